From an optimization exercise on the open Yosys and OpenROAD flow, aimed at small area; shortcuts taken in it are not production practice. Function was checked by simulation only, so behaviour that the tests miss may differ from the original. Order is by start time. A run may have started before the one above it ended, and the first run may already hold edits. Not every run is shown, and edits may drop behaviour that the tests do not exercise. No driver is modelled on the clock port, so clocking that relies on it looks cheaper here than on a real chip.

## design.v

```verilog
module INTEL_8254(
    input clk,
    input rst,
    input CS,
    output wire [7:0] data,
    output reg OUT0,
    input wire GATE0
    );
    reg GATE0S, flag, FLAG;  
    reg [3:0] counter;  
    reg [3:0] capture;  
    reg [3:0] Toggles;  
    wire toggle = GATE0 ^ GATE0S;  
    wire flag_now = flag | toggle;  
    wire [3:0] Toggles_now = (Toggles < 10) ? Toggles + 4'd1 : (FLAG ? 4'd1 : Toggles);
    always @(posedge clk, negedge rst)  
        if(~rst) begin
            flag <= 0;
            capture <= 0;
            Toggles <= 4'hF;
        end
        else if(CS && toggle) begin
            capture <= counter;  
            flag <= 1;  
            Toggles <= Toggles_now;  
        end
    always @(posedge clk, negedge rst)  
        if(~rst) begin
            GATE0S <= 1;
            FLAG <= 0;
        end
        else if(CS) begin
            GATE0S <= GATE0;  
            FLAG <= flag_now;
        end
    always @(posedge clk, negedge rst)
        if(~rst) begin
            OUT0 <= 0;
            counter <= 1;
        end
        else if(CS)
            begin
                if(flag_now)
                    if(toggle)  
                            begin
                                if(FLAG & ~(Toggles_now%10 == 0))  
                                    OUT0 <= 1;  
                                else
                                    OUT0 <= 0;
                                counter <= 1;  
                            end
                        else
                            begin
                                OUT0 <= 0;  
                                counter <= counter + 1;  
                            end
            end
        else
            OUT0 <= 0;  
assign data = {4'b0000, capture};  
endmodule
module INTEL_8237(
input clk,
input rst,
output [8:0] Address,
output reg EOP,
output MEMW,
input  DREQ,
input  CS,
output BHE
);
reg [8:0] address;
assign MEMW = DREQ && CS;   
assign BHE  = MEMW && address[0];   
always @ (posedge clk or negedge rst)  
    begin
      if(!rst)
        begin
          address <= 0;
          EOP <= 0;
        end
      else if (DREQ == 1 && CS)
        begin
          address <= address + 1;  
          EOP <= (address == 98) ? 1:0;  
        end
    end
assign Address = address;  
endmodule
module RAM(
input clk,
input rst,
input wire MEMW,
input wire MEMR,
input [7:0] Address,
input [7:0] data_in,
output [7:0] data_out,
input CS
);
parameter size = 256,
          word = 16;
integer i;
reg [word/2-1:0]Mem[0:size-1];
always @ ( posedge clk or negedge rst )
begin
 if ( !rst )
   for ( i =0 ; i<size ; i = i + 1)
   begin
     Mem[i] <= 0;
   end
 else
 begin
  if ( MEMW == 1 && CS)
    Mem[Address] <= data_in;
 end
end
assign data_out = (MEMR && CS) ? Mem[Address]: 8'b0;
endmodule
module barcode39(
input clk,
input rst_n,
input scan_en,
input scan_bit,
input mem_rd,
input [8:0] rd_addr,
output [7:0] rd_data,
output eop
);
wire wDREQ, wMEMW, wBHE;
wire [7:0] data_timer_wire;
wire [8:0] dma_address;
wire [7:0] even_data, odd_data;
wire [8:0] wAddressBus = wMEMW ? dma_address : rd_addr;
wire wBHE_bus = wMEMW ? wBHE : rd_addr[0];
INTEL_8254 Timer(
.clk(clk),
.rst(rst_n),
.CS(scan_en),
.data(data_timer_wire),
.OUT0(wDREQ),
.GATE0(scan_bit));
INTEL_8237 DMA_Unit(
.clk(clk),
.rst(rst_n),
.Address(dma_address),
.MEMW(wMEMW),
.DREQ(wDREQ),
.CS(!mem_rd),
.EOP(eop),
.BHE(wBHE));
RAM EVEN(
.clk(clk),
.rst(rst_n),
.MEMW(wMEMW),
.MEMR(mem_rd),
.Address(wAddressBus[8:1]),
.data_in(data_timer_wire),
.data_out(even_data),
.CS(!wBHE_bus && wAddressBus[0] == 1'b0)
);
RAM ODD(
.clk(clk),
.rst(rst_n),
.MEMW(wMEMW),
.MEMR(mem_rd),
.Address(wAddressBus[8:1]),
.data_in(data_timer_wire),
.data_out(odd_data),
.CS(wBHE_bus && wAddressBus[0] == 1'b1)
);
assign rd_data = even_data | odd_data;
endmodule
```

## constraint.sdc

```tcl
create_clock -name core_clock -period 20.0 [get_ports {clk}]
set_input_delay 4.0000 -clock core_clock [delete_from_list [all_inputs] [get_ports {clk}]]
set_output_delay 4.0000 -clock core_clock [all_outputs]
set_load 0.01 [all_outputs]
```

## run.sh

```bash
#!/bin/bash
# synth_recipe.tcl (not shown) runs the flow's synth.tcl, then flattens the netlist and writes it again
# the make line also repeats each setting of config.mk as NAME=value (left out here)
make -C /OpenROAD-flow-scripts/flow DESIGN_CONFIG=/design/flow/config.mk WORK_HOME=/design/flow/orfs CLKGATE_MAP_FILE= SYNTH_SCRIPT=/design/flow/synth_recipe.tcl finish
```

## config.mk

```make
export PLATFORM = sky130hd
export DESIGN_NAME = barcode39
export DESIGN_NICKNAME = barcode39
export VERILOG_FILES = /design/flow/design.v
export SDC_FILE = /design/flow/constraint.sdc
export NUM_CORES = 8
export LEC_CHECK = 0
export CAP_MARGIN = 50
export CORE_MARGIN = 2
export CORE_UTILIZATION = 30
export PLACE_DENSITY = 0.45
export SLEW_MARGIN = 50
```

==> results of run 1 <==
worst paths after layout:
| path | to | start | slack [ns] | depth (start not counted) |
|---|---|---|---|---|
| max reg2reg | ODD.Mem[0][2] | Timer.OUT0 | 14.34 | 14 |
| min reg2reg | ODD.Mem[243][2] | ODD.Mem[243][2] | 0.50 | 1 |
| min | ODD.Mem[243][2] | ODD.Mem[243][2] | 0.50 | 1 |
| max in group asynchronous | EVEN.Mem[169][2] | rst_n | 13.48 | 8 |
| min in group asynchronous | Timer.FLAG | rst_n | 2.93 | 1 |
| max | rd_data[2] | mem_rd | 4.43 | 16 |
cell type report:
| type | instances | area share [%] |
|---|---|---|
| inverters | 19 | 0.0607 |
| clock buffers | 394 | 6.63 |
| repair buffers | 789 | 6.27 |
| well taps | 4140 | 4.41 |
| diodes | 114 | 0.243 |
| clock inverters | 69 | 0.917 |
| multi-input cells | 4582 | 37.3 |
| flip-flops and latches | 2074 | 44.2 |
routing by layer:
layer	share of wire (%)	vias up	global-route usage [%]	routed length (um)
met4	10	34	40.6	79000
met2	39	6836	65.0	307000
met1	39	44820	61.1	306000
li1	-	28678	-	-
met5	0.030	-	0	234
met3	12	2003	19.0	92900
cells in the final DEF, fill, tap and decap left out, types with 64 or more instances in the layout:
master | Yosys | final
clkbuf_1 | 297 | 65
mux2_2 | 2051 | 2050
diode_2 | 0 | 114
nor4_4 | 2 | 124
a22o_1 | 307 | 302
nand2_1 | 411 | 377
buf_4 | 39 | 584
a221oi_1 | 302 | 236
nor4_2 | 72 | 147
dfrtp_1 | 2068 | 2060
a22oi_1 | 348 | 323
clkbuf_16 | 0 | 268
nand3_1 | 73 | 70
nor2_2 | 0 | 98
nand4_1 | 140 | 140
clkbuf_8 | 0 | 64
nor2_1 | 347 | 204
flip-flops by register name, indices dropped and copies added, names as in the netlist:
register / count
Timer.capture: 4
Timer.Toggles: 4
EVEN.Mem: 1024
Timer.flag: 1
Timer.counter: 4
ODD.Mem: 1024
Timer.GATE0S: 1
Timer.OUT0: 1
Timer.FLAG: 1
DMA_Unit.address: 9
DMA_Unit.EOP: 1
kinds of logic (layout without fill, tap and decap cells):
family          Yosys count  count (layout)
xor+xnor                  9               9
buf+inv                 476            1271
other cells               1             118
compound gates         1115            1115
flops                  2074            2074
mux                    2069            2069
fa+ha+maj                 7               7
simple gates           1378            1378
per-stage QoR:
stage                     util, %  std cells
after floorplan                 -       7132
after global placement       33.4      11411
after detailed placement     34.6      11585
after CTS                    37.5      12048
after global routing         37.6      12078
final                        37.7      12181
==> flow_metrics.env, run 1 <==
export IMPL_setup_viol=0
export IMPL_synth_most_common_cell="dfrtp_1"
export IMPL_yosysUniqueCellTypes=64
export IMPL_nFillCells=30008
export IMPL_portBuffers=18
export IMPL_cp_end_kind="output port"
export IMPL_slew_violations=0
export IMPL_nets=7750
export IMPL_setup_slack_ns=4.43
export IMPL_hold_violations=0
export IMPL_routed_wl_mm=785
export IMPL_cts_max_level=5
export IMPL_rsz0062_at_grt="no"
export IMPL_yosys_most_used_dff="dfrtp_1"
export IMPL_grt_pass1_vias=75659
export IMPL_ios=23
export IMPL_root_buffer="clkbuf_16"
export IMPL_hold_slack_ns=0.504
export IMPL_hp_class="flip-flop to flip-flop"
export IMPL_drc=0
export IMPL_cts_tree="done"
export IMPL_synth_compound_area_share_pct=9.78
export IMPL_chipHeight_um=563
export IMPL_avgViaCountPerCell=6.76
export IMPL_grt_max_degree=82
export IMPL_synth_seq_area_share_pct=55.3
export IMPL_yosys_top_cells_area="dfrtp_1 (55%), mux2_2 (25%), a22o_1 (2.9%)"
export IMPL_maxCapViolations=0
export IMPL_period_minus_slack_ns=15.57
export IMPL_synth_xor_area_share_pct=0.0840
export IMPL_antenna_found_initial=154
export IMPL_wl_per_cell_um=64.5
export IMPL_max_freq_mhz=64.2
export IMPL_drtAntennaViolNets=0
export IMPL_synth_mux_area_share_pct=24.8
export IMPL_dp_hpwl_mm=605
export IMPL_initial_utilization_pct=30.1
export IMPL_synthSimpleGateAreaFrac_pct=7.61
export IMPL_regArea_sq_um=51900
export IMPL_drtIter0Drc=13071
export IMPL_clock_sinks=2074
export IMPL_cp_buffers_inverters=6
export IMPL_yosysTopAreaCell="dfrtp_1"
export IMPL_async_reset_ff_share_pct=100
export IMPL_ys_warn_count=4
export IMPL_grt_overflow_total=0
export IMPL_drive_gt1_share_pct=48.3
export IMPL_period_share_pct=77.9
export IMPL_track_usage_pct=48.6
export IMPL_synth_top_family_by_area="multiplexers"
export IMPL_die_w_um=563
export IMPL_dpl_cell_area_sq_um=108000
export IMPL_synth_edf_count=0
export IMPL_cp_required_ns=16.00
export IMPL_multiInputGateArea_sq_um=43800
export IMPL_slowest_delay_ns=0.78
export IMPL_status="no timing/DRC/antenna violations"
export IMPL_critPathKind="input pin to output port"
export IMPL_post_place_ws_ns=4.76
export IMPL_crit_arrival_ns=11.57
export IMPL_cts_resized=0
export IMPL_grt_pass1_wl_mm=965
export IMPL_place_congestion=1.09
export IMPL_stdcell_area_sq_um=117000
export IMPL_clock_latency_ns=0.95
export IMPL_tns_ns=0
export IMPL_worst_pin_slew_ns=0.907
export IMPL_fp_row_count=205
export IMPL_clkTransAtPathRegs_ns=0.06
export IMPL_critPathLaunchType="input pin"
export IMPL_slew_headroom_pct=39.5
export IMPL_clockBufferDepth=4
export IMPL_syn_inst=7129
export IMPL_syn_area_sq_um=93900
export IMPL_finClkSkew_ns=0.0616
export IMPL_dr_total_vias=82371
export IMPL_yosysTopAreaCellShare_pct=55.1
export IMPL_synth_area_per_cell_sq_um=13.2
export IMPL_design_core_area_sq_um=312000
export IMPL_cts_hold_buf=0
export IMPL_syn2layout_area_growth_pct=25.1
export IMPL_cts_buffers=263
export IMPL_critical_path_top_delay_family="buffers and inverters"
export IMPL_cp_slowest_cell="clkdlybuf4s50_1"
export IMPL_drt_first_pass_iters=6
export IMPL_path_max_fanout=38
export IMPL_die_area_sq_um=317000
export IMPL_crit_path_cell_trace="clkdlybuf4s50_1 -> nand2b_4 -> buf_12 -> buf_16 -> mux2_8 -> buf_4 -> nor4_2 -> buf_4 -> a22o_1 -> a221oi_2 -> nand4_1 -> nor4_2 -> nand4_1 -> o32ai_1 -> o22ai_1 -> clkdlybuf4s50_1"
export IMPL_synth_common_cells="dfrtp_1 (2,068), mux2_2 (2,051), nand2_1 (411)"
export IMPL_synth_fa_ha_area_share_pct=0.0933
export IMPL_post_cts_buffers=0
export IMPL_synth_seq_cells=2074
Power of run 1 is not shown: the default activity estimate is doubtful for this run.
==> run 2, diff against run 1 <==
--- a/design.v
+++ b/design.v
@@ -66,6 +66,6 @@
 output reg EOP,
+output reg Wrapped,
 output MEMW,
 input  DREQ,
-input  CS,
-output BHE
+input  CS
 );
@@ -73,3 +73,2 @@
 assign MEMW = DREQ && CS;   
-assign BHE  = MEMW && address[0];   
 always @ (posedge clk or negedge rst)  
@@ -80,4 +79,5 @@
           EOP <= 0;
+          Wrapped <= 0;
         end
-      else if (DREQ == 1 && CS)
+      else if (MEMW)
         begin
@@ -85,2 +85,3 @@
           EOP <= (address == 98) ? 1:0;  
+          if (&address) Wrapped <= 1;
         end
@@ -92,27 +93,44 @@
 input rst,
-input wire MEMW,
-input wire MEMR,
-input [7:0] Address,
-input [7:0] data_in,
-output [7:0] data_out,
-input CS
+input MEMW,             
+input [8:0] waddr,
+input [3:0] wdata,
+input [8:0] raddr,
+output [3:0] rdata      
 );
-parameter size = 256,
-          word = 16;
-integer i;
-reg [word/2-1:0]Mem[0:size-1];
-always @ ( posedge clk or negedge rst )
-begin
- if ( !rst )
-   for ( i =0 ; i<size ; i = i + 1)
-   begin
-     Mem[i] <= 0;
-   end
- else
- begin
-  if ( MEMW == 1 && CS)
-    Mem[Address] <= data_in;
- end
-end
-assign data_out = (MEMR && CS) ? Mem[Address]: 8'b0;
+reg [8:0] phase;        
+reg [8:0] head;         
+reg [2047:0] ring;
+reg [63:0] pb;          
+wire [8:0] d = head - phase - 9'd1;            
+wire [4:0] m = waddr[4:0] - head[4:0];         
+wire drain = (m != 5'd0) && (d[3:0] == 4'd0);  
+wire [3:0] hdata = pb[4*head[3:0] +: 4];
+always @(posedge clk or negedge rst)
+  if (!rst) begin
+    phase <= 0;
+    head <= 0;
+  end else begin
+    phase <= phase + 9'd1;
+    if (drain) head <= head + 9'd1;
+  end
+genvar g;
+generate
+  for (g = 0; g < 16; g = g + 1) begin : pbw
+    always @(posedge clk)
+      if (MEMW && waddr[3:0] == g) pb[4*g +: 4] <= wdata;
+  end
+  for (g = 0; g < 512; g = g + 1) begin : rw
+    if (g % 16 == 0) begin : ins
+      always @(posedge clk)
+        ring[4*g +: 4] <= (drain && d[8:4] == g/16) ? hdata : ring[4*((g+1)%512) +: 4];
+    end else begin : sh
+      always @(posedge clk)
+        ring[4*g +: 4] <= ring[4*((g+1)%512) +: 4];
+    end
+  end
+endgenerate
+wire [8:0] rpos = raddr - phase;
+wire [8:0] roff = raddr - head;
+wire pend = roff < {4'd0, m};
+assign rdata = pend ? pb[4*raddr[3:0] +: 4] : ring[4*rpos +: 4];
 endmodule
@@ -128,8 +146,6 @@
 );
-wire wDREQ, wMEMW, wBHE;
+wire wDREQ, wMEMW, wWrapped;
 wire [7:0] data_timer_wire;
 wire [8:0] dma_address;
-wire [7:0] even_data, odd_data;
-wire [8:0] wAddressBus = wMEMW ? dma_address : rd_addr;
-wire wBHE_bus = wMEMW ? wBHE : rd_addr[0];
+wire [3:0] mem_data;
 INTEL_8254 Timer(
@@ -145,8 +161,8 @@
 .Address(dma_address),
+.EOP(eop),
+.Wrapped(wWrapped),
 .MEMW(wMEMW),
 .DREQ(wDREQ),
-.CS(!mem_rd),
-.EOP(eop),
-.BHE(wBHE));
-RAM EVEN(
+.CS(!mem_rd));
+RAM Buffer(
 .clk(clk),
@@ -154,19 +170,8 @@
 .MEMW(wMEMW),
-.MEMR(mem_rd),
-.Address(wAddressBus[8:1]),
-.data_in(data_timer_wire),
-.data_out(even_data),
-.CS(!wBHE_bus && wAddressBus[0] == 1'b0)
-);
-RAM ODD(
-.clk(clk),
-.rst(rst_n),
-.MEMW(wMEMW),
-.MEMR(mem_rd),
-.Address(wAddressBus[8:1]),
-.data_in(data_timer_wire),
-.data_out(odd_data),
-.CS(wBHE_bus && wAddressBus[0] == 1'b1)
-);
-assign rd_data = even_data | odd_data;
+.waddr(dma_address),
+.wdata(data_timer_wire[3:0]),
+.raddr(rd_addr),
+.rdata(mem_data));
+wire written = wWrapped || (rd_addr < dma_address);
+assign rd_data = {4'b0000, written ? mem_data : 4'b0000};
 endmodule
==> run 2 against run 1 <==
Against the previous run: still clean on timing, DRC and antenna; clock skew decreased by 0.025 ns; synthesized cell count decreased by 43%; maximum frequency increased by 13%; core utilization decreased by 2.6 points; critical path depth unchanged; highest routed layer unchanged.
==> flow_metrics.env, run 2 <==
export IMPL_drtAntennaViolNets=0
export IMPL_reg_top3="Buffer.ring (2048), Buffer.pb (64)"
export IMPL_most_common_layout_cells="dfxtp_1 (2,048), mux4_2 (608), nand2_1 (237), clkbuf_16 (222), mux2_2 (146)"
export IMPL_cts_hold_buf=0
export IMPL_post_cts_buffers=0
export IMPL_cts_resized=0
export IMPL_status="no timing/DRC/antenna violations"
export IMPL_path_max_fanout=44
export IMPL_rr_endpoint="Buffer.ring[960]"
export IMPL_syn_area_sq_um=66700
export IMPL_avgViaCountPerCell=4.55
export IMPL_yosysTopAreaCell="dfxtp_1"
export IMPL_yosys_top_cells_area="dfxtp_1 (61%), mux4_2 (21%), edfxtp_1 (2.9%)"
export IMPL_maxCapViolations=0
export IMPL_grt_pass1_wl_mm=236
export IMPL_yosys_most_used_dff="dfxtp_1"
export IMPL_synth_seq_cells=2157
export IMPL_ios=23
export IMPL_setup_viol=0
export IMPL_dr_total_vias=33150
export IMPL_wl_per_cell_um=21.4
export IMPL_hp_class="flip-flop to flip-flop"
export IMPL_period_minus_slack_ns=13.83
export IMPL_crit_arrival_ns=9.83
export IMPL_nets=4194
export IMPL_synth_common_cells="dfxtp_1 (2,048), mux4_2 (611), nand2_1 (240)"
export IMPL_portBuffers=18
export IMPL_hold_violations=0
export IMPL_largest_register_ff_count=2048
export IMPL_cts_tree="done"
export IMPL_worst_pin_slew_ns=0.742
export IMPL_routed_wl_mm=156
export IMPL_yosysTopAreaCellShare_pct=61.5
export IMPL_clkTransAtPathRegs_ns=0.06
export IMPL_async_reset_ff_share_pct=2.09
export IMPL_synth_edf_count=64
export IMPL_period_share_pct=69.1
export IMPL_grt_pass1_vias=35354
export IMPL_die_area_sq_um=226000
export IMPL_yosysUniqueCellTypes=89
export IMPL_fp_row_count=173
export IMPL_mostFrequentLayoutCell="dfxtp_1"
export IMPL_root_buffer="clkbuf_16"
export IMPL_crit_path_start="rd_addr[0]"
export IMPL_ff2ff_path_depth=11
export IMPL_ys_warn_count=3
export IMPL_track_usage_pct=14.0
export IMPL_critPathLaunchType="input pin"
export IMPL_synth_seq_area_share_pct=66.1
export IMPL_synth_most_common_cell="dfxtp_1"
export IMPL_dp_hpwl_mm=99.1
export IMPL_drt_first_pass_iters=7
export IMPL_grt_max_degree=107
export IMPL_grt_overflow_total=0
export IMPL_drtIter0Drc=2200
export IMPL_design_core_area_sq_um=222000
export IMPL_syn2layout_area_growth_pct=16.8
export IMPL_stdcell_count=7284
export IMPL_placedCellCount=6874
export IMPL_regToRegSetupSlack_ns=16.01
export IMPL_clock_latency_ns=0.85
export IMPL_slew_violations=0
export IMPL_die_w_um=475
export IMPL_chipHeight_um=475
export IMPL_endpoint="rd_data[0]"
export IMPL_largest_register="Buffer.ring"
export IMPL_antenna_found_initial=16
export IMPL_tns_ns=0
export IMPL_syn_inst=4030
export IMPL_drive_gt1_share_pct=28.8
export IMPL_cts_max_level=4
export IMPL_r2r_start="Buffer.head[0]"
export IMPL_slew_headroom_pct=50.6
export IMPL_place_congestion=0.742
export IMPL_initial_utilization_pct=30.1
export IMPL_cp_required_ns=16.00
export IMPL_clockBufferDepth=3
export IMPL_cp_end_kind="output port"
export IMPL_min_from="Buffer.ring[1298]"
export IMPL_clock_sinks=2157
export IMPL_cts_buffers=219
export IMPL_synth_area_per_cell_sq_um=16.5
export IMPL_finClkSkew_ns=0.0365
export IMPL_drc=0
export IMPL_rsz0062_at_grt="no"
export IMPL_max_freq_mhz=72.3
export IMPL_critPathKind="input pin to output port"
-- run 2: area by class of cell --
class | count | area, sq um
fill | 21109 | 144000
sequential | 2157 | 44100
multi-input combinational | 1622 | 21400
clock buffer | 330 | 6520
tap | 2975 | 3720
timing repair buffer | 79 | 1050
clock inverter | 71 | 962
inverter | 46 | 173
antenna | 4 | 10.0
-- run 2: critical path, cell delays in order --
cell	delay, ns
clkdlybuf4s50_1	0.45
buf_4	0.35
inv_1	0.16
ha_4	0.20
fa_4	0.90
buf_12	0.23
buf_16	0.18
buf_4	0.56
mux4_2	0.41
mux4_2	0.53
nand2_1	0.09
nand3_1	0.08
a21oi_1	0.64
o31ai_1	0.12
a41o_1	0.33
clkdlybuf4s50_1	0.51
-- run 2: kinds of logic after synthesis --
logic type	Yosys count	synth area share [%]
xor+xnor	50	0.696
compound gates	175	2.05
flops	2157	66.1
buf+inv	254	2.14
other cells	1	0.00562
simple gates	515	3.66
fa+ha+maj	55	1.08
mux	823	24.3
-- run 2: stage by stage --
stage / area [sq um] / hold slack, ns / worst slack, ns / utilization, %
2_1_floorplan: 66700 / 0.326 / 8.55 / -
3_5_place_dp: 70300 / 0.331 / 5.96 / 31.7
5_1_grt: 77900 / 0.320 / 5.84 / 35.1
4_1_cts: 77800 / 0.307 / 5.97 / 35.1
3_3_place_gp: 69900 / 0.327 / 5.43 / 31.5
6_report: 77900 / 0.316 / 6.17 / 35.1
-- run 2: worst min path at each step --
stage	slack (ns)	endpoint	cells past startpoint
2_1_floorplan	0.33	Buffer.ring[1008]	0
3_3_place_gp	0.33	Buffer.ring[116]	0
3_5_place_dp	0.33	Buffer.ring[722]	0
4_1_cts	0.31	Buffer.ring[1339]	0
5_1_grt	0.32	Buffer.ring[1035]	0
6_report	0.32	Buffer.ring[1294]	0
-- run 2: metal layers --
metal	part of all wire, %	track usage (%)
met5	0.026	0
met4	2.4	4.25
met3	4.5	2.76
met2	45	21.2
met1	48	20.0
Power of run 2 is not shown: the default activity estimate is doubtful for this run.
==> run 3, diff against run 2 <==
--- a/config.mk
+++ b/config.mk
@@ -7,6 +7,7 @@
 export LEC_CHECK = 0
-export CAP_MARGIN = 50
+export ABC_AREA = 1
+export CAP_MARGIN = 10
 export CORE_MARGIN = 2
-export CORE_UTILIZATION = 30
-export PLACE_DENSITY = 0.45
-export SLEW_MARGIN = 50
+export CORE_UTILIZATION = 60
+export PLACE_DENSITY = 0.7
+export SLEW_MARGIN = 10
==> run 3 against run 2 <==
Against the previous run: global-route usage increased by 15 points; die area decreased by 46%; flip-flop and latch count unchanged; non-clock buffer count decreased by 6; first-iteration DRC count increased by 130%; worst setup slack got worse by 1.2 ns; count of clock-buffer cells in the layout decreased by 45.
==> flow_metrics.env, run 3 <==
export IMPL_yosys_top_cells_area="dfxtp_1 (58%), nand2_1 (16%), nand3_1 (9.2%)"
export IMPL_slowest_delay_ns=1.58
export IMPL_drive_gt1_share_pct=5.28
export IMPL_yosys_most_used_dff="dfxtp_1"
export IMPL_grt_max_degree=205
export IMPL_crit_path_start="rd_addr[1]"
export IMPL_chipHeight_um=348
export IMPL_finClkSkew_ns=0.0318
export IMPL_cp_slowest_cell="fa_4"
export IMPL_multiInputGateArea_sq_um=24000
export IMPL_reg_top3="Buffer.ring (2048), Buffer.pb (64)"
export IMPL_largest_register_ff_count=2048
export IMPL_cp_required_ns=16.00
export IMPL_grt_overflow_total=0
export IMPL_avgViaCountPerCell=5.40
export IMPL_cp_buffers_inverters=6
export IMPL_design_core_area_sq_um=118000
export IMPL_cts_hold_buf=0
export IMPL_clock_sinks=2157
export IMPL_rsz0062_at_grt="no"
export IMPL_synth_edf_count=64
export IMPL_yosysTopAreaCell="dfxtp_1"
export IMPL_antenna_cells=0
export IMPL_syn_inst=8332
export IMPL_critical_path_top_delay_family="buffers and inverters"
export IMPL_drt_first_pass_iters=6
export IMPL_maxCapViolations=0
export IMPL_ys_warn_count=3
export IMPL_largest_register="Buffer.ring"
export IMPL_die_w_um=348
export IMPL_clkTransAtPathRegs_ns=0.07
export IMPL_status="no timing/DRC/antenna violations"
export IMPL_yosysTopAreaCellShare_pct=57.8
export IMPL_fin_util_pct=66.7
export IMPL_dp_hpwl_mm=94.8
export IMPL_antenna_found_initial=2
export IMPL_r2r_start="Buffer.head[1]"
export IMPL_synth_most_common_cell="nand2_1"
export IMPL_worst_pin_slew_ns=1.10
export IMPL_synth_common_cells="nand2_1 (3,085), dfxtp_1 (2,048), nand3_1 (1,311)"
export IMPL_critPathKind="input pin to output port"
export IMPL_hp_class="flip-flop to flip-flop"
export IMPL_initial_utilization_pct=60.3
export IMPL_routed_wl_mm=173
export IMPL_fp_row_count=126
export IMPL_nets=8196
export IMPL_synth_seq_area_share_pct=62.1
export IMPL_syn_area_sq_um=71000
export IMPL_rr_endpoint="Buffer.ring[1027]"
export IMPL_period_share_pct=75.4
export IMPL_critPathLaunchType="input pin"
export IMPL_wl_per_cell_um=17.6
export IMPL_dr_total_vias=53077
export IMPL_cts_resized=0
export IMPL_cts_max_level=4
export IMPL_slew_headroom_pct=26.4
export IMPL_post_cts_buffers=0
export IMPL_grt_pass1_vias=51143
export IMPL_root_buffer="clkbuf_16"
export IMPL_crit_path_frequent_cell="nand3_1"
export IMPL_die_area_sq_um=121000
export IMPL_place_congestion=0.860
export IMPL_synth_area_per_cell_sq_um=8.52
export IMPL_slew_violations=0
export IMPL_tns_ns=0
export IMPL_portBuffers=18
export IMPL_crit_path_cell_trace="clkdlybuf4s50_1 -> inv_1 -> fa_4 -> buf_12 -> buf_4 -> o21ai_0 -> o21ai_0 -> nand2_1 -> nand3_1 -> nand3_1 -> nand3_1 -> nand3_1 -> nand3_1 -> nand3_1 -> nand3_1 -> nand2_1 -> inv_1 -> clkdlybuf4s50_1"
export IMPL_grt_pass1_wl_mm=279
export IMPL_cp_num_cells=18
export IMPL_path_max_fanout=160
export IMPL_track_usage_pct=28.5
export IMPL_max_freq_mhz=66.4
export IMPL_hold_depth=0
export IMPL_period_minus_slack_ns=15.07
export IMPL_drc=0
export IMPL_drtIter0Drc=5091
export IMPL_mostFrequentLayoutCell="nand2_1"
export IMPL_regToRegSetupSlack_ns=14.88
export IMPL_syn2layout_area_growth_pct=10.6
export IMPL_clock_latency_ns=0.82
export IMPL_async_reset_ff_share_pct=2.09
export IMPL_drtAntennaViolNets=0
export IMPL_synth_seq_cells=2157
export IMPL_ff2ff_path_depth=10
export IMPL_setup_viol=0
export IMPL_endpoint="rd_data[2]"
export IMPL_ios=23
export IMPL_yosysUniqueCellTypes=47
export IMPL_most_common_layout_cells="nand2_1 (3,083), dfxtp_1 (2,048), nand3_1 (1,311), o21ai_0 (401), nor2_1 (395)"
export IMPL_crit_arrival_ns=11.07
export IMPL_cts_tree="done"
export IMPL_cts_buffers=202
export IMPL_nFillCells=9558
export IMPL_regArea_sq_um=44100
export IMPL_clockBufferDepth=3
export IMPL_hold_violations=0
export IMPL_cp_end_kind="output port"
==> run 3: cell types whose count changed after synthesis, sizes merged, moves of 50 or more <==
cell | previous run | this run
a21oi | 38 | 88
buf | 153 | 311
clkbuf | 55 | 174
inv | 45 | 214
mux2 | 146 | 0
mux2i | 57 | 0
mux4 | 620 | 0
nand2 | 242 | 3096
nand3 | 62 | 1312
nor2 | 72 | 397
o21ai | 35 | 412
==> run 3: metal layers <==
| layer | up-vias | wire [um] | global-route usage, % |
|---|---|---|---|
| met5 | - | 0 | 0 |
| met4 | 0 | 4870 | 9.81 |
| met3 | 322 | 10400 | 4.16 |
| met2 | 1539 | 78900 | 45.8 |
| met1 | 24955 | 78900 | 39.5 |
| li1 | 26261 | - | - |
==> run 3: area by class of cell <==
class                      instances  area share [%]
tap                             1536            2.45
sequential                      2157            56.1
inverter                         215            1.05
clock buffer                     285            7.60
clock inverter                    85            1.28
timing repair buffer              73           0.909
multi-input combinational       5478            30.6
==> run 3: cell families after synthesis <==
group           Yosys count  synth area share, %
simple gates           4828                 28.0
xor+xnor                 48                0.613
fa+ha+maj                55                 1.01
flops                  2157                 62.1
compound gates          543                 4.01
other cells               1              0.00528
buf+inv                 700                 4.33
==> run 3: worst reg2reg max path: cells and delay by family, from the launching register on <==
family	cells	cell delay, ns
DFF	1	0.86
and+or+nand+nor	6	2.10
AOI/OAI and AO/OA	1	0.34
adders and majority gates	1	0.73
buffers and inverters	1	0.88
xor gates and xnor gates	1	0.15
==> run 3: through the flow <==
step	worst slack, ns	area, sq um	hold WS [ns]	instances
after floorplan	9.21	71000	0.323	8335
after global placement	4.98	71500	0.327	9459
after detailed placement	5.02	71500	0.332	9459
after CTS	5.01	78500	0.321	9829
after global routing	4.66	78500	0.330	9829
final	4.93	78500	0.315	9829
==> run 3: worst min path at each step <==
stage	endpoint	slack [ns]	start
floorplan	Buffer.ring[1706]	0.32	Buffer.ring[1710]
global placement	Buffer.ring[1262]	0.33	Buffer.ring[1266]
detailed placement	Buffer.ring[98]	0.33	Buffer.ring[102]
CTS	Buffer.ring[1628]	0.32	Buffer.ring[1632]
global route	Buffer.ring[1628]	0.33	Buffer.ring[1632]
finish	Buffer.ring[1628]	0.32	Buffer.ring[1632]
Power of run 3 is not shown: the default activity estimate is doubtful for this run.
==> run 4, diff against run 3 <==
--- a/design.v
+++ b/design.v
@@ -134,3 +134,52 @@
 wire pend = roff < {4'd0, m};
-assign rdata = pend ? pb[4*raddr[3:0] +: 4] : ring[4*rpos +: 4];
+wire [7:0] lsel = 8'd1 << rpos[2:0];
+wire [63:0] bseln = ~(64'd1 << rpos[8:3]);
+wire [3:0] rval;
+genvar b, k;
+generate
+  for (b = 0; b < 4; b = b + 1) begin : rb
+    wire [63:0] blk;
+    for (k = 0; k < 64; k = k + 1) begin : bk
+      wire [7:0] d;
+      assign d = {ring[4*(8*k+7)+b], ring[4*(8*k+6)+b], ring[4*(8*k+5)+b], ring[4*(8*k+4)+b],
+                  ring[4*(8*k+3)+b], ring[4*(8*k+2)+b], ring[4*(8*k+1)+b], ring[4*(8*k+0)+b]};
+      rd_blk u (.d(d), .s(lsel), .gn(bseln[k]), .y(blk[k]));
+    end
+    rd_or64 o (.a(blk), .y(rval[b]));
+  end
+endgenerate
+assign rdata = pend ? pb[4*raddr[3:0] +: 4] : rval;
+endmodule
+module rd_blk(
+input [7:0] d,
+input [7:0] s,
+input gn,
+output y
+);
+wire n0, n1;
+ao222n g0 (.a(d[2:0]), .s(s[2:0]), .y(n0));
+ao222n g1 (.a(d[5:3]), .s(s[5:3]), .y(n1));
+rd_tail g2 (.n0(n0), .n1(n1), .a(d[7:6]), .s(s[7:6]), .gn(gn), .y(y));
+endmodule
+module ao222n(input [2:0] a, input [2:0] s, output y);
+assign y = ~((a[0] & s[0]) | (a[1] & s[1]) | (a[2] & s[2]));
+endmodule
+module rd_tail(input n0, input n1, input [1:0] a, input [1:0] s, input gn, output y);
+assign y = ~((n0 & n1 & ~((a[0] & s[0]) | (a[1] & s[1]))) | gn);
+endmodule
+module rd_or64(
+input [63:0] a,
+output y
+);
+wire [3:0] l2;
+genvar i;
+generate
+  for (i = 0; i < 4; i = i + 1) begin : g
+    or16 u (.a(a[16*i +: 16]), .y(l2[i]));
+  end
+endgenerate
+assign y = |l2;
+endmodule
+module or16(input [15:0] a, output y);
+assign y = ~&{~|a[3:0], ~|a[7:4], ~|a[11:8], ~|a[15:12]};
 endmodule
--- a/config.mk
+++ b/config.mk
@@ -7,3 +7,2 @@
 export LEC_CHECK = 0
-export ABC_AREA = 1
 export CAP_MARGIN = 10
@@ -11,3 +10,7 @@
 export CORE_UTILIZATION = 60
+export CTS_BUF_LIST = sky130_fd_sc_hd__clkbuf_8
+export CTS_CLUSTER_DIAMETER = 80
+export CTS_CLUSTER_SIZE = 12
 export PLACE_DENSITY = 0.7
 export SLEW_MARGIN = 10
+export SYNTH_HIERARCHICAL = 1
==> run 4 against run 3 <==
Against the previous run: critical path type unchanged; maximum frequency up 1.6%; hold slack lost 0.0034 ns; die area is 16% lower.
==> flow_metrics.env, run 4 <==
export IMPL_status="no timing/DRC/antenna violations"
export IMPL_portBuffers=18
export IMPL_grt_max_degree=151
export IMPL_place_congestion=0.829
export IMPL_track_usage_pct=29.0
export IMPL_ys_warn_count=9
export IMPL_setup_viol=0
export IMPL_slew_headroom_pct=19.6
export IMPL_period_minus_slack_ns=14.84
export IMPL_die_area_sq_um=101000
export IMPL_crit_arrival_ns=10.84
export IMPL_clock_sinks=2157
export IMPL_largest_register="Buffer.ring"
export IMPL_nets=4339
export IMPL_hold_violations=0
export IMPL_cts_max_level=4
export IMPL_hp_class="flip-flop to flip-flop"
export IMPL_dr_total_vias=37025
export IMPL_syn2layout_area_growth_pct=8.58
export IMPL_rsz0062_at_grt="no"
export IMPL_syn_inst=4051
export IMPL_grt_overflow_total=0
export IMPL_maxCapViolations=0
export IMPL_most_common_layout_cells="dfxtp_1 (2,048), a222oi_1 (512), a31oi_1 (258), a22oi_1 (257), clkbuf_8 (199)"
export IMPL_drtAntennaViolNets=0
export IMPL_chipHeight_um=319
export IMPL_slew_violations=0
export IMPL_clockBufferDepth=3
export IMPL_critPathKind="input pin to output port"
export IMPL_cts_hold_buf=0
export IMPL_fp_row_count=115
export IMPL_cts_buffers=197
export IMPL_drtIter0Drc=5740
export IMPL_worst_pin_slew_ns=1.20
export IMPL_cp_end_kind="output port"
export IMPL_cp_required_ns=16.00
export IMPL_dp_hpwl_mm=87.4
export IMPL_post_cts_buffers=0
export IMPL_regToRegSetupSlack_ns=15.48
export IMPL_finClkSkew_ns=0.0575
export IMPL_clkTransAtPathRegs_ns=0.08
export IMPL_avgViaCountPerCell=6.62
export IMPL_max_freq_mhz=67.4
export IMPL_reg_top3="Buffer.ring (2048), Buffer.pb (64)"
export IMPL_cts_resized=0
export IMPL_period_share_pct=74.2
export IMPL_initial_utilization_pct=60.4
export IMPL_die_w_um=319
export IMPL_tns_ns=0
export IMPL_critPathLaunchType="input pin"
export IMPL_wl_per_cell_um=26.7
export IMPL_routed_wl_mm=149
export IMPL_syn_area_sq_um=59400
export IMPL_path_max_fanout=127
export IMPL_cts_tree="done"
export IMPL_nFillCells=7138
export IMPL_antenna_found_initial=10
export IMPL_largest_register_ff_count=2048
export IMPL_design_core_area_sq_um=98300
export IMPL_drive_gt1_share_pct=10.9
export IMPL_clock_latency_ns=0.92
export IMPL_mostFrequentLayoutCell="dfxtp_1"
export IMPL_drc=0
export IMPL_ios=23
export IMPL_drt_first_pass_iters=15
export IMPL_grt_pass1_wl_mm=226
export IMPL_root_buffer="clkbuf_8"
export IMPL_synth_area_per_cell_sq_um=14.7
export IMPL_grt_pass1_vias=36704
[run 4: worst max-delay path, cell delays in order]
cell             delay, ns
clkdlybuf4s50_1       0.40
buf_4                 0.25
inv_1                 0.12
ha_1                  0.17
inv_1                 0.06
fa_1                  0.43
xnor2_1               0.72
nor3_4                0.03
buf_4                 0.38
buf_12                0.42
buf_4                 0.43
a222oi_1              0.36
a31oi_1               0.18
nor4_1                0.48
nand4_1               0.55
or4_1                 0.80
mux2_2                0.33
o221ai_1              0.08
a21oi_1               0.06
clkdlybuf4s50_1       0.49
[run 4: through the flow]
| step | setup slack, ns | area [sq um] | hold slack [ns] | instances | util [%] |
|---|---|---|---|---|---|
| after global placement | 5.28 | 61500 | 0.332 | 5360 | 62.6 |
| final | 5.16 | 64500 | 0.312 | 5590 | 65.6 |
| after detailed placement | 5.30 | 61500 | 0.334 | 5360 | 62.6 |
| after CTS | 5.29 | 64500 | 0.312 | 5587 | 65.6 |
| after floorplan | 1.05 | 59400 | 0.330 | 4054 | - |
| after global routing | 5.03 | 64500 | 0.319 | 5589 | 65.6 |
[run 4: routing by layer]
| metal | part of all wire [%] | track usage (%) | wire (um) |
|---|---|---|---|
| met2 | 44 | 43.1 | 65400 |
| met5 | 0.013 | 0 | 20 |
| met1 | 44 | 42.2 | 65800 |
| met4 | 3.0 | 9.96 | 4480 |
| met3 | 9.2 | 6.08 | 13700 |
[run 4: layout make-up]
cell class	count	area, sq um	area share (%)
tap	1287	1610	2.50
multi-input combinational	1815	15100	23.5
timing repair buffer	56	573	0.889
clock inverter	28	190	0.295
inverter	45	169	0.262
antenna	3	7.51	0.0116
clock buffer	199	2740	4.25
sequential	2157	44100	68.3
[run 4: worst paths after layout]
check / startpoint / endpoint / cells past startpoint
min in group asynchronous: rst_n / Timer.OUT0 / 1
max in group asynchronous: rst_n / Buffer.phase[8] / 1
hold / removal: Buffer.ring[1049] / Buffer.ring[1045] / 0
setup / recovery: rd_addr[0] / rd_data[1] / 20
setup reg to reg: Buffer.head[3] / Buffer.ring[322] / 9
hold reg to reg: Buffer.ring[1049] / Buffer.ring[1045] / 0
Power of run 4 is not shown: the default activity estimate is doubtful for this run.
==> run 5, diff against run 4 <==
==> design.v (replaced) <==
module INTEL_8254(
    input clk,
    input rst,
    input CS,
    output [3:0] WIDTH,   
    output WSTB,          
    output reg OUT0,
    input wire GATE0
    );
    reg GATE0S;           
    reg flag;             
    reg [3:0] elem;       
    reg [3:0] counter;    
    wire toggle = GATE0 ^ GATE0S;
    always @(posedge clk, negedge rst)
        if (~rst) begin
            GATE0S <= 1;
            flag <= 0;
            elem <= 0;
            OUT0 <= 0;
        end
        else if (CS) begin
            GATE0S <= GATE0;
            if (toggle) begin
                flag <= 1;
                OUT0 <= flag && (elem != 4'd0);  
                elem <= (elem == 4'd9) ? 4'd0 : elem + 4'd1;
            end
            else
                OUT0 <= 0;
        end
        else
            OUT0 <= 0;  
    always @(posedge clk)
        if (CS)
            counter <= toggle ? 4'd1 : counter + 4'd1;
    assign WIDTH = counter;
    assign WSTB = CS && toggle;
endmodule
module INTEL_8237(
input clk,
input rst,
output [8:0] Address,
output [3:0] NextLow,   
output reg EOP,
output reg Wrapped,
output MEMW,
input  DREQ,
input  CS
);
reg [8:0] address;
assign MEMW = DREQ && CS;   
assign NextLow = address[3:0] + {3'b000, MEMW};
always @ (posedge clk or negedge rst)  
    begin
      if(!rst)
        begin
          address <= 0;
          EOP <= 0;
          Wrapped <= 0;
        end
      else if (MEMW)
        begin
          address <= address + 1;  
          EOP <= (address == 98) ? 1:0;  
          if (&address) Wrapped <= 1;
        end
    end
assign Address = address;  
endmodule
module RAM(
input clk,
input rst,
input MEMW,             
input [8:0] waddr,
input stage,            
input [3:0] slot,
input [3:0] wdata,
input [8:0] raddr,
output [3:0] rdata      
);
reg [8:0] phase;        
reg [8:0] head;         
reg [2047:0] ring;
reg [63:0] pb;          
wire [8:0] d = head - phase - 9'd1;            
wire [4:0] m = waddr[4:0] - head[4:0];         
wire drain = (m != 5'd0) && (d[3:0] == 4'd0);  
wire [3:0] hdata = pb[4*head[3:0] +: 4];
wire [31:0] insel = {31'd0, drain} << d[8:4];    
always @(posedge clk or negedge rst)
  if (!rst) begin
    phase <= 0;
    head <= 0;
  end else begin
    phase <= phase + 9'd1;
    if (drain) head <= head + 9'd1;
  end
genvar g, b;
generate
  for (g = 0; g < 16; g = g + 1) begin : pbw
    always @(posedge clk)
      if (stage && slot == g) pb[4*g +: 4] <= wdata;
  end
  for (g = 0; g < 512; g = g + 1) begin : rw
    if (g % 16 == 0) begin : ins
      wire [3:0] nx;
      for (b = 0; b < 4; b = b + 1) begin : ib
        ins_mux u (.s(insel[g/16]), .sn(~insel[g/16]), .h(hdata[b]), .r(ring[4*((g+1)%512)+b]), .y(nx[b]));
      end
      always @(posedge clk)
        ring[4*g +: 4] <= nx;
    end else begin : sh
      always @(posedge clk)
        ring[4*g +: 4] <= ring[4*((g+1)%512) +: 4];
    end
  end
endgenerate
wire [8:0] rpos = raddr - phase;
wire [8:0] roff = raddr - head;
wire pend = roff < {4'd0, m};
wire [7:0] lsel = 8'd1 << rpos[2:0];
wire [7:0] psel = 8'd1 << raddr[2:0];
wire [63:0] bseln = ~({63'd0, ~pend} << rpos[8:3]);
wire [1:0] pseln = ~({1'b0, pend} << raddr[3]);
genvar k;
generate
  for (b = 0; b < 4; b = b + 1) begin : rb
    wire [65:0] blk;
    for (k = 0; k < 64; k = k + 1) begin : bk
      wire [7:0] dd;
      for (g = 0; g < 8; g = g + 1) begin : bd
        assign dd[g] = ring[4*(8*k+g)+b];
      end
      rd_blk u (.d(dd), .s(lsel), .gn(bseln[k]), .y(blk[k]));
    end
    for (k = 0; k < 2; k = k + 1) begin : pk
      wire [7:0] dd;
      for (g = 0; g < 8; g = g + 1) begin : pd
        assign dd[g] = pb[4*(8*k+g)+b];
      end
      rd_blk u (.d(dd), .s(psel), .gn(pseln[k]), .y(blk[64+k]));
    end
    wire [3:0] l2;
    for (k = 0; k < 4; k = k + 1) begin : ok
      or16 u (.a(blk[16*k +: 16]), .y(l2[k]));
    end
    assign rdata[b] = |{l2, blk[65:64]};
  end
endgenerate
endmodule
module ins_mux(input s, input sn, input h, input r, output y);
assign y = (s & h) | (sn & r);
endmodule
module rd_blk(
input [7:0] d,
input [7:0] s,
input gn,
output y
);
wire n0, n1;
ao222n g0 (.a(d[2:0]), .s(s[2:0]), .y(n0));
ao222n g1 (.a(d[5:3]), .s(s[5:3]), .y(n1));
rd_tail g2 (.n0(n0), .n1(n1), .a(d[7:6]), .s(s[7:6]), .gn(gn), .y(y));
endmodule
module ao222n(input [2:0] a, input [2:0] s, output y);
assign y = ~((a[0] & s[0]) | (a[1] & s[1]) | (a[2] & s[2]));
endmodule
module rd_tail(input n0, input n1, input [1:0] a, input [1:0] s, input gn, output y);
assign y = ~((n0 & n1 & ~((a[0] & s[0]) | (a[1] & s[1]))) | gn);
endmodule
module or16(input [15:0] a, output y);
assign y = ~&{~|a[3:0], ~|a[7:4], ~|a[11:8], ~|a[15:12]};
endmodule
module barcode39(
input clk,
input rst_n,
input scan_en,
input scan_bit,
input mem_rd,
input [8:0] rd_addr,
output [7:0] rd_data,
output eop
);
wire wDREQ, wMEMW, wWrapped, wWSTB;
wire [3:0] wWIDTH, wNextLow;
wire [8:0] dma_address;
wire [3:0] mem_data;
INTEL_8254 Timer(
.clk(clk),
.rst(rst_n),
.CS(scan_en),
.WIDTH(wWIDTH),
.WSTB(wWSTB),
.OUT0(wDREQ),
.GATE0(scan_bit));
INTEL_8237 DMA_Unit(
.clk(clk),
.rst(rst_n),
.Address(dma_address),
.NextLow(wNextLow),
.EOP(eop),
.Wrapped(wWrapped),
.MEMW(wMEMW),
.DREQ(wDREQ),
.CS(!mem_rd));
RAM Buffer(
.clk(clk),
.rst(rst_n),
.MEMW(wMEMW),
.waddr(dma_address),
.stage(wWSTB),
.slot(wNextLow),
.wdata(wWIDTH),
.raddr(rd_addr),
.rdata(mem_data));
wire written = mem_rd && (wWrapped || (rd_addr < dma_address));
assign rd_data = {4'b0000, written ? mem_data : 4'b0000};
endmodule
--- a/config.mk
+++ b/config.mk
@@ -10,5 +10,5 @@
 export CORE_UTILIZATION = 60
-export CTS_BUF_LIST = sky130_fd_sc_hd__clkbuf_8
-export CTS_CLUSTER_DIAMETER = 80
-export CTS_CLUSTER_SIZE = 12
+export CTS_BUF_LIST = sky130_fd_sc_hd__clkbuf_16
+export CTS_CLUSTER_DIAMETER = 120
+export CTS_CLUSTER_SIZE = 30
 export PLACE_DENSITY = 0.7
==> run 5 against run 4 <==
Against the previous run: maximum frequency up 1.2%; routed wire length down 0.64%; clock skew down 0.029 ns; first-iteration DRC count down 2.6%; non-clock buffer count up 6; via count about the same; hold slack better by 0.030 ns; global-route usage down 0.35 points; synthesized cell count up 0.20%; worst setup slack better by 0.18 ns; register-to-register slack about the same.
==> flow_metrics.env, run 5 <==
export IMPL_stdcell_area_sq_um=63400
export IMPL_initial_utilization_pct=60.3
export IMPL_grt_pass1_wl_mm=225
export IMPL_maxCapViolations=0
export IMPL_cts_buffers=81
export IMPL_fp_row_count=115
export IMPL_place_congestion=0.838
export IMPL_fin_util_pct=64.7
export IMPL_drc=0
export IMPL_synth_seq_area_share_pct=74.4
export IMPL_cp_required_ns=16.00
export IMPL_die_area_sq_um=101000
export IMPL_dp_hpwl_mm=89.4
export IMPL_post_cts_buffers=0
export IMPL_ff2ff_path_depth=8
export IMPL_critPathLaunchType="input pin"
export IMPL_period_minus_slack_ns=14.66
export IMPL_critPathKind="input pin to output port"
export IMPL_routed_wl_mm=148
export IMPL_yosys_most_used_dff="dfxtp_1"
export IMPL_finClkSkew_ns=0.0282
export IMPL_slew_violations=0
export IMPL_crit_arrival_ns=10.66
export IMPL_cp_buffers_inverters=7
export IMPL_avgViaCountPerCell=6.76
export IMPL_syn_inst=4059
export IMPL_cp_end_kind="output port"
export IMPL_antenna_cells=0
export IMPL_root_buffer="clkbuf_16"
export IMPL_synth_common_cells="dfxtp_1 (2,048), a222oi_1 (528), a22oi_1 (265), a31oi_1 (265), a22o_1 (131)"
export IMPL_r2r_start="Buffer.head[1]"
export IMPL_yosys_top_cells_area="dfxtp_1 (69%), a222oi_1 (8.9%), edfxtp_1 (3.5%)"
export IMPL_ys_warn_count=9
export IMPL_slowest_delay_ns=0.71
export IMPL_rsz0062_at_grt="no"
export IMPL_wl_per_cell_um=27.1
export IMPL_synth_seq_cells=2152
export IMPL_path_max_fanout=132
export IMPL_use_met3_pct=3.32
export IMPL_synth_most_common_cell="dfxtp_1"
export IMPL_nets=4242
export IMPL_syn2layout_area_growth_pct=7.26
export IMPL_max_freq_mhz=68.2
export IMPL_dpl_cell_area_sq_um=61200
export IMPL_yosysTopAreaCellShare_pct=69.4
export IMPL_crit_path_start="rd_addr[0]"
export IMPL_antenna_found_initial=0
export IMPL_die_w_um=318
export IMPL_tns_ns=0
export IMPL_drt_first_pass_iters=11
export IMPL_drtAntennaViolNets=0
export IMPL_cts_resized=0
export IMPL_synth_edf_count=68
export IMPL_mostFrequentLayoutCell="dfxtp_1"
export IMPL_critical_path_top_delay_family="buffers and inverters"
export IMPL_hold_violations=0
export IMPL_drtIter0Drc=5589
export IMPL_clock_sinks=2152
export IMPL_clkTransAtPathRegs_ns=0.11
export IMPL_reg_top3="Buffer.ring (2048), Buffer.pb (64)"
export IMPL_use_met2_pct=44.8
export IMPL_grt_max_degree=133
export IMPL_status="no timing/DRC/antenna violations"
export IMPL_cts_max_level=3
export IMPL_dr_total_vias=37022
export IMPL_setup_viol=0
export IMPL_endpoint="rd_data[2]"
export IMPL_busiest_layer="met2"
export IMPL_largest_register="Buffer.ring"
export IMPL_crit_path_cell_trace="clkdlybuf4s50_1 -> inv_1 -> ha_1 -> inv_1 -> fa_1 -> xor2_1 -> nor2_4 -> buf_4 -> buf_4 -> buf_12 -> a222oi_1 -> a31oi_1 -> nor4_1 -> nand4_1 -> nor4_2 -> nand2_1 -> a21boi_1 -> clkdlybuf4s50_1"
export IMPL_most_common_layout_cells="dfxtp_1 (2,048), a222oi_1 (528), a22oi_1 (265), a31oi_1 (265), a22o_1 (131)"
export IMPL_clock_latency_ns=0.69
export IMPL_regToRegSetupSlack_ns=15.48
export IMPL_nFillCells=7286
export IMPL_design_core_area_sq_um=98000
export IMPL_cp_num_cells=18
export IMPL_portBuffers=18
export IMPL_period_share_pct=73.3
export IMPL_async_reset_ff_share_pct=1.67
export IMPL_slew_headroom_pct=16.8
export IMPL_largest_register_ff_count=2048
export IMPL_chipHeight_um=318
export IMPL_drive_gt1_share_pct=4.87
export IMPL_syn_area_sq_um=59100
export IMPL_synth_area_per_cell_sq_um=14.6
export IMPL_cp_slowest_cell="nor4_2"
export IMPL_hp_class="flip-flop to flip-flop"
export IMPL_cts_tree="done"
export IMPL_rr_endpoint="Buffer.ring[834]"
export IMPL_ios=23
export IMPL_yosysUniqueCellTypes=80
export IMPL_track_usage_pct=28.6
export IMPL_worst_pin_slew_ns=1.24
export IMPL_grt_use_met1_pct=42.2
export IMPL_yosysTopAreaCell="dfxtp_1"
export IMPL_cts_hold_buf=0
export IMPL_grt_pass1_vias=35963
export IMPL_clockBufferDepth=3
export IMPL_grt_overflow_total=0
[run 5: per-module statistics from Yosys (local to each module, per instance), excerpt]
module	cells inside	copies in the design	cell area (sq um)	flops+latches
barcode39	41	1	300	0
or16	5	16	31.3	0
INTEL_8237	51	1	559	11
ins_mux	1	128	8.76	0
RAM	2664	1	47200	2130
INTEL_8254	39	1	503	11
[run 5: final cells by class]
| cell class | instances | area, sq um | area share, % |
|---|---|---|---|
| Clock buffer | 84 | 2100 | 3.32 |
| Tap cell | 1287 | 1610 | 2.54 |
| Multi-Input combinational cell | 1841 | 14900 | 23.5 |
| Clock inverter | 10 | 85.1 | 0.134 |
| Timing Repair Buffer | 62 | 606 | 0.956 |
| Sequential cell | 2152 | 43900 | 69.4 |
| Inverter | 39 | 146 | 0.231 |
[run 5: worst min-delay path by stage]
stage,start,to,slack [ns],cells after the start
floorplan,Buffer.ring[1004],Buffer.ring[1000],0.33,0
global placement,Buffer.ring[2041],Buffer.ring[2037],0.33,0
detailed placement,Buffer.ring[1261],Buffer.ring[1257],0.33,0
CTS,Buffer.ring[212],Buffer.ring[208],0.35,0
global route,Buffer.ring[218],Buffer.ring[214],0.35,0
finish,Buffer.ring[600],Buffer.ring[596],0.34,0
[run 5: layer usage]
metal  wire length [um]  vias up
li1                   -    16649
met2              67500     1634
met4               4380        0
met1              65100    18511
met3              11400      228
met5                  0        -
[run 5: cells by family after synthesis]
group | after synthesis | synth area share [%]
flip-flops | 2152 | 74.4
AO/OA/AOI/OAI | 1289 | 18.3
AND/OR/NAND/NOR | 417 | 3.82
buffers and inverters | 69 | 0.597
XOR/XNOR | 58 | 0.923
adder cells (fa/ha/maj) | 51 | 1.13
multiplexers | 22 | 0.807
other | 1 | 0.00635
[run 5: per-stage QoR]
stage                     hold WS (ns)  setup WS, ns  instances
after floorplan                  0.330          1.76       4062
after global placement           0.332          5.48       5381
after detailed placement         0.334          5.45       5381
after CTS                        0.346          5.42       5475
after global routing             0.347          5.12       5475
final                            0.342          5.34       5475
Power of run 5 is not shown: the default activity estimate is doubtful for this run.
==> run 6, diff against run 5 <==
--- a/design.v
+++ b/design.v
@@ -85,6 +85,6 @@
 reg [63:0] pb;          
-wire [8:0] d = head - phase - 9'd1;            
+wire [8:0] d = head + ~phase;                  
 wire [4:0] m = waddr[4:0] - head[4:0];         
 wire drain = (m != 5'd0) && (d[3:0] == 4'd0);  
-wire [3:0] hdata = pb[4*head[3:0] +: 4];
+wire [3:0] hdata;
 wire [31:0] insel = {31'd0, drain} << d[8:4];    
@@ -118,20 +118,28 @@
 endgenerate
-wire [8:0] rpos = raddr - phase;
-wire [8:0] roff = raddr - head;
-wire pend = roff < {4'd0, m};
-wire [7:0] lsel = 8'd1 << rpos[2:0];
+wire [8:0] q = raddr + ~phase;
+wire [3:0] qoff = q[3:0] - d[3:0];
+wire pend = (q[8:4] == d[8:4]) && (q[3:0] >= d[3:0]) && ({1'b0, qoff} < m);
+wire [7:0] lsel = 8'd1 << q[2:0];
+wire [7:0] mseln = ~(8'd1 << q[5:3]);
+wire [7:0] hseln = ~({7'd0, ~pend} << q[8:6]);
 wire [7:0] psel = 8'd1 << raddr[2:0];
-wire [63:0] bseln = ~({63'd0, ~pend} << rpos[8:3]);
 wire [1:0] pseln = ~({1'b0, pend} << raddr[3]);
-genvar k;
+wire [7:0] hsel = 8'd1 << head[2:0];
+wire [1:0] hseln2 = ~(2'd1 << head[3]);
+genvar k, j;
 generate
   for (b = 0; b < 4; b = b + 1) begin : rb
-    wire [65:0] blk;
-    for (k = 0; k < 64; k = k + 1) begin : bk
-      wire [7:0] dd;
-      for (g = 0; g < 8; g = g + 1) begin : bd
-        assign dd[g] = ring[4*(8*k+g)+b];
-      end
-      rd_blk u (.d(dd), .s(lsel), .gn(bseln[k]), .y(blk[k]));
-    end
+    wire [7:0] grp;
+    for (j = 0; j < 8; j = j + 1) begin : gj
+      wire [7:0] blk;
+      for (k = 0; k < 8; k = k + 1) begin : bk
+        wire [7:0] dd;
+        for (g = 0; g < 8; g = g + 1) begin : bd
+          assign dd[g] = ring[4*((64*j+8*k+g+1)%512)+b];
+        end
+        rd_blk u (.d(dd), .s(lsel), .gn(mseln[k]), .y(blk[k]));
+      end
+      rd_grp u (.y(blk), .gn(hseln[j]), .g(grp[j]));
+    end
+    wire [1:0] pblk;
     for (k = 0; k < 2; k = k + 1) begin : pk
@@ -141,9 +149,14 @@
       end
-      rd_blk u (.d(dd), .s(psel), .gn(pseln[k]), .y(blk[64+k]));
-    end
-    wire [3:0] l2;
-    for (k = 0; k < 4; k = k + 1) begin : ok
-      or16 u (.a(blk[16*k +: 16]), .y(l2[k]));
-    end
-    assign rdata[b] = |{l2, blk[65:64]};
+      rd_blk u (.d(dd), .s(psel), .gn(pseln[k]), .y(pblk[k]));
+    end
+    assign rdata[b] = |{grp, pblk};
+    wire [1:0] hblk;
+    for (k = 0; k < 2; k = k + 1) begin : hk
+      wire [7:0] dd;
+      for (g = 0; g < 8; g = g + 1) begin : hd
+        assign dd[g] = pb[4*(8*k+g)+b];
+      end
+      rd_blk u (.d(dd), .s(hsel), .gn(hseln2[k]), .y(hblk[k]));
+    end
+    assign hdata[b] = |hblk;
   end
@@ -171,4 +184,4 @@
 endmodule
-module or16(input [15:0] a, output y);
-assign y = ~&{~|a[3:0], ~|a[7:4], ~|a[11:8], ~|a[15:12]};
+module rd_grp(input [7:0] y, input gn, output g);
+assign g = ~((~|y[3:0] & ~|y[7:4]) | gn);
 endmodule
==> run 6 against run 5 <==
Against the previous run: now fails the layout checks on capacitance limit, slew limit; worst setup slack got worse by 1.0 ns; flip-flop and latch count did not move; hold slack got worse by 0.0070 ns; die area fell by 1.2%; count of clock-buffer cells in the layout fell by 1; global-route usage rose by 0.25 points; via count fell by 1.8%; critical path type unchanged; largest cell class unchanged.
==> flow_metrics.env, run 6 <==
export IMPL_status="complete, but fails checks"
export IMPL_so_violations="capacitance limit, slew limit"
export IMPL_grt_pass1_wl_mm=221
export IMPL_cts_hold_buf=0
export IMPL_cp_required_ns=16.00
export IMPL_dr_total_vias=36370
export IMPL_drtAntennaViolNets=0
export IMPL_clkTransAtPathRegs_ns=0.11
export IMPL_cts_buffers=81
export IMPL_synth_common_cells="dfxtp_1 (2,048), a222oi_1 (544), a22oi_1 (272), a31oi_1 (272), a22o_1 (129)"
export IMPL_slew_headroom_pct=-3.58
export IMPL_yosysTopAreaCell="dfxtp_1"
export IMPL_syn_area_sq_um=58300
export IMPL_ios=23
export IMPL_drive_gt1_share_pct=4.66
export IMPL_root_buffer="clkbuf_16"
export IMPL_finClkSkew_ns=0.0292
export IMPL_setup_slack_ns=4.32
export IMPL_path_max_fanout=11
export IMPL_period_minus_slack_ns=15.68
export IMPL_cts_tree="done"
export IMPL_synth_edf_count=68
export IMPL_tns_ns=0
export IMPL_grt_overflow_total=0
export IMPL_drc=0
export IMPL_largest_register_ff_count=2048
export IMPL_clock_latency_ns=0.70
export IMPL_yosysUniqueCellTypes=82
export IMPL_crit_path_frequent_cell="ha_1"
export IMPL_period_share_pct=78.4
export IMPL_ys_warn_count=9
export IMPL_crit_path_cell_trace="clkdlybuf4s50_1 -> ha_1 -> inv_1 -> fa_1 -> inv_1 -> ha_1 -> a221o_1 -> o21ai_0 -> xnor2_1 -> ha_1 -> o211ai_1 -> a21oi_1 -> a211o_1 -> a2bb2oi_1 -> nand4_4 -> o311ai_1 -> a21oi_1 -> nor4_1 -> nand3_1 -> a21boi_2 -> clkdlybuf4s50_1"
export IMPL_clock_sinks=2152
export IMPL_wl_per_cell_um=27.0
export IMPL_most_common_layout_cells="dfxtp_1 (2,048), a222oi_1 (544), a22oi_1 (272), a31oi_1 (272), a22o_1 (129)"
export IMPL_place_congestion=0.876
export IMPL_yosys_top_cells_area="dfxtp_1 (70%), a222oi_1 (9.3%), a22oi_1 (3.5%)"
export IMPL_antenna_cells=0
export IMPL_post_cts_buffers=0
export IMPL_die_area_sq_um=99700
export IMPL_cp_buffers_inverters=4
export IMPL_setup_viol=0
export IMPL_slew_violations=2
export IMPL_synth_seq_area_share_pct=75.3
export IMPL_critPathLaunchType="input pin"
export IMPL_crit_arrival_ns=11.68
export IMPL_synth_area_per_cell_sq_um=14.6
export IMPL_nFillCells=6982
export IMPL_cp_end_kind="output port"
export IMPL_multiInputGateArea_sq_um=14300
export IMPL_mostFrequentLayoutCell="dfxtp_1"
export IMPL_fp_row_count=114
export IMPL_cts_resized=0
export IMPL_design_core_area_sq_um=96600
export IMPL_nets=4197
export IMPL_critical_path_top_delay_family="compound AO/OA/AOI/OAI gates"
export IMPL_grt_max_degree=133
export IMPL_hold_violations=0
export IMPL_rsz0062_at_grt="no"
export IMPL_grt_pass1_vias=36210
export IMPL_largest_register="Buffer.ring"
export IMPL_slowest_delay_ns=1.11
export IMPL_reg_top3="Buffer.ring (2048), Buffer.pb (64)"
export IMPL_drtIter0Drc=5521
export IMPL_cts_max_level=3
export IMPL_syn2layout_area_growth_pct=7.67
export IMPL_synth_most_common_cell="dfxtp_1"
export IMPL_syn_inst=3990
export IMPL_routed_wl_mm=146
export IMPL_drt_first_pass_iters=14
export IMPL_post_place_ws_ns=4.67
export IMPL_worst_pin_slew_ns=1.54
export IMPL_yosys_most_used_dff="dfxtp_1"
export IMPL_async_reset_ff_share_pct=1.67
export IMPL_initial_utilization_pct=60.4
export IMPL_max_freq_mhz=63.8
export IMPL_chipHeight_um=316
export IMPL_maxCapViolations=2
export IMPL_cp_slowest_cell="nor4_1"
export IMPL_antenna_found_initial=2
export IMPL_hp_class="flip-flop to flip-flop"
export IMPL_die_w_um=316
export IMPL_track_usage_pct=28.9
export IMPL_avgViaCountPerCell=6.71
export IMPL_fin_util_pct=65.0
export IMPL_portBuffers=18
export IMPL_yosysTopAreaCellShare_pct=70.3
export IMPL_synth_seq_cells=2152
export IMPL_dp_hpwl_mm=83.7
export IMPL_regArea_sq_um=43900
export IMPL_clockBufferDepth=3
export IMPL_critPathKind="input pin to output port"
run 6: cell count changes in the layout (fill, tap and decap cells not counted), moves of 10 or more:
cell	previous run	this run
a21oi_1	16	49
a222oi_1	528	544
and2_1	17	6
mux4_2	20	0
nand2_1	53	64
nand2b_1	16	6
nand3_1	78	17
nand4_1	32	9
nor2_1	53	77
nor2_2	16	1
or2_1	17	2
run 6: cells by family after synthesis:
family / count (synthesis) / synth area share, %
flops: 2152 / 75.3
fa+ha+maj: 49 / 1.10
other cells: 1 / 0.00643
mux: 5 / 0.101
compound gates: 1325 / 18.9
xor+xnor: 58 / 0.959
simple gates: 346 / 3.18
buf+inv: 54 / 0.397
run 6: path summary, 6_finish.rpt:
check                      slack [ns]              from               end  depth (start not counted)
min reg2reg                      0.34  Buffer.ring[866]  Buffer.ring[862]                          0
max reg2reg                     15.54    Buffer.head[0]  Buffer.ring[578]                         10
min in group asynchronous        3.75             rst_n  DMA_Unit.Wrapped                          2
max in group asynchronous       15.90             rst_n      Timer.GATE0S                          2
min                              0.34  Buffer.ring[866]  Buffer.ring[862]                          0
max                              4.32        rd_addr[0]        rd_data[3]                         21
run 6: modules after synthesis, one instance, submodules excluded, a selection:
module / cells inside / cell area, sq um
INTEL_8237: 51 / 559
ao222n: 1 / 10.0
RAM: 2547 / 46100
rd_tail: 2 / 13.8
ins_mux: 1 / 8.76
INTEL_8254: 39 / 503
rd_grp: 3 / 17.5
barcode39: 41 / 300
run 6: layer usage:
layer	vias to the layer above	GRT usage [%]	share of wire (%)	wire (um)
li1	16440	-	-	-
met1	18073	40.0	43	62200
met2	1575	45.1	45	65200
met3	280	5.86	8.8	12900
met4	2	10.9	4.0	5830
met5	-	0	0.013	19
run 6: layout make-up:
| class | count | share of cell area [%] |
|---|---|---|
| Tap cell | 1276 | 2.54 |
| Sequential cell | 2152 | 70.0 |
| Clock inverter | 11 | 0.0976 |
| Multi-Input combinational cell | 1787 | 22.7 |
| Inverter | 40 | 0.239 |
| Clock buffer | 83 | 3.31 |
| Timing Repair Buffer | 72 | 1.13 |
run 6: metrics by stage:
stage               area [sq um]  hold WS, ns  cells
floorplan                  58400        0.330   3993
global placement           60700        0.331   5327
detailed placement         60700        0.334   5327
CTS                        62800        0.345   5421
global route               62800        0.346   5421
finish                     62800        0.335   5421
run 6: worst register-to-register path, cell delays in order (launching register included):
cell     delay [ns]
dfrtp_1        0.54
ha_1           0.23
inv_1          0.06
fa_1           0.41
nor2b_1        0.23
o21ai_1        0.15
and3_1         0.20
o22ai_1        0.92
nand2_1        0.73
nor2_1         0.66
a22o_1         0.26
Power of run 6 is not shown: the default activity estimate is doubtful for this run.
==> run 7, diff against run 6 <==
--- a/config.mk
+++ b/config.mk
@@ -7,3 +7,3 @@
 export LEC_CHECK = 0
-export CAP_MARGIN = 10
+export CAP_MARGIN = 30
 export CORE_MARGIN = 2
@@ -14,3 +14,3 @@
 export PLACE_DENSITY = 0.7
-export SLEW_MARGIN = 10
+export SLEW_MARGIN = 30
 export SYNTH_HIERARCHICAL = 1
==> run 7 against run 6 <==
Against the previous run: hold slack gained 0.0040 ns; worst setup slack gained 0.65 ns; final cell count is essentially flat; the run now finishes clean; register-to-register slack gained 0.22 ns; synthesized cell count is the same.
==> flow_metrics.env, run 7 <==
export IMPL_status="no timing/DRC/antenna violations"
export IMPL_path_max_fanout=11
export IMPL_cts_tree="done"
export IMPL_period_share_pct=75.2
export IMPL_initial_utilization_pct=60.4
export IMPL_root_buffer="clkbuf_16"
export IMPL_synth_seq_area_share_pct=75.3
export IMPL_avgViaCountPerCell=6.75
export IMPL_nFillCells=6960
export IMPL_reg_top3="Buffer.ring (2048), Buffer.pb (64)"
export IMPL_nets=4197
export IMPL_grt_max_degree=133
export IMPL_cts_buffers=81
export IMPL_critical_path_top_delay_family="compound AO/OA/AOI/OAI gates"
export IMPL_mostFrequentLayoutCell="dfxtp_1"
export IMPL_portBuffers=18
export IMPL_crit_path_frequent_cell="ha_1"
export IMPL_cp_end_kind="output port"
export IMPL_tns_ns=0
export IMPL_cts_max_level=3
export IMPL_slew_violations=0
export IMPL_period_minus_slack_ns=15.03
export IMPL_async_reset_ff_share_pct=1.67
export IMPL_track_usage_pct=28.9
export IMPL_synth_seq_cells=2152
export IMPL_yosys_top_cells_area="dfxtp_1 (70%), a222oi_1 (9.3%), a22oi_1 (3.5%)"
export IMPL_fp_row_count=114
export IMPL_ios=23
export IMPL_largest_register="Buffer.ring"
export IMPL_cp_required_ns=16.00
export IMPL_max_freq_mhz=66.5
export IMPL_maxCapViolations=0
export IMPL_yosys_most_used_dff="dfxtp_1"
export IMPL_slowest_delay_ns=0.90
export IMPL_antenna_found_initial=0
export IMPL_die_w_um=316
export IMPL_routed_wl_mm=147
export IMPL_yosysUniqueCellTypes=82
export IMPL_clock_latency_ns=0.70
export IMPL_clock_sinks=2152
export IMPL_hold_violations=0
export IMPL_finClkSkew_ns=0.0232
export IMPL_worst_pin_slew_ns=1.05
export IMPL_grt_overflow_total=0
export IMPL_drtIter0Drc=5216
export IMPL_die_area_sq_um=99700
export IMPL_hold_slack_ns=0.339
export IMPL_most_common_layout_cells="dfxtp_1 (2,048), a222oi_1 (544), a22oi_1 (272), a31oi_1 (272), a22o_1 (129)"
export IMPL_cp_buffers_inverters=4
export IMPL_drc=0
export IMPL_cts_hold_buf=0
export IMPL_clkTransAtPathRegs_ns=0.11
export IMPL_dp_hpwl_mm=83.8
export IMPL_regToRegSetupSlack_ns=15.76
export IMPL_rsz0062_at_grt="no"
export IMPL_cp_slowest_cell="o311ai_1"
export IMPL_post_cts_buffers=0
export IMPL_setup_viol=0
export IMPL_grt_pass1_wl_mm=222
export IMPL_syn2layout_area_growth_pct=7.83
export IMPL_yosysTopAreaCellShare_pct=70.3
export IMPL_slew_headroom_pct=29.9
export IMPL_crit_arrival_ns=11.03
export IMPL_drive_gt1_share_pct=4.95
export IMPL_crit_path_cell_trace="clkdlybuf4s50_1 -> ha_1 -> inv_1 -> fa_1 -> inv_1 -> ha_1 -> a221o_1 -> o21ai_0 -> xnor2_1 -> ha_1 -> o211ai_1 -> a21oi_1 -> a211o_1 -> a2bb2oi_1 -> nand4_4 -> o311ai_1 -> a21oi_1 -> nor4_2 -> nand3_1 -> a21boi_2 -> clkdlybuf4s50_1"
export IMPL_place_congestion=0.876
export IMPL_hp_class="flip-flop to flip-flop"
export IMPL_synth_edf_count=68
export IMPL_wl_per_cell_um=27.0
export IMPL_critPathKind="input pin to output port"
export IMPL_chipHeight_um=316
export IMPL_synth_most_common_cell="dfxtp_1"
export IMPL_syn_inst=3990
export IMPL_synth_area_per_cell_sq_um=14.6
export IMPL_synth_common_cells="dfxtp_1 (2,048), a222oi_1 (544), a22oi_1 (272), a31oi_1 (272), a22o_1 (129)"
export IMPL_drt_first_pass_iters=13
export IMPL_dr_total_vias=36587
export IMPL_clockBufferDepth=3
export IMPL_drtAntennaViolNets=0
export IMPL_largest_register_ff_count=2048
export IMPL_cts_resized=0
export IMPL_ys_warn_count=9
export IMPL_design_core_area_sq_um=96600
export IMPL_grt_pass1_vias=36273
export IMPL_syn_area_sq_um=58300
export IMPL_yosysTopAreaCell="dfxtp_1"
export IMPL_critPathLaunchType="input pin"
[run 7: cell counts after synthesis]
Identical to the previous run, type by type.
[run 7: worst register-to-register path: cells and delay by family, from the launching register on]
kind / cells / cell delay, ns
buffers and inverters: 1 / 0.13
DFF: 1 / 0.41
AOI/OAI and AO/OA: 4 / 1.02
adders and majority gates: 1 / 0.41
and+or+nand+nor: 3 / 2.14
[run 7: through the flow]
step / util (%) / std cells / instance area (sq um) / setup slack [ns]
finish: 65.1 / 5423 / 62900 / 4.97
global placement: 62.8 / 5327 / 60700 / 4.84
detailed placement: 62.9 / 5327 / 60700 / 4.86
floorplan: - / 3993 / 58400 / 1.75
global route: 65.1 / 5421 / 62900 / 4.72
CTS: 65.1 / 5421 / 62900 / 4.84
[run 7: cell families after synthesis]
| group | synth area share, % |
|---|---|
| DFF | 75.3 |
| AOI/OAI and AO/OA | 18.9 |
| and+or+nand+nor | 3.18 |
| xor gates and xnor gates | 0.959 |
| buffers and inverters | 0.397 |
| adders and majority gates | 1.10 |
| muxes | 0.101 |
| other | 0.00643 |
[run 7: path summary, 6_finish.rpt]
path	from	cells past startpoint	endpoint
max	rd_addr[0]	21	rd_data[3]
min	Buffer.ring[980]	0	Buffer.ring[976]
max reg2reg	Buffer.phase[3]	9	Buffer.ring[643]
min reg2reg	Buffer.ring[980]	0	Buffer.ring[976]
max in group asynchronous	rst_n	2	Timer.GATE0S
min in group asynchronous	rst_n	2	DMA_Unit.address[1]
[run 7: modules after synthesis (local to each module, per instance), excerpt]
module | cell area [sq um] | copies in the design | cells inside
barcode39 | 300 | 1 | 41
INTEL_8237 | 559 | 1 | 51
INTEL_8254 | 503 | 1 | 39
ins_mux | 8.76 | 128 | 1
RAM | 46100 | 1 | 2547
ao222n | 10.0 | 544 | 1
[run 7: layout make-up]
type / instances / area (sq um) / area share, %
timing repair buffer: 72 / 711 / 1.13
sequential: 2152 / 43900 / 69.9
antenna: 2 / 5.00 / 0.00796
multi-input combinational: 1787 / 14300 / 22.8
inverter: 40 / 150 / 0.239
clock inverter: 10 / 60.1 / 0.0955
tap: 1276 / 1600 / 2.54
clock buffer: 84 / 2100 / 3.34
[run 7: per-layer routing]
metal / part of all wire [%] / global-route usage [%]
met1: 43 / 40.6
met2: 45 / 45.6
met3: 8.1 / 5.12
met4: 3.5 / 9.93
met5: 0 / 0
Power of run 7 is not shown: the default activity estimate is doubtful for this run.
==> run 8, diff against run 7 <==
--- a/config.mk
+++ b/config.mk
@@ -11,4 +11,4 @@
 export CTS_BUF_LIST = sky130_fd_sc_hd__clkbuf_16
-export CTS_CLUSTER_DIAMETER = 120
-export CTS_CLUSTER_SIZE = 30
+export CTS_CLUSTER_DIAMETER = 100
+export CTS_CLUSTER_SIZE = 28
 export PLACE_DENSITY = 0.7
==> run 8 against run 7 <==
Against the previous run: register-to-register slack about the same; final cell count increased by 0.20%; critical path depth unchanged; worst setup slack worse by 0.032 ns; core utilization up 0.27 points; hold slack got worse by 0.0062 ns; sequential share of layout area down 0.29 points; synthesized area is the same; first-iteration DRC count up 5.5%; via count grew 0.40%; maximum frequency decreased by 0.21%.
==> flow_metrics.env, run 8 <==
export IMPL_grt_pass1_wl_mm=222
export IMPL_ff2ff_path_depth=9
export IMPL_clock_sinks=2152
export IMPL_place_congestion=0.876
export IMPL_maxCapViolations=0
export IMPL_nFillCells=6943
export IMPL_synth_edf_count=68
export IMPL_top_layer="met4"
export IMPL_critPathKind="input pin to output port"
export IMPL_dr_total_vias=36732
export IMPL_track_usage_pct=29.0
export IMPL_largest_register_ff_count=2048
export IMPL_hp_class="flip-flop to flip-flop"
export IMPL_rr_endpoint="Buffer.ring[643]"
export IMPL_cp_end_kind="output port"
export IMPL_hold_violations=0
export IMPL_largest_register="Buffer.ring"
export IMPL_grt_pass1_vias=36350
export IMPL_dr_wl_met3_mm=12.5
export IMPL_yosysUniqueCellTypes=82
export IMPL_synth_seq_cells=2152
export IMPL_design_core_area_sq_um=96600
export IMPL_slew_violations=0
export IMPL_m1WireLength_mm=63.2
export IMPL_initial_utilization_pct=60.4
export IMPL_setup_viol=0
export IMPL_most_common_layout_cells="dfxtp_1 (2,048), a222oi_1 (544), a22oi_1 (272), a31oi_1 (272), a22o_1 (129)"
export IMPL_yosysTopAreaCell="dfxtp_1"
export IMPL_drc=0
export IMPL_slew_headroom_pct=32.2
export IMPL_tns_ns=0
export IMPL_mostFrequentLayoutCell="dfxtp_1"
export IMPL_drive_gt1_share_pct=5.22
export IMPL_finClkSkew_ns=0.0338
export IMPL_cts_max_level=3
export IMPL_multiInputGateArea_sq_um=14300
export IMPL_wl_per_cell_um=27.0
export IMPL_clkTransAtPathRegs_ns=0.11
export IMPL_cp_required_ns=16.00
export IMPL_dp_hpwl_mm=83.8
export IMPL_yosys_top_cells_area="dfxtp_1 (70%), a222oi_1 (9.3%), a22oi_1 (3.5%)"
export IMPL_clock_latency_ns=0.72
export IMPL_period_minus_slack_ns=15.06
export IMPL_synth_most_common_cell="dfxtp_1"
export IMPL_crit_arrival_ns=11.06
export IMPL_grt_max_degree=133
export IMPL_async_reset_ff_share_pct=1.67
export IMPL_yosysTopAreaCellShare_pct=70.3
export IMPL_synth_area_per_cell_sq_um=14.6
export IMPL_routed_wl_mm=147
export IMPL_ys_warn_count=9
export IMPL_syn2layout_area_growth_pct=8.28
export IMPL_status="no timing/DRC/antenna violations"
export IMPL_avgViaCountPerCell=6.76
export IMPL_die_area_sq_um=99700
export IMPL_die_w_um=316
export IMPL_period_share_pct=75.3
export IMPL_worst_pin_slew_ns=1.01
export IMPL_synth_common_cells="dfxtp_1 (2,048), a222oi_1 (544), a22oi_1 (272), a31oi_1 (272), a22o_1 (129)"
export IMPL_grt_overflow_total=0
export IMPL_syn_inst=3990
export IMPL_antenna_found_initial=0
export IMPL_cts_buffers=88
export IMPL_chipHeight_um=316
export IMPL_drt_first_pass_iters=10
export IMPL_root_buffer="clkbuf_16"
export IMPL_drtIter0Drc=5503
export IMPL_clockBufferDepth=3
export IMPL_cts_resized=0
export IMPL_cts_tree="done"
export IMPL_endpoint="rd_data[3]"
export IMPL_ios=23
export IMPL_yosys_most_used_dff="dfxtp_1"
export IMPL_portBuffers=18
export IMPL_drtAntennaViolNets=0
export IMPL_post_cts_buffers=0
export IMPL_wl_met2_mm=65.6
export IMPL_reg_top3="Buffer.ring (2048), Buffer.pb (64)"
export IMPL_critPathLaunchType="input pin"
export IMPL_regToRegSetupSlack_ns=15.76
export IMPL_r2r_start="Buffer.phase[3]"
export IMPL_synth_seq_area_share_pct=75.3
export IMPL_max_freq_mhz=66.4
export IMPL_syn_area_sq_um=58300
export IMPL_fp_row_count=114
export IMPL_regArea_sq_um=43900
export IMPL_crit_path_start="rd_addr[0]"
export IMPL_rsz0062_at_grt="no"
export IMPL_path_max_fanout=11
export IMPL_nets=4204
export IMPL_cts_hold_buf=0
[run 8: cell counts after synthesis]
No cell type changed its count.
[run 8: kinds of logic after synthesis]
kind of cell             after synthesis  synth area share (%)
AO/OA/AOI/OAI                       1325                  18.9
XOR/XNOR                              58                 0.959
adder cells (fa/ha/maj)               49                  1.10
buffers and inverters                 54                 0.397
flip-flops                          2152                  75.3
multiplexers                           5                 0.101
other                                  1               0.00643
AND/OR/NAND/NOR                      346                  3.18
[run 8: final cells by class]
| class | instances | share of cell area (%) |
|---|---|---|
| sequential | 2152 | 69.6 |
| timing repair buffer | 72 | 1.13 |
| antenna | 1 | 0.00396 |
| multi-input combinational | 1787 | 22.7 |
| inverter | 40 | 0.238 |
| clock inverter | 16 | 0.277 |
| tap | 1276 | 2.53 |
| clock buffer | 90 | 3.57 |
[run 8: worst min path at each step]
stage,start,endpoint,slack [ns],cells past startpoint
after floorplan,Buffer.ring[1008],Buffer.ring[1004],0.33,0
after global placement,Buffer.ring[626],Buffer.ring[622],0.33,0
after detailed placement,Buffer.ring[1042],Buffer.ring[1038],0.33,0
after CTS,Buffer.ring[1174],Buffer.ring[1170],0.34,0
after global routing,Buffer.ring[631],Buffer.ring[627],0.34,0
final,Buffer.ring[1174],Buffer.ring[1170],0.33,0
[run 8: Yosys stat by module (local to each module, per instance), a selection]
module,flip-flops and latches,cells inside
ao222n,0,1
INTEL_8254,11,39
ins_mux,0,1
rd_tail,0,2
RAM,2130,2547
INTEL_8237,11,51
rd_grp,0,3
barcode39,0,41
[run 8: per-layer routing]
layer,vias up,global-route usage (%)
met2,1596,45.2
met1,18407,40.6
li1,16464,-
met5,-,0
met3,265,5.27
met4,0,11.0
[run 8: worst max-delay path, stage by stage]
cell	delay, ns
clkdlybuf4s50_1	0.71
ha_1	0.24
inv_1	0.06
fa_1	0.70
inv_1	0.16
ha_1	0.33
a221o_1	0.31
o21ai_0	0.10
xnor2_1	0.15
ha_1	0.27
o211ai_1	0.10
a21oi_1	0.07
a211o_1	0.30
a2bb2oi_1	0.23
nand4_4	0.28
o311ai_1	0.89
a21oi_1	0.26
nor4_2	0.80
nand3_1	0.35
a21boi_2	0.25
clkdlybuf4s50_1	0.49
[run 8: metrics by stage]
step	setup WS [ns]	hold slack (ns)	area, sq um	std cells	utilization (%)
CTS	4.86	0.340	63100	5433	65.4
detailed placement	4.86	0.335	60700	5327	62.9
floorplan	1.75	0.330	58400	3993	-
global route	4.72	0.343	63200	5433	65.4
finish	4.94	0.333	63200	5434	65.4
global placement	4.84	0.331	60700	5327	62.8
Power of run 8 is not shown: the default activity estimate is doubtful for this run.
==> run 9, diff against run 8 <==
--- a/design.v
+++ b/design.v
@@ -51,4 +51,7 @@
 reg [8:0] address;
+wire [8:0] address_inc;
+wire carry;
+inc9 ainc (.a(address), .e(MEMW), .y(address_inc), .co(carry));  
 assign MEMW = DREQ && CS;   
-assign NextLow = address[3:0] + {3'b000, MEMW};
+assign NextLow = address_inc[3:0];
 always @ (posedge clk or negedge rst)  
@@ -61,7 +64,8 @@
         end
-      else if (MEMW)
+      else
         begin
-          address <= address + 1;  
-          EOP <= (address == 98) ? 1:0;  
-          if (&address) Wrapped <= 1;
+          address <= address_inc;  
+          if (MEMW)
+            EOP <= (address == 98) ? 1:0;  
+          if (carry) Wrapped <= 1;
         end
@@ -85,3 +89,5 @@
 reg [63:0] pb;          
-wire [8:0] d = head + ~phase;                  
+wire [8:0] nphase = ~phase;
+wire [8:0] d;                                  
+add9 dadd (.a(head), .b(nphase), .y(d));
 wire [4:0] m = waddr[4:0] - head[4:0];         
@@ -90,2 +96,5 @@
 wire [31:0] insel = {31'd0, drain} << d[8:4];    
+wire [8:0] phase_inc, head_inc;
+inc9 pinc (.a(phase), .e(1'b1), .y(phase_inc), .co());
+inc9 hinc (.a(head), .e(drain), .y(head_inc), .co());
 always @(posedge clk or negedge rst)
@@ -95,4 +104,4 @@
   end else begin
-    phase <= phase + 9'd1;
-    if (drain) head <= head + 9'd1;
+    phase <= phase_inc;
+    head <= head_inc;
   end
@@ -118,3 +127,4 @@
 endgenerate
-wire [8:0] q = raddr + ~phase;
+wire [8:0] q;
+add9 qadd (.a(raddr), .b(nphase), .y(q));
 wire [3:0] qoff = q[3:0] - d[3:0];
@@ -186,2 +196,29 @@
 assign g = ~((~|y[3:0] & ~|y[7:4]) | gn);
+endmodule
+module add9(input [8:0] a, input [8:0] b, output [8:0] y);
+wire [8:0] c;
+ha1 h0 (.a(a[0]), .b(b[0]), .s(y[0]), .co(c[0]));
+genvar i;
+generate
+  for (i = 1; i < 9; i = i + 1) begin : f
+    fa1 u (.a(a[i]), .b(b[i]), .ci(c[i-1]), .s(y[i]), .co(c[i]));
+  end
+endgenerate
+endmodule
+module inc9(input [8:0] a, input e, output [8:0] y, output co);
+wire [9:0] c;
+assign c[0] = e;
+genvar i;
+generate
+  for (i = 0; i < 9; i = i + 1) begin : h
+    ha1 u (.a(a[i]), .b(c[i]), .s(y[i]), .co(c[i+1]));
+  end
+endgenerate
+assign co = c[9];
+endmodule
+module fa1(input a, input b, input ci, output s, output co);
+assign {co, s} = a + b + ci;
+endmodule
+module ha1(input a, input b, output s, output co);
+assign {co, s} = a + b;
 endmodule
@@ -229,4 +266,16 @@
 .rdata(mem_data));
-wire written = mem_rd && (wWrapped || (rd_addr < dma_address));
+wire below;
+lt9 cmp (.a(rd_addr), .b(dma_address), .y(below));
+wire written = mem_rd && (wWrapped || below);
 assign rd_data = {4'b0000, written ? mem_data : 4'b0000};
 endmodule
+module lt9(input [8:0] a, input [8:0] b, output y);
+reg r;
+integer i;
+always @* begin
+  r = 1'b0;
+  for (i = 0; i < 9; i = i + 1)
+    r = (~a[i] & b[i]) | (~(a[i] & ~b[i]) & r);
+end
+assign y = r;
+endmodule
--- a/config.mk
+++ b/config.mk
@@ -11,4 +11,4 @@
 export CTS_BUF_LIST = sky130_fd_sc_hd__clkbuf_16
-export CTS_CLUSTER_DIAMETER = 100
-export CTS_CLUSTER_SIZE = 28
+export CTS_CLUSTER_DIAMETER = 120
+export CTS_CLUSTER_SIZE = 30
 export PLACE_DENSITY = 0.7
==> run 9 against run 8 <==
Against the previous run: clock skew rose by 0.0015 ns; global-route usage fell by 0.069 points; routed wire length fell by 1.6%.
==> flow_metrics.env, run 9 <==
export IMPL_status="no timing/DRC/antenna violations"
export IMPL_regArea_sq_um=43900
export IMPL_drc=0
export IMPL_antenna_found_initial=2
export IMPL_post_cts_buffers=0
export IMPL_syn_area_sq_um=57600
export IMPL_avgViaCountPerCell=6.74
export IMPL_synth_common_cells="dfxtp_1 (2,048), a222oi_1 (544), a22oi_1 (273)"
export IMPL_path_max_fanout=10
export IMPL_largest_register="Buffer.ring"
export IMPL_design_core_area_sq_um=95000
export IMPL_cp_slowest_cell="nor4_1"
export IMPL_cts_resized=0
export IMPL_grt_pass1_wl_mm=219
export IMPL_drtIter0Drc=5304
export IMPL_place_congestion=0.844
export IMPL_dpl_cell_area_sq_um=59900
export IMPL_synth_seq_cells=2152
export IMPL_syn_inst=3851
export IMPL_clockBufferDepth=3
export IMPL_grt_max_degree=131
export IMPL_yosys_top_cells_area="dfxtp_1 (71%), a222oi_1 (9.5%), a22oi_1 (3.6%)"
export IMPL_cp_end_kind="output port"
export IMPL_wl_per_cell_um=27.5
export IMPL_slew_violations=0
export IMPL_setup_viol=0
export IMPL_period_minus_slack_ns=15.81
export IMPL_r2r_start="Buffer.head[0]"
export IMPL_yosysUniqueCellTypes=59
export IMPL_most_common_layout_cells="dfxtp_1 (2,048), a222oi_1 (544), a22oi_1 (273), a31oi_1 (272), a22o_1 (128)"
export IMPL_syn2layout_area_growth_pct=7.90
export IMPL_clkTransAtPathRegs_ns=0.11
export IMPL_clock_latency_ns=0.70
export IMPL_critPathKind="input pin to output port"
export IMPL_multiInputGateArea_sq_um=13600
export IMPL_nFillCells=6936
export IMPL_maxCapViolations=0
export IMPL_slowest_delay_ns=0.91
export IMPL_min_from="Buffer.ring[2024]"
export IMPL_ff2ff_path_depth=13
export IMPL_drt_first_pass_iters=12
export IMPL_largest_register_ff_count=2048
export IMPL_root_buffer="clkbuf_16"
export IMPL_max_freq_mhz=63.3
export IMPL_cp_num_cells=20
export IMPL_drive_gt1_share_pct=4.95
export IMPL_tns_ns=0
export IMPL_critical_path_top_delay_family="adder cells"
export IMPL_endpoint="rd_data[1]"
export IMPL_ios=23
export IMPL_crit_path_start="rd_addr[0]"
export IMPL_cts_tree="done"
export IMPL_cts_max_level=3
export IMPL_cts_buffers=81
export IMPL_cts_hold_buf=0
export IMPL_period_share_pct=79.0
export IMPL_hp_class="flip-flop to flip-flop"
export IMPL_rr_endpoint="Buffer.ring[1282]"
export IMPL_track_usage_pct=28.9
export IMPL_synth_area_per_cell_sq_um=15.0
export IMPL_chipHeight_um=314
export IMPL_reg_top3="Buffer.ring (2048), Buffer.pb (64)"
export IMPL_die_area_sq_um=98500
export IMPL_critPathLaunchType="input pin"
export IMPL_mostFrequentLayoutCell="dfxtp_1"
export IMPL_cp_required_ns=16.00
export IMPL_nets=4059
export IMPL_yosys_most_used_dff="dfxtp_1"
export IMPL_yosysTopAreaCellShare_pct=71.2
export IMPL_async_reset_ff_share_pct=1.67
export IMPL_hold_violations=0
export IMPL_clock_sinks=2152
export IMPL_synth_seq_area_share_pct=76.3
export IMPL_stdcell_area_sq_um=62200
export IMPL_crit_path_frequent_cell="fa_1"
export IMPL_fp_row_count=113
export IMPL_finClkSkew_ns=0.0353
export IMPL_crit_path_cell_trace="clkdlybuf4s50_1 -> ha_1 -> fa_1 -> fa_1 -> fa_1 -> fa_1 -> fa_1 -> fa_1 -> fa_1 -> fa_1 -> xnor2_1 -> nand3_1 -> nor3_1 -> o211ai_2 -> nand4b_1 -> a21oi_1 -> nor4_1 -> nand3_1 -> o211a_1 -> clkdlybuf4s50_1"
export IMPL_worst_pin_slew_ns=1.03
export IMPL_routed_wl_mm=145
export IMPL_portBuffers=18
export IMPL_hold_depth=0
export IMPL_die_w_um=314
export IMPL_drtAntennaViolNets=0
export IMPL_dr_total_vias=35494
export IMPL_grt_overflow_total=0
export IMPL_rsz0062_at_grt="no"
export IMPL_dp_hpwl_mm=82.6
export IMPL_regToRegSetupSlack_ns=13.73
export IMPL_slew_headroom_pct=30.7
export IMPL_grt_pass1_vias=35823
export IMPL_hold_slack_ns=0.335
export IMPL_synth_most_common_cell="dfxtp_1"
export IMPL_ys_warn_count=10
export IMPL_cp_buffers_inverters=2
export IMPL_synth_edf_count=68
export IMPL_initial_utilization_pct=60.6
export IMPL_yosysTopAreaCell="dfxtp_1"
export IMPL_crit_arrival_ns=11.81
## run 9: stage by stage
step	setup slack, ns	utilization (%)	instances
after detailed placement	4.40	63.1	5167
after global placement	4.37	63.0	5166
final	4.19	65.4	5267
after CTS	4.36	65.4	5264
after floorplan	2.52	-	3854
after global routing	3.99	65.4	5265
## run 9: logic make-up (layout without fill, tap and decap cells)
logic type      count (synthesis)  count (layout)  share of synthesized area [%]
flops                        2152            2152                           76.3
compound gates               1277            1277                           18.6
simple gates                  284             284                           2.83
fa+ha+maj                      61              61                           1.55
buf+inv                        56             202                          0.469
xor+xnor                       17              17                          0.258
other cells                     2               7                         0.0130
mux                             2               2                         0.0391
## run 9: metal layers
| layer | vias up | wire, um | GRT usage (%) |
|---|---|---|---|
| met4 | 2 | 5210 | 10.3 |
| met2 | 1472 | 66400 | 46.5 |
| met5 | - | 13 | 0 |
| li1 | 15938 | - | - |
| met3 | 261 | 10800 | 4.58 |
| met1 | 17821 | 62200 | 39.9 |
## run 9: Yosys stat by module, one instance, submodules excluded, excerpt
module      cell area [sq um]  copies in the design  flip-flops and latches  cells
RAM                     45000                     1                    2130   2405
INTEL_8254                484                     1                      11     39
INTEL_8237                329                     1                      11     19
lt9                       149                     1                       0     21
barcode39                77.6                     1                       0     10
fa1                      20.0                    16                       0      1
rd_grp                   17.5                    32                       0      3
rd_tail                  13.8                   272                       0      2
ha1                      12.5                    29                       0      1
ao222n                   10.0                   544                       0      1
ins_mux                  8.76                   128                       0      1
## run 9: worst min path at each step
stage,slack [ns],end
CTS,0.34,Buffer.ring[997]
finish,0.34,Buffer.ring[2020]
global placement,0.33,Buffer.ring[44]
floorplan,0.33,Buffer.ring[1004]
detailed placement,0.34,Buffer.ring[2016]
global route,0.35,Buffer.ring[1355]
## run 9: final cells by class
| cell class | count | share of cell area (%) |
|---|---|---|
| inverter | 32 | 0.193 |
| timing repair buffer | 73 | 1.17 |
| clock buffer | 85 | 3.42 |
| tap | 1265 | 2.55 |
| clock inverter | 12 | 0.0966 |
| sequential | 2152 | 70.7 |
| multi-input combinational | 1646 | 21.9 |
| antenna | 2 | 0.00805 |
Power of run 9 is not shown: the default activity estimate is doubtful for this run.
==> run 10, diff against run 9 <==
--- a/design.v
+++ b/design.v
@@ -87,3 +87,3 @@
 reg [8:0] head;         
-reg [2047:0] ring;
+wire [2047:0] ring;
 reg [63:0] pb;          
@@ -95,3 +95,4 @@
 wire [3:0] hdata;
-wire [31:0] insel = {31'd0, drain} << d[8:4];    
+wire [31:0] insel, inseln;                     
+dec32 idec (.en(drain), .a(d[8:4]), .y(insel), .yn(inseln));
 wire [8:0] phase_inc, head_inc;
@@ -107,2 +108,4 @@
   end
+wire [15:0] pbwe;
+dec16 wdec (.en(stage), .a(slot), .y(pbwe));
 genvar g, b;
@@ -111,3 +114,3 @@
     always @(posedge clk)
-      if (stage && slot == g) pb[4*g +: 4] <= wdata;
+      if (pbwe[g]) pb[4*g +: 4] <= wdata;
   end
@@ -115,11 +118,16 @@
     if (g % 16 == 0) begin : ins
-      wire [3:0] nx;
       for (b = 0; b < 4; b = b + 1) begin : ib
-        ins_mux u (.s(insel[g/16]), .sn(~insel[g/16]), .h(hdata[b]), .r(ring[4*((g+1)%512)+b]), .y(nx[b]));
+        wire nx;
+        ins_muxn u (.s(insel[g/16]), .sn(inseln[g/16]), .h(hdata[b] ^ ((g/16) % 2 == 1)),
+                    .r(ring[4*((g+1)%512)+b]), .y(nx));
+        reg w;
+        always @(posedge clk)
+          w <= nx;
+        assign ring[4*g+b] = w;
       end
-      always @(posedge clk)
-        ring[4*g +: 4] <= nx;
     end else begin : sh
+      reg [3:0] w;
       always @(posedge clk)
-        ring[4*g +: 4] <= ring[4*((g+1)%512) +: 4];
+        w <= ring[4*((g+1)%512) +: 4];
+      assign ring[4*g +: 4] = w;
     end
@@ -131,8 +139,11 @@
 wire pend = (q[8:4] == d[8:4]) && (q[3:0] >= d[3:0]) && ({1'b0, qoff} < m);
-wire [7:0] lsel = 8'd1 << q[2:0];
-wire [7:0] mseln = ~(8'd1 << q[5:3]);
-wire [7:0] hseln = ~({7'd0, ~pend} << q[8:6]);
-wire [7:0] psel = 8'd1 << raddr[2:0];
+wire [7:0] lsel, mseln, hseln, psel;
+dec8 ldec (.a(q[2:0]), .y(lsel));
+dec8n mdec (.en(1'b1), .a(q[5:3]), .yn(mseln));
+dec8n hdec (.en(~pend), .a(q[8:6]), .yn(hseln));
+dec8 pdec (.a(raddr[2:0]), .y(psel));
 wire [1:0] pseln = ~({1'b0, pend} << raddr[3]);
-wire [7:0] hsel = 8'd1 << head[2:0];
+wire rflip = q[4] & ~pend;   
+wire [7:0] hsel;
+dec8 hsdec (.a(head[2:0]), .y(hsel));
 wire [1:0] hseln2 = ~(2'd1 << head[3]);
@@ -161,3 +172,3 @@
     end
-    assign rdata[b] = |{grp, pblk};
+    assign rdata[b] = ((|grp) ^ rflip) | (|pblk);
     wire [1:0] hblk;
@@ -174,4 +185,4 @@
 endmodule
-module ins_mux(input s, input sn, input h, input r, output y);
-assign y = (s & h) | (sn & r);
+module ins_muxn(input s, input sn, input h, input r, output y);
+assign y = ~((s | r) & (sn | h));
 endmodule
@@ -224,2 +235,35 @@
 endmodule
+module dec8(input [2:0] a, output [7:0] y);
+assign y = 8'd1 << a;
+endmodule
+module dec8n(input en, input [2:0] a, output [7:0] yn);
+assign yn = ~({7'd0, en} << a);
+endmodule
+module dec16(input en, input [3:0] a, output [15:0] y);
+wire [3:0] lo_n = ~({3'd0, en} << a[1:0]);
+wire [3:0] hi_n = ~(4'd1 << a[3:2]);
+genvar i;
+generate
+  for (i = 0; i < 16; i = i + 1) begin : g
+    nor2m u (.a(lo_n[i%4]), .b(hi_n[i/4]), .y(y[i]));
+  end
+endgenerate
+endmodule
+module dec32(input en, input [4:0] a, output [31:0] y, output [31:0] yn);
+wire [3:0] lo_n = ~({3'd0, en} << a[1:0]);
+wire [7:0] hi_n = ~(8'd1 << a[4:2]);
+genvar i;
+generate
+  for (i = 0; i < 32; i = i + 1) begin : g
+    nor2m u (.a(lo_n[i%4]), .b(hi_n[i/4]), .y(y[i]));
+    invm v (.a(y[i]), .y(yn[i]));
+  end
+endgenerate
+endmodule
+module nor2m(input a, input b, output y);
+assign y = ~(a | b);
+endmodule
+module invm(input a, output y);
+assign y = ~a;
+endmodule
 module barcode39(
--- a/config.mk
+++ b/config.mk
@@ -9,7 +9,7 @@
 export CORE_MARGIN = 2
-export CORE_UTILIZATION = 60
+export CORE_UTILIZATION = 75
 export CTS_BUF_LIST = sky130_fd_sc_hd__clkbuf_16
-export CTS_CLUSTER_DIAMETER = 120
-export CTS_CLUSTER_SIZE = 30
-export PLACE_DENSITY = 0.7
+export CTS_CLUSTER_DIAMETER = 130
+export CTS_CLUSTER_SIZE = 31
+export PLACE_DENSITY = 0.85
 export SLEW_MARGIN = 30
==> run 10 against run 9 <==
Against the previous run: non-clock buffer count increased by 7; critical endpoint is now rd_data[3]; still clean on timing, DRC and antenna; synthesized area decreased by 0.50%; maximum frequency shrank 5.5%.
==> flow_metrics.env, run 10 <==
export IMPL_post_cts_buffers=0
export IMPL_maxCapViolations=0
export IMPL_synth_edf_count=68
export IMPL_dr_total_vias=36864
export IMPL_reg_top3="Buffer.rw.sh.w (1920), Buffer.rw.ins.ib.w (128), Buffer.pb (64)"
export IMPL_drive_gt1_share_pct=5.29
export IMPL_design_core_area_sq_um=75800
export IMPL_mostFrequentLayoutCell="dfxtp_1"
export IMPL_clock_latency_ns=0.68
export IMPL_ios=23
export IMPL_place_congestion=0.904
export IMPL_hold_slack_ns=0.337
export IMPL_dp_hpwl_mm=84.4
export IMPL_drtIter0Drc=5996
export IMPL_slew_violations=0
export IMPL_slew_headroom_pct=29.4
export IMPL_most_common_layout_cells="dfxtp_1 (2,048), a222oi_1 (544), a31oi_1 (273), a22oi_1 (273), o22ai_1 (129)"
export IMPL_yosysTopAreaCell="dfxtp_1"
export IMPL_synth_seq_cells=2152
export IMPL_yosys_most_used_dff="dfxtp_1"
export IMPL_yosys_top_cells_area="dfxtp_1 (72%), a222oi_1 (9.5%), a22oi_1 (3.6%)"
export IMPL_root_buffer="clkbuf_16"
export IMPL_nFillCells=3978
export IMPL_critical_path_top_delay_family="adder cells"
export IMPL_cts_buffers=79
export IMPL_drc=0
export IMPL_syn_area_sq_um=57300
export IMPL_initial_utilization_pct=75.6
export IMPL_grt_pass1_wl_mm=225
export IMPL_yosysUniqueCellTypes=59
export IMPL_multiInputGateArea_sq_um=13300
export IMPL_avgViaCountPerCell=7.37
export IMPL_critPathLaunchType="input pin"
export IMPL_grt_pass1_vias=37020
export IMPL_cp_required_ns=16.00
export IMPL_setup_slack_ns=3.27
export IMPL_synth_area_per_cell_sq_um=14.9
export IMPL_post_place_ws_ns=3.56
export IMPL_cp_end_kind="output port"
export IMPL_drtAntennaViolNets=0
export IMPL_placedCellCount=4912
export IMPL_cts_hold_buf=0
export IMPL_period_minus_slack_ns=16.73
export IMPL_hp_class="flip-flop to flip-flop"
export IMPL_track_usage_pct=37.3
export IMPL_synth_common_cells="dfxtp_1 (2,048), a222oi_1 (544), a22oi_1 (273), a31oi_1 (273), o22ai_1 (129)"
export IMPL_finClkSkew_ns=0.0279
export IMPL_drt_first_pass_iters=14
export IMPL_crit_path_cell_trace="clkdlybuf4s50_1 -> ha_1 -> fa_1 -> fa_1 -> fa_1 -> fa_1 -> fa_1 -> fa_1 -> fa_1 -> fa_1 -> xor2_1 -> nor3_1 -> nand3_1 -> a211oi_1 -> inv_1 -> nand4bb_1 -> a21oi_1 -> or4_1 -> o211ai_2 -> inv_2 -> a221o_1 -> nor3_1 -> o211a_1 -> clkdlybuf4s50_1"
export IMPL_ys_warn_count=10
export IMPL_cts_resized=0
export IMPL_portBuffers=18
export IMPL_cp_buffers_inverters=4
export IMPL_tns_ns=0
export IMPL_async_reset_ff_share_pct=1.67
export IMPL_routed_wl_mm=148
export IMPL_cts_max_level=3
export IMPL_critPathKind="input pin to output port"
export IMPL_cts_tree="done"
export IMPL_wl_per_cell_um=29.6
export IMPL_max_freq_mhz=59.8
export IMPL_largest_register_ff_count=1920
export IMPL_worst_pin_slew_ns=1.05
export IMPL_fp_row_count=101
export IMPL_path_max_fanout=10
export IMPL_syn2layout_area_growth_pct=7.48
export IMPL_regArea_sq_um=43900
export IMPL_cp_slowest_cell="fa_1"
export IMPL_status="no timing/DRC/antenna violations"
export IMPL_hold_violations=0
export IMPL_clkTransAtPathRegs_ns=0.11
export IMPL_syn_inst=3848
export IMPL_yosysTopAreaCellShare_pct=71.5
export IMPL_nets=4088
export IMPL_period_share_pct=83.7
export IMPL_synth_most_common_cell="dfxtp_1"
export IMPL_clockBufferDepth=3
export IMPL_antenna_found_initial=5
export IMPL_antenna_cells=0
export IMPL_grt_overflow_total=0
export IMPL_synth_seq_area_share_pct=76.7
export IMPL_clock_sinks=2152
export IMPL_die_w_um=280
export IMPL_grt_max_degree=148
export IMPL_rsz0062_at_grt="no"
export IMPL_largest_register="Buffer.rw.sh.w"
export IMPL_chipHeight_um=280
export IMPL_stdcell_count=5005
export IMPL_crit_arrival_ns=12.73
export IMPL_slowest_delay_ns=0.69
export IMPL_setup_viol=0
export IMPL_crit_path_frequent_cell="fa_1"
export IMPL_die_area_sq_um=78700
run 10: changes by cell type after synthesis, moves of 10 or more:
cell     previous run  this run
nor4_1             74        64
nor2_1             29        64
o22ai_1             1       129
nor3_1             46        16
inv_1              32        68
nand3_1            35         9
nand2_1            19         8
a22o_1            128         0
run 10: modules after synthesis (local to each module, per instance), excerpt:
module | flops+latches | copies in the design | cell area, sq um | cells inside
ao222n | 0 | 544 | 10.0 | 1
barcode39 | 0 | 1 | 77.6 | 10
dec8 | 0 | 3 | 65.1 | 8
dec8n | 0 | 2 | 76.3 | 8
fa1 | 0 | 16 | 20.0 | 1
ha1 | 0 | 29 | 12.5 | 1
ins_muxn | 0 | 128 | 6.26 | 1
lt9 | 0 | 1 | 149 | 21
nor2m | 0 | 48 | 3.75 | 1
rd_grp | 0 | 32 | 17.5 | 3
rd_tail | 0 | 272 | 13.8 | 2
run 10: logic make-up after synthesis:
kind of cell	Yosys count	synth area share (%)
AND/OR/NAND/NOR	244	2.59
AO/OA/AOI/OAI	1292	18.3
multiplexers	2	0.0393
XOR/XNOR	18	0.275
buffers and inverters	77	0.533
other	2	0.0131
flip-flops	2152	76.7
adder cells (fa/ha/maj)	61	1.56
run 10: area by class of cell:
cell class,instances,area share [%]
Sequential cell,2152,71.3
Multi-Input combinational cell,1630,21.6
Clock buffer,82,3.33
Tap cell,978,1.99
Timing Repair Buffer,80,1.21
Inverter,72,0.439
Clock inverter,11,0.130
run 10: worst paths after layout:
kind                                         from                          to  depth (start not counted)  slack [ns]
min in group asynchronous                   rst_n              Buffer.head[3]                          1        3.42
min                        Buffer.rw[247].sh.w[2]      Buffer.rw[246].sh.w[2]                          0        0.34
min reg2reg                Buffer.rw[247].sh.w[2]      Buffer.rw[246].sh.w[2]                          0        0.34
max in group asynchronous                   rst_n             Buffer.phase[4]                          1       16.05
max                                    rd_addr[0]                  rd_data[3]                         24        3.27
max reg2reg                        Buffer.head[0]  Buffer.rw[160].ins.ib[2].w                         13       13.55
run 10: per-layer routing:
metal / wire (um) / GRT usage, % / vias to the layer above
li1: - / - / 15953
met1: 56600 / 50.4 / 18182
met2: 67800 / 57.9 / 2325
met3: 17400 / 9.18 / 396
met4: 6260 / 15.7 / 8
met5: 54 / 0 / -
run 10: worst reg2reg max path: stages, from the launching register on:
cell and delay (ns):
dfrtp_1 0.53, ha_1 0.28, fa_1 0.38, fa_1 0.42, fa_1 0.42, fa_1 0.42, fa_1 0.42, fa_1 0.40
fa_1 0.39, fa_1 0.79, or3b_1 0.65, nor2_1 0.64, inv_1 0.32, o22ai_1 0.29
run 10: through the flow:
step / util (%) / instance area, sq um
floorplan: - / 57400
global placement: 78.3 / 59400
detailed placement: 78.4 / 59500
CTS: 81.2 / 61600
global route: 81.3 / 61600
finish: 81.3 / 61600
Power of run 10 is not shown: the default activity estimate is doubtful for this run.
==> run 11, diff against run 10 <==
==> flow/run.sh (new file) <==
#!/bin/bash
# Own layout flow: the standard flow (standard.sh: the standard synthesis
# and ORFS steps, unchanged), with two settings passed to the ORFS scripts:
#  - the port buffers are the smallest buffer, sky130_fd_sc_hd__buf_1;
#  - clock tree synthesis inserts no dummy loads and clusters up to 33
#    flip-flops within 70 um per clkbuf_16 leaf buffer.
# The whole output of the make run is kept in standard.log in this folder;
# ORFS keeps each step's own log under orfs/logs/.
set -euo pipefail
export BUFFER_PORTS_ARGS="-buffer_cell sky130_fd_sc_hd__buf_1"
export CTS_ARGS="-sink_clustering_enable -repair_clock_nets -sink_clustering_size 33 -sink_clustering_max_diameter 70 -buf_list sky130_fd_sc_hd__clkbuf_16 -dont_use_dummy_load"
bash standard.sh > standard.log 2>&1
==> standard.sh (new file) <==
#!/bin/bash
# synth_recipe.tcl (not shown) runs the flow's synth.tcl, then flattens the netlist and writes it again
# the make line also repeats each setting of config.mk as NAME=value (left out here)
make -C /OpenROAD-flow-scripts/flow DESIGN_CONFIG=/design/flow/config.mk WORK_HOME=/design/flow/orfs CLKGATE_MAP_FILE= SYNTH_SCRIPT=/design/flow/synth_recipe.tcl "${@:-finish}"
removed: run.sh
==> run 11 against run 10 <==
Against the previous run: global-route usage is 0.071 points lower; cell area fell by 0.57%; hold slack lost 0.076 ns; worst setup slack gained 0.82 ns; critical path type unchanged; routed wire length is essentially flat; synthesized area did not move; non-clock buffer count is 5 lower; register-to-register slack improved by 0.13 ns; synthesized cell count unchanged; first-iteration DRC count is 10% higher; still clean; count of clock-buffer cells in the layout shrank 6; critical path depth stayed put.
==> flow_metrics.env, run 11 <==
export IMPL_status="no timing/DRC/antenna violations"
export IMPL_wl_per_cell_um=29.7
export IMPL_path_max_fanout=10
export IMPL_yosysTopAreaCell="dfxtp_1"
export IMPL_dp_hpwl_mm=85.6
export IMPL_mostFrequentLayoutCell="dfxtp_1"
export IMPL_cp_required_ns=16.00
export IMPL_ios=23
export IMPL_hp_class="flip-flop to flip-flop"
export IMPL_most_common_layout_cells="dfxtp_1 (2,048), a222oi_1 (544), a31oi_1 (273), a22oi_1 (273), o22ai_1 (129)"
export IMPL_chipHeight_um=280
export IMPL_slew_violations=0
export IMPL_yosysTopAreaCellShare_pct=71.5
export IMPL_syn2layout_area_growth_pct=6.86
export IMPL_tns_ns=0
export IMPL_crit_path_cell_trace="buf_1 -> ha_1 -> fa_1 -> fa_1 -> fa_1 -> fa_1 -> fa_1 -> fa_1 -> fa_1 -> fa_1 -> xor2_1 -> nor3_1 -> nand3_1 -> a211oi_1 -> inv_1 -> nand4bb_1 -> a21oi_1 -> or4_1 -> o211ai_2 -> inv_2 -> a221o_1 -> nor3_1 -> o211a_1 -> buf_1"
export IMPL_finClkSkew_ns=0.0915
export IMPL_synth_seq_area_share_pct=76.7
export IMPL_design_core_area_sq_um=75800
export IMPL_drtAntennaViolNets=0
export IMPL_dr_total_vias=37107
export IMPL_rsz0062_at_grt="no"
export IMPL_synth_most_common_cell="dfxtp_1"
export IMPL_place_congestion=0.903
export IMPL_reg_top3="Buffer.rw.sh.w (1920), Buffer.rw.ins.ib.w (128), Buffer.pb (64)"
export IMPL_die_w_um=280
export IMPL_ys_warn_count=10
export IMPL_placedCellCount=4907
export IMPL_maxCapViolations=0
export IMPL_post_cts_buffers=0
export IMPL_fp_row_count=101
export IMPL_worst_pin_slew_ns=1.09
export IMPL_nFillCells=4021
export IMPL_yosys_most_used_dff="dfxtp_1"
export IMPL_clock_sinks=2152
export IMPL_slowest_delay_ns=0.69
export IMPL_syn_inst=3848
export IMPL_root_buffer="clkbuf_16"
export IMPL_period_minus_slack_ns=15.92
export IMPL_drc=0
export IMPL_cts_hold_buf=0
export IMPL_synth_area_per_cell_sq_um=14.9
export IMPL_track_usage_pct=37.2
export IMPL_slew_headroom_pct=26.7
export IMPL_crit_path_frequent_cell="fa_1"
export IMPL_cp_slowest_cell="fa_1"
export IMPL_antenna_found_initial=10
export IMPL_yosys_top_cells_area="dfxtp_1 (72%), a222oi_1 (9.5%), a22oi_1 (3.6%)"
export IMPL_grt_max_degree=152
export IMPL_yosysUniqueCellTypes=59
export IMPL_syn_area_sq_um=57300
export IMPL_cp_end_kind="output port"
export IMPL_stdcell_count=4990
export IMPL_critical_path_top_delay_family="adder cells"
export IMPL_drtIter0Drc=6614
export IMPL_synth_seq_cells=2152
export IMPL_routed_wl_mm=148
export IMPL_crit_arrival_ns=11.92
export IMPL_synth_edf_count=68
export IMPL_dpl_cell_area_sq_um=59300
export IMPL_hold_violations=0
export IMPL_setup_viol=0
export IMPL_grt_overflow_total=0
export IMPL_portBuffers=18
export IMPL_grt_pass1_vias=37049
export IMPL_cts_max_level=3
export IMPL_clock_latency_ns=0.69
export IMPL_cts_resized=0
export IMPL_initial_utilization_pct=75.6
export IMPL_largest_register="Buffer.rw.sh.w"
export IMPL_stdcell_area_sq_um=61300
export IMPL_die_area_sq_um=78700
export IMPL_clkTransAtPathRegs_ns=0.11
export IMPL_drt_first_pass_iters=14
export IMPL_drive_gt1_share_pct=4.97
export IMPL_cts_tree="done"
export IMPL_critPathLaunchType="input pin"
export IMPL_hold_slack_ns=0.260
export IMPL_nets=4080
export IMPL_period_share_pct=79.6
export IMPL_max_freq_mhz=62.8
export IMPL_avgViaCountPerCell=7.44
export IMPL_synth_common_cells="dfxtp_1 (2,048), a222oi_1 (544), a22oi_1 (273), a31oi_1 (273), o22ai_1 (129)"
export IMPL_largest_register_ff_count=1920
export IMPL_cts_buffers=76
export IMPL_critPathKind="input pin to output port"
export IMPL_grt_pass1_wl_mm=224
export IMPL_async_reset_ff_share_pct=1.67
export IMPL_clockBufferDepth=3
export IMPL_cp_buffers_inverters=4
[run 11: worst paths after layout]
kind	slack [ns]	end	cells past startpoint	from
setup / recovery	4.08	rd_data[1]	24	rd_addr[0]
hold / removal	0.26	Buffer.rw[60].sh.w[0]	0	Buffer.rw[61].sh.w[0]
setup reg to reg	13.68	Buffer.rw[448].ins.ib[0].w	13	Buffer.head[0]
hold reg to reg	0.26	Buffer.rw[60].sh.w[0]	0	Buffer.rw[61].sh.w[0]
max in group asynchronous	16.00	Buffer.head[7]	1	rst_n
min in group asynchronous	3.45	DMA_Unit.EOP	1	rst_n
[run 11: final cells by class]
class	count	area, sq um	area share [%]
tap	978	1220	2.00
multi-input combinational	1630	13300	21.7
inverter	72	270	0.441
antenna	7	17.5	0.0286
clock buffer	76	1900	3.10
sequential	2152	43900	71.7
timing repair buffer	75	604	0.987
[run 11: per-stage QoR]
stage	util, %	setup WS (ns)
2_1_floorplan	-	2.03
3_3_place_gp	78.2	4.48
3_5_place_dp	78.2	4.38
4_1_cts	80.7	4.31
5_1_grt	80.8	3.85
6_report	80.8	4.08
[run 11: worst reg2reg max path: stages (launching register included)]
cell and delay (ns):
dfrtp_1 0.54, ha_1 0.29, fa_1 0.38, fa_1 0.43
fa_1 0.41, fa_1 0.41, fa_1 0.44, fa_1 0.41
fa_1 0.43, fa_1 1.07, nand3_1 0.34, nor2_1 0.42
inv_1 0.17, o22ai_1 0.48
[run 11: per-layer routing]
metal	track usage, %	part of all wire, %	vias to the layer above
li1	-	-	15955
met5	0	0.026	-
met1	50.5	38	18349
met3	7.98	12	392
met2	57.8	45	2405
met4	17.1	4.6	6
[run 11: kinds of logic after synthesis]
| kind of cell | share of synthesized area (%) |
|---|---|
| compound gates | 18.3 |
| xor+xnor | 0.275 |
| fa+ha+maj | 1.56 |
| buf+inv | 0.533 |
| flops | 76.7 |
| mux | 0.0393 |
| other cells | 0.0131 |
| simple gates | 2.59 |
[run 11: Yosys stat by module, one instance, submodules excluded, a selection]
module      cells inside  copies in the design
dec8n                  8                     2
fa1                    1                    16
lt9                   21                     1
dec32                 12                     1
RAM                 2262                     1
ins_muxn               1                   128
invm                   1                    32
ao222n                 1                   544
rd_grp                 3                    32
ha1                    1                    29
INTEL_8254            39                     1
Power of run 11 is not shown: the default activity estimate is doubtful for this run.
==> run 12, diff against run 11 <==
--- a/design.v
+++ b/design.v
@@ -80,3 +80,3 @@
 input stage,            
-input [3:0] slot,
+input [3:0] slot,       
 input [3:0] wdata,
@@ -88,3 +88,3 @@
 wire [2047:0] ring;
-reg [63:0] pb;          
+wire [63:0] pr;         
 wire [8:0] nphase = ~phase;
@@ -94,3 +94,3 @@
 wire drain = (m != 5'd0) && (d[3:0] == 4'd0);  
-wire [3:0] hdata;
+wire [3:0] hdata = pr[7:4];                    
 wire [31:0] insel, inseln;                     
@@ -108,9 +108,17 @@
   end
-wire [15:0] pbwe;
-dec16 wdec (.en(stage), .a(slot), .y(pbwe));
+wire [3:0] wpos;
+add4 wadd (.a(slot), .b(nphase[3:0]), .y(wpos));
+wire [15:0] pbwe, pbwen;
+dec16 wdec (.en(stage), .a(wpos), .y(pbwe), .yn(pbwen));
 genvar g, b;
 generate
-  for (g = 0; g < 16; g = g + 1) begin : pbw
-    always @(posedge clk)
-      if (pbwe[g]) pb[4*g +: 4] <= wdata;
+  for (g = 0; g < 16; g = g + 1) begin : prw
+    for (b = 0; b < 4; b = b + 1) begin : pb
+      wire nx;
+      ins_mux u (.s(pbwe[g]), .sn(pbwen[g]), .h(wdata[b]), .r(pr[4*((g+1)%16)+b]), .y(nx));
+      reg w;
+      always @(posedge clk)
+        w <= nx;
+      assign pr[4*g+b] = w;
+    end
   end
@@ -139,3 +147,3 @@
 wire pend = (q[8:4] == d[8:4]) && (q[3:0] >= d[3:0]) && ({1'b0, qoff} < m);
-wire [7:0] lsel, mseln, hseln, psel;
+wire [7:0] lsel, mseln, hseln;
 dec8 ldec (.a(q[2:0]), .y(lsel));
@@ -143,8 +151,4 @@
 dec8n hdec (.en(~pend), .a(q[8:6]), .yn(hseln));
-dec8 pdec (.a(raddr[2:0]), .y(psel));
-wire [1:0] pseln = ~({1'b0, pend} << raddr[3]);
+wire [1:0] pseln = ~({1'b0, pend} << q[3]);
 wire rflip = q[4] & ~pend;   
-wire [7:0] hsel;
-dec8 hsdec (.a(head[2:0]), .y(hsel));
-wire [1:0] hseln2 = ~(2'd1 << head[3]);
 genvar k, j;
@@ -168,16 +172,7 @@
       for (g = 0; g < 8; g = g + 1) begin : pd
-        assign dd[g] = pb[4*(8*k+g)+b];
+        assign dd[g] = pr[4*((8*k+g+1)%16)+b];
       end
-      rd_blk u (.d(dd), .s(psel), .gn(pseln[k]), .y(pblk[k]));
+      rd_blk u (.d(dd), .s(lsel), .gn(pseln[k]), .y(pblk[k]));
     end
     assign rdata[b] = ((|grp) ^ rflip) | (|pblk);
-    wire [1:0] hblk;
-    for (k = 0; k < 2; k = k + 1) begin : hk
-      wire [7:0] dd;
-      for (g = 0; g < 8; g = g + 1) begin : hd
-        assign dd[g] = pb[4*(8*k+g)+b];
-      end
-      rd_blk u (.d(dd), .s(hsel), .gn(hseln2[k]), .y(hblk[k]));
-    end
-    assign hdata[b] = |hblk;
   end
@@ -185,2 +180,5 @@
 endmodule
+module ins_mux(input s, input sn, input h, input r, output y);
+assign y = (s & h) | (sn & r);
+endmodule
 module ins_muxn(input s, input sn, input h, input r, output y);
@@ -218,2 +216,12 @@
 endmodule
+module add4(input [3:0] a, input [3:0] b, output [3:0] y);
+wire [3:0] c;
+ha1 h0 (.a(a[0]), .b(b[0]), .s(y[0]), .co(c[0]));
+genvar i;
+generate
+  for (i = 1; i < 4; i = i + 1) begin : f
+    fa1 u (.a(a[i]), .b(b[i]), .ci(c[i-1]), .s(y[i]), .co(c[i]));
+  end
+endgenerate
+endmodule
 module inc9(input [8:0] a, input e, output [8:0] y, output co);
@@ -241,3 +249,3 @@
 endmodule
-module dec16(input en, input [3:0] a, output [15:0] y);
+module dec16(input en, input [3:0] a, output [15:0] y, output [15:0] yn);
 wire [3:0] lo_n = ~({3'd0, en} << a[1:0]);
@@ -248,2 +256,3 @@
     nor2m u (.a(lo_n[i%4]), .b(hi_n[i/4]), .y(y[i]));
+    invm v (.a(y[i]), .y(yn[i]));
   end
==> run 12 against run 11 <==
Against the previous run: register-to-register slack better by 0.02 ns; first-iteration DRC count is 2.7% lower; final cell count increased by 0.72%; synthesized cell count increased by 0.83%; sequential share of layout area down 0.56 points; hold slack improved by 0.035 ns; worst setup slack gained 0.31 ns; cell area down 0.68%; global-route usage decreased by 0.32 points; critical path depth down 1; critical endpoint is now rd_data[2]; largest cell class unchanged; highest routed layer unchanged.
==> flow_metrics.env, run 12 <==
export IMPL_status="no timing/DRC/antenna violations"
export IMPL_design_core_area_sq_um=75600
export IMPL_ff2ff_path_depth=14
export IMPL_slew_violations=0
export IMPL_hold_slack_ns=0.296
export IMPL_cts_tree="done"
export IMPL_maxCapViolations=0
export IMPL_drtIter0Drc=6433
export IMPL_max_freq_mhz=64.1
export IMPL_worst_pin_slew_ns=1.09
export IMPL_critPathLaunchType="input pin"
export IMPL_clock_latency_ns=0.69
export IMPL_dpl_cell_area_sq_um=58900
export IMPL_busiest_layer="met2"
export IMPL_ios=23
export IMPL_root_buffer="clkbuf_16"
export IMPL_drc=0
export IMPL_synth_common_cells="dfxtp_1 (2,112), a222oi_1 (528), a22oi_1 (265), a31oi_1 (265), o22ai_1 (129)"
export IMPL_avgViaCountPerCell=7.34
export IMPL_wl_per_cell_um=29.0
export IMPL_dp_hpwl_mm=85.1
export IMPL_syn_area_sq_um=56900
export IMPL_setup_viol=0
export IMPL_rsz0062_at_grt="no"
export IMPL_yosys_most_used_dff="dfxtp_1"
export IMPL_crit_arrival_ns=11.61
export IMPL_routed_wl_mm=146
export IMPL_most_common_layout_cells="dfxtp_1 (2,112), a222oi_1 (528), a31oi_1 (265), a22oi_1 (265), o22ai_1 (129)"
export IMPL_synth_edf_count=4
export IMPL_regToRegSetupSlack_ns=13.70
export IMPL_synth_most_common_cell="dfxtp_1"
export IMPL_syn_inst=3880
export IMPL_finClkSkew_ns=0.0612
export IMPL_largest_register_ff_count=1920
export IMPL_largest_register="Buffer.rw.sh.w"
export IMPL_fp_row_count=101
export IMPL_antenna_found_initial=5
export IMPL_placedCellCount=4945
export IMPL_stdcell_area_sq_um=60800
export IMPL_clkTransAtPathRegs_ns=0.11
export IMPL_drive_gt1_share_pct=4.58
export IMPL_initial_utilization_pct=75.4
export IMPL_grt_pass1_wl_mm=222
export IMPL_critPathKind="input pin to output port"
export IMPL_post_cts_buffers=0
export IMPL_hold_violations=0
export IMPL_cp_required_ns=16.00
export IMPL_hp_class="flip-flop to flip-flop"
export IMPL_yosys_top_cells_area="dfxtp_1 (74%), a222oi_1 (9.3%), a22oi_1 (3.5%)"
export IMPL_grt_overflow_total=0
export IMPL_slew_headroom_pct=26.3
export IMPL_grt_max_degree=144
export IMPL_die_w_um=280
export IMPL_grt_pass1_vias=36969
export IMPL_hold_depth=0
export IMPL_grt_use_met1_pct=51.5
export IMPL_reg_top3="Buffer.rw.sh.w (1920), Buffer.rw.ins.ib.w (128), Buffer.prw.pb.w (64)"
export IMPL_rr_endpoint="Buffer.rw[448].ins.ib[0].w"
export IMPL_synth_seq_cells=2152
export IMPL_use_met3_pct=7.06
export IMPL_clockBufferDepth=3
export IMPL_dr_total_vias=36912
export IMPL_yosysTopAreaCellShare_pct=74.2
export IMPL_cp_end_kind="output port"
export IMPL_synth_area_per_cell_sq_um=14.7
export IMPL_yosysUniqueCellTypes=60
export IMPL_chipHeight_um=280
export IMPL_stdcell_count=5026
export IMPL_cts_resized=0
export IMPL_hold_path_end="Buffer.rw[308].sh.w[2]"
export IMPL_mostFrequentLayoutCell="dfxtp_1"
export IMPL_cts_max_level=3
export IMPL_drt_first_pass_iters=11
export IMPL_track_usage_pct=36.9
export IMPL_synth_seq_area_share_pct=76.0
export IMPL_ys_warn_count=10
export IMPL_period_minus_slack_ns=15.61
export IMPL_r2r_start="Buffer.phase[0]"
export IMPL_yosysTopAreaCell="dfxtp_1"
export IMPL_die_area_sq_um=78200
export IMPL_clock_sinks=2152
export IMPL_place_congestion=0.896
export IMPL_path_max_fanout=9
export IMPL_period_share_pct=78.0
export IMPL_syn2layout_area_growth_pct=6.83
export IMPL_min_from="Buffer.rw[309].sh.w[2]"
export IMPL_cts_buffers=76
export IMPL_async_reset_ff_share_pct=1.67
export IMPL_use_met2_pct=56.5
export IMPL_portBuffers=18
export IMPL_drtAntennaViolNets=0
export IMPL_cts_hold_buf=0
export IMPL_tns_ns=0
export IMPL_nets=4122
==> run 12: worst max-delay path by stage <==
stage / start / endpoint / slack [ns] / depth (start not counted)
floorplan: rd_addr[0] / rd_data[0] / 1.80 / 13
finish: rd_addr[0] / rd_data[2] / 4.39 / 23
CTS: rd_addr[0] / rd_data[2] / 4.64 / 23
global route: rd_addr[0] / rd_data[2] / 4.22 / 23
detailed placement: rd_addr[0] / rd_data[2] / 4.65 / 23
global placement: rd_addr[0] / rd_data[3] / 4.86 / 23
==> run 12: modules after synthesis (local to each module, per instance), excerpt <==
module / flip-flops and latches / cells inside / times used / cell area, sq um
INTEL_8237: 11 / 19 / 1 / 329
RAM: 2130 / 2258 / 1 / 43600
dec8: 0 / 8 / 1 / 65.1
fa1: 0 / 1 / 19 / 20.0
INTEL_8254: 11 / 39 / 1 / 484
ha1: 0 / 1 / 30 / 12.5
invm: 0 / 1 / 48 / 3.75
lt9: 0 / 21 / 1 / 149
rd_grp: 0 / 3 / 32 / 17.5
dec32: 0 / 12 / 1 / 88.8
barcode39: 0 / 10 / 1 / 77.6
nor2m: 0 / 1 / 48 / 3.75
ao222n: 0 / 1 / 528 / 10.0
ins_mux: 0 / 1 / 64 / 8.76
dec16: 0 / 8 / 1 / 51.3
==> run 12: routing by layer <==
| metal | up-vias | share of wire [%] |
|---|---|---|
| met1 | 18285 | 39 |
| met4 | 4 | 4.5 |
| met2 | 2248 | 45 |
| met5 | - | 0.018 |
| met3 | 386 | 11 |
| li1 | 15989 | - |
==> run 12: area by class of cell <==
class                      count  area [sq um]
sequential                  2152         43300
antenna                        5          12.5
tap                          978          1220
timing repair buffer          81           619
fill                        4059         14700
clock buffer                  76          1900
inverter                      88           330
multi-input combinational   1646         13400
==> run 12: through the flow <==
| stage | worst slack [ns] | util [%] |
|---|---|---|
| 6_report | 4.39 | 80.5 |
| 4_1_cts | 4.64 | 80.5 |
| 5_1_grt | 4.22 | 80.5 |
| 2_1_floorplan | 1.80 | - |
| 3_5_place_dp | 4.65 | 78.0 |
| 3_3_place_gp | 4.86 | 77.9 |
==> run 12: critical path, stage by stage <==
cell       delay, ns
buf_1           0.12
ha_1            0.22
fa_1            0.41
fa_1            0.42
fa_1            0.45
fa_1            0.41
fa_1            0.43
fa_1            0.40
fa_1            0.39
fa_1            0.70
xnor2_1         0.16
nand3_1         0.28
a211oi_1        0.41
inv_1           0.22
nand4bb_1       0.32
a21oi_1         0.15
or4_4           0.58
o211ai_2        0.26
inv_2           0.05
a221o_1         0.34
nor3_1          0.50
o211a_1         0.25
buf_1           0.15
==> run 12: kinds of logic after synthesis <==
| logic type | Yosys count | synth area share [%] |
|---|---|---|
| AO/OA/AOI/OAI | 1324 | 19.0 |
| multiplexers | 2 | 0.0395 |
| other | 2 | 0.0132 |
| XOR/XNOR | 18 | 0.277 |
| AND/OR/NAND/NOR | 224 | 2.33 |
| adder cells (fa/ha/maj) | 65 | 1.70 |
| flip-flops | 2152 | 76.0 |
| buffers and inverters | 93 | 0.642 |
Power of run 12 is not shown: the default activity estimate is doubtful for this run.
==> run 13, diff against run 12 <==
==> flow/run.sh (replaced) <==
#!/bin/bash
# Own layout flow: the standard flow (standard.sh: the standard synthesis
# and ORFS steps, unchanged), with two settings passed to the ORFS scripts:
#  - the port buffers are the smallest buffer, sky130_fd_sc_hd__buf_1;
#  - clock tree synthesis inserts no dummy loads and clusters up to 10
#    flip-flops within 40 um per clkbuf_4 buffer.
# The whole output of the make run is kept in standard.log in this folder;
# ORFS keeps each step's own log under orfs/logs/.
set -euo pipefail
export BUFFER_PORTS_ARGS="-buffer_cell sky130_fd_sc_hd__buf_1"
export CTS_ARGS="-sink_clustering_enable -repair_clock_nets -sink_clustering_size 10 -sink_clustering_max_diameter 40 -buf_list sky130_fd_sc_hd__clkbuf_4 -dont_use_dummy_load"
bash standard.sh > standard.log 2>&1
==> run 13 against run 12 <==
Against the previous run: critical path type unchanged; register-to-register slack improved by 0.24 ns; synthesized area stayed put; count of clock-buffer cells in the layout grew 160; routed wire length is 0.30% lower; via count rose by 1.6%.
==> flow_metrics.env, run 13 <==
export IMPL_min_from="Buffer.rw[85].sh.w[0]"
export IMPL_rr_endpoint="Buffer.rw[448].ins.ib[0].w"
export IMPL_ys_warn_count=10
export IMPL_avgViaCountPerCell=7.22
export IMPL_synth_most_common_cell="dfxtp_1"
export IMPL_ff2ff_path_depth=14
export IMPL_cts_resized=0
export IMPL_largest_register_ff_count=1920
export IMPL_drt_first_pass_iters=14
export IMPL_initial_utilization_pct=75.4
export IMPL_dr_total_vias=37487
export IMPL_fin_util_pct=80.3
export IMPL_root_buffer="clkbuf_4"
export IMPL_tns_ns=0
export IMPL_most_common_layout_cells="dfxtp_1 (2,112), a222oi_1 (528), a31oi_1 (265), a22oi_1 (265), clkbuf_4 (236)"
export IMPL_path_max_fanout=9
export IMPL_crit_path_cell_trace="buf_1 -> ha_1 -> fa_1 -> fa_1 -> fa_1 -> fa_1 -> fa_1 -> fa_1 -> fa_1 -> fa_1 -> xnor2_1 -> nand3_1 -> a211oi_1 -> inv_1 -> nand4bb_1 -> a21oi_1 -> or4_1 -> o211ai_2 -> inv_2 -> a221o_1 -> nor3_1 -> o211a_1 -> buf_1"
export IMPL_cp_slowest_cell="fa_1"
export IMPL_cts_buffers=236
export IMPL_synth_seq_area_share_pct=76.0
export IMPL_post_cts_buffers=0
export IMPL_r2r_start="Buffer.phase[0]"
export IMPL_cts_hold_buf=0
export IMPL_rsz0062_at_grt="no"
export IMPL_synth_area_per_cell_sq_um=14.7
export IMPL_clockBufferDepth=3
export IMPL_clock_latency_ns=1.21
export IMPL_design_core_area_sq_um=75600
export IMPL_routed_wl_mm=146
export IMPL_ios=23
export IMPL_hold_path_end="Buffer.rw[84].sh.w[0]"
export IMPL_slew_headroom_pct=24.4
export IMPL_hp_class="flip-flop to flip-flop"
export IMPL_wl_per_cell_um=28.0
export IMPL_yosys_most_used_dff="dfxtp_1"
export IMPL_die_area_sq_um=78200
export IMPL_synth_seq_cells=2152
export IMPL_drtIter0Drc=6201
export IMPL_critPathKind="input pin to output port"
export IMPL_period_minus_slack_ns=15.56
export IMPL_setup_viol=0
export IMPL_crit_path_frequent_cell="fa_1"
export IMPL_antenna_found_initial=6
export IMPL_hold_depth=0
export IMPL_hold_violations=0
export IMPL_synthSimpleGateAreaFrac_pct=2.33
export IMPL_period_share_pct=77.8
export IMPL_track_usage_pct=37.0
export IMPL_mostFrequentLayoutCell="dfxtp_1"
export IMPL_synth_top_family_by_area="compound AO/OA/AOI/OAI gates"
export IMPL_yosysUniqueCellTypes=60
export IMPL_largest_register="Buffer.rw.sh.w"
export IMPL_slew_violations=0
export IMPL_syn2layout_area_growth_pct=6.60
export IMPL_crit_arrival_ns=11.56
export IMPL_drc=0
export IMPL_chipHeight_um=280
export IMPL_syn_inst=3880
export IMPL_yosysTopAreaCellShare_pct=74.2
export IMPL_yosysTopAreaCell="dfxtp_1"
export IMPL_worst_pin_slew_ns=1.12
export IMPL_nFillCells=4101
export IMPL_dp_hpwl_mm=85.1
export IMPL_synth_compound_area_share_pct=19.0
export IMPL_reg_top3="Buffer.rw.sh.w (1920), Buffer.rw.ins.ib.w (128), Buffer.prw.pb.w (64)"
export IMPL_drive_gt1_share_pct=8.16
export IMPL_nets=4282
export IMPL_finClkSkew_ns=0.118
export IMPL_clock_sinks=2152
export IMPL_synth_mux_area_share_pct=0.0395
export IMPL_die_w_um=280
export IMPL_maxCapViolations=0
export IMPL_status="no timing/DRC/antenna violations"
export IMPL_cts_max_level=4
export IMPL_synth_xor_area_share_pct=0.277
export IMPL_grt_pass1_wl_mm=222
export IMPL_grt_pass1_vias=38116
export IMPL_yosys_top_cells_area="dfxtp_1 (74%), a222oi_1 (9.3%), a22oi_1 (3.5%)"
export IMPL_drtAntennaViolNets=0
export IMPL_async_reset_ff_share_pct=1.67
export IMPL_synth_fa_ha_area_share_pct=1.70
export IMPL_synth_edf_count=4
export IMPL_synth_common_cells="dfxtp_1 (2,112), a222oi_1 (528), a22oi_1 (265), a31oi_1 (265), o22ai_1 (129)"
export IMPL_grt_max_degree=144
export IMPL_slowest_delay_ns=0.69
export IMPL_max_freq_mhz=64.3
export IMPL_cp_end_kind="output port"
export IMPL_place_congestion=0.896
export IMPL_cts_tree="done"
export IMPL_fp_row_count=101
export IMPL_clkTransAtPathRegs_ns=0.10
export IMPL_cp_required_ns=16.00
export IMPL_grt_overflow_total=0
export IMPL_regToRegSetupSlack_ns=13.94
export IMPL_portBuffers=18
export IMPL_critPathLaunchType="input pin"
export IMPL_syn_area_sq_um=56900
-- run 13: kinds of logic after synthesis --
family,after synthesis
buffers and inverters,93
and+or+nand+nor,224
other,2
muxes,2
DFF,2152
AOI/OAI and AO/OA,1324
adders and majority gates,65
xor gates and xnor gates,18
-- run 13: layout make-up --
class                      instances  area, sq um  area share (%)
tap                              978         1220            2.02
inverter                          88          330           0.544
sequential                      2152        43300            71.3
antenna                           10         25.0          0.0412
multi-input combinational       1646        13400            22.1
clock buffer                     236         1770            2.92
timing repair buffer              81          619            1.02
-- run 13: worst max-delay path by stage --
stage	start	endpoint	slack (ns)	cells past startpoint
3_5_place_dp	rd_addr[0]	rd_data[2]	4.65	23
4_1_cts	rd_addr[0]	rd_data[2]	4.64	23
3_3_place_gp	rd_addr[0]	rd_data[3]	4.86	23
2_1_floorplan	rd_addr[0]	rd_data[0]	1.80	13
6_report	rd_addr[0]	rd_data[1]	4.44	23
5_1_grt	rd_addr[0]	rd_data[2]	4.24	23
-- run 13: per-layer routing --
| metal | track usage (%) | share of wire (%) | vias to the layer above |
|---|---|---|---|
| met3 | 9.04 | 11 | 406 |
| li1 | - | - | 16388 |
| met2 | 55.9 | 45 | 2331 |
| met5 | 0 | 0.018 | - |
| met4 | 17.2 | 4.3 | 4 |
| met1 | 50.8 | 39 | 18358 |
-- run 13: per-stage QoR --
| stage | area [sq um] | cells | hold slack [ns] | setup WS (ns) |
|---|---|---|---|---|
| floorplan | 57000 | 3891 | 0.330 | 1.80 |
| detailed placement | 58900 | 4945 | 0.335 | 4.65 |
| global placement | 58900 | 4943 | 0.331 | 4.86 |
| finish | 60700 | 5191 | 0.259 | 4.44 |
| CTS | 60700 | 5181 | 0.242 | 4.64 |
| global route | 60700 | 5185 | 0.271 | 4.24 |
-- run 13: per-module statistics from Yosys, one instance, submodules excluded, excerpt --
module,cells,copies in the design,flip-flops and latches
ha1,1,30,0
dec8,8,1,0
ao222n,1,528,0
barcode39,10,1,0
ins_muxn,1,128,0
dec8n,8,2,0
rd_tail,2,264,0
dec32,12,1,0
INTEL_8254,39,1,11
lt9,21,1,0
rd_grp,3,32,0
nor2m,1,48,0
INTEL_8237,19,1,11
ins_mux,1,64,0
-- run 13: critical path, delay by kind of cell --
kind                     cells  cell delay, ns
AO/OA/AOI/OAI                5            1.36
XOR/XNOR                     1            0.16
adder cells (fa/ha/maj)      9            3.81
buffers and inverters        4            0.54
AND/OR/NAND/NOR              4            1.70
Power of run 13 is not shown: the default activity estimate is doubtful for this run.
==> run 14, diff against run 13 <==
==> flow/run.sh (replaced) <==
#!/bin/bash
# Own layout flow: the standard flow (standard.sh: the standard synthesis
# and ORFS steps, unchanged), with two settings passed to the ORFS scripts:
#  - the port buffers are the smallest buffer, sky130_fd_sc_hd__buf_1;
#  - clock tree synthesis inserts no dummy loads and clusters up to 33
#    flip-flops within 70 um per clkbuf_16 leaf buffer.
# The whole output of the make run is kept in standard.log in this folder;
# ORFS keeps each step's own log under orfs/logs/.
set -euo pipefail
export BUFFER_PORTS_ARGS="-buffer_cell sky130_fd_sc_hd__buf_1"
export CTS_ARGS="-sink_clustering_enable -repair_clock_nets -sink_clustering_size 30 -sink_clustering_max_diameter 80 -buf_list sky130_fd_sc_hd__clkbuf_16 -dont_use_dummy_load"
bash standard.sh > standard.log 2>&1
==> run 14 against run 13 <==
Against the previous run: worst setup slack got worse by 0.0061 ns; largest cell class unchanged; final cell count fell by 3.1%; maximum frequency barely moved; still clean on timing, DRC and antenna.
==> flow_metrics.env, run 14 <==
export IMPL_status="no timing/DRC/antenna violations"
export IMPL_crit_path_cell_trace="buf_1 -> ha_1 -> fa_1 -> fa_1 -> fa_1 -> fa_1 -> fa_1 -> fa_1 -> fa_1 -> fa_1 -> xnor2_1 -> nand3_1 -> a211oi_1 -> inv_1 -> nand4bb_1 -> a21oi_1 -> or4_4 -> o211ai_2 -> inv_2 -> a221o_1 -> nor3_1 -> o211a_1 -> buf_1"
export IMPL_finClkSkew_ns=0.0498
export IMPL_avgViaCountPerCell=7.41
export IMPL_place_congestion=0.896
export IMPL_nFillCells=4011
export IMPL_synth_fa_ha_area_share_pct=1.70
export IMPL_yosysTopAreaCell="dfxtp_1"
export IMPL_drive_gt1_share_pct=4.72
export IMPL_drtAntennaViolNets=0
export IMPL_clock_latency_ns=0.67
export IMPL_clkTransAtPathRegs_ns=0.10
export IMPL_synth_most_common_cell="dfxtp_1"
export IMPL_maxCapViolations=0
export IMPL_path_max_fanout=9
export IMPL_synth_edf_count=4
export IMPL_largest_register="Buffer.rw.sh.w"
export IMPL_syn_area_sq_um=56900
export IMPL_dp_hpwl_mm=85.1
export IMPL_tns_ns=0
export IMPL_synth_top_family_by_area="compound AO/OA/AOI/OAI gates"
export IMPL_rsz0062_at_grt="no"
export IMPL_fp_row_count=101
export IMPL_worst_pin_slew_ns=1.17
export IMPL_yosys_top_cells_area="dfxtp_1 (74%), a222oi_1 (9.3%), a22oi_1 (3.5%)"
export IMPL_cts_max_level=3
export IMPL_post_cts_buffers=0
export IMPL_largest_register_ff_count=1920
export IMPL_track_usage_pct=37.3
export IMPL_hold_violations=0
export IMPL_synth_common_cells="dfxtp_1 (2,112), a222oi_1 (528), a22oi_1 (265), a31oi_1 (265), o22ai_1 (129)"
export IMPL_syn_inst=3880
export IMPL_yosys_most_used_dff="dfxtp_1"
export IMPL_cp_slowest_cell="fa_1"
export IMPL_yosysTopAreaCellShare_pct=74.2
export IMPL_chipHeight_um=280
export IMPL_critical_path_top_delay_family="adder cells"
export IMPL_cp_required_ns=16.00
export IMPL_period_minus_slack_ns=15.57
export IMPL_most_common_layout_cells="dfxtp_1 (2,112), a222oi_1 (528), a31oi_1 (265), a22oi_1 (265), o22ai_1 (129)"
export IMPL_cts_buffers=82
export IMPL_hold_slack_ns=0.310
export IMPL_yosysUniqueCellTypes=60
export IMPL_synth_compound_area_share_pct=19.0
export IMPL_cp_buffers_inverters=4
export IMPL_hp_class="flip-flop to flip-flop"
export IMPL_synth_seq_cells=2152
export IMPL_cts_hold_buf=0
export IMPL_clockBufferDepth=3
export IMPL_initial_utilization_pct=75.4
export IMPL_portBuffers=18
export IMPL_cts_tree="done"
export IMPL_setup_viol=0
export IMPL_crit_path_frequent_cell="fa_1"
export IMPL_die_w_um=280
export IMPL_period_share_pct=77.8
export IMPL_grt_pass1_wl_mm=225
export IMPL_cp_end_kind="output port"
export IMPL_dr_total_vias=37261
export IMPL_synth_xor_area_share_pct=0.277
export IMPL_critPathLaunchType="input pin"
export IMPL_mostFrequentLayoutCell="dfxtp_1"
export IMPL_max_freq_mhz=64.2
export IMPL_die_area_sq_um=78200
export IMPL_antenna_found_initial=5
export IMPL_drt_first_pass_iters=14
export IMPL_synthSimpleGateAreaFrac_pct=2.33
export IMPL_routed_wl_mm=147
export IMPL_crit_arrival_ns=11.57
export IMPL_drtIter0Drc=6608
export IMPL_clock_sinks=2152
export IMPL_synth_mux_area_share_pct=0.0395
export IMPL_async_reset_ff_share_pct=1.67
export IMPL_grt_max_degree=144
export IMPL_grt_overflow_total=0
export IMPL_ys_warn_count=10
export IMPL_drc=0
export IMPL_grt_pass1_vias=37446
export IMPL_synth_seq_area_share_pct=76.0
export IMPL_design_core_area_sq_um=75600
export IMPL_slowest_delay_ns=0.68
export IMPL_ios=23
export IMPL_wl_per_cell_um=29.3
export IMPL_root_buffer="clkbuf_16"
export IMPL_slew_violations=0
export IMPL_cts_resized=0
export IMPL_slew_headroom_pct=21.4
export IMPL_critPathKind="input pin to output port"
export IMPL_synth_area_per_cell_sq_um=14.7
export IMPL_nets=4128
export IMPL_syn2layout_area_growth_pct=7.09
export IMPL_reg_top3="Buffer.rw.sh.w (1920), Buffer.rw.ins.ib.w (128), Buffer.prw.pb.w (64)"
run 14: cell counts after synthesis:
No cell type changed its count.
run 14: stage by stage:
stage	instances	cell area [sq um]	utilization [%]	setup WS, ns
after CTS	5027	61000	80.7	4.64
final	5030	61000	80.7	4.43
after global routing	5027	61000	80.7	4.24
after floorplan	3891	57000	-	1.80
after detailed placement	4945	58900	78.0	4.65
after global placement	4943	58900	77.9	4.86
run 14: area by class of cell:
| type | instances | area (sq um) | area share [%] |
|---|---|---|---|
| tap | 978 | 1220 | 2.01 |
| inverter | 88 | 330 | 0.542 |
| multi-input combinational | 1646 | 13400 | 22.1 |
| clock buffer | 82 | 2050 | 3.36 |
| sequential | 2152 | 43300 | 71.0 |
| timing repair buffer | 81 | 619 | 1.02 |
| antenna | 3 | 7.51 | 0.0123 |
run 14: per-module statistics from Yosys, one instance, submodules excluded, a selection:
module / area (sq um) / flops+latches / cells inside
rd_grp: 17.5 / 0 / 3
dec8: 65.1 / 0 / 8
ins_mux: 8.76 / 0 / 1
ao222n: 10.0 / 0 / 1
barcode39: 77.6 / 0 / 10
INTEL_8254: 484 / 11 / 39
invm: 3.75 / 0 / 1
fa1: 20.0 / 0 / 1
dec32: 88.8 / 0 / 12
lt9: 149 / 0 / 21
run 14: worst paths after layout:
check / to / depth (start not counted) / from / slack (ns)
max in group asynchronous: Buffer.head[3] / 1 / rst_n / 16.06
hold / removal: Buffer.rw[308].sh.w[3] / 0 / Buffer.rw[309].sh.w[3] / 0.31
setup / recovery: rd_data[3] / 23 / rd_addr[0] / 4.43
min in group asynchronous: DMA_Unit.address[0] / 1 / rst_n / 3.43
hold reg to reg: Buffer.rw[308].sh.w[3] / 0 / Buffer.rw[309].sh.w[3] / 0.31
setup reg to reg: Buffer.rw[448].ins.ib[0].w / 14 / Buffer.phase[0] / 13.88
run 14: kinds of logic (layout without fill, tap and decap cells):
| family | after synthesis | in the layout |
|---|---|---|
| fa+ha+maj | 65 | 65 |
| mux | 2 | 2 |
| other cells | 2 | 16 |
| compound gates | 1324 | 1324 |
| flops | 2152 | 2152 |
| buf+inv | 93 | 251 |
| xor+xnor | 18 | 18 |
| simple gates | 224 | 224 |
run 14: per-layer routing:
metal	global-route usage [%]	wire length [um]	vias up
li1	-	-	15991
met5	0	27	-
met3	7.31	17000	411
met1	52.0	57400	18418
met2	57.1	65900	2437
met4	17.4	7040	4
Power of run 14 is not shown: the default activity estimate is doubtful for this run.
==> run 15, diff against run 14 <==
--- a/flow/run.sh
+++ b/flow/run.sh
@@ -10,3 +10,3 @@
 export BUFFER_PORTS_ARGS="-buffer_cell sky130_fd_sc_hd__buf_1"
-export CTS_ARGS="-sink_clustering_enable -repair_clock_nets -sink_clustering_size 30 -sink_clustering_max_diameter 80 -buf_list sky130_fd_sc_hd__clkbuf_16 -dont_use_dummy_load"
+export CTS_ARGS="-sink_clustering_enable -repair_clock_nets -sink_clustering_size 18 -sink_clustering_max_diameter 60 -buf_list sky130_fd_sc_hd__clkbuf_8 -dont_use_dummy_load"
 bash standard.sh > standard.log 2>&1
==> run 15 against run 14 <==
Against the previous run: sequential share of layout area up 0.17 points; worst setup slack worse by 0.043 ns; global-route usage down 0.077 points; non-clock buffer count unchanged; maximum frequency down 0.27%; first-iteration DRC count up 0.35%; via count down 0.23%; cell area down 0.24%; flip-flop and latch count unchanged; clock skew up 0.033 ns; register-to-register slack worse by 0.17 ns; critical path depth unchanged.
==> flow_metrics.env, run 15 <==
export IMPL_m1WireLength_mm=57.8
export IMPL_grt_max_degree=144
export IMPL_slew_violations=0
export IMPL_synth_edf_count=4
export IMPL_chipHeight_um=280
export IMPL_dr_wl_met3_mm=16.5
export IMPL_portBuffers=18
export IMPL_yosys_most_used_dff="dfxtp_1"
export IMPL_hold_depth=0
export IMPL_grt_pass1_vias=37652
export IMPL_root_buffer="clkbuf_8"
export IMPL_yosysTopAreaCellShare_pct=74.2
export IMPL_hold_violations=0
export IMPL_crit_path_cell_trace="buf_1 -> ha_1 -> fa_1 -> fa_1 -> fa_1 -> fa_1 -> fa_1 -> fa_1 -> fa_1 -> fa_1 -> xnor2_1 -> nand3_1 -> a211oi_1 -> inv_1 -> nand4bb_1 -> a21oi_1 -> or4_1 -> o211ai_2 -> inv_2 -> a221o_1 -> nor3_1 -> o211a_1 -> buf_1"
export IMPL_drtAntennaViolNets=0
export IMPL_regToRegSetupSlack_ns=13.71
export IMPL_synth_area_per_cell_sq_um=14.7
export IMPL_min_from="Buffer.rw[411].sh.w[0]"
export IMPL_largest_register="Buffer.rw.sh.w"
export IMPL_slew_headroom_pct=22.3
export IMPL_avgViaCountPerCell=7.31
export IMPL_die_w_um=280
export IMPL_routed_wl_mm=147
export IMPL_fp_row_count=101
export IMPL_cts_max_level=4
export IMPL_drtIter0Drc=6631
export IMPL_period_share_pct=78.0
export IMPL_wl_met2_mm=65.3
export IMPL_wl_per_cell_um=28.8
export IMPL_largest_register_ff_count=1920
export IMPL_post_cts_buffers=0
export IMPL_top_layer="met4"
export IMPL_cts_tree="done"
export IMPL_ff2ff_path_depth=14
export IMPL_design_core_area_sq_um=75600
export IMPL_synth_seq_cells=2152
export IMPL_cp_buffers_inverters=4
export IMPL_path_max_fanout=9
export IMPL_ys_warn_count=10
export IMPL_ios=23
export IMPL_multiInputGateArea_sq_um=13400
export IMPL_hold_path_end="Buffer.rw[410].sh.w[0]"
export IMPL_yosys_top_cells_area="dfxtp_1 (74%), a222oi_1 (9.3%), a22oi_1 (3.5%)"
export IMPL_critPathLaunchType="input pin"
export IMPL_synth_xor_area_share_pct=0.277
export IMPL_synth_top_family_by_area="compound AO/OA/AOI/OAI gates"
export IMPL_grt_pass1_wl_mm=224
export IMPL_cts_buffers=138
export IMPL_cp_slowest_cell="fa_1"
export IMPL_slowest_delay_ns=0.70
export IMPL_initial_utilization_pct=75.4
export IMPL_dr_total_vias=37174
export IMPL_drt_first_pass_iters=17
export IMPL_antenna_found_initial=3
export IMPL_grt_overflow_total=0
export IMPL_synth_seq_area_share_pct=76.0
export IMPL_worst_pin_slew_ns=1.15
export IMPL_synth_mux_area_share_pct=0.0395
export IMPL_tns_ns=0
export IMPL_rr_endpoint="Buffer.rw[448].ins.ib[0].w"
export IMPL_reg_top3="Buffer.rw.sh.w (1920), Buffer.rw.ins.ib.w (128), Buffer.prw.pb.w (64)"
export IMPL_most_common_layout_cells="dfxtp_1 (2,112), a222oi_1 (528), a31oi_1 (265), a22oi_1 (265), clkbuf_8 (138)"
export IMPL_async_reset_ff_share_pct=1.67
export IMPL_synth_compound_area_share_pct=19.0
export IMPL_yosysTopAreaCell="dfxtp_1"
export IMPL_critical_path_top_delay_family="adder cells"
export IMPL_rsz0062_at_grt="no"
export IMPL_synth_common_cells="dfxtp_1 (2,112), a222oi_1 (528), a22oi_1 (265), a31oi_1 (265), o22ai_1 (129)"
export IMPL_syn_inst=3880
export IMPL_nFillCells=4029
export IMPL_clockBufferDepth=3
export IMPL_period_minus_slack_ns=15.61
export IMPL_mostFrequentLayoutCell="dfxtp_1"
export IMPL_dp_hpwl_mm=85.1
export IMPL_hp_class="flip-flop to flip-flop"
export IMPL_cts_hold_buf=0
export IMPL_finClkSkew_ns=0.0831
export IMPL_die_area_sq_um=78200
export IMPL_max_freq_mhz=64.1
export IMPL_cp_required_ns=16.00
export IMPL_nets=4184
export IMPL_crit_arrival_ns=11.61
export IMPL_crit_path_start="rd_addr[0]"
export IMPL_r2r_start="Buffer.phase[0]"
export IMPL_place_congestion=0.896
export IMPL_syn_area_sq_um=56900
export IMPL_regArea_sq_um=43300
export IMPL_crit_path_frequent_cell="fa_1"
export IMPL_synth_fa_ha_area_share_pct=1.70
export IMPL_synth_most_common_cell="dfxtp_1"
export IMPL_maxCapViolations=0
export IMPL_fin_util_pct=80.5
export IMPL_synthSimpleGateAreaFrac_pct=2.33
export IMPL_clock_sinks=2152
export IMPL_syn2layout_area_growth_pct=6.83
export IMPL_drc=0
export IMPL_status="no timing/DRC/antenna violations"
export IMPL_drive_gt1_share_pct=6.02
export IMPL_track_usage_pct=37.3
export IMPL_cp_end_kind="output port"
export IMPL_cts_resized=0
export IMPL_setup_viol=0
export IMPL_critPathKind="input pin to output port"
export IMPL_clkTransAtPathRegs_ns=0.10
export IMPL_clock_latency_ns=0.87
export IMPL_yosysUniqueCellTypes=60
[run 15: cell families after synthesis]
group	count (synthesis)
mux	2
simple gates	224
other cells	2
compound gates	1324
xor+xnor	18
fa+ha+maj	65
buf+inv	93
flops	2152
[run 15: cell type report]
cell class              instances  share of cell area [%]
clock buffers                 138                    3.12
well taps                     978                    2.01
flip-flops and latches       2152                    71.2
repair buffers                 81                    1.02
multi-input cells            1646                    22.1
diodes                          5                  0.0206
inverters                      88                   0.543
[run 15: worst max path at each step]
stage	cells past startpoint	to	slack, ns
6_report	23	rd_data[0]	4.39
2_1_floorplan	13	rd_data[0]	1.80
3_5_place_dp	23	rd_data[2]	4.65
4_1_cts	23	rd_data[2]	4.64
5_1_grt	23	rd_data[1]	4.24
3_3_place_gp	23	rd_data[3]	4.86
[run 15: metal layers]
metal / global-route usage (%) / vias to the layer above
li1: - / 16091
met1: 52.0 / 18268
met2: 56.2 / 2362
met3: 7.84 / 453
met4: 17.7 / 0
met5: 0 / -
[run 15: per-stage QoR]
| step | hold slack, ns | setup WS, ns | std cells | cell area, sq um |
|---|---|---|---|---|
| CTS | 0.291 | 4.64 | 5083 | 60800 |
| finish | 0.291 | 4.39 | 5088 | 60800 |
| global placement | 0.331 | 4.86 | 4943 | 58900 |
| global route | 0.285 | 4.24 | 5084 | 60800 |
| floorplan | 0.330 | 1.80 | 3891 | 57000 |
| detailed placement | 0.335 | 4.65 | 4945 | 58900 |
[run 15: per-module statistics from Yosys, one instance, submodules excluded, a selection]
module | flip-flops and latches | copies in the design | cells inside | cell area [sq um]
ins_muxn | 0 | 128 | 1 | 6.26
ins_mux | 0 | 64 | 1 | 8.76
dec8n | 0 | 2 | 8 | 76.3
lt9 | 0 | 1 | 21 | 149
INTEL_8237 | 11 | 1 | 19 | 329
RAM | 2130 | 1 | 2258 | 43600
nor2m | 0 | 48 | 1 | 3.75
dec8 | 0 | 1 | 8 | 65.1
INTEL_8254 | 11 | 1 | 39 | 484
rd_grp | 0 | 32 | 3 | 17.5
dec32 | 0 | 1 | 12 | 88.8
ao222n | 0 | 528 | 1 | 10.0
barcode39 | 0 | 1 | 10 | 77.6
ha1 | 0 | 30 | 1 | 12.5
Power of run 15 is not shown: the default activity estimate is doubtful for this run.
==> run 16, diff against run 15 <==
--- a/flow/run.sh
+++ b/flow/run.sh
@@ -10,3 +10,3 @@
 export BUFFER_PORTS_ARGS="-buffer_cell sky130_fd_sc_hd__buf_1"
-export CTS_ARGS="-sink_clustering_enable -repair_clock_nets -sink_clustering_size 18 -sink_clustering_max_diameter 60 -buf_list sky130_fd_sc_hd__clkbuf_8 -dont_use_dummy_load"
+export CTS_ARGS="-sink_clustering_enable -repair_clock_nets -sink_clustering_size 18 -sink_clustering_max_diameter 60 -buf_list sky130_fd_sc_hd__clkbuf_4 -sink_clustering_buffer sky130_fd_sc_hd__clkbuf_8 -dont_use_dummy_load"
 bash standard.sh > standard.log 2>&1
==> run 16 against run 15 <==
Against the previous run: hold slack got worse by 0.040 ns; final cell count barely moved; flip-flop and latch count did not move; routed wire length fell by 0.83%; first-iteration DRC count fell by 9.0%; clock skew rose by 0.035 ns; worst setup slack got worse by 0.040 ns.
==> flow_metrics.env, run 16 <==
export IMPL_yosys_top_cells_area="dfxtp_1 (74%), a222oi_1 (9.3%), a22oi_1 (3.5%)"
export IMPL_die_area_sq_um=78200
export IMPL_maxCapViolations=0
export IMPL_critPathKind="input pin to output port"
export IMPL_syn2layout_area_growth_pct=6.63
export IMPL_grt_pass1_vias=37535
export IMPL_yosys_most_used_dff="dfxtp_1"
export IMPL_critPathLaunchType="input pin"
export IMPL_use_met2_pct=56.0
export IMPL_status="no timing/DRC/antenna violations"
export IMPL_largest_register="Buffer.rw.sh.w"
export IMPL_syn_area_sq_um=56900
export IMPL_multiInputGateArea_sq_um=13400
export IMPL_grt_overflow_total=0
export IMPL_clkTransAtPathRegs_ns=0.10
export IMPL_syn_inst=3880
export IMPL_cts_max_level=4
export IMPL_cp_end_kind="output port"
export IMPL_grt_use_met1_pct=51.7
export IMPL_avgViaCountPerCell=7.29
export IMPL_hold_violations=0
export IMPL_path_max_fanout=9
export IMPL_use_met3_pct=8.18
export IMPL_nets=4184
export IMPL_largest_register_ff_count=1920
export IMPL_track_usage_pct=37.0
export IMPL_design_core_area_sq_um=75600
export IMPL_slowest_delay_ns=0.69
export IMPL_r2r_start="Buffer.phase[0]"
export IMPL_crit_path_cell_trace="buf_1 -> ha_1 -> fa_1 -> fa_1 -> fa_1 -> fa_1 -> fa_1 -> fa_1 -> fa_1 -> fa_1 -> xnor2_1 -> nand3_1 -> a211oi_1 -> inv_1 -> nand4bb_1 -> a21oi_1 -> or4_4 -> o211ai_2 -> inv_2 -> a221o_1 -> nor3_1 -> o211a_1 -> buf_1"
export IMPL_crit_arrival_ns=11.65
export IMPL_crit_path_frequent_cell="fa_1"
export IMPL_synth_area_per_cell_sq_um=14.7
export IMPL_drive_gt1_share_pct=5.99
export IMPL_initial_utilization_pct=75.4
export IMPL_async_reset_ff_share_pct=1.67
export IMPL_clock_sinks=2152
export IMPL_rsz0062_at_grt="no"
export IMPL_setup_viol=0
export IMPL_cts_buffers=138
export IMPL_mostFrequentLayoutCell="dfxtp_1"
export IMPL_most_common_layout_cells="dfxtp_1 (2,112), a222oi_1 (528), a31oi_1 (265), a22oi_1 (265), o22ai_1 (129)"
export IMPL_slew_headroom_pct=22.9
export IMPL_drtAntennaViolNets=0
export IMPL_portBuffers=18
export IMPL_hold_depth=0
export IMPL_root_buffer="clkbuf_4"
export IMPL_slew_violations=0
export IMPL_cp_required_ns=16.00
export IMPL_hp_class="flip-flop to flip-flop"
export IMPL_yosysTopAreaCell="dfxtp_1"
export IMPL_dr_total_vias=37106
export IMPL_wl_per_cell_um=28.6
export IMPL_synth_common_cells="dfxtp_1 (2,112), a222oi_1 (528), a22oi_1 (265), a31oi_1 (265), o22ai_1 (129)"
export IMPL_yosysTopAreaCellShare_pct=74.2
export IMPL_drc=0
export IMPL_max_freq_mhz=63.9
export IMPL_die_w_um=280
export IMPL_synth_seq_cells=2152
export IMPL_rr_endpoint="Buffer.rw[448].ins.ib[0].w"
export IMPL_synth_edf_count=4
export IMPL_synth_most_common_cell="dfxtp_1"
export IMPL_routed_wl_mm=146
export IMPL_post_cts_buffers=0
export IMPL_cts_resized=0
export IMPL_yosysUniqueCellTypes=60
export IMPL_antenna_found_initial=5
export IMPL_ios=23
export IMPL_synth_seq_area_share_pct=76.0
export IMPL_place_congestion=0.896
export IMPL_hold_path_end="Buffer.rw[410].sh.w[0]"
export IMPL_dp_hpwl_mm=85.1
export IMPL_regArea_sq_um=43300
export IMPL_period_share_pct=78.2
export IMPL_ys_warn_count=10
export IMPL_ff2ff_path_depth=14
export IMPL_busiest_layer="met2"
export IMPL_regToRegSetupSlack_ns=13.88
export IMPL_cts_tree="done"
export IMPL_clockBufferDepth=3
export IMPL_worst_pin_slew_ns=1.15
export IMPL_cp_slowest_cell="fa_1"
export IMPL_reg_top3="Buffer.rw.sh.w (1920), Buffer.rw.ins.ib.w (128), Buffer.prw.pb.w (64)"
export IMPL_fp_row_count=101
export IMPL_finClkSkew_ns=0.118
export IMPL_grt_max_degree=144
export IMPL_chipHeight_um=280
export IMPL_clock_latency_ns=1.14
export IMPL_cts_hold_buf=0
export IMPL_period_minus_slack_ns=15.65
export IMPL_tns_ns=0
export IMPL_drt_first_pass_iters=15
export IMPL_drtIter0Drc=6032
export IMPL_nFillCells=4072
export IMPL_min_from="Buffer.rw[411].sh.w[0]"
export IMPL_grt_pass1_wl_mm=222
run 16: changes by cell type in the layout (fill, tap and decap cells not counted), sizes merged:
| cell | previous run | this run |
|---|---|---|
| diode | 5 | 6 |
run 16: cell type report:
cell class,count,share of cell area (%)
diodes,6,0.0247
clock buffers,138,2.95
inverters,88,0.544
multi-input cells,1646,22.1
flip-flops and latches,2152,71.3
well taps,978,2.02
repair buffers,81,1.02
run 16: Yosys stat by module, one instance, submodules excluded, a selection:
module / area, sq um / copies in the design / flip-flops and latches / cells inside
lt9: 149 / 1 / 0 / 21
ha1: 12.5 / 30 / 0 / 1
rd_grp: 17.5 / 32 / 0 / 3
INTEL_8237: 329 / 1 / 11 / 19
barcode39: 77.6 / 1 / 0 / 10
dec8n: 76.3 / 2 / 0 / 8
ao222n: 10.0 / 528 / 0 / 1
INTEL_8254: 484 / 1 / 11 / 39
ins_mux: 8.76 / 64 / 0 / 1
nor2m: 3.75 / 48 / 0 / 1
run 16: kinds of logic (layout without fill, tap and decap cells):
group | Yosys count | after routing | synth area share [%]
compound gates | 1324 | 1324 | 19.0
xor+xnor | 18 | 18 | 0.277
fa+ha+maj | 65 | 65 | 1.70
buf+inv | 93 | 307 | 0.642
flops | 2152 | 2152 | 76.0
mux | 2 | 2 | 0.0395
other cells | 2 | 19 | 0.0132
simple gates | 224 | 224 | 2.33
run 16: worst max-delay path, delay by kind of cell:
family,cells,cell delay [ns]
AOI/OAI and AO/OA,5,1.44
and+or+nand+nor,4,1.67
xor gates and xnor gates,1,0.16
buffers and inverters,4,0.56
adders and majority gates,9,3.82
run 16: how the worst max path moves through the flow:
stage                from         end  slack, ns  cells after the start
2_1_floorplan  rd_addr[0]  rd_data[0]       1.80                     13
3_3_place_gp   rd_addr[0]  rd_data[3]       4.86                     23
3_5_place_dp   rd_addr[0]  rd_data[2]       4.65                     23
4_1_cts        rd_addr[0]  rd_data[2]       4.64                     23
5_1_grt        rd_addr[0]  rd_data[2]       4.23                     23
6_report       rd_addr[0]  rd_data[2]       4.35                     23
run 16: metal layers:
layer / vias to the layer above / part of all wire [%]
li1: 16111 / -
met1: 18260 / 39
met2: 2344 / 45
met3: 387 / 12
met4: 4 / 4.5
met5: - / 0.022
run 16: metrics by stage:
| stage | utilization, % | instance area, sq um | hold WS (ns) | std cells | setup WS, ns |
|---|---|---|---|---|---|
| 6_report | 80.4 | 60700 | 0.251 | 5089 | 4.35 |
| 5_1_grt | 80.3 | 60700 | 0.239 | 5085 | 4.23 |
| 4_1_cts | 80.3 | 60700 | 0.242 | 5083 | 4.64 |
| 3_5_place_dp | 78.0 | 58900 | 0.335 | 4945 | 4.65 |
| 3_3_place_gp | 77.9 | 58900 | 0.331 | 4943 | 4.86 |
| 2_1_floorplan | - | 57000 | 0.330 | 3891 | 1.80 |
Power of run 16 is not shown: the default activity estimate is doubtful for this run.
==> run 17, diff against run 16 <==
--- a/design.v
+++ b/design.v
@@ -98,3 +98,3 @@
 wire [8:0] phase_inc, head_inc;
-inc9 pinc (.a(phase), .e(1'b1), .y(phase_inc), .co());
+inc9c pinc (.a(phase), .y(phase_inc));
 inc9 hinc (.a(head), .e(drain), .y(head_inc), .co());
@@ -149,3 +149,3 @@
 dec8 ldec (.a(q[2:0]), .y(lsel));
-dec8n mdec (.en(1'b1), .a(q[5:3]), .yn(mseln));
+dec8m mdec (.a(q[5:3]), .yn(mseln));
 dec8n hdec (.en(~pend), .a(q[8:6]), .yn(hseln));
@@ -226,2 +226,13 @@
 endmodule
+module inc9c(input [8:0] a, output [8:0] y);
+wire [9:0] c;
+assign y[0] = ~a[0];
+assign c[1] = a[0];
+genvar i;
+generate
+  for (i = 1; i < 9; i = i + 1) begin : h
+    ha1 u (.a(a[i]), .b(c[i]), .s(y[i]), .co(c[i+1]));
+  end
+endgenerate
+endmodule
 module inc9(input [8:0] a, input e, output [8:0] y, output co);
@@ -246,2 +257,5 @@
 endmodule
+module dec8m(input [2:0] a, output [7:0] yn);
+assign yn = ~(8'd1 << a);
+endmodule
 module dec8n(input en, input [2:0] a, output [7:0] yn);
--- a/flow/run.sh
+++ b/flow/run.sh
@@ -4,4 +4,5 @@
 #  - the port buffers are the smallest buffer, sky130_fd_sc_hd__buf_1;
-#  - clock tree synthesis inserts no dummy loads and clusters up to 33
-#    flip-flops within 70 um per clkbuf_16 leaf buffer.
+#  - clock tree synthesis inserts no dummy loads, clusters up to 18
+#    flip-flops within 60 um per clkbuf_8 leaf buffer, and builds the tree
+#    above the leaves from clkbuf_4.
 # The whole output of the make run is kept in standard.log in this folder;
==> run 17 against run 16 <==
Against the previous run: flip-flop and latch count is the same; critical endpoint unchanged; count of clock-buffer cells in the layout is the same; die area is essentially flat.
==> flow_metrics.env, run 17 <==
export IMPL_largest_register_ff_count=1920
export IMPL_grt_overflow_total=0
export IMPL_period_minus_slack_ns=15.77
export IMPL_ys_warn_count=10
export IMPL_regArea_sq_um=43300
export IMPL_initial_utilization_pct=75.3
export IMPL_place_congestion=0.885
export IMPL_die_area_sq_um=78100
export IMPL_rr_endpoint="Buffer.rw[64].ins.ib[0].w"
export IMPL_crit_arrival_ns=11.77
export IMPL_most_common_layout_cells="dfxtp_1 (2,112), a222oi_1 (528), a31oi_1 (265), a22oi_1 (265), o22ai_1 (129)"
export IMPL_syn_area_sq_um=56900
export IMPL_cp_required_ns=16.00
export IMPL_drt_first_pass_iters=14
export IMPL_critPathKind="input pin to output port"
export IMPL_ff2ff_path_depth=14
export IMPL_mostFrequentLayoutCell="dfxtp_1"
export IMPL_synth_common_cells="dfxtp_1 (2,112), a222oi_1 (528), a22oi_1 (265), a31oi_1 (265), o22ai_1 (129)"
export IMPL_drive_gt1_share_pct=5.98
export IMPL_max_freq_mhz=63.4
export IMPL_synth_seq_area_share_pct=76.1
export IMPL_grt_pass1_wl_mm=223
export IMPL_yosys_top_cells_area="dfxtp_1 (74%), a222oi_1 (9.3%), a22oi_1 (3.5%)"
export IMPL_synth_most_common_cell="dfxtp_1"
export IMPL_post_cts_buffers=0
export IMPL_root_buffer="clkbuf_4"
export IMPL_dp_hpwl_mm=84.9
export IMPL_path_max_fanout=9
export IMPL_cp_end_kind="output port"
export IMPL_min_from="Buffer.rw[116].sh.w[1]"
export IMPL_syn2layout_area_growth_pct=6.62
export IMPL_cts_hold_buf=0
export IMPL_reg_top3="Buffer.rw.sh.w (1920), Buffer.rw.ins.ib.w (128), Buffer.prw.pb.w (64)"
export IMPL_grt_max_degree=159
export IMPL_track_usage_pct=37.1
export IMPL_yosys_most_used_dff="dfxtp_1"
export IMPL_dr_total_vias=37408
export IMPL_clockBufferDepth=3
export IMPL_synth_seq_cells=2152
export IMPL_maxCapViolations=0
export IMPL_regToRegSetupSlack_ns=13.89
export IMPL_r2r_start="Buffer.phase[0]"
export IMPL_largest_register="Buffer.rw.sh.w"
export IMPL_crit_path_start="rd_addr[0]"
export IMPL_avgViaCountPerCell=7.37
export IMPL_cts_resized=0
export IMPL_routed_wl_mm=146
export IMPL_grt_pass1_vias=37969
export IMPL_nFillCells=4141
export IMPL_yosysTopAreaCell="dfxtp_1"
export IMPL_ios=23
export IMPL_synth_edf_count=4
export IMPL_die_w_um=279
export IMPL_async_reset_ff_share_pct=1.67
export IMPL_rsz0062_at_grt="no"
export IMPL_cts_max_level=4
export IMPL_yosysTopAreaCellShare_pct=74.3
export IMPL_cts_tree="done"
export IMPL_finClkSkew_ns=0.109
export IMPL_period_share_pct=78.9
export IMPL_chipHeight_um=279
export IMPL_drtIter0Drc=6161
export IMPL_slew_headroom_pct=24.9
export IMPL_yosysUniqueCellTypes=60
export IMPL_portBuffers=18
export IMPL_synth_area_per_cell_sq_um=14.7
export IMPL_multiInputGateArea_sq_um=13400
export IMPL_status="no timing/DRC/antenna violations"
export IMPL_tns_ns=0
export IMPL_wl_per_cell_um=28.8
export IMPL_critPathLaunchType="input pin"
export IMPL_clock_latency_ns=1.10
export IMPL_clock_sinks=2152
export IMPL_hold_violations=0
export IMPL_drc=0
export IMPL_antenna_found_initial=10
export IMPL_worst_pin_slew_ns=1.12
export IMPL_clkTransAtPathRegs_ns=0.11
export IMPL_fp_row_count=101
export IMPL_slew_violations=0
export IMPL_syn_inst=3879
export IMPL_cts_buffers=138
export IMPL_hp_class="flip-flop to flip-flop"
export IMPL_endpoint="rd_data[2]"
export IMPL_drtAntennaViolNets=0
export IMPL_design_core_area_sq_um=75600
export IMPL_nets=4172
export IMPL_setup_viol=0
## run 17: worst max-delay path, cell delays in order
cell	delay [ns]
buf_1	0.11
ha_1	0.22
fa_1	0.38
fa_1	0.42
fa_1	0.45
fa_1	0.40
fa_1	0.44
fa_1	0.40
fa_1	0.39
fa_1	0.67
xnor2_1	0.16
nand3_1	0.33
a211oi_1	0.53
inv_1	0.26
nand4bb_1	0.29
a21oi_1	0.09
or4_1	0.68
o211ai_2	0.25
inv_2	0.04
a221o_1	0.33
nor3_1	0.48
o211a_1	0.25
buf_1	0.17
## run 17: layout make-up
class	count	share of cell area, %
clock buffers	138	2.95
inverters	89	0.550
flip-flops and latches	2152	71.4
repair buffers	79	1.06
well taps	978	2.02
diodes	7	0.0289
multi-input cells	1636	22.0
## run 17: stage by stage
step | worst slack (ns) | utilization, % | std cells | hold slack [ns] | cell area, sq um
6_report | 4.23 | 80.3 | 5079 | 0.292 | 60700
4_1_cts | 4.55 | 80.3 | 5072 | 0.267 | 60700
2_1_floorplan | 1.80 | - | 3882 | 0.330 | 57000
3_3_place_gp | 4.62 | 77.9 | 4933 | 0.332 | 58800
3_5_place_dp | 4.56 | 77.9 | 4934 | 0.334 | 58900
5_1_grt | 4.11 | 80.3 | 5074 | 0.287 | 60700
## run 17: worst min-delay path by stage
stage          cells past startpoint                     end  slack, ns
2_1_floorplan                      0  Buffer.rw[104].sh.w[0]       0.33
3_3_place_gp                       0  Buffer.rw[443].sh.w[3]       0.33
3_5_place_dp                       0  Buffer.rw[203].sh.w[1]       0.33
4_1_cts                            0  Buffer.rw[115].sh.w[1]       0.27
5_1_grt                            0  Buffer.rw[296].sh.w[2]       0.29
6_report                           0  Buffer.rw[115].sh.w[1]       0.29
## run 17: per-module statistics from Yosys, one instance, submodules excluded, excerpt
module	cells	flip-flops and latches	area (sq um)
fa1	1	0	20.0
dec8	8	0	65.1
dec32	12	0	88.8
barcode39	10	0	77.6
dec8n	8	0	76.3
INTEL_8254	39	11	484
ins_mux	1	0	8.76
dec8m	8	0	60.1
lt9	21	0	149
rd_grp	3	0	17.5
ao222n	1	0	10.0
nor2m	1	0	3.75
## run 17: logic make-up (layout without fill, tap and decap cells)
family,Yosys count,count (layout),synth area share [%]
compound gates,1324,1324,19.0
xor+xnor,18,18,0.277
fa+ha+maj,64,64,1.68
buf+inv,94,306,0.648
flops,2152,2152,76.1
mux,2,2,0.0396
other cells,1,11,0.00659
simple gates,224,224,2.31
## run 17: routing by layer
metal	wire length [um]	up-vias	track usage (%)
met5	42	-	0
met4	7660	6	18.8
met3	16700	456	8.59
met2	64500	2427	56.0
met1	57200	18454	50.8
li1	-	16065	-
Power of run 17 is not shown: the default activity estimate is doubtful for this run.
==> run 18, diff against run 17 <==
--- a/design.v
+++ b/design.v
@@ -94,3 +94,3 @@
 wire drain = (m != 5'd0) && (d[3:0] == 4'd0);  
-wire [3:0] hdata = pr[7:4];                    
+wire [3:0] hdata = pr[7:4] ^ {4{phase[0]}};   
 wire [31:0] insel, inseln;                     
@@ -110,2 +110,3 @@
 add4 wadd (.a(slot), .b(nphase[3:0]), .y(wpos));
+wire [3:0] wdin = wdata ^ {4{phase[0]}};       
 wire [15:0] pbwe, pbwen;
@@ -117,3 +118,3 @@
       wire nx;
-      ins_mux u (.s(pbwe[g]), .sn(pbwen[g]), .h(wdata[b]), .r(pr[4*((g+1)%16)+b]), .y(nx));
+      ins_muxn u (.s(pbwe[g]), .sn(pbwen[g]), .h(wdin[b]), .r(pr[4*((g+1)%16)+b]), .y(nx));
       reg w;
@@ -152,3 +153,3 @@
 wire [1:0] pseln = ~({1'b0, pend} << q[3]);
-wire rflip = q[4] & ~pend;   
+wire rflip = pend ? phase[0] : q[4];
 genvar k, j;
@@ -176,3 +177,3 @@
     end
-    assign rdata[b] = ((|grp) ^ rflip) | (|pblk);
+    assign rdata[b] = (|{grp, pblk}) ^ rflip;
   end
@@ -180,5 +181,2 @@
 endmodule
-module ins_mux(input s, input sn, input h, input r, output y);
-assign y = (s & h) | (sn & r);
-endmodule
 module ins_muxn(input s, input sn, input h, input r, output y);
==> run 18 against run 17 <==
Against the previous run: routed wire length down 1.1%; core utilization up 0.80 points; hold slack better by 0.0067 ns; critical path depth down 2; global-route usage down 0.20 points; first-iteration DRC count down 0.21%.
==> flow_metrics.env, run 18 <==
export IMPL_clock_sinks=2152
export IMPL_slew_violations=0
export IMPL_mostFrequentLayoutCell="dfxtp_1"
export IMPL_tns_ns=0
export IMPL_dr_total_vias=36807
export IMPL_grt_max_degree=154
export IMPL_wl_per_cell_um=28.6
export IMPL_root_buffer="clkbuf_4"
export IMPL_drtAntennaViolNets=0
export IMPL_drc=0
export IMPL_critPathKind="input pin to output port"
export IMPL_period_minus_slack_ns=14.88
export IMPL_cp_end_kind="output port"
export IMPL_maxCapViolations=0
export IMPL_path_max_fanout=9
export IMPL_synth_most_common_cell="dfxtp_1"
export IMPL_worst_pin_slew_ns=1.04
export IMPL_syn_inst=3853
export IMPL_grt_overflow_total=0
export IMPL_clock_latency_ns=1.09
export IMPL_antenna_found_initial=4
export IMPL_ys_warn_count=10
export IMPL_critPathLaunchType="input pin"
export IMPL_cts_max_level=4
export IMPL_synth_seq_area_share_pct=76.5
export IMPL_drt_first_pass_iters=15
export IMPL_max_freq_mhz=67.2
export IMPL_placedCellCount=4902
export IMPL_period_share_pct=74.4
export IMPL_avgViaCountPerCell=7.29
export IMPL_post_place_ws_ns=5.36
export IMPL_grt_pass1_wl_mm=221
export IMPL_synth_common_cells="dfxtp_1 (2,112), a222oi_1 (528), a22oi_1 (265)"
export IMPL_clockBufferDepth=3
export IMPL_routed_wl_mm=144
export IMPL_cp_required_ns=16.00
export IMPL_synth_seq_cells=2152
export IMPL_largest_register_ff_count=1920
export IMPL_drive_gt1_share_pct=6.04
export IMPL_fp_row_count=100
export IMPL_post_cts_buffers=0
export IMPL_syn2layout_area_growth_pct=6.79
export IMPL_initial_utilization_pct=75.9
export IMPL_clkTransAtPathRegs_ns=0.10
export IMPL_most_common_layout_cells="dfxtp_1 (2,112), a222oi_1 (528), a22oi_1 (265), a31oi_1 (264), o22ai_1 (193)"
export IMPL_async_reset_ff_share_pct=1.67
export IMPL_largest_register="Buffer.rw.sh.w"
export IMPL_hp_class="flip-flop to flip-flop"
export IMPL_status="no timing/DRC/antenna violations"
export IMPL_hold_violations=0
export IMPL_die_area_sq_um=77700
export IMPL_yosysUniqueCellTypes=57
export IMPL_rsz0062_at_grt="no"
export IMPL_slew_headroom_pct=30.0
export IMPL_setup_viol=0
export IMPL_cts_buffers=138
export IMPL_track_usage_pct=36.9
export IMPL_portBuffers=18
export IMPL_cts_tree="done"
export IMPL_place_congestion=0.869
export IMPL_ios=23
export IMPL_yosys_most_used_dff="dfxtp_1"
export IMPL_nets=4149
export IMPL_design_core_area_sq_um=74600
export IMPL_cts_hold_buf=0
export IMPL_yosysTopAreaCellShare_pct=74.7
export IMPL_synth_area_per_cell_sq_um=14.7
export IMPL_die_w_um=279
export IMPL_drtIter0Drc=6148
export IMPL_synth_edf_count=4
export IMPL_cts_resized=0
export IMPL_grt_pass1_vias=37461
export IMPL_dp_hpwl_mm=84.5
export IMPL_setup_slack_ns=5.12
export IMPL_reg_top3="Buffer.rw.sh.w (1920), Buffer.rw.ins.ib.w (128), Buffer.prw.pb.w (64)"
export IMPL_yosysTopAreaCell="dfxtp_1"
export IMPL_chipHeight_um=279
export IMPL_finClkSkew_ns=0.0870
export IMPL_stdcell_count=5046
export IMPL_syn_area_sq_um=56600
export IMPL_crit_arrival_ns=10.88
export IMPL_yosys_top_cells_area="dfxtp_1 (75%), a222oi_1 (9.3%), a22oi_1 (3.5%)"
==> run 18: routing by layer <==
metal | share of wire, % | track usage, % | vias to the layer above
met4 | 5.0 | 18.6 | 2
li1 | - | - | 15979
met1 | 38 | 49.0 | 18081
met5 | 0.0076 | 0 | -
met2 | 45 | 56.8 | 2297
met3 | 11 | 9.42 | 448
==> run 18: cell type report <==
cell class                 count  area (sq um)
antenna                        6          15.0
clock buffer                 138          1790
fill                        3895         14100
inverter                      84           315
multi-input combinational   1615         13200
sequential                  2152         43300
tap                          969          1210
timing repair buffer          82           649
==> run 18: Yosys stat by module (local to each module, per instance), excerpt <==
module	copies in the design	flip-flops and latches	cells inside	area, sq um
INTEL_8237	1	11	19	329
barcode39	1	0	10	77.6
nor2m	48	0	1	3.75
rd_grp	32	0	3	17.5
dec8m	1	0	8	60.1
INTEL_8254	1	11	39	484
ao222n	528	0	1	10.0
invm	48	0	1	3.75
dec32	1	0	12	88.8
RAM	1	2130	2231	43500
fa1	19	0	1	20.0
lt9	1	0	21	149
ins_muxn	192	0	1	6.26
dec16	1	0	8	51.3
inc9c	1	0	1	3.75
rd_tail	264	0	2	13.8
==> run 18: metrics by stage <==
stage	area (sq um)	hold WS [ns]	util, %
3_3_place_gp	58600	0.332	78.6
2_1_floorplan	56700	0.330	-
6_report	60500	0.299	81.1
5_1_grt	60500	0.298	81.1
4_1_cts	60500	0.290	81.1
3_5_place_dp	58700	0.335	78.7
==> run 18: final timing paths <==
| check | start | to | slack [ns] | cells after the start |
|---|---|---|---|---|
| worst max-delay path | rd_addr[0] | rd_data[1] | 5.12 | 21 |
| worst min-delay path | Buffer.rw[152].sh.w[2] | Buffer.rw[151].sh.w[2] | 0.30 | 0 |
| worst max register to register | Buffer.phase[0] | Buffer.rw[48].ins.ib[1].w | 13.36 | 15 |
| worst min register to register | Buffer.rw[152].sh.w[2] | Buffer.rw[151].sh.w[2] | 0.30 | 0 |
| max in group asynchronous | rst_n | DMA_Unit.address[7] | 16.42 | 1 |
| min in group asynchronous | rst_n | Timer.flag | 3.01 | 1 |
==> run 18: critical path, stage by stage <==
cell and delay (ns):
buf_1 0.12, ha_1 0.22, fa_1 0.40, fa_1 0.40, fa_1 0.44, fa_1 0.41, fa_1 0.42, fa_1 0.40
fa_1 0.39, fa_1 0.78, xnor2_1 0.17, nand4_1 0.15, a2111oi_4 0.34, inv_1 0.28, or4b_1 0.36, a21oi_1 0.14
nor4_1 0.42, nand3_1 0.23, xnor2_1 0.42, o211a_1 0.22, buf_1 0.15
==> run 18: kinds of logic after synthesis <==
logic type / Yosys count / synth area share, %
fa+ha+maj: 64 / 1.69
compound gates: 1311 / 18.6
other cells: 1 / 0.00662
buf+inv: 89 / 0.619
xor+xnor: 29 / 0.448
mux: 3 / 0.0641
flops: 2152 / 76.5
simple gates: 204 / 2.11
Power of run 18 is not shown: the default activity estimate is doubtful for this run.
==> run 19, diff against run 18 <==
--- a/flow/run.sh
+++ b/flow/run.sh
@@ -11,3 +11,3 @@
 export BUFFER_PORTS_ARGS="-buffer_cell sky130_fd_sc_hd__buf_1"
-export CTS_ARGS="-sink_clustering_enable -repair_clock_nets -sink_clustering_size 18 -sink_clustering_max_diameter 60 -buf_list sky130_fd_sc_hd__clkbuf_4 -sink_clustering_buffer sky130_fd_sc_hd__clkbuf_8 -dont_use_dummy_load"
+export CTS_ARGS="-sink_clustering_enable -repair_clock_nets -sink_clustering_size 20 -sink_clustering_max_diameter 60 -buf_list sky130_fd_sc_hd__clkbuf_4 -sink_clustering_buffer sky130_fd_sc_hd__clkbuf_8 -dont_use_dummy_load"
 bash standard.sh > standard.log 2>&1
==> run 19 against run 18 <==
Against the previous run: hold slack hardly changed; count of clock-buffer cells in the layout is 19 lower; routed wire length is 0.51% lower; critical path depth stayed put; critical endpoint unchanged.
==> flow_metrics.env, run 19 <==
export IMPL_worst_pin_slew_ns=1.01
export IMPL_yosys_most_used_dff="dfxtp_1"
export IMPL_root_buffer="clkbuf_4"
export IMPL_hold_slack_ns=0.299
export IMPL_clkTransAtPathRegs_ns=0.12
export IMPL_reg_top3="Buffer.rw.sh.w (1920), Buffer.rw.ins.ib.w (128), Buffer.prw.pb.w (64)"
export IMPL_die_area_sq_um=77700
export IMPL_use_met3_pct=7.88
export IMPL_grt_overflow_total=0
export IMPL_drc=0
export IMPL_initial_utilization_pct=75.9
export IMPL_drtIter0Drc=6080
export IMPL_clock_latency_ns=1.07
export IMPL_slowest_delay_ns=0.77
export IMPL_cts_buffers=119
export IMPL_tns_ns=0
export IMPL_clock_sinks=2152
export IMPL_fin_util_pct=80.8
export IMPL_dp_hpwl_mm=84.5
export IMPL_drive_gt1_share_pct=5.63
export IMPL_stdcell_count=5023
export IMPL_synth_seq_area_share_pct=76.5
export IMPL_hp_class="flip-flop to flip-flop"
export IMPL_critPathKind="input pin to output port"
export IMPL_crit_arrival_ns=10.94
export IMPL_avgViaCountPerCell=7.30
export IMPL_wl_per_cell_um=28.6
export IMPL_slew_headroom_pct=32.2
export IMPL_drtAntennaViolNets=0
export IMPL_cp_end_kind="output port"
export IMPL_crit_path_cell_trace="buf_1 -> ha_1 -> fa_1 -> fa_1 -> fa_1 -> fa_1 -> fa_1 -> fa_1 -> fa_1 -> fa_1 -> xnor2_1 -> nand4_1 -> a2111oi_4 -> inv_1 -> or4b_1 -> a21oi_1 -> nor4_1 -> nand3_1 -> xnor2_1 -> o211a_1 -> buf_1"
export IMPL_cts_hold_buf=0
export IMPL_status="no timing/DRC/antenna violations"
export IMPL_period_minus_slack_ns=14.94
export IMPL_syn_area_sq_um=56600
export IMPL_hold_violations=0
export IMPL_synth_seq_cells=2152
export IMPL_syn_inst=3853
export IMPL_yosysUniqueCellTypes=57
export IMPL_synth_area_per_cell_sq_um=14.7
export IMPL_cp_slowest_cell="fa_1"
export IMPL_synth_most_common_cell="dfxtp_1"
export IMPL_die_w_um=279
export IMPL_clockBufferDepth=3
export IMPL_cts_tree="done"
export IMPL_placedCellCount=4902
export IMPL_nets=4130
export IMPL_slew_violations=0
export IMPL_crit_path_frequent_cell="fa_1"
export IMPL_chipHeight_um=279
export IMPL_dr_total_vias=36674
export IMPL_place_congestion=0.869
export IMPL_critical_path_top_delay_family="adder cells"
export IMPL_largest_register_ff_count=1920
export IMPL_synth_edf_count=4
export IMPL_setup_viol=0
export IMPL_drt_first_pass_iters=11
export IMPL_finClkSkew_ns=0.115
export IMPL_critPathLaunchType="input pin"
export IMPL_syn2layout_area_growth_pct=6.41
export IMPL_yosys_top_cells_area="dfxtp_1 (75%), a222oi_1 (9.3%), a22oi_1 (3.5%)"
export IMPL_yosysTopAreaCellShare_pct=74.7
export IMPL_ys_warn_count=10
export IMPL_path_max_fanout=9
export IMPL_cp_required_ns=16.00
export IMPL_grt_max_degree=154
export IMPL_period_share_pct=74.7
export IMPL_largest_register="Buffer.rw.sh.w"
export IMPL_busiest_layer="met2"
export IMPL_design_core_area_sq_um=74600
export IMPL_portBuffers=18
export IMPL_grt_pass1_vias=37168
export IMPL_most_common_layout_cells="dfxtp_1 (2,112), a222oi_1 (528), a22oi_1 (265), a31oi_1 (264), o22ai_1 (193)"
export IMPL_routed_wl_mm=144
export IMPL_cts_resized=0
export IMPL_grt_pass1_wl_mm=219
export IMPL_maxCapViolations=0
export IMPL_fp_row_count=100
export IMPL_mostFrequentLayoutCell="dfxtp_1"
export IMPL_grt_use_met1_pct=49.1
export IMPL_post_cts_buffers=0
export IMPL_yosysTopAreaCell="dfxtp_1"
export IMPL_antenna_found_initial=2
export IMPL_track_usage_pct=36.6
export IMPL_synth_common_cells="dfxtp_1 (2,112), a222oi_1 (528), a22oi_1 (265)"
export IMPL_async_reset_ff_share_pct=1.67
export IMPL_cp_buffers_inverters=3
export IMPL_rsz0062_at_grt="no"
export IMPL_use_met2_pct=56.6
export IMPL_ios=23
export IMPL_max_freq_mhz=66.9
export IMPL_cts_max_level=3
-- run 19: cell type report --
type                    count  area [sq um]
diodes                      2          5.00
clock buffers             119          1580
fillers                  3954         14300
inverters                  84           315
multi-input cells        1615         13200
flip-flops and latches   2152         43300
well taps                 969          1210
repair buffers             82           649
-- run 19: per-stage QoR --
step | area, sq um | setup WS (ns)
3_3_place_gp | 58600 | 5.50
6_report | 60300 | 5.06
4_1_cts | 60300 | 5.35
3_5_place_dp | 58700 | 5.36
5_1_grt | 60300 | 5.04
2_1_floorplan | 56700 | 2.16
-- run 19: modules after synthesis, one instance, submodules excluded, a selection --
module	copies in the design	flops+latches
invm	48	0
lt9	1	0
INTEL_8237	1	11
ha1	29	0
ao222n	528	0
inc9c	1	0
dec8m	1	0
barcode39	1	0
-- run 19: logic make-up (layout without fill, tap and decap cells) --
group / after synthesis / count (layout) / synth area share [%]
compound gates: 1311 / 1311 / 18.6
xor+xnor: 29 / 29 / 0.448
fa+ha+maj: 64 / 64 / 1.69
buf+inv: 89 / 285 / 0.619
flops: 2152 / 2152 / 76.5
mux: 3 / 3 / 0.0641
other cells: 1 / 6 / 0.00662
simple gates: 204 / 204 / 2.11
-- run 19: per-layer routing --
| layer | part of all wire (%) | vias to the layer above |
|---|---|---|
| li1 | - | 15922 |
| met1 | 38 | 18027 |
| met2 | 45 | 2269 |
| met3 | 11 | 454 |
| met4 | 5.4 | 2 |
| met5 | 0.0042 | - |
-- run 19: worst register-to-register path, stage by stage (launching register included) --
cell and delay, ns:
dfrtp_1 0.32, buf_4 0.35, inv_1 0.17, ha_1 0.23, fa_1 0.39, fa_1 0.43
fa_1 0.42, fa_1 0.40, fa_1 0.42, fa_1 0.41, fa_1 0.41, fa_1 0.99
nand3_1 0.39, nor2_1 0.39, inv_1 0.17, o22ai_1 0.50
-- run 19: final timing paths --
check	end	depth (start not counted)	from	slack, ns
max	rd_data[1]	21	rd_addr[0]	5.06
min	Buffer.rw[101].sh.w[0]	0	Buffer.rw[102].sh.w[0]	0.30
max reg2reg	Buffer.rw[448].ins.ib[0].w	15	Buffer.phase[0]	13.55
min reg2reg	Buffer.rw[101].sh.w[0]	0	Buffer.rw[102].sh.w[0]	0.30
max in group asynchronous	Buffer.phase[0]	1	rst_n	16.35
min in group asynchronous	Buffer.phase[8]	1	rst_n	3.07
Power of run 19 is not shown: the default activity estimate is doubtful for this run.
==> run 20, diff against run 19 <==
--- a/flow/run.sh
+++ b/flow/run.sh
@@ -11,3 +11,3 @@
 export BUFFER_PORTS_ARGS="-buffer_cell sky130_fd_sc_hd__buf_1"
-export CTS_ARGS="-sink_clustering_enable -repair_clock_nets -sink_clustering_size 20 -sink_clustering_max_diameter 60 -buf_list sky130_fd_sc_hd__clkbuf_4 -sink_clustering_buffer sky130_fd_sc_hd__clkbuf_8 -dont_use_dummy_load"
+export CTS_ARGS="-sink_clustering_enable -repair_clock_nets -sink_clustering_size 19 -sink_clustering_max_diameter 55 -buf_list sky130_fd_sc_hd__clkbuf_2 -sink_clustering_buffer sky130_fd_sc_hd__clkbuf_8 -dont_use_dummy_load"
 bash standard.sh > standard.log 2>&1
==> run 20 against run 19 <==
Against the previous run: still clean on timing, DRC and antenna; final cell count increased by 0.36%; non-clock buffer count unchanged; synthesized area unchanged; die area unchanged; via count increased by 0.43%; critical path type unchanged.
==> flow_metrics.env, run 20 <==
export IMPL_reg_top3="Buffer.rw.sh.w (1920), Buffer.rw.ins.ib.w (128), Buffer.prw.pb.w (64)"
export IMPL_path_max_fanout=9
export IMPL_clockBufferDepth=3
export IMPL_cts_max_level=4
export IMPL_post_cts_buffers=0
export IMPL_synth_common_cells="dfxtp_1 (2,112), a222oi_1 (528), a22oi_1 (265)"
export IMPL_dr_total_vias=36832
export IMPL_worst_pin_slew_ns=1.13
export IMPL_clock_latency_ns=1.50
export IMPL_cts_buffers=134
export IMPL_critPathLaunchType="input pin"
export IMPL_cts_hold_buf=0
export IMPL_dp_hpwl_mm=84.5
export IMPL_syn2layout_area_growth_pct=6.61
export IMPL_drc=0
export IMPL_drt_first_pass_iters=14
export IMPL_drive_gt1_share_pct=5.95
export IMPL_yosys_most_used_dff="dfxtp_1"
export IMPL_post_place_ws_ns=5.36
export IMPL_yosys_top_cells_area="dfxtp_1 (75%), a222oi_1 (9.3%), a22oi_1 (3.5%)"
export IMPL_nFillCells=3944
export IMPL_most_common_layout_cells="dfxtp_1 (2,112), a222oi_1 (528), a22oi_1 (265), a31oi_1 (264), o22ai_1 (193)"
export IMPL_root_buffer="clkbuf_2"
export IMPL_routed_wl_mm=144
export IMPL_yosysUniqueCellTypes=57
export IMPL_antenna_found_initial=3
export IMPL_setup_slack_ns=5.13
export IMPL_slew_headroom_pct=24.0
export IMPL_cp_required_ns=16.00
export IMPL_portBuffers=18
export IMPL_drtAntennaViolNets=0
export IMPL_crit_path_cell_trace="buf_1 -> ha_1 -> fa_1 -> fa_1 -> fa_1 -> fa_1 -> fa_1 -> fa_1 -> fa_1 -> fa_1 -> xnor2_1 -> nand4_1 -> a2111oi_4 -> inv_1 -> or4b_1 -> a21oi_1 -> nor4_1 -> nand3_1 -> xnor2_1 -> o211a_1 -> buf_1"
export IMPL_syn_inst=3853
export IMPL_grt_pass1_vias=37311
export IMPL_cp_end_kind="output port"
export IMPL_ys_warn_count=10
export IMPL_grt_max_degree=154
export IMPL_drtIter0Drc=6207
export IMPL_synth_seq_area_share_pct=76.5
export IMPL_stdcell_count=5041
export IMPL_cp_slowest_cell="fa_1"
export IMPL_cts_resized=0
export IMPL_largest_register_ff_count=1920
export IMPL_yosysTopAreaCell="dfxtp_1"
export IMPL_synth_most_common_cell="dfxtp_1"
export IMPL_status="no timing/DRC/antenna violations"
export IMPL_design_core_area_sq_um=74600
export IMPL_mostFrequentLayoutCell="dfxtp_1"
export IMPL_syn_area_sq_um=56600
export IMPL_largest_register="Buffer.rw.sh.w"
export IMPL_fp_row_count=100
export IMPL_period_share_pct=74.4
export IMPL_rsz0062_at_grt="no"
export IMPL_crit_path_frequent_cell="fa_1"
export IMPL_ios=23
export IMPL_place_congestion=0.869
export IMPL_async_reset_ff_share_pct=1.67
export IMPL_slowest_delay_ns=0.77
export IMPL_setup_viol=0
export IMPL_tns_ns=0
export IMPL_nets=4145
export IMPL_cts_tree="done"
export IMPL_finClkSkew_ns=0.159
export IMPL_grt_pass1_wl_mm=220
export IMPL_maxCapViolations=0
export IMPL_placedCellCount=4902
export IMPL_grt_overflow_total=0
export IMPL_synth_seq_cells=2152
export IMPL_hp_class="flip-flop to flip-flop"
export IMPL_clock_sinks=2152
export IMPL_clkTransAtPathRegs_ns=0.11
export IMPL_hold_violations=0
export IMPL_max_freq_mhz=67.2
export IMPL_crit_arrival_ns=10.87
export IMPL_chipHeight_um=279
export IMPL_wl_per_cell_um=28.5
export IMPL_track_usage_pct=36.8
export IMPL_initial_utilization_pct=75.9
export IMPL_synth_edf_count=4
export IMPL_slew_violations=0
export IMPL_die_area_sq_um=77700
export IMPL_yosysTopAreaCellShare_pct=74.7
export IMPL_period_minus_slack_ns=14.87
export IMPL_synth_area_per_cell_sq_um=14.7
export IMPL_die_w_um=279
export IMPL_critPathKind="input pin to output port"
export IMPL_avgViaCountPerCell=7.31
==> run 20: cell counts after synthesis <==
No cell type changed its count.
==> run 20: through the flow <==
stage	util [%]	hold WS [ns]	area (sq um)
after global routing	81.0	0.234	60400
after global placement	78.6	0.332	58600
after CTS	81.0	0.224	60400
final	81.0	0.236	60400
after floorplan	-	0.330	56700
after detailed placement	78.7	0.335	58700
==> run 20: layout make-up <==
class,instances,area (sq um),share of cell area (%)
inverter,84,315,0.522
tap,969,1210,2.01
antenna,5,12.5,0.0207
clock buffer,134,1700,2.81
sequential,2152,43300,71.7
timing repair buffer,82,649,1.08
multi-input combinational,1615,13200,21.8
==> run 20: worst paths after layout <==
path / to / slack (ns) / start / depth (start not counted)
worst max-delay path: rd_data[1] / 5.13 / rd_addr[0] / 21
worst min-delay path: Buffer.rw[110].sh.w[0] / 0.24 / Buffer.rw[111].sh.w[0] / 0
worst max register to register: Buffer.rw[368].ins.ib[0].w / 13.56 / Buffer.phase[0] / 15
worst min register to register: Buffer.rw[110].sh.w[0] / 0.24 / Buffer.rw[111].sh.w[0] / 0
max in group asynchronous: Buffer.phase[0] / 16.74 / rst_n / 1
min in group asynchronous: Timer.flag / 2.65 / rst_n / 1
==> run 20: Yosys stat by module, one instance, submodules excluded, excerpt <==
module	cells inside	flip-flops and latches	cell area, sq um
invm	1	0	3.75
dec16	8	0	51.3
nor2m	1	0	3.75
INTEL_8254	39	11	484
rd_grp	3	0	17.5
ha1	1	0	12.5
ao222n	1	0	10.0
inc9c	1	0	3.75
==> run 20: worst max-delay path, delay by kind of cell <==
family | cells | cell delay (ns)
AO/OA/AOI/OAI | 3 | 0.69
XOR/XNOR | 2 | 0.57
adder cells (fa/ha/maj) | 9 | 3.85
buffers and inverters | 3 | 0.55
AND/OR/NAND/NOR | 4 | 1.20
==> run 20: logic make-up (layout without fill, tap and decap cells) <==
group           after synthesis  count (layout)  share of synthesized area (%)
buf+inv                      89             300                          0.619
simple gates                204             204                           2.11
xor+xnor                     29              29                          0.448
mux                           3               3                         0.0641
fa+ha+maj                    64              64                           1.69
other cells                   1               9                        0.00662
compound gates             1311            1311                           18.6
flops                      2152            2152                           76.5
==> run 20: layer usage <==
layer	track usage (%)	up-vias	routed length (um)	part of all wire, %
met1	49.5	18034	55100	38
met3	8.49	447	16700	12
met5	0	-	9	0.0063
li1	-	15948	-	-
met4	18.9	2	7820	5.4
met2	56.5	2401	64200	45
Power of run 20 is not shown: the default activity estimate is doubtful for this run.
==> run 21, diff against run 20 <==
--- a/design.v
+++ b/design.v
@@ -148,5 +148,6 @@
 wire pend = (q[8:4] == d[8:4]) && (q[3:0] >= d[3:0]) && ({1'b0, qoff} < m);
-wire [7:0] lsel, mseln, hseln;
-dec8 ldec (.a(q[2:0]), .y(lsel));
-dec8m mdec (.a(q[5:3]), .yn(mseln));
+wire [63:0] lsel;
+wire [7:0] psel, hseln;
+dec64 ldec (.a(q[5:0]), .y(lsel));
+dec8 pdec (.a(q[2:0]), .y(psel));
 dec8n hdec (.en(~pend), .a(q[8:6]), .yn(hseln));
@@ -159,11 +160,7 @@
     for (j = 0; j < 8; j = j + 1) begin : gj
-      wire [7:0] blk;
-      for (k = 0; k < 8; k = k + 1) begin : bk
-        wire [7:0] dd;
-        for (g = 0; g < 8; g = g + 1) begin : bd
-          assign dd[g] = ring[4*((64*j+8*k+g+1)%512)+b];
-        end
-        rd_blk u (.d(dd), .s(lsel), .gn(mseln[k]), .y(blk[k]));
+      wire [63:0] dd;
+      for (g = 0; g < 64; g = g + 1) begin : gd
+        assign dd[g] = ring[4*((64*j+g+1)%512)+b];
       end
-      rd_grp u (.y(blk), .gn(hseln[j]), .g(grp[j]));
+      rd_grp64 u (.d(dd), .s(lsel), .gn(hseln[j]), .g(grp[j]));
     end
@@ -175,3 +172,3 @@
       end
-      rd_blk u (.d(dd), .s(lsel), .gn(pseln[k]), .y(pblk[k]));
+      rd_blk u (.d(dd), .s(psel), .gn(pseln[k]), .y(pblk[k]));
     end
@@ -201,4 +198,31 @@
 endmodule
-module rd_grp(input [7:0] y, input gn, output g);
-assign g = ~((~|y[3:0] & ~|y[7:4]) | gn);
+module rd_grp64(
+input [63:0] d,
+input [63:0] s,
+input gn,
+output g
+);
+wire [21:0] n;    
+wire [5:0] p;     
+genvar i;
+generate
+  for (i = 0; i < 21; i = i + 1) begin : t
+    ao222n u (.a(d[3*i +: 3]), .s(s[3*i +: 3]), .y(n[i]));
+  end
+  for (i = 0; i < 5; i = i + 1) begin : o
+    nand4m u (.a(n[4*i +: 4]), .y(p[i]));
+  end
+endgenerate
+nand2m l (.a(d[63]), .b(s[63]), .y(n[21]));
+nand2m o5 (.a(n[20]), .b(n[21]), .y(p[5]));
+grp_tail gt (.p(p), .gn(gn), .g(g));
+endmodule
+module grp_tail(input [5:0] p, input gn, output g);
+assign g = ~((~|p[3:0] & ~|p[5:4]) | gn);
+endmodule
+module nand4m(input [3:0] a, output y);
+assign y = ~&a;
+endmodule
+module nand2m(input a, input b, output y);
+assign y = ~(a & b);
 endmodule
@@ -258,2 +282,13 @@
 endmodule
+module dec64(input [5:0] a, output [63:0] y);
+wire [7:0] lo_n, hi_n;
+dec8m lo (.a(a[2:0]), .yn(lo_n));
+dec8m hi (.a(a[5:3]), .yn(hi_n));
+genvar i;
+generate
+  for (i = 0; i < 64; i = i + 1) begin : g
+    nor2m u (.a(lo_n[i%8]), .b(hi_n[i/8]), .y(y[i]));
+  end
+endgenerate
+endmodule
 module dec8n(input en, input [2:0] a, output [7:0] yn);
--- a/flow/run.sh
+++ b/flow/run.sh
@@ -11,3 +11,3 @@
 export BUFFER_PORTS_ARGS="-buffer_cell sky130_fd_sc_hd__buf_1"
-export CTS_ARGS="-sink_clustering_enable -repair_clock_nets -sink_clustering_size 19 -sink_clustering_max_diameter 55 -buf_list sky130_fd_sc_hd__clkbuf_2 -sink_clustering_buffer sky130_fd_sc_hd__clkbuf_8 -dont_use_dummy_load"
+export CTS_ARGS="-sink_clustering_enable -repair_clock_nets -sink_clustering_size 18 -sink_clustering_max_diameter 60 -buf_list sky130_fd_sc_hd__clkbuf_4 -sink_clustering_buffer sky130_fd_sc_hd__clkbuf_8 -dont_use_dummy_load"
 bash standard.sh > standard.log 2>&1
==> run 21 against run 20 <==
Against the previous run: critical path type unchanged; count of clock-buffer cells in the layout increased by 4; critical path depth decreased by 2; die area is 0.80% lower; sequential share of layout area up 0.38 points; highest routed layer unchanged; non-clock buffer count is 7 higher.
==> flow_metrics.env, run 21 <==
export IMPL_status="no timing/DRC/antenna violations"
export IMPL_synth_common_cells="dfxtp_1 (2,112), a222oi_1 (688), o22ai_1 (193)"
export IMPL_synth_seq_cells=2152
export IMPL_synth_edf_count=4
export IMPL_wl_per_cell_um=31.3
export IMPL_ios=23
export IMPL_nFillCells=3987
export IMPL_reg_top3="Buffer.rw.sh.w (1920), Buffer.rw.ins.ib.w (128), Buffer.prw.pb.w (64)"
export IMPL_syn_inst=3797
export IMPL_maxCapViolations=0
export IMPL_portBuffers=18
export IMPL_stdcell_area_sq_um=60100
export IMPL_use_met3_pct=9.92
export IMPL_critPathLaunchType="input pin"
export IMPL_largest_register="Buffer.rw.sh.w"
export IMPL_cts_hold_buf=0
export IMPL_fp_row_count=100
export IMPL_yosysTopAreaCell="dfxtp_1"
export IMPL_busiest_layer="met2"
export IMPL_largest_register_ff_count=1920
export IMPL_crit_arrival_ns=11.06
export IMPL_place_congestion=0.991
export IMPL_cts_max_level=4
export IMPL_cts_tree="done"
export IMPL_critPathKind="input pin to output port"
export IMPL_most_common_layout_cells="dfxtp_1 (2,112), a222oi_1 (688), o22ai_1 (193), nand4_1 (163), clkbuf_8 (121)"
export IMPL_chipHeight_um=278
export IMPL_ys_warn_count=10
export IMPL_grt_overflow_total=0
export IMPL_worst_pin_slew_ns=1.10
export IMPL_synth_area_per_cell_sq_um=14.8
export IMPL_die_w_um=278
export IMPL_finClkSkew_ns=0.117
export IMPL_synth_seq_area_share_pct=77.1
export IMPL_cp_end_kind="output port"
export IMPL_async_reset_ff_share_pct=1.67
export IMPL_yosysTopAreaCellShare_pct=75.3
export IMPL_syn2layout_area_growth_pct=6.91
export IMPL_period_share_pct=75.3
export IMPL_rsz0062_at_grt="no"
export IMPL_dpl_cell_area_sq_um=58200
export IMPL_drt_first_pass_iters=14
export IMPL_avgViaCountPerCell=7.36
export IMPL_routed_wl_mm=157
export IMPL_hold_slack_ns=0.241
export IMPL_initial_utilization_pct=75.6
export IMPL_grt_pass1_wl_mm=230
export IMPL_max_freq_mhz=66.4
export IMPL_hp_class="flip-flop to flip-flop"
export IMPL_period_minus_slack_ns=15.06
export IMPL_mostFrequentLayoutCell="dfxtp_1"
export IMPL_die_area_sq_um=77100
export IMPL_dp_hpwl_mm=106
export IMPL_track_usage_pct=40.0
export IMPL_yosysUniqueCellTypes=57
export IMPL_path_max_fanout=32
export IMPL_drc=0
export IMPL_post_cts_buffers=0
export IMPL_grt_use_met1_pct=53.3
export IMPL_cts_buffers=138
export IMPL_dr_total_vias=36791
export IMPL_drive_gt1_share_pct=7.48
export IMPL_cts_resized=0
export IMPL_setup_viol=0
export IMPL_clockBufferDepth=3
export IMPL_slew_headroom_pct=25.9
export IMPL_antenna_found_initial=16
export IMPL_drtIter0Drc=7293
export IMPL_tns_ns=0
export IMPL_grt_max_degree=37
export IMPL_nets=4100
export IMPL_slew_violations=0
export IMPL_cp_required_ns=16.00
export IMPL_yosys_top_cells_area="dfxtp_1 (75%), a222oi_1 (12%), o22ai_1 (2.1%)"
export IMPL_syn_area_sq_um=56200
export IMPL_clock_sinks=2152
export IMPL_design_core_area_sq_um=74300
export IMPL_drtAntennaViolNets=0
export IMPL_clock_latency_ns=1.12
export IMPL_root_buffer="clkbuf_4"
export IMPL_yosys_most_used_dff="dfxtp_1"
export IMPL_grt_pass1_vias=35639
export IMPL_hold_violations=0
export IMPL_synth_most_common_cell="dfxtp_1"
export IMPL_clkTransAtPathRegs_ns=0.11
export IMPL_use_met2_pct=59.7
==> run 21: layout make-up <==
| cell class | count | area (sq um) | area share, % |
|---|---|---|---|
| tap | 969 | 1210 | 2.02 |
| inverter | 84 | 315 | 0.525 |
| multi-input combinational | 1559 | 12800 | 21.3 |
| timing repair buffer | 89 | 602 | 1.00 |
| sequential | 2152 | 43300 | 72.1 |
| antenna | 8 | 20.0 | 0.0333 |
| clock buffer | 138 | 1790 | 2.99 |
==> run 21: worst max-delay path: stages <==
cell,delay (ns)
buf_1,0.13
ha_1,0.23
fa_1,0.39
fa_1,0.41
fa_1,0.40
fa_1,0.40
fa_1,1.01
or3b_1,0.50
nor2_2,0.07
buf_4,0.27
a222oi_1,0.44
nand4_1,0.39
nor4_1,1.03
a21oi_1,0.18
nor4_1,0.32
nand3_1,0.20
xnor2_1,0.32
o211a_1,0.19
buf_1,0.15
==> run 21: cell families after synthesis <==
logic type | Yosys count | synth area share (%)
other | 1 | 0.00668
buffers and inverters | 89 | 0.624
and+or+nand+nor | 500 | 4.73
muxes | 3 | 0.0646
AOI/OAI and AO/OA | 959 | 15.3
DFF | 2152 | 77.1
xor gates and xnor gates | 29 | 0.452
adders and majority gates | 64 | 1.70
==> run 21: through the flow <==
step,cells,util (%),setup slack (ns)
floorplan,3800,-,6.82
global placement,4853,78.4,5.40
detailed placement,4853,78.4,5.29
CTS,4991,80.8,5.24
global route,4993,80.8,4.97
finish,4999,80.8,4.94
==> run 21: metal layers <==
layer / vias to the layer above / wire (um) / part of all wire (%)
met5: - / 53 / 0.034
met4: 10 / 10400 / 6.7
met3: 464 / 19100 / 12
met2: 2565 / 68700 / 44
met1: 18063 / 58200 / 37
li1: 15689 / - / -
==> run 21: per-module statistics from Yosys, one instance, submodules excluded, a selection <==
module | flip-flops and latches | times used
nor2m | 0 | 112
nand4m | 0 | 160
inc9c | 0 | 1
lt9 | 0 | 1
ha1 | 0 | 29
ao222n | 0 | 688
dec32 | 0 | 1
INTEL_8237 | 11 | 1
==> run 21: final timing paths <==
path | startpoint | endpoint | slack (ns) | cells after the start
setup / recovery | rd_addr[0] | rd_data[1] | 4.94 | 19
hold / removal | Buffer.rw[489].sh.w[0] | Buffer.rw[488].sh.w[0] | 0.24 | 0
setup reg to reg | Buffer.phase[0] | Buffer.rw[432].ins.ib[2].w | 13.20 | 14
hold reg to reg | Buffer.rw[489].sh.w[0] | Buffer.rw[488].sh.w[0] | 0.24 | 0
max in group asynchronous | rst_n | Buffer.head[2] | 16.47 | 1
min in group asynchronous | rst_n | DMA_Unit.address[7] | 2.96 | 1
Power of run 21 is not shown: the default activity estimate is doubtful for this run.
==> run 22, diff against run 21 <==
==> flow/run.sh (replaced) <==
#!/bin/bash
# Own layout flow: the standard flow (standard.sh: the standard synthesis
# and ORFS steps, unchanged), with two settings passed to the ORFS scripts:
#  - the port buffers are the smallest buffer, sky130_fd_sc_hd__buf_1;
#  - clock tree synthesis inserts no dummy loads, clusters up to 18
#    flip-flops within 50 um per clkbuf_8 leaf buffer, and builds the tree
#    above the leaves from clkbuf_4.
# The whole output of the make run is kept in standard.log in this folder;
# ORFS keeps each step's own log under orfs/logs/.
set -euo pipefail
export BUFFER_PORTS_ARGS="-buffer_cell sky130_fd_sc_hd__buf_1"
export CTS_ARGS="-sink_clustering_enable -repair_clock_nets -sink_clustering_size 18 -sink_clustering_max_diameter 50 -buf_list sky130_fd_sc_hd__clkbuf_4 -sink_clustering_buffer sky130_fd_sc_hd__clkbuf_8 -dont_use_dummy_load"
bash standard.sh > standard.log 2>&1
==> run 22 against run 21 <==
Against the previous run: sequential share of layout area is 0.069 points lower; non-clock buffer count unchanged; still clean on timing, DRC and antenna; synthesized cell count is the same; hold slack gained 0.029 ns; routed wire length down 0.52%; first-iteration DRC count grew 3.9%; core utilization rose by 0.077 points; maximum frequency increased by 0.37%; flip-flop and latch count did not move; die area did not move; via count decreased by 0.34%.
==> flow_metrics.env, run 22 <==
export IMPL_status="no timing/DRC/antenna violations"
export IMPL_critPathKind="input pin to output port"
export IMPL_avgViaCountPerCell=7.33
export IMPL_regArea_sq_um=43300
export IMPL_grt_max_degree=37
export IMPL_ys_warn_count=10
export IMPL_synth_edf_count=4
export IMPL_reg_top3="Buffer.rw.sh.w (1920), Buffer.rw.ins.ib.w (128), Buffer.prw.pb.w (64)"
export IMPL_fp_row_count=100
export IMPL_rsz0062_at_grt="no"
export IMPL_stdcell_area_sq_um=60100
export IMPL_antenna_found_initial=13
export IMPL_min_from="Buffer.rw[496].ins.ib[3].w"
export IMPL_initial_utilization_pct=75.6
export IMPL_ios=23
export IMPL_nFillCells=3976
export IMPL_syn2layout_area_growth_pct=7.02
export IMPL_yosysUniqueCellTypes=57
export IMPL_clock_latency_ns=1.10
export IMPL_die_w_um=278
export IMPL_mostFrequentLayoutCell="dfxtp_1"
export IMPL_largest_register="Buffer.rw.sh.w"
export IMPL_portBuffers=18
export IMPL_drive_gt1_share_pct=7.58
export IMPL_drc=0
export IMPL_async_reset_ff_share_pct=1.67
export IMPL_most_common_layout_cells="dfxtp_1 (2,112), a222oi_1 (688), o22ai_1 (193), nand4_1 (163), clkbuf_8 (125)"
export IMPL_post_cts_buffers=0
export IMPL_cts_hold_buf=0
export IMPL_path_max_fanout=32
export IMPL_crit_arrival_ns=11.00
export IMPL_worst_pin_slew_ns=1.14
export IMPL_synth_area_per_cell_sq_um=14.8
export IMPL_place_congestion=0.991
export IMPL_routed_wl_mm=156
export IMPL_regToRegSetupSlack_ns=13.20
export IMPL_synth_seq_area_share_pct=77.1
export IMPL_grt_overflow_total=0
export IMPL_clkTransAtPathRegs_ns=0.10
export IMPL_yosys_most_used_dff="dfxtp_1"
export IMPL_drt_first_pass_iters=22
export IMPL_rr_endpoint="Buffer.rw[432].ins.ib[2].w"
export IMPL_r2r_start="Buffer.phase[0]"
export IMPL_period_minus_slack_ns=15.00
export IMPL_design_core_area_sq_um=74300
export IMPL_grt_pass1_wl_mm=229
export IMPL_dr_total_vias=36665
export IMPL_cp_end_kind="output port"
export IMPL_slew_headroom_pct=23.2
export IMPL_yosysTopAreaCell="dfxtp_1"
export IMPL_slew_violations=0
export IMPL_hold_path_end="Buffer.rw[495].sh.w[3]"
export IMPL_chipHeight_um=278
export IMPL_multiInputGateArea_sq_um=12800
export IMPL_hold_depth=0
export IMPL_largest_register_ff_count=1920
export IMPL_period_share_pct=75.0
export IMPL_clockBufferDepth=3
export IMPL_critPathLaunchType="input pin"
export IMPL_tns_ns=0
export IMPL_finClkSkew_ns=0.101
export IMPL_cts_tree="done"
export IMPL_synth_common_cells="dfxtp_1 (2,112), a222oi_1 (688), o22ai_1 (193)"
export IMPL_max_freq_mhz=66.7
export IMPL_synth_seq_cells=2152
export IMPL_drtAntennaViolNets=0
export IMPL_hp_class="flip-flop to flip-flop"
export IMPL_syn_area_sq_um=56200
export IMPL_cts_buffers=142
export IMPL_cts_max_level=4
export IMPL_track_usage_pct=39.8
export IMPL_nets=4104
export IMPL_dpl_cell_area_sq_um=58200
export IMPL_ff2ff_path_depth=14
export IMPL_cts_resized=0
export IMPL_hold_violations=0
export IMPL_setup_viol=0
export IMPL_wl_per_cell_um=31.1
export IMPL_root_buffer="clkbuf_4"
export IMPL_syn_inst=3797
export IMPL_synth_most_common_cell="dfxtp_1"
export IMPL_maxCapViolations=0
export IMPL_grt_pass1_vias=35444
export IMPL_die_area_sq_um=77100
export IMPL_yosysTopAreaCellShare_pct=75.3
export IMPL_clock_sinks=2152
export IMPL_yosys_top_cells_area="dfxtp_1 (75%), a222oi_1 (12%), o22ai_1 (2.1%)"
export IMPL_drtIter0Drc=7579
export IMPL_cp_required_ns=16.00
export IMPL_dp_hpwl_mm=106
[run 22: cell types whose count changed in the layout (fill, tap and decap cells not counted), sizes merged]
| cell | delta |
|---|---|
| clkbuf | +4 |
| diode | +1 |
[run 22: through the flow]
step | utilization [%] | worst slack [ns] | hold slack [ns] | instances
after global placement | 78.4 | 5.40 | 0.331 | 4853
after detailed placement | 78.4 | 5.29 | 0.335 | 4853
after global routing | 80.9 | 5.01 | 0.281 | 5000
final | 80.9 | 5.00 | 0.270 | 5004
after CTS | 80.8 | 5.23 | 0.262 | 4995
after floorplan | - | 6.82 | 0.330 | 3800
[run 22: worst max path at each step]
stage,startpoint,end,slack [ns],cells past startpoint
floorplan,rd_addr[0],rd_data[0],6.82,19
global placement,rd_addr[0],rd_data[2],5.40,21
detailed placement,rd_addr[0],rd_data[3],5.29,19
CTS,rd_addr[0],rd_data[3],5.23,19
global route,rd_addr[0],rd_data[1],5.01,19
finish,rd_addr[0],rd_data[3],5.00,19
[run 22: cell families after synthesis]
logic type                 count (synthesis)  share of synthesized area, %
DFF                                     2152                          77.1
AOI/OAI and AO/OA                        959                          15.3
and+or+nand+nor                          500                          4.73
buffers and inverters                     89                         0.624
adders and majority gates                 64                          1.70
xor gates and xnor gates                  29                         0.452
muxes                                      3                        0.0646
other                                      1                       0.00668
[run 22: critical path: stages]
cell and delay, ns:
buf_1 0.13, ha_1 0.24, fa_1 0.39, fa_1 0.41, fa_1 0.40, fa_1 0.40
fa_1 0.99, or3b_1 0.49, nor2_2 0.07, buf_4 0.28, a222oi_1 0.47, nand4_1 0.35
nor4_1 0.93, a21oi_1 0.15, nor4_1 0.41, nand3_1 0.24, xnor2_1 0.29, o211a_1 0.18
buf_1 0.15
[run 22: final cells by class]
type	count	area share (%)
multi-input cells	1559	21.3
well taps	969	2.02
flip-flops and latches	2152	72.0
repair buffers	89	1.00
clock buffers	142	3.07
inverters	84	0.524
diodes	9	0.0375
[run 22: modules after synthesis (local to each module, per instance), a selection]
| module | cells | flops+latches |
|---|---|---|
| RAM | 2231 | 2130 |
| INTEL_8254 | 39 | 11 |
| dec32 | 12 | 0 |
| barcode39 | 10 | 0 |
| dec8n | 8 | 0 |
| dec8m | 8 | 0 |
| fa1 | 1 | 0 |
| rd_tail | 2 | 0 |
| ao222n | 1 | 0 |
| ins_muxn | 1 | 0 |
| invm | 1 | 0 |
| inc9c | 1 | 0 |
[run 22: routing by layer]
metal  track usage [%]  part of all wire [%]
met4              23.9                   7.0
met2              58.5                    43
met3              10.3                    13
met5                 0                 0.019
met1              53.5                    37
Power of run 22 is not shown: the default activity estimate is doubtful for this run.

## port drivers added, routing unchanged
The flow's constraints put no driver on any port. The routed layouts listed below were extracted and timed again, unchanged, in two steps.
Step 1: set_driving_cell puts a clkbuf_16 on clk and a buf_2 on each other input, an assumption about the parent block.
Step 2 times the ports against the registers' clock, not the clock port: input delays grow and output delays shrink by t, the midpoint of the rising clock arrivals with the driver on.
a / b / c = ideal ports / drivers / drivers and shift; a / b = the first two.
| run | t (ns) | setup slack, ns | worst setup path at the end | worst slew at a driven data input, ns |
|---|---|---|---|---|
| run 1 | 1.043 | 4.428 / 4.383 / 4.383 | input to output | 0.15 |
| run 2 | 0.906 | 6.171 / 6.143 / 6.143 | input to output | 0.03 |
| run 3 | 0.885 | 4.930 / 4.907 / 4.907 | input to output | 0.04 |
| run 4 | 0.955 | 5.163 / 5.142 / 5.142 | input to output | 0.03 |
| run 5 | 0.750 | 5.341 / 5.320 / 5.320 | input to output | 0.06 |
| run 6 | 0.757 | 4.324 / 4.300 / 4.300 | input to output | 0.07 |
| run 7 | 0.761 | 4.970 / 4.947 / 4.947 | input to output | 0.07 |
| run 8 | 0.769 | 4.938 / 4.915 / 4.915 | input to output | 0.07 |
| run 9 | 0.756 | 4.193 / 4.157 / 4.157 | input to output | 0.07 |
| run 10 | 0.737 | 3.267 / 3.235 / 3.235 | input to output | 0.04 |
| run 11 | 0.718 | 4.083 / 4.050 / 4.050 | input to output | 0.04 |
| run 12 | 0.730 | 4.395 / 4.369 / 4.369 | input to output | 0.04 |
| run 13 | 1.196 | 4.441 / 4.415 / 4.415 | input to output | 0.03 |
| run 14 | 0.721 | 4.435 / 4.408 / 4.408 | input to output | 0.03 |
| run 15 | 0.899 | 4.392 / 4.363 / 4.363 | input to output | 0.03 |
| run 16 | 1.139 | 4.352 / 4.326 / 4.326 | input to output | 0.04 |
| run 17 | 1.115 | 4.227 / 4.205 / 4.205 | input to output | 0.04 |
| run 18 | 1.113 | 5.120 / 5.099 / 5.099 | input to output | 0.03 |
| run 19 | 1.071 | 5.056 / 5.035 / 5.035 | input to output | 0.03 |
| run 20 | 1.489 | 5.126 / 5.105 / 5.105 | input to output | 0.04 |
| run 21 | 1.124 | 4.943 / 4.923 / 4.923 | input to output | 0.03 |
| run 22 | 1.111 | 4.998 / 4.979 / 4.979 | input to output | 0.03 |
For run 1, which loses most, drivers alone change the setup slack by -0.045 ns; drivers and shift together by -0.045 ns.
